Context: an optimization exercise on an open-source flow, tuned for small area. The choices shown serve that exercise and are no tape-out recipe. Where RTL was checked, it was by simulation tests only, not by an equivalence proof against the original. The runs stand in the order in which they began. Some may have run side by side, so a run need not build on the results above it, and the first need not be the original design. Some runs may be left out. An edit can pass the tests and still lose a function that they never use. Only the layout flow was run in run 4; the RTL was not checked for function there. In runs 6 to 13 the design's own scripts or RTL, not TritonCTS, make the clock network. The clock input has no modelled driver; a real chip could not lean on it and would need a root buffer or a full tree. Power figures rest on the tool's default switching activity, not on a simulated workload.

===== flow/run.sh =====
#!/bin/bash
# synth_recipe.tcl (not shown) runs the flow's synth.tcl, then flattens the netlist and writes it again
# the make line also repeats each setting of config.mk as NAME=value (left out here)
make -C /OpenROAD-flow-scripts/flow DESIGN_CONFIG=/design/flow/config.mk WORK_HOME=/design/flow/orfs CLKGATE_MAP_FILE= SYNTH_SCRIPT=/design/flow/synth_recipe.tcl finish

===== flow/config.mk =====
export PLATFORM = sky130hd
export DESIGN_NAME = dcf77_clock_top
export DESIGN_NICKNAME = dcf77_clock_top
export VERILOG_FILES = /design/flow/design.v
export SDC_FILE = /design/flow/constraint.sdc
export NUM_CORES = 4
export LEC_CHECK = 0
export CAP_MARGIN = 20
export CORE_MARGIN = 2
export CORE_UTILIZATION = 40
export SLEW_MARGIN = 20

===== flow/constraint.sdc =====
create_clock -name core_clock -period 10.0 [get_ports {clk}]
set_input_delay 2.0000 -clock core_clock [delete_from_list [all_inputs] [get_ports {clk}]]
set_output_delay 2.0000 -clock core_clock [all_outputs]
set_load 0.01 [all_outputs]

===== flow/design.v =====
module sync_reset(input        clk,     
		  input        key,     
		  output logic reset);  
   logic [1:2] reset_s;  
   always_ff @(posedge clk or negedge key)
     if(!key)
       {reset_s,reset}<='1;
     else
       {reset_s,reset}<={1'b0,reset_s};
endmodule
module clk_en #(parameter integer DIV=24)    
  (input        reset,    
   input        clk,      
   output logic clk_en);  
   logic [$clog2(DIV)-1:0] count_10ms;  
   always_ff @(posedge clk)
     if(reset)
       count_10ms<='0;
     else if(clk_en)
       count_10ms<='0;
     else
       count_10ms<=count_10ms+1'b1;
   always_comb
     clk_en=(count_10ms==DIV-1);
endmodule
module dcf77(input               reset,        
	     input               clk,          
	     input               clk_en,       
	     input               rx,           
	     output logic [58:0] data_hold,    
	     output logic        error,        
	     output logic        sync,         
	     output logic [7:0]  minute,       
	     output logic [7:0]  hour,         
	     output logic [7:0]  day,          
	     output logic [2:0]  day_of_week,  
	     output logic [7:0]  month,        
	     output logic [7:0]  year);        
   logic [58:0] data_shift;            
   logic        valid,data_valid;      
   always_comb
     begin:intrface
	minute     ={1'b0,data_hold[27:21]};
	hour       ={2'b0,data_hold[34:29]};
	day        ={2'b0,data_hold[41:36]};
	day_of_week=      data_hold[44:42];
	month      ={3'b0,data_hold[49:45]};
	year       =      data_hold[57:50];
     end:intrface
   logic [0:3]  rx_s;                 
   logic [0:1]  rx_d;                 
   logic [4:0]  counter_pulse;        
   logic        d;                    
   logic        shift_en;             
   logic [7:0]  counter_start1;       
   logic [7:0]  counter_start2;
   logic        start;                
   always_ff @(posedge clk)
     begin:main
	if(reset)
	  begin
	     rx_s            <='0;
	     rx_d            <='0;
	     counter_pulse   <='0;
	     d               <='0;
	     shift_en        <='0;
	     counter_start1  <='0;
	     counter_start2  <='0;
	     start           <='0;
	     data_shift      <='0;
	     data_hold       <='0;
	     error           <='1;
	     data_valid      <='0;
	  end
	else if(clk_en)
	  begin
	     rx_s<={rx,rx_s[0:2]};
	     rx_d[0]<=(rx_s[1] && rx_s[2]) || (rx_s[2] && rx_s[3]) || (rx_s[1] && rx_s[3]);
	     rx_d[1]<=rx_d[0];
	     shift_en<=1'b0;
	     if(rx_d==2'b11)  
	       counter_pulse<=counter_pulse+5'd1;
	     else if(rx_d==2'b01)  
	       begin
		  d<=(counter_pulse<5'd15)?1'b0:1'b1;  
		  shift_en<=1'b1;
		  counter_pulse<=5'd0;
	       end
	     counter_start1<=counter_start1+8'd1;
	     start<=1'b0;
	     if(rx_d==2'b10)  
	       begin
		  start<=(counter_start1-counter_start2)>8'd150;  
		  counter_start2<=counter_start1;
	       end
	     if(shift_en)
	       data_shift<={d,data_shift[58:1]};
	     data_valid<=1'b0;
	     if(start)
	       begin
		  data_hold<=data_shift;
		  error<=!valid;
		  data_valid<=valid;
	       end
	  end
     end:main
   always_comb sync=data_valid & clk_en;
   logic p1,p2,p3;                    
   logic start_of_minute,             
	 start_of_encoding_times,
	 minutes,hours,day_of_month,
	 day_of_week_ok,month_ok,year_ok;
   always_comb
     begin:validy_check
	p1=~^data_shift[28:21];  
	p2=~^data_shift[35:29];  
	p3=~^data_shift[58:36];  
	start_of_minute=!data_shift[0];
	start_of_encoding_times=data_shift[20];
	minutes       =(data_shift[27:25]<6 && data_shift[24:21]<10);
	hours         =(data_shift[34:33]<3 && data_shift[32:29]<10 && !(data_shift[34:33]==2 && data_shift[32:29]>3));
	day_of_month  =(data_shift[39:36]<10 && !(data_shift[41:40]==3 && data_shift[39:36]>1));
	day_of_week_ok=(data_shift[44:42]>0 && {1'b0,data_shift[44:42]}<8);
	month_ok      =(data_shift[48:45]<10 && !(data_shift[49]==1 && data_shift[48:45]>2));
	year_ok       =(data_shift[57:54]<10 && data_shift[53:50]<10);
	valid=(p1 && p2 && p3 &&
	       start_of_minute && start_of_encoding_times &&
	       minutes && hours &&
	       day_of_month && day_of_week_ok &&
	       month_ok && year_ok);
     end:validy_check
endmodule
module clock(input        reset,       
	     input        clk,         
	     input        clk_en,      
	     input        dcf77_sync,  
	     input  [1:0][3:0]  dcf77_year,
	     input  [1:0][3:0]  dcf77_month,
	     input  [1:0][3:0]  dcf77_day,
	     input  [2:0]       dcf77_day_of_week,
	     input  [1:0][3:0]  dcf77_hour,
	     input  [1:0][3:0]  dcf77_minute,
	     output logic [1:0][3:0] year,
	     output logic [1:0][3:0] month,
	     output logic [1:0][3:0] day,
	     output logic [1:0][3:0] hour,
	     output logic [1:0][3:0] minute,
	     output logic [1:0][3:0] second,
	     output logic [2:0]      day_of_week);
   logic [6:0] counter;
   logic january,february,march,april,may,june,july,august,september,october,november,december,
	leap_year,month_has_28_days,month_has_29_days,month_has_30_days,month_has_31_days,
	last_tick,last_second,last_minute,last_hour,last_day,last_month,last_year;
   always_comb
     begin:flags
		  january  =month[1]==4'd0 && month[0]==4'd1;
		  february =month[1]==4'd0 && month[0]==4'd2;
		  march    =month[1]==4'd0 && month[0]==4'd3;
		  april    =month[1]==4'd0 && month[0]==4'd4;
		  may      =month[1]==4'd0 && month[0]==4'd5;
		  june     =month[1]==4'd0 && month[0]==4'd6;
		  july     =month[1]==4'd0 && month[0]==4'd7;
		  august   =month[1]==4'd0 && month[0]==4'd8;
		  september=month[1]==4'd0 && month[0]==4'd9;
		  october  =month[1]==4'd1 && month[0]==4'd0;
		  november =month[1]==4'd1 && month[0]==4'd1;
		  december =month[1]==4'd1 && month[0]==4'd2;
		  leap_year=(year[1]==4'd0 && year[0]==4'd4) ||
			    (year[1]==4'd0 && year[0]==4'd8) ||
			    (year[1]==4'd1 && year[0]==4'd2) ||
			    (year[1]==4'd1 && year[0]==4'd6) ||
			    (year[1]==4'd2 && year[0]==4'd0) ||
			    (year[1]==4'd2 && year[0]==4'd4) ||
			    (year[1]==4'd2 && year[0]==4'd8) ||
			    (year[1]==4'd3 && year[0]==4'd2) ||
			    (year[1]==4'd3 && year[0]==4'd6) ||
			    (year[1]==4'd4 && year[0]==4'd0) ||
			    (year[1]==4'd4 && year[0]==4'd4) ||
			    (year[1]==4'd4 && year[0]==4'd8) ||
			    (year[1]==4'd5 && year[0]==4'd2) ||
			    (year[1]==4'd5 && year[0]==4'd6) ||
			    (year[1]==4'd6 && year[0]==4'd0) ||
			    (year[1]==4'd6 && year[0]==4'd4) ||
			    (year[1]==4'd6 && year[0]==4'd8) ||
			    (year[1]==4'd7 && year[0]==4'd2) ||
			    (year[1]==4'd7 && year[0]==4'd6) ||
			    (year[1]==4'd8 && year[0]==4'd0) ||
			    (year[1]==4'd8 && year[0]==4'd4) ||
			    (year[1]==4'd8 && year[0]==4'd8) ||
			    (year[1]==4'd9 && year[0]==4'd2) ||
			    (year[1]==4'd9 && year[0]==4'd6);
		  month_has_28_days=february && !leap_year;
		  month_has_29_days=february && leap_year;
		  month_has_30_days=april || june || september || november;
		  month_has_31_days=january || march || may || july || august || october || december;
		  last_tick  =counter==7'd99;
		  last_second=second[1]==4'd5 && second[0]==4'd9;
		  last_minute=minute[1]==4'd5 && minute[0]==4'd9;
		  last_hour  =  hour[1]==4'd2 && hour[0]==4'd3;
		  last_day   =(month_has_28_days && day[1]==4'd2 && day[0]==4'd8) ||
			      (month_has_29_days && day[1]==4'd2 && day[0]==4'd9) ||
			      (month_has_30_days && day[1]==4'd3 && day[0]==4'd0) ||
			      (month_has_31_days && day[1]==4'd3 && day[0]==4'd1);
		  last_month = month[1]==4'd1 && month[0]==4'd2;
		  last_year  =  year[1]==4'd9 &&  year[0]==4'd9;
     end:flags
   always_ff @(posedge clk)
     begin:main
	if(reset)
	  begin
	     counter    <='0;
	     year       <='0;
	     month      <={4'd0,4'd1};
	     day        <={4'd0,4'd1};
	     day_of_week<=3'd1;
	     hour       <='0;
	     minute     <='0;
	     second     <='0;
	  end
	else if(clk_en)
	  begin
	     if(dcf77_sync)
	       begin
		  counter    <=7'd7;  
		  year       <=dcf77_year;
		  month      <=dcf77_month;
		  day        <=dcf77_day;
		  day_of_week<=dcf77_day_of_week;
		  hour       <=dcf77_hour;
		  minute     <=dcf77_minute;
		  second     <='0;
	       end
	     else
	       begin
		  if(last_tick)
		    counter<=7'd0;
		  else
		    counter<=counter+7'd1;
		  if(last_tick)
		    begin:count_seconds
		       second[0]<=second[0]+4'd1;
		       if(second[0]==4'd9)
			 begin
			    second[0]<=4'd0;
			    second[1]<=second[1]+4'd1;
			 end
		       if(last_second)
			 second[1]<=4'd0;
		       if(last_second)
			 begin:count_minutes
			    minute[0]<=minute[0]+4'd1;
			    if(minute[0]==4'd9)
			      begin
				 minute[0]<=4'd0;
				 minute[1]<=minute[1]+4'd1;
			      end
			    if(last_minute)
			      minute[1]<=4'd0;
			 end:count_minutes
		       if(last_minute && last_second)
			 begin:count_hours
			    hour[0]<=hour[0]+4'd1;
			    if(hour[0]==4'd9)
			      begin
				 hour[0]<=4'd0;
				 hour[1]<=hour[1]+4'd1;
			      end
			    if(last_hour)
			      begin
				 hour[0]<=4'd0;
				 hour[1]<=4'd0;
			      end
			 end:count_hours
		       if(last_hour && last_minute && last_second)
			 begin:count_days
			    day_of_week<=day_of_week+3'd1;
			    day[0]<=day[0]+4'd1;
			    if(day_of_week==3'd7)
			      day_of_week<=3'd1;
			    if(day[0]==4'd9)
			      begin
				 day[0]<=4'd0;
				 day[1]<=day[1]+4'd1;
			      end
			    if(last_day)
			      begin
				 day[0]<=4'd1;
				 day[1]<=4'd0;
			      end
			 end:count_days
		       if(last_day && last_hour && last_minute && last_second)
			 begin:count_months
			    month[0]<=month[0]+4'd1;
			    if(month[0]==4'd9)
			      begin
				 month[0]<=4'd0;
				 month[1]<=month[1]+4'd1;
			      end
			    if(last_month)
			      begin
				 month[0]<=4'd1;
				 month[1]<=4'd0;
			      end
			 end:count_months
		       if(last_month && last_day && last_hour && last_minute && last_second)
			 begin:count_years
			    year[0]<=year[0]+4'd1;
			    if(year[0]==4'd9)
			      begin
				 year[0]<=4'd0;
				 year[1]<=year[1]+4'd1;
			      end
			    if(last_year)
			      year[1]<=4'd0;
			 end:count_years
		    end:count_seconds
	       end
	  end
     end:main
endmodule
module display_decoder(input        [2:0]       SW,           
		       input        [1:0][3:0]  year,
		       input        [1:0][3:0]  month,
		       input        [1:0][3:0]  day,
		       input        [1:0][3:0]  hour,
		       input        [1:0][3:0]  minute,
		       input        [1:0][3:0]  second,
		       input        [2:0]       day_of_week,
		       output logic [6:0]  HEX0,   
		       output logic [6:0]  HEX1,   
		       output logic [6:0]  HEX2,   
		       output logic [6:0]  HEX3);  
   always_comb
     if(SW[0])
       begin
	  HEX3=~7'b0;
	  HEX2=~7'b0;
	  HEX1=bcd_digit(second[1]);
	  HEX0=bcd_digit(second[0]);
       end
     else if(SW[1])
       begin
	  {HEX3,HEX2}=week_day_chars(day_of_week);
	  HEX1=bcd_digit(day[1]);
	  HEX0=bcd_digit(day[0]);
       end
     else if(SW[2])
       begin
	  HEX3=bcd_digit(year[1]);
	  HEX2=bcd_digit(year[0]);
	  HEX1=bcd_digit(month[1]);
	  HEX0=bcd_digit(month[0]);
       end
     else
       begin
	  HEX3=bcd_digit(hour[1]);
	  HEX2=bcd_digit(hour[0]);
	  HEX1=bcd_digit(minute[1]);
	  HEX0=bcd_digit(minute[0]);
       end
   function [6:0] bcd_digit(input [3:0] i);
      case(i)               
	4'h0:    bcd_digit=~7'b0111111;   
	4'h1:    bcd_digit=~7'b0000110;   
	4'h2:    bcd_digit=~7'b1011011;   
	4'h3:    bcd_digit=~7'b1001111;   
	4'h4:    bcd_digit=~7'b1100110;   
	4'h5:    bcd_digit=~7'b1101101;   
	4'h6:    bcd_digit=~7'b1111101;   
	4'h7:    bcd_digit=~7'b0000111;   
	4'h8:    bcd_digit=~7'b1111111;   
	4'h9:    bcd_digit=~7'b1101111;   
	4'ha:    bcd_digit=~7'b1110111;   
	4'hb:    bcd_digit=~7'b1111100;   
	4'hc:    bcd_digit=~7'b0111001;   
	4'hd:    bcd_digit=~7'b1011110;   
	4'he:    bcd_digit=~7'b1111001;   
	default: bcd_digit=~7'b1110001;   
      endcase
   endfunction
   function [13:0] week_day_chars(input [2:0] i);
      case(i)               
	3'd0:    week_day_chars=~14'b1000000_1000000;   
	3'd1:    week_day_chars=~14'b0110111_1011100;   
	3'd2:    week_day_chars=~14'b1111000_0011100;   
	3'd3:    week_day_chars=~14'b0111110_1111001;   
	3'd4:    week_day_chars=~14'b1111000_1110100;   
	3'd5:    week_day_chars=~14'b1110001_1010000;   
	3'd6:    week_day_chars=~14'b1101101_1110111;   
	default: week_day_chars=~14'b1101101_1011100;   
      endcase
   endfunction
endmodule
module dcf77_clock_top(input        clk,       
		       input        key_n,     
		       input        rx,        
		       input  [2:0] sw_disp,   
		       input        sw_fast,   
		       input        sw_sync,   
		       output [6:0] hex0,      
		       output [6:0] hex1,      
		       output [6:0] hex2,      
		       output [6:0] hex3,      
		       output       led_error, 
		       output       led_rx);   
   wire reset;
   wire clk_en_10ms;
   wire dcf77_error;
   wire dcf77_sync;
   logic clock_clk_en;
   logic clock_dcf77_sync;
   wire [1:0][3:0] dcf77_year,dcf77_month,dcf77_day,dcf77_hour,dcf77_minute;
   wire [2:0]      dcf77_day_of_week;
   wire [1:0][3:0] clock_year,clock_month,clock_day,clock_hour,clock_minute,clock_second;
   wire [2:0]      clock_day_of_week;
   assign led_error=dcf77_error;
   assign led_rx   =rx;
   sync_reset sync_reset(.clk(clk),.key(key_n),.reset(reset));
   clk_en clk_en(.reset(reset),.clk(clk),.clk_en(clk_en_10ms));
   dcf77 dcf77(.reset(reset),.clk(clk),.clk_en(clk_en_10ms),
	       .rx(rx),
	       .data_hold( ),
	       .error(dcf77_error),.sync(dcf77_sync),
	       .minute(dcf77_minute),.hour(dcf77_hour),.day(dcf77_day),
	       .day_of_week(dcf77_day_of_week),.month(dcf77_month),.year(dcf77_year));
   clock clock(.reset(reset),.clk(clk),.clk_en(clock_clk_en),
	       .dcf77_sync(clock_dcf77_sync),
	       .dcf77_year(dcf77_year),.dcf77_month(dcf77_month),.dcf77_day(dcf77_day),
	       .dcf77_day_of_week(dcf77_day_of_week),.dcf77_hour(dcf77_hour),.dcf77_minute(dcf77_minute),
	       .year(clock_year),.month(clock_month),.day(clock_day),.hour(clock_hour),
	       .minute(clock_minute),.second(clock_second),.day_of_week(clock_day_of_week));
   display_decoder display_decoder(.SW(sw_disp),
				   .year(clock_year),.month(clock_month),.day(clock_day),
				   .hour(clock_hour),.minute(clock_minute),.second(clock_second),
				   .day_of_week(clock_day_of_week),
				   .HEX0(hex0),.HEX1(hex1),.HEX2(hex2),.HEX3(hex3));
   always_comb
     begin
	clock_clk_en     = clk_en_10ms | sw_fast;
	clock_dcf77_sync = dcf77_sync  & sw_sync;
     end
endmodule

==> results.sh, run 1 <==
export IMPL_outcome="complete, no violations"
export IMPL_io_pins=38
export IMPL_synthTopCellsByArea="dfxtp_1, ha_1, nand2_1"
export IMPL_antenna_found_initial=0
export IMPL_fin_setup_tns_ns=0
export IMPL_wl_mm=35.1
export IMPL_initial_core_util=0.403
export IMPL_cp_required_ns=8.00
export IMPL_fmax_mhz=162
export IMPL_cts_root_buf="clkbuf_16"
export IMPL_setup_violations=0
export IMPL_die_w_um=198
export IMPL_wl_met3_mm=1.17
export IMPL_reg2reg_from="clock.counter[5]"
export IMPL_endpoint_kind="output pin"
export IMPL_slowest_delay_ns=0.66
export IMPL_hp_class="register to register"
export IMPL_cts_reportedPaths_clkPinSlew_ns=0.06
export IMPL_grt_pass1_vias=11500
export IMPL_period_needed_ns=6.17
export IMPL_grt_max_degree=79
export IMPL_layout_drive_gt1_share=0.0668
export IMPL_ys_ff_latch=276
export IMPL_synth_top_cell_area_share=0.363
export IMPL_routedWlPerCell_um=15.0
export IMPL_dp_hpwl_mm=24.5
export IMPL_dr_wl_met2_mm=16.4
export IMPL_yosys_warnings=6
export IMPL_max_cap_violations=0
export IMPL_rrSetupSlack_ns=4.98
export IMPL_die_h_um=198
export IMPL_min_to="sync_reset.reset"
export IMPL_tightest_slew_ns=1.09
export IMPL_grt_pass1_wl_mm=57.9
export IMPL_gr_usage_all_layers=0.178
export IMPL_ys_async_sr_fraction=0.0109
export IMPL_port_buffers=37
export IMPL_highest_signal_layer="met4"
export IMPL_ir_worst_vdd_mv=0.0925
export IMPL_met1_length_mm=16.9
export IMPL_fin_skew_ns=0.0161
export IMPL_cts_tree="done"
export IMPL_drc=0
export IMPL_synth_cells=1816
export IMPL_ant_nets=0
export IMPL_rr_worst_depth=11
export IMPL_rsz0062_at_grt="false"
export IMPL_num_vias=12300
export IMPL_antenna_cells=0
export IMPL_rows=71
export IMPL_post_cts_buffers=0
export IMPL_dpl_cell_area_um2=15800
export IMPL_finalHoldViolCount=0
export IMPL_area_growth_pct=12.3
export IMPL_synth_seq_area_share=0.368
export IMPL_fin_area_um2=16900
export IMPL_synth_edff_count=0
export IMPL_synth_most_common_cell="nand2_1"
export IMPL_critPathMaxFanout=50
export IMPL_core_area_um2=37400
export IMPL_power_density_nw_per_um2=140
export IMPL_hold_depth=0
export IMPL_drt_initial_drc_count=769
export IMPL_cts_resized=0
export IMPL_gr_total_overflow=0
export IMPL_avgViaCountPerCell=5.24
export IMPL_final_max_slew_viol_count=0
export IMPL_path_cells="buf_2 > o21ai_0 > nor4b_1 > o21bai_1 > clkdlybuf4s50_1"
export IMPL_yosys_area_top_type="dfxtp_1"
export IMPL_cts_sinks=276
export IMPL_synth_ff_type="dfxtp_1"
export IMPL_finalCritPeriodShare=0.617
export IMPL_maxSlewHeadroom=0.277
export IMPL_clk_latency_ns=0.57
export IMPL_place_gp_congestion=0.864
export IMPL_cp_start_kind="primary input"
export IMPL_clockBufferDepth=3
export IMPL_dp_cells=2283
export IMPL_synth_cell_area_um2=15100
export IMPL_ys_types=96
export IMPL_cts_buffers_inserted=31
export IMPL_leakagePower_nw=6.42
export IMPL_hold_buffers=0
export IMPL_first_pass_iters=5
export IMPL_crit_buf_inv=2
export IMPL_criticalPathCategory="primary input to output pin"
export IMPL_hold_start="sync_reset.reset_s[2]"
export IMPL_fin_cells=2338
export IMPL_synthesis_nets=1948
export IMPL_cp_arrival_ns=4.17
export IMPL_finalNetCount=1938
export IMPL_cts_max_level=1
export IMPL_synth_commonest_cells="nand2_1, dfxtp_1, a21oi_1, nor2_1, ha_1"
export IMPL_dieArea_um2=39200
export IMPL_syn_area_per_cell_um2=8.30
export IMPL_critPathTopFamily="buffers and inverters"
export IMPL_slowest_stage="buf_2"
## layout make-up
class | count | area (um2)
Fill cell | 3659 | 20500
Multi-Input combinational cell | 1345 | 8780
Sequential cell | 276 | 5550
Clock buffer | 44 | 915
Tap cell | 511 | 639
Timing Repair Buffer | 54 | 495
Inverter | 98 | 369
Clock inverter | 10 | 169
## worst max-delay path by stage
| stage | start | to | slack, ns | cells past startpoint |
|---|---|---|---|---|
| after CTS | sw_disp[1] | hex3[1] | 3.83 | 5 |
| after global routing | sw_disp[1] | hex3[4] | 3.64 | 5 |
| after global placement | sw_sync | register | 3.66 | 13 |
| after detailed placement | sw_sync | register | 3.54 | 13 |
| final | sw_disp[1] | hex3[1] | 3.83 | 5 |
| after floorplan | sw_disp[2] | hex1[6] | 4.63 | 6 |
## metrics by stage
step	hold WS (ns)	utilization	setup slack [ns]	power (W)
3_5_place_dp	0.348	0.423	3.54	0.00120
2_1_floorplan	0.345	-	4.63	0.00117
3_3_place_gp	0.347	0.423	3.66	0.00120
6_report	0.356	0.452	3.83	0.00237
4_1_cts	0.357	0.452	3.83	0.00240
5_1_grt	0.365	0.452	3.64	0.00244
## power by group
group	internal, W	switching (W)	total (W)
registers	0.00111	0.00000397	0.00111
logic	0.0000256	0.0000411	0.0000667
clock network	0.000735	0.000454	0.00119
## logic make-up after synthesis
kind of cell    synth area share
compound gates             0.185
xor+xnor                  0.0390
fa+ha+maj                  0.103
buf+inv                   0.0502
flops                      0.368
mux                       0.0588
other cells             0.000249
simple gates               0.196
## cells in the final DEF (no fill, tap or decap), types with 9 or more instances in the layout
cell	count
nor2b_1	12
or3_1	16
xor2_1	26
nor3_1	32
clkbuf_8	9
nand4_1	11
nor3b_1	12
clkbuf_16	31
mux2i_1	62
and2_1	15
inv_1	95
nand2_1	303
a211oi_1	32
nand3_1	33
xnor2_1	41
buf_4	16
nor2_1	126
ha_1	123
dfxtp_1	273
mux2_2	12
a21o_1	13
a31oi_1	9
o22ai_1	24
a21oi_1	168
o31ai_1	13
clkdlybuf4s50_1	35
o211ai_1	11
o21ai_0	71
a22oi_1	13
nand2b_1	19
## layer usage
layer | up-vias | global-route usage
li1 | 6286 | -
met1 | 5741 | 0.239
met2 | 183 | 0.306
met3 | 41 | 0.0186
met4 | 0 | 0.0462
met5 | - | 0
==> inputs of run 2 (changes only) <==
==> flow/design.v (replaced) <==
module sync_reset(input        clk,     
		  input        key,     
		  output logic reset);  
   logic [1:2] reset_s;  
   always_ff @(posedge clk or negedge key)
     if(!key)
       {reset_s,reset}<='1;
     else
       {reset_s,reset}<={1'b0,reset_s};
endmodule
module clk_en
  (input        reset,    
   input        clk,      
   output logic clk_en);  
   logic [4:0] lfsr_10ms;  
   always_ff @(posedge clk)
     if(reset || clk_en)
       lfsr_10ms<='0;
     else
       lfsr_10ms<={lfsr_10ms[3:0],~(lfsr_10ms[4]^lfsr_10ms[2])};
   always_comb
     clk_en=(lfsr_10ms==5'b11010);
endmodule
module dcf77(input               reset,        
	     input               clk,          
	     input               clk_en,       
	     input               rx,           
	     output logic [58:0] data_shift,   
	     output logic        error,        
	     output logic        sync);        
   logic [0:3]  rx_s;            
   logic [0:2]  rx_d;            
   logic [4:0]  counter_pulse;   
   logic [7:0]  counter_start;   
   logic        data_valid;      
   logic        valid;
   logic        rise,fall,start,d;
   always_comb
     begin
	rise =rx_d[1] && !rx_d[2];   
	fall =!rx_d[1] && rx_d[2];   
	start=rise && (counter_start>8'd151 || counter_start==8'd0);
	d    =counter_pulse>=5'd15;  
     end
   always_ff @(posedge clk)
     if(reset)
       begin
	  rx_s              <='0;
	  rx_d              <='0;
	  counter_start     <='0;
	  data_shift[58:20] <='0;
	  error             <='1;
	  data_valid        <='0;
       end
     else if(clk_en)
       begin
	  rx_s<={rx,rx_s[0:2]};
	  rx_d[0]<=(rx_s[1] && rx_s[2]) || (rx_s[2] && rx_s[3]) || (rx_s[1] && rx_s[3]);
	  rx_d[1:2]<=rx_d[0:1];
	  if(rise)
	    counter_start<=8'd2;
	  else
	    counter_start<=counter_start+8'd1;
	  if(fall)
	    data_shift[58:20]<={d,data_shift[58:21]};
	  data_valid<=start && valid;
	  if(start)
	    error<=!valid;
       end
   always_ff @(posedge clk)
     if(clk_en)
       begin
	  if(rx_d[0:1]==2'b10)  
	    counter_pulse<=5'd0;
	  else if(rx_d[0:1]==2'b11)  
	    counter_pulse<=counter_pulse+5'd1;
	  if(fall)
	    data_shift[19:0]<=data_shift[20:1];
       end
   always_comb sync=data_valid & clk_en;
   logic p1,p2,p3;                    
   logic start_of_minute,             
	 start_of_encoding_times,
	 minutes,hours,day_of_month,
	 day_of_week_ok,month_ok,year_ok;
   always_comb
     begin:validy_check
	p1=~^data_shift[28:21];  
	p2=~^data_shift[35:29];  
	p3=~^data_shift[58:36];  
	start_of_minute=!data_shift[0];
	start_of_encoding_times=data_shift[20];
	minutes       =(data_shift[27:25]<6 && data_shift[24:21]<10);
	hours         =(data_shift[34:33]<3 && data_shift[32:29]<10 && !(data_shift[34:33]==2 && data_shift[32:29]>3));
	day_of_month  =(data_shift[39:36]<10 && !(data_shift[41:40]==3 && data_shift[39:36]>1));
	day_of_week_ok=(data_shift[44:42]>0);
	month_ok      =(data_shift[48:45]<10 && !(data_shift[49]==1 && data_shift[48:45]>2));
	year_ok       =(data_shift[57:54]<10 && data_shift[53:50]<10);
	valid=(p1 && p2 && p3 &&
	       start_of_minute && start_of_encoding_times &&
	       minutes && hours &&
	       day_of_month && day_of_week_ok &&
	       month_ok && year_ok);
     end:validy_check
endmodule
module clock(input        reset,       
	     input        clk,         
	     input        clk_en,      
	     input        dcf77_sync,  
	     input  [58:0] dcf77_data,  
	     output logic [3:0] year1,year0,
	     output logic       month1,
	     output logic [3:0] month0,
	     output logic [3:0] day1,day0,
	     output logic [1:0] hour1,
	     output logic [3:0] hour0,
	     output logic [2:0] minute1,
	     output logic [3:0] minute0,
	     output logic [2:0] second1,
	     output logic [3:0] second0,
	     output logic [2:0] day_of_week);
   logic [6:0] counter;
   logic leap_year,february,month_has_30_days,month_has_31_days,
	 last_tick,last_second,last_minute,last_hour,last_day,last_month,last_year,
	 s0_9,m0_9,h0_9,d0_9,mo0_9,y0_9;
   function automatic [3:0] bcd_inc(input [3:0] q);
      bcd_inc={q[3] ? !q[0] : q[2]&q[1]&q[0],
	       q[2]^(q[1]&q[0]),
	       !q[3]&(q[1]^q[0]),
	       !q[0]};
   endfunction
   always_comb
     begin:flags
	s0_9 =second0[3]&second0[0];
	m0_9 =minute0[3]&minute0[0];
	h0_9 =hour0[3]&hour0[0];
	d0_9 =day0[3]&day0[0];
	mo0_9=month0[3]&month0[0];
	y0_9 =year0[3]&year0[0];
	february         =!month1 && month0==4'd2;
	month_has_30_days=(!month1 && (month0==4'd4 || month0==4'd6 || month0==4'd9)) ||
			  (month1 && month0[0]);
	month_has_31_days=(!month1 && (month0==4'd1 || month0==4'd3 || month0==4'd5 ||
				       month0==4'd7 || month0==4'd8)) ||
			  (month1 && !month0[0]);
	leap_year=!year0[0] && (year0[1]==year1[0]) && (year0!=4'd0 || year1!=4'd0);
	last_tick  =counter==7'b1001011;
	last_second=second1[2]&second1[0]&s0_9;
	last_minute=minute1[2]&minute1[0]&m0_9;
	last_hour  =hour1[1]&hour0[1]&hour0[0];
	last_day   =(february && !leap_year && day1==4'd2 && day0[3] && !day0[0]) ||
		    (february && leap_year && day1==4'd2 && d0_9) ||
		    (month_has_30_days && day1==4'd3 && day0==4'd0) ||
		    (month_has_31_days && day1==4'd3 && day0==4'd1);
	last_month =month1 && month0[1];
	last_year  =year1[3]&year1[0]&y0_9;
     end:flags
   always_ff @(posedge clk)
     begin:main
	if(reset)
	  begin
	     counter    <='0;
	     year1      <='0;
	     year0      <='0;
	     month1     <='0;
	     month0     <=4'd1;
	     day1       <='0;
	     day0       <=4'd1;
	     day_of_week<=3'd1;
	     hour1      <='0;
	     hour0      <='0;
	     minute1    <='0;
	     minute0    <='0;
	     second1    <='0;
	     second0    <='0;
	  end
	else if(clk_en)
	  begin
	     if(dcf77_sync)
	       begin
		  counter    <=7'b1111110;  
		  year1      <=dcf77_data[57:54];
		  year0      <=dcf77_data[53:50];
		  month1     <=dcf77_data[49];
		  month0     <=dcf77_data[48:45];
		  day_of_week<=dcf77_data[44:42];
		  day1       <={2'b0,dcf77_data[41:40]};
		  day0       <=dcf77_data[39:36];
		  hour1      <=dcf77_data[34:33];
		  hour0      <=dcf77_data[32:29];
		  minute1    <=dcf77_data[27:25];
		  minute0    <=dcf77_data[24:21];
		  second1    <='0;
		  second0    <='0;
	       end
	     else
	       begin
		  if(last_tick)
		    counter<=7'd0;
		  else
		    counter<={counter[5:0],~(counter[6]^counter[5])};
		  if(last_tick)
		    begin:count_seconds
		       second0<=bcd_inc(second0);
		       if(s0_9)
			 second1<=last_second ? 3'd0 : second1+3'd1;
		       if(last_second)
			 begin:count_minutes
			    minute0<=bcd_inc(minute0);
			    if(m0_9)
			      minute1<=last_minute ? 3'd0 : minute1+3'd1;
			 end:count_minutes
		       if(last_minute && last_second)
			 begin:count_hours
			    if(last_hour)
			      begin
				 hour0<=4'd0;
				 hour1<=2'd0;
			      end
			    else
			      begin
				 hour0<=bcd_inc(hour0);
				 if(h0_9)
				   hour1<=hour1+2'd1;
			      end
			 end:count_hours
		       if(last_hour && last_minute && last_second)
			 begin:count_days
			    day_of_week<=(day_of_week==3'd7) ? 3'd1 : day_of_week+3'd1;
			    if(last_day)
			      begin
				 day0<=4'd1;
				 day1<=4'd0;
			      end
			    else
			      begin
				 day0<=bcd_inc(day0);
				 if(d0_9)
				   day1<=day1+4'd1;
			      end
			 end:count_days
		       if(last_day && last_hour && last_minute && last_second)
			 begin:count_months
			    if(last_month)
			      begin
				 month0<=4'd1;
				 month1<=1'b0;
			      end
			    else
			      begin
				 month0<=bcd_inc(month0);
				 if(mo0_9)
				   month1<=1'b1;
			      end
			 end:count_months
		       if(last_month && last_day && last_hour && last_minute && last_second)
			 begin:count_years
			    year0<=bcd_inc(year0);
			    if(y0_9)
			      year1<=last_year ? 4'd0 : year1+4'd1;
			 end:count_years
		    end:count_seconds
	       end
	  end
     end:main
endmodule
module display_decoder(input        [2:0] SW,           
		       input        [3:0] year1,year0,
		       input              month1,
		       input        [3:0] month0,
		       input        [3:0] day1,day0,
		       input        [1:0] hour1,
		       input        [3:0] hour0,
		       input        [2:0] minute1,
		       input        [3:0] minute0,
		       input        [2:0] second1,
		       input        [3:0] second0,
		       input        [2:0] day_of_week,
		       output logic [6:0] HEX0,   
		       output logic [6:0] HEX1,   
		       output logic [6:0] HEX2,   
		       output logic [6:0] HEX3);  
   logic [3:0] digit0,digit1,digit2,digit3;
   always_comb
     begin
	if(SW[0])
	  begin
	     digit0=second0;
	     digit1={1'b0,second1};
	  end
	else if(SW[1])
	  begin
	     digit0=day0;
	     digit1=day1;
	  end
	else if(SW[2])
	  begin
	     digit0=month0;
	     digit1={3'b0,month1};
	  end
	else
	  begin
	     digit0=minute0;
	     digit1={1'b0,minute1};
	  end
	digit2=SW[2] ? year0 : hour0;
	digit3=SW[2] ? year1 : {2'b0,hour1};
	HEX0=dec_digit(digit0);
	HEX1=hex_digit(digit1);
	if(SW[0])
	  begin
	     HEX3=~7'b0;
	     HEX2=~7'b0;
	  end
	else if(SW[1])
	  {HEX3,HEX2}=week_day_chars(day_of_week);
	else
	  begin
	     HEX3=dec_digit(digit3);
	     HEX2=dec_digit(digit2);
	  end
     end
   function [6:0] hex_digit(input [3:0] i);
      case(i)               
	4'h0:    hex_digit=~7'b0111111;   
	4'h1:    hex_digit=~7'b0000110;   
	4'h2:    hex_digit=~7'b1011011;   
	4'h3:    hex_digit=~7'b1001111;   
	4'h4:    hex_digit=~7'b1100110;   
	4'h5:    hex_digit=~7'b1101101;   
	4'h6:    hex_digit=~7'b1111101;   
	4'h7:    hex_digit=~7'b0000111;   
	4'h8:    hex_digit=~7'b1111111;   
	4'h9:    hex_digit=~7'b1101111;   
	4'ha:    hex_digit=~7'b1110111;   
	4'hb:    hex_digit=~7'b1111100;   
	4'hc:    hex_digit=~7'b0111001;   
	4'hd:    hex_digit=~7'b1011110;   
	4'he:    hex_digit=~7'b1111001;   
	default: hex_digit=~7'b1110001;   
      endcase
   endfunction
   function [6:0] dec_digit(input [3:0] i);
      dec_digit=hex_digit(i);
   endfunction
   function [13:0] week_day_chars(input [2:0] i);
      case(i)               
	3'd1:    week_day_chars=~14'b0110111_1011100;   
	3'd2:    week_day_chars=~14'b1111000_0011100;   
	3'd3:    week_day_chars=~14'b0111110_1111001;   
	3'd4:    week_day_chars=~14'b1111000_1110100;   
	3'd5:    week_day_chars=~14'b1110001_1010000;   
	3'd6:    week_day_chars=~14'b1101101_1110111;   
	default: week_day_chars=~14'b1101101_1011100;   
      endcase
   endfunction
endmodule
module dcf77_clock_top(input        clk,       
		       input        key_n,     
		       input        rx,        
		       input  [2:0] sw_disp,   
		       input        sw_fast,   
		       input        sw_sync,   
		       output [6:0] hex0,      
		       output [6:0] hex1,      
		       output [6:0] hex2,      
		       output [6:0] hex3,      
		       output       led_error, 
		       output       led_rx);   
   wire reset;
   wire clk_en_10ms;
   wire dcf77_error;
   wire dcf77_sync;
   logic clock_clk_en;
   logic clock_dcf77_sync;
   wire [58:0] dcf77_data;
   wire [3:0]  year1,year0,month0,day1,day0,hour0,minute0,second0;
   wire        month1;
   wire [1:0]  hour1;
   wire [2:0]  minute1,second1,day_of_week;
   assign led_error=dcf77_error;
   assign led_rx   =rx;
   sync_reset sync_reset(.clk(clk),.key(key_n),.reset(reset));
   clk_en clk_en(.reset(reset),.clk(clk),.clk_en(clk_en_10ms));
   dcf77 dcf77(.reset(reset),.clk(clk),.clk_en(clk_en_10ms),
	       .rx(rx),
	       .data_shift(dcf77_data),
	       .error(dcf77_error),.sync(dcf77_sync));
   clock clock(.reset(reset),.clk(clk),.clk_en(clock_clk_en),
	       .dcf77_sync(clock_dcf77_sync),.dcf77_data(dcf77_data),
	       .year1(year1),.year0(year0),.month1(month1),.month0(month0),
	       .day1(day1),.day0(day0),.hour1(hour1),.hour0(hour0),
	       .minute1(minute1),.minute0(minute0),.second1(second1),.second0(second0),
	       .day_of_week(day_of_week));
   display_decoder display_decoder(.SW(sw_disp),
				   .year1(year1),.year0(year0),.month1(month1),.month0(month0),
				   .day1(day1),.day0(day0),.hour1(hour1),.hour0(hour0),
				   .minute1(minute1),.minute0(minute0),.second1(second1),.second0(second0),
				   .day_of_week(day_of_week),
				   .HEX0(hex0),.HEX1(hex1),.HEX2(hex2),.HEX3(hex3));
   always_comb
     begin
	clock_clk_en     = clk_en_10ms | sw_fast;
	clock_dcf77_sync = dcf77_sync  & sw_sync;
     end
endmodule
--- a/flow/config.mk
+++ b/flow/config.mk
@@ -5,6 +5,7 @@
 export SDC_FILE = /design/flow/constraint.sdc
 export NUM_CORES = 4
 export LEC_CHECK = 0
+export ABC_AREA = 1
 export CAP_MARGIN = 20
 export CORE_MARGIN = 2
 export CORE_UTILIZATION = 40
==> run 2 against run 1 <==
Sequential cell count is 136 lower. Non-clock buffer count is 14 lower. Sequential power is 48% lower. Sequential share of layout area is 0.13 points lower. Clock skew is 0.0073 ns lower. Register-to-register slack better by 2.2 ns. Still clean. Highest routed layer unchanged. Critical path type unchanged.
==> results.sh, run 2 <==
export IMPL_reg2reg_from="clk_en.lfsr_10ms[0]"
export IMPL_max_cap_violations=0
export IMPL_cp_arrival_ns=5.21
export IMPL_avgViaCountPerCell=5.05
export IMPL_postLayoutCoreUtil=0.463
export IMPL_cts_root_buf="clkbuf_16"
export IMPL_hold_buffers=0
export IMPL_slowest_delay_ns=0.86
export IMPL_ys_types=54
export IMPL_hold_depth=0
export IMPL_hold_start="sync_reset.reset_s[1]"
export IMPL_die_h_um=148
export IMPL_outcome="complete, no violations"
export IMPL_crit_top_cell="o21ai_0"
export IMPL_post_cts_buffers=0
export IMPL_dieArea_um2=21900
export IMPL_drt_initial_drc_count=485
export IMPL_cts_resized=0
export IMPL_synth_edff_count=25
export IMPL_cp_required_ns=8.00
export IMPL_slowest_stage="clkdlybuf4s50_1"
export IMPL_fin_setup_tns_ns=0
export IMPL_grt_max_degree=85
export IMPL_gr_usage_all_layers=0.183
export IMPL_grt_pass1_vias=6554
export IMPL_r2r_end="clock.year1[3]"
export IMPL_cts_max_level=4
export IMPL_top_register="dcf77.data_shift"
export IMPL_setup_violations=0
export IMPL_synthTopCellsByArea="dfxtp_1, ha_1, o21ai_0"
export IMPL_yosys_warnings=6
export IMPL_synth_cell_area_um2=8280
export IMPL_ant_nets=0
export IMPL_rrSetupSlack_ns=7.22
export IMPL_dp_hpwl_mm=13.6
export IMPL_gr_total_overflow=0
export IMPL_cts_buffers_inserted=17
export IMPL_path_cells="clkdlybuf4s50_1 > inv_2 > o21ai_0 > o21ai_0 > or2_2 > o21ai_1 > inv_1 > nand2_1 > o21ai_0 > a21boi_0 > clkdlybuf4s50_1"
export IMPL_yosys_area_top_type="dfxtp_1"
export IMPL_place_gp_congestion=0.819
export IMPL_rr_worst_depth=10
export IMPL_final_max_slew_viol_count=0
export IMPL_pre_cts_ws_ns=2.79
export IMPL_leakagePower_nw=3.95
export IMPL_power_density_nw_per_um2=135
export IMPL_die_w_um=148
export IMPL_io_pins=38
export IMPL_grt_pass1_wl_mm=32.7
export IMPL_initial_core_util=0.408
export IMPL_maxSlewHeadroom=0.461
export IMPL_endpoint_kind="output pin"
export IMPL_fmax_mhz=139
export IMPL_hp_class="register to register"
export IMPL_mostFrequentLayoutCell="nand2_1"
export IMPL_port_buffers=37
export IMPL_largest_registers="dcf77.data_shift (59), dcf77.counter_start (8), clock.counter (7)"
export IMPL_dp_cells=1383
export IMPL_setup_slack_ns=2.79
export IMPL_synth_top_cell_area_share=0.271
export IMPL_final_cell_mix="nand2_1, o21ai_0, inv_1, dfxtp_1, a21oi_1"
export IMPL_synth_ff_type="dfxtp_1"
export IMPL_criticalPathCategory="primary input to output pin"
export IMPL_synth_commonest_cells="nand2_1, o21ai_0, inv_1, dfxtp_1, a21oi_1"
export IMPL_whs_ns=0.357
export IMPL_num_vias=7148
export IMPL_cts_tree="done"
export IMPL_synth_seq_area_share=0.371
export IMPL_wl_mm=19.4
export IMPL_ys_async_sr_fraction=0.0214
export IMPL_syn_area_per_cell_um2=7.46
export IMPL_synth_cells=1110
export IMPL_rsz0062_at_grt="false"
export IMPL_fin_cells=1415
export IMPL_clockBufferDepth=2
export IMPL_ir_worst_vdd_mv=0.123
export IMPL_largest_register_ffs=59
export IMPL_routedWlPerCell_um=13.7
export IMPL_finalNetCount=1209
export IMPL_antenna_cells=0
export IMPL_synth_most_common_cell="nand2_1"
export IMPL_antenna_found_initial=0
export IMPL_drc=0
export IMPL_critPathMaxFanout=24
export IMPL_finalCritPeriodShare=0.721
export IMPL_ys_ff_latch=140
export IMPL_clk_latency_ns=0.43
export IMPL_cp_start_kind="primary input"
export IMPL_area_growth_pct=13.6
export IMPL_min_to="sync_reset.reset_s[2]"
export IMPL_cts_reportedPaths_clkPinSlew_ns=0.06
export IMPL_layout_drive_gt1_share=0.0576
export IMPL_tightest_slew_ns=0.803
export IMPL_cts_sinks=140
export IMPL_finalHoldViolCount=0
export IMPL_rows=52
export IMPL_period_needed_ns=7.21
export IMPL_first_pass_iters=5
export IMPL_fin_skew_ns=0.00876
export IMPL_synthesis_nets=1187
export IMPL_core_area_um2=20300
==> run 2: worst max-delay path by stage <==
stage	cells past startpoint	to	from	slack, ns
global placement	11	hex1[1]	sw_disp[1]	2.80
detailed placement	11	hex1[1]	sw_disp[1]	2.79
floorplan	10	hex0[1]	sw_disp[1]	4.46
global route	11	hex1[1]	sw_disp[1]	2.47
CTS	11	hex1[1]	sw_disp[1]	2.78
finish	11	hex1[1]	sw_disp[1]	2.79
==> run 2: where the power goes <==
part,internal [W],switching (W)
combinational,0.0000336,0.0000452
sequential,0.000576,0.00000325
clock,0.000334,0.000274
total,0.000943,0.000322
==> run 2: area by class of cell <==
| type | count | area, um2 |
|---|---|---|
| clock inverters | 14 | 123 |
| fillers | 2084 | 10900 |
| repair buffers | 40 | 393 |
| well taps | 270 | 338 |
| inverters | 145 | 546 |
| multi-input cells | 788 | 4490 |
| flip-flops and latches | 140 | 3070 |
| clock buffers | 18 | 439 |
==> run 2: logic make-up (layout without fill, tap and decap cells) <==
kind of cell               Yosys count  in the layout  share of synthesized area
xor gates and xnor gates            32             32                     0.0339
other                                1              1                   0.000453
AOI/OAI and AO/OA                  313            313                      0.208
adders and majority gates           69             69                      0.104
buffers and inverters              182            217                     0.0860
and+or+nand+nor                    373            373                      0.196
DFF                                140            140                      0.371
==> run 2: worst max-delay path, delay by kind of cell <==
family                 cells  cell delay (ns)
buffers and inverters      4             1.89
and+or+nand+nor            2             0.40
AOI/OAI and AO/OA          5             0.90
==> run 2: layer usage <==
layer,global-route usage,part of all wire,vias up
met1,0.258,0.51,3247
met5,0,0,-
met2,0.289,0.44,132
met4,0.0457,0.013,0
li1,-,-,3745
met3,0.0346,0.037,24
==> run 2: through the flow <==
| step | power, W | instance area [um2] |
|---|---|---|
| final | 0.00126 | 9400 |
| after global placement | 0.000670 | 8840 |
| after detailed placement | 0.000670 | 8840 |
| after CTS | 0.00128 | 9400 |
| after global routing | 0.00131 | 9400 |
| after floorplan | 0.000639 | 8280 |
==> inputs of run 3 (changes only) <==
--- a/flow/config.mk
+++ b/flow/config.mk
@@ -9,4 +9,5 @@
 export CAP_MARGIN = 20
 export CORE_MARGIN = 2
 export CORE_UTILIZATION = 40
+export CTS_BUF_LIST = sky130_fd_sc_hd__clkbuf_8
 export SLEW_MARGIN = 20
==> run 3 against run 2 <==
Die area stayed put. First-iteration DRC count is 1.4% lower. Routed wire length is 0.72% lower. Sequential power hardly changed. Combinational power hardly changed. Via count is 0.39% lower. Area after synthesis stayed put. Register-to-register slack hardly changed. Sequential cell count stayed put. Clock skew is 0.0065 ns higher. Hold slack better by 0.0035 ns. Synthesized cell count stayed put.
==> results.sh, run 3 <==
export IMPL_synth_top_cell_area_share=0.271
export IMPL_synthTopCellsByArea="dfxtp_1, ha_1, o21ai_0"
export IMPL_fin_setup_tns_ns=0
export IMPL_r2r_end="clock.year1[3]"
export IMPL_slowest_delay_ns=0.87
export IMPL_seq_area_um2=3070
export IMPL_synth_cell_area_um2=8280
export IMPL_path_cells="clkdlybuf4s50_1 > inv_2 > o21ai_0 > o21ai_0 > or2_2 > o21ai_1 > inv_1 > nand2_1 > o21ai_0 > a21boi_0 > clkdlybuf4s50_1"
export IMPL_dp_hpwl_mm=13.6
export IMPL_syn_area_per_cell_um2=7.46
export IMPL_core_area_um2=20300
export IMPL_largest_register_ffs=59
export IMPL_clk_latency_ns=0.46
export IMPL_period_needed_ns=7.21
export IMPL_die_w_um=148
export IMPL_crit_top_cell="o21ai_0"
export IMPL_cp_required_ns=8.00
export IMPL_top_usage_layer="met2"
export IMPL_rr_worst_depth=9
export IMPL_power_density_nw_per_um2=119
export IMPL_synth_ff_type="dfxtp_1"
export IMPL_finalHoldViolCount=0
export IMPL_hp_class="register to register"
export IMPL_finalCritPeriodShare=0.721
export IMPL_drt_initial_drc_count=478
export IMPL_rows=52
export IMPL_maxSlewHeadroom=0.446
export IMPL_area_growth_pct=11.3
export IMPL_fill_cells=2104
export IMPL_use_met2=0.287
export IMPL_hold_start="sync_reset.reset_s[1]"
export IMPL_place_gp_congestion=0.819
export IMPL_cts_max_level=4
export IMPL_synth_edff_count=25
export IMPL_fin_skew_ns=0.0152
export IMPL_outcome="complete, no violations"
export IMPL_ys_async_sr_fraction=0.0214
export IMPL_io_pins=38
export IMPL_hold_depth=0
export IMPL_cts_resized=0
export IMPL_post_cts_buffers=0
export IMPL_max_cap_violations=0
export IMPL_antenna_cells=0
export IMPL_cp_arrival_ns=5.21
export IMPL_first_pass_iters=5
export IMPL_ir_worst_vdd_mv=0.0900
export IMPL_largest_registers="dcf77.data_shift (59), dcf77.counter_start (8), clock.counter (7)"
export IMPL_synth_seq_area_share=0.371
export IMPL_gr_usage_all_layers=0.182
export IMPL_grt_pass1_wl_mm=32.5
export IMPL_synth_commonest_cells="nand2_1, o21ai_0, inv_1, dfxtp_1, a21oi_1"
export IMPL_tightest_slew_ns=0.830
export IMPL_top_register="dcf77.data_shift"
export IMPL_routedWlPerCell_um=13.6
export IMPL_antenna_found_initial=0
export IMPL_criticalPathCategory="primary input to output pin"
export IMPL_grt_pass1_vias=6555
export IMPL_final_cell_mix="nand2_1, o21ai_0, inv_1, dfxtp_1, a21oi_1"
export IMPL_leakagePower_nw=3.86
export IMPL_finalNetCount=1209
export IMPL_critPathTopFamily="buffers and inverters"
export IMPL_wl_mm=19.2
export IMPL_crit_buf_inv=4
export IMPL_ant_nets=0
export IMPL_synthesis_nets=1187
export IMPL_cts_sinks=140
export IMPL_mostFrequentLayoutCell="nand2_1"
export IMPL_cts_buffers_inserted=17
export IMPL_fmax_mhz=139
export IMPL_cp_start_kind="primary input"
export IMPL_cts_tree="done"
export IMPL_initial_core_util=0.408
export IMPL_gr_usage_met1=0.258
export IMPL_num_vias=7120
export IMPL_layout_drive_gt1_share=0.0576
export IMPL_yosys_area_top_type="dfxtp_1"
export IMPL_min_to="sync_reset.reset_s[2]"
export IMPL_multi_input_area_um2=4490
export IMPL_rrSetupSlack_ns=7.22
export IMPL_critPathMaxFanout=24
export IMPL_ys_types=54
export IMPL_synth_cells=1110
export IMPL_avgViaCountPerCell=5.03
export IMPL_hold_buffers=0
export IMPL_yosys_warnings=6
export IMPL_port_buffers=37
export IMPL_ys_ff_latch=140
export IMPL_dieArea_um2=21900
export IMPL_cts_root_buf="clkbuf_8"
export IMPL_synth_most_common_cell="nand2_1"
export IMPL_reg2reg_from="clk_en.lfsr_10ms[1]"
export IMPL_clockBufferDepth=2
export IMPL_grt_use_met3=0.0336
export IMPL_final_max_slew_viol_count=0
export IMPL_slowest_stage="clkdlybuf4s50_1"
export IMPL_drc=0
export IMPL_setup_violations=0
export IMPL_rsz0062_at_grt="false"
export IMPL_grt_max_degree=85
export IMPL_gr_total_overflow=0
export IMPL_endpoint_kind="output pin"
export IMPL_finalPower_w=0.00110
export IMPL_cts_reportedPaths_clkPinSlew_ns=0.09
export IMPL_die_h_um=148
## run 3: changes by cell type in the layout (fill, tap and decap cells not counted)
cell	change
clkbuf_16	-17
clkbuf_8	+17
## run 3: cell families after synthesis
kind of cell | count (synthesis) | share of synthesized area
and+or+nand+nor | 373 | 0.196
AOI/OAI and AO/OA | 313 | 0.208
buffers and inverters | 182 | 0.0860
DFF | 140 | 0.371
adders and majority gates | 69 | 0.104
xor gates and xnor gates | 32 | 0.0339
other | 1 | 0.000453
## run 3: per-stage QoR
step	util	hold slack [ns]	setup WS, ns	std cells	instance area (um2)
finish	0.454	0.360	2.79	1415	9210
global route	0.454	0.366	2.47	1415	9210
CTS	0.454	0.362	2.78	1415	9210
detailed placement	0.436	0.348	2.79	1383	8840
global placement	0.436	0.346	2.80	1383	8840
floorplan	-	0.345	4.46	1110	8280
## run 3: routing by layer
metal	routed length, um	share of wire	vias to the layer above
met3	723	0.038	19
met4	248	0.013	0
li1	-	-	3744
met1	9790	0.51	3219
met5	0	0	-
met2	8460	0.44	138
## run 3: where the power goes
part / internal [W] / switching [W] / total, W
logic: 0.0000336 / 0.0000454 / 0.0000791
clock network: 0.000188 / 0.000255 / 0.000443
registers: 0.000575 / 0.00000322 / 0.000578
## run 3: final cells by class
type | count | area share
Tap cell | 270 | 0.0367
Inverter | 145 | 0.0592
Clock inverter | 14 | 0.0133
Multi-Input combinational cell | 788 | 0.488
Timing Repair Buffer | 40 | 0.0426
Sequential cell | 140 | 0.333
Clock buffer | 18 | 0.0269
## run 3: worst register-to-register path, cell delays in order, from the launching register on
cell and delay, ns:
dfxtp_1 0.37, nand3_2 0.14, nor2_8 0.26, nand2_4 0.35
nand2_2 0.19, nand2_4 0.11, o21ai_2 0.58, nand4_2 0.41
nor2_1 0.21, nor2_1 0.06
## run 3: worst max-delay path by stage
stage | from | endpoint | slack (ns) | cells past startpoint
global placement | sw_disp[1] | hex1[1] | 2.80 | 11
floorplan | sw_disp[1] | hex0[1] | 4.46 | 10
CTS | sw_disp[1] | hex1[1] | 2.78 | 11
global route | sw_disp[1] | hex1[1] | 2.47 | 11
finish | sw_disp[1] | hex1[1] | 2.79 | 11
detailed placement | sw_disp[1] | hex1[1] | 2.79 | 11
==> inputs of run 4 (changes only) <==
--- a/flow/design.v
+++ b/flow/design.v
@@ -1,12 +1,13 @@
 module sync_reset(input        clk,     
 		  input        key,     
 		  output logic reset);  
-   logic [1:2] reset_s;  
+   logic [1:0] reset_s;  
    always_ff @(posedge clk or negedge key)
      if(!key)
-       {reset_s,reset}<='1;
+       reset_s<=2'b11;
      else
-       {reset_s,reset}<={1'b0,reset_s};
+       reset_s<={reset_s[1]&reset_s[0],!reset_s[1]};
+   always_comb reset=reset_s[1] | !reset_s[0];
 endmodule
 module clk_en
   (input        reset,    
@@ -35,6 +36,7 @@
    logic        data_valid;      
    logic        valid;
    logic        rise,fall,start,d;
+   logic        par1,par2,par3;  
    always_comb
      begin
 	rise =rx_d[1] && !rx_d[2];   
@@ -49,6 +51,7 @@
 	  rx_d              <='0;
 	  counter_start     <='0;
 	  data_shift[58:20] <='0;
+	  {par1,par2,par3}  <='0;
 	  error             <='1;
 	  data_valid        <='0;
        end
@@ -62,7 +65,12 @@
 	  else
 	    counter_start<=counter_start+8'd1;
 	  if(fall)
-	    data_shift[58:20]<={d,data_shift[58:21]};
+	    begin
+	       data_shift[58:20]<={d,data_shift[58:21]};
+	       par1<=par1^data_shift[29]^data_shift[21];
+	       par2<=par2^data_shift[36]^data_shift[29];
+	       par3<=par3^d^data_shift[36];
+	    end
 	  data_valid<=start && valid;
 	  if(start)
 	    error<=!valid;
@@ -85,9 +93,9 @@
 	 day_of_week_ok,month_ok,year_ok;
    always_comb
      begin:validy_check
-	p1=~^data_shift[28:21];  
-	p2=~^data_shift[35:29];  
-	p3=~^data_shift[58:36];  
+	p1=!par1;  
+	p2=!par2;  
+	p3=!par3;  
 	start_of_minute=!data_shift[0];
 	start_of_encoding_times=data_shift[20];
 	minutes       =(data_shift[27:25]<6 && data_shift[24:21]<10);
@@ -283,75 +291,105 @@
    logic [3:0] digit0,digit1,digit2,digit3;
    always_comb
      begin
-	if(SW[0])
-	  begin
-	     digit0=second0;
-	     digit1={1'b0,second1};
-	  end
-	else if(SW[1])
-	  begin
-	     digit0=day0;
-	     digit1=day1;
-	  end
-	else if(SW[2])
-	  begin
-	     digit0=month0;
-	     digit1={3'b0,month1};
-	  end
-	else
-	  begin
-	     digit0=minute0;
-	     digit1={1'b0,minute1};
-	  end
-	digit2=SW[2] ? year0 : hour0;
-	digit3=SW[2] ? year1 : {2'b0,hour1};
+	if(SW[0]) begin digit0=second0; digit1={1'b0,second1}; end
+	else if(SW[1]) begin digit0=day0; digit1=day1; end
+	else if(SW[2]) begin digit0=month0; digit1={3'b0,month1}; end
+	else begin digit0=minute0; digit1={1'b0,minute1}; end
+	digit2=SW[1] ? code2(day_of_week) : SW[2] ? year0 : hour0;
+	digit3=SW[1] ? code3(day_of_week) : SW[2] ? year1 : {2'b0,hour1};
 	HEX0=dec_digit(digit0);
 	HEX1=hex_digit(digit1);
-	if(SW[0])
-	  begin
-	     HEX3=~7'b0;
-	     HEX2=~7'b0;
-	  end
-	else if(SW[1])
-	  {HEX3,HEX2}=week_day_chars(day_of_week);
-	else
-	  begin
-	     HEX3=dec_digit(digit3);
-	     HEX2=dec_digit(digit2);
-	  end
+	HEX2=SW[0] ? ~7'b0 : seg2(digit2);
+	HEX3=SW[0] ? ~7'b0 : seg3(digit3);
      end
    function [6:0] hex_digit(input [3:0] i);
-      case(i)               
-	4'h0:    hex_digit=~7'b0111111;   
-	4'h1:    hex_digit=~7'b0000110;   
-	4'h2:    hex_digit=~7'b1011011;   
-	4'h3:    hex_digit=~7'b1001111;   
-	4'h4:    hex_digit=~7'b1100110;   
-	4'h5:    hex_digit=~7'b1101101;   
-	4'h6:    hex_digit=~7'b1111101;   
-	4'h7:    hex_digit=~7'b0000111;   
-	4'h8:    hex_digit=~7'b1111111;   
-	4'h9:    hex_digit=~7'b1101111;   
-	4'ha:    hex_digit=~7'b1110111;   
-	4'hb:    hex_digit=~7'b1111100;   
-	4'hc:    hex_digit=~7'b0111001;   
-	4'hd:    hex_digit=~7'b1011110;   
-	4'he:    hex_digit=~7'b1111001;   
-	default: hex_digit=~7'b1110001;   
+      case(i)
+	4'h0: hex_digit=~7'b0111111;
+	4'h1: hex_digit=~7'b0000110;
+	4'h2: hex_digit=~7'b1011011;
+	4'h3: hex_digit=~7'b1001111;
+	4'h4: hex_digit=~7'b1100110;
+	4'h5: hex_digit=~7'b1101101;
+	4'h6: hex_digit=~7'b1111101;
+	4'h7: hex_digit=~7'b0000111;
+	4'h8: hex_digit=~7'b1111111;
+	4'h9: hex_digit=~7'b1101111;
+	4'ha: hex_digit=~7'b1110111;
+	4'hb: hex_digit=~7'b1111100;
+	4'hc: hex_digit=~7'b0111001;
+	4'hd: hex_digit=~7'b1011110;
+	4'he: hex_digit=~7'b1111001;
+	4'hf: hex_digit=~7'b1110001;
+	default: hex_digit='0;
       endcase
    endfunction
    function [6:0] dec_digit(input [3:0] i);
-      dec_digit=hex_digit(i);
+      dec_digit=hex_digit(i[3] ? {3'b100,i[0]} : i);
+   endfunction
+   function [6:0] seg2(input [3:0] i);
+      case(i)
+	4'h0: seg2=~7'b0111111;
+	4'h1: seg2=~7'b0000110;
+	4'h2: seg2=~7'b1011011;
+	4'h3: seg2=~7'b1001111;
+	4'h4: seg2=~7'b1100110;
+	4'h5: seg2=~7'b1101101;
+	4'h6: seg2=~7'b1111101;
+	4'h7: seg2=~7'b0000111;
+	4'h8: seg2=~7'b1111111;
+	4'h9: seg2=~7'b1101111;
+	4'ha: seg2=~7'b1011100;
+	4'hb: seg2=~7'b1110100;
+	4'hc: seg2=~7'b1111001;
+	4'hd: seg2=~7'b1010000;
+	4'he: seg2=~7'b1110111;
+	4'hf: seg2=~7'b0011100;
+	default: seg2='0;
+      endcase
+   endfunction
+   function [6:0] seg3(input [3:0] i);
+      case(i)
+	4'h0: seg3=~7'b0111111;
+	4'h1: seg3=~7'b0000110;
+	4'h2: seg3=~7'b1011011;
+	4'h3: seg3=~7'b1001111;
+	4'h4: seg3=~7'b1100110;
+	4'h5: seg3=~7'b1101101;
+	4'h6: seg3=~7'b1111101;
+	4'h7: seg3=~7'b0000111;
+	4'h8: seg3=~7'b1111111;
+	4'h9: seg3=~7'b1101111;
+	4'ha: seg3=~7'b1111000;
+	4'hb: seg3=~7'b1110001;
+	4'hc: seg3=~7'b0110111;
+	4'hd: seg3=~7'b1011110;
+	4'he: seg3=~7'b0111110;
+	4'hf: seg3=~7'b1110001;
+	default: seg3='0;
+      endcase
+   endfunction
+   function [3:0] code2(input [2:0] i);
+      case(i)
+	3'd1: code2=4'd10;
+	3'd2: code2=4'd15;
+	3'd3: code2=4'd12;
+	3'd4: code2=4'd11;
+	3'd5: code2=4'd13;
+	3'd6: code2=4'd14;
+	3'd7: code2=4'd10;
+	default: code2=4'd10;
+      endcase
    endfunction
-   function [13:0] week_day_chars(input [2:0] i);
-      case(i)               
-	3'd1:    week_day_chars=~14'b0110111_1011100;   
-	3'd2:    week_day_chars=~14'b1111000_0011100;   
-	3'd3:    week_day_chars=~14'b0111110_1111001;   
-	3'd4:    week_day_chars=~14'b1111000_1110100;   
-	3'd5:    week_day_chars=~14'b1110001_1010000;   
-	3'd6:    week_day_chars=~14'b1101101_1110111;   
-	default: week_day_chars=~14'b1101101_1011100;   
+   function [3:0] code3(input [2:0] i);
+      case(i)
+	3'd1: code3=4'd12;
+	3'd2: code3=4'd10;
+	3'd3: code3=4'd14;
+	3'd4: code3=4'd10;
+	3'd5: code3=4'd11;
+	3'd6: code3=4'd5;
+	3'd7: code3=4'd5;
+	default: code3=4'd12;
       endcase
    endfunction
 endmodule
==> flow/flow/run.sh (new file) <==
#!/bin/bash
# Layout flow: the standard synthesis, then its combinational logic
# re-mapped for area by ABC (the registers, their names and cells are kept as
# the standard synthesis made them), then the standard layout steps with
# buf_1 port buffers and clkbuf_8 clock buffers without dummy loads.
# Each tool's output goes to its own log file in the work folder.
set -euo pipefail
R=orfs/results/sky130hd/dcf77_clock_top/base

bash standard.sh synth > 1_standard_synth.log 2>&1
cp "$R/1_2_yosys.v" standard_synth.v

# re-map, and use the result only if it is proven equivalent
if yosys -c flow/resyn.tcl > 2_resyn.log 2>&1 &&
   yosys -c flow/equiv.tcl > 3_equiv.log 2>&1; then
  # the re-mapped netlist replaces the synthesis result; make rebuilds from it
  cp resyn.v "$R/1_2_yosys.v"
else
  echo "re-mapping not used" > 3_equiv_failed.txt
fi

bash standard.sh finish \
  BUFFER_PORTS_ARGS="-buffer_cell sky130_fd_sc_hd__buf_1" \
  CTS_ARGS="-sink_clustering_enable -repair_clock_nets -buf_list sky130_fd_sc_hd__clkbuf_8 -dont_use_dummy_load" \
  > 4_standard_layout.log 2>&1
==> flow/flow/conb.v (new file) <==
module sky130_fd_sc_hd__conb_1(output HI, output LO);
  assign HI = 1'b1;
  assign LO = 1'b0;
endmodule
==> flow/flow/equiv.tcl (new file) <==
# Prove that the re-mapped netlist (resyn.v) computes what the standard
# synthesis netlist (standard_synth.v) computes: the register cells are cut
# into inputs (their outputs) and outputs (their inputs), matched by instance
# name, and a SAT miter checks every output and register input.
yosys -import
set lib $::env(FLOW_HOME)/platforms/sky130hd/lib/sky130_fd_sc_hd__tt_025C_1v80.lib
read_liberty -ignore_miss_func $lib
set fh [open $lib]
set text [read $fh]
close $fh
foreach {all cell} [regexp -all -inline {cell\s*\(\s*"?(sky130_fd_sc_hd__\w+)"?\s*\)} $text] {
  if { [regexp {__(df|edf|sdf|sedf|dl[rx]|dlclkp|sdlclkp)} $cell] } {
    blackbox $cell
  }
}
read_verilog -overwrite flow/conb.v
read_verilog standard_synth.v
yosys rename $::env(FLOW_TOP) gold
read_verilog resyn.v
yosys rename $::env(FLOW_TOP) gate
hierarchy -check
yosys cd gate
check -assert
yosys cd
flatten gold gate
opt_clean
yosys cd gold
yosys rename -hide w:* x:* %d
yosys cd gate
yosys rename -hide w:* x:* %d
yosys cd
expose -evert gold gate
opt_clean
miter -equiv -flatten -make_outputs -ignore_gold_x gold gate miter
hierarchy -top miter
sat -verify -prove trigger 0 miter
==> flow/flow/resyn.abc (new file) <==
strash
&get -n
&deepsyn -T 20
&put
dch -f
amap
==> flow/flow/resyn.tcl (new file) <==
# Re-map the combinational logic of the standard synthesis netlist for area.
# Sequential cells are read as black boxes, so every register instance keeps
# its name, its cell and its connections; everything else is flattened into
# logic and mapped again by ABC with flow/resyn.abc.
yosys -import
set lib $::env(FLOW_HOME)/platforms/sky130hd/lib/sky130_fd_sc_hd__tt_025C_1v80.lib

read_liberty -ignore_miss_func $lib
set fh [open $lib]
set text [read $fh]
close $fh
foreach {all cell} [regexp -all -inline {cell\s*\(\s*"?(sky130_fd_sc_hd__\w+)"?\s*\)} $text] {
  if { [regexp {__(df|edf|sdf|sedf|dl[rx]|dlclkp|sdlclkp)} $cell] } {
    blackbox $cell
  }
}

# the tie cell has no logic function in the library
read_verilog -overwrite flow/conb.v
read_verilog standard_synth.v
hierarchy -top $::env(FLOW_TOP)
tee -o resyn_before.txt stat -liberty $lib
flatten
opt_clean
synth -run fine:
abc -liberty $lib -dont_use *lpflow* -dont_use *probe* -script [pwd]/flow/resyn.abc
opt_clean -purge
setundef -zero
hilomap -singleton -hicell sky130_fd_sc_hd__conb_1 HI -locell sky130_fd_sc_hd__conb_1 LO
insbuf -buf sky130_fd_sc_hd__buf_1 A X
splitnets
opt_clean -purge
# (check runs in flow/equiv.tcl on the written netlist)
tee -o resyn_after.txt stat -liberty $lib
write_verilog -noattr -nohex -nodec resyn.v
==> flow/standard.sh (new file) <==
#!/bin/bash
# synth_recipe.tcl (not shown) runs the flow's synth.tcl, then flattens the netlist and writes it again
# the make line also repeats each setting of config.mk as NAME=value (left out here)
make -C /OpenROAD-flow-scripts/flow DESIGN_CONFIG=/design/flow/config.mk WORK_HOME=/design/flow/orfs CLKGATE_MAP_FILE= SYNTH_SCRIPT=/design/flow/synth_recipe.tcl "${@:-finish}"
--- a/flow/config.mk
+++ b/flow/config.mk
@@ -9,5 +9,4 @@
 export CAP_MARGIN = 20
 export CORE_MARGIN = 2
 export CORE_UTILIZATION = 40
-export CTS_BUF_LIST = sky130_fd_sc_hd__clkbuf_8
 export SLEW_MARGIN = 20
removed: flow/run.sh
==> run 4 against run 3 <==
Still clean on timing, DRC and antenna. Global-route usage up 1.1 points. Sequential power up 3%. Die area down 25%. Clock skew up 0.015 ns. Design area down 27%. Hold slack better by 0.048 ns. Final cell count down 30%. Critical path depth up 1. Largest cell class is now flip-flops and latches.
==> results.sh, run 4 <==
export IMPL_period_needed_ns=6.63
export IMPL_die_w_um=128
export IMPL_critical_path_endpoint="hex2[4]"
export IMPL_cts_sinks=142
export IMPL_fill_cells=1482
export IMPL_synth_cells=746
export IMPL_drc=0
export IMPL_cp_required_ns=8.00
export IMPL_num_vias=5488
export IMPL_routedWlPerCell_um=15.1
export IMPL_switchingPower_w=0.000220
export IMPL_max_cap_violations=0
export IMPL_fin_setup_tns_ns=0
export IMPL_finalCritPeriodShare=0.663
export IMPL_top_register="dcf77.data_shift"
export IMPL_pwr_share_clk=0.332
export IMPL_endpoint_kind="output pin"
export IMPL_critPathMaxFanout=13
export IMPL_tightest_slew_ns=0.987
export IMPL_switching_share=0.225
export IMPL_rows=45
export IMPL_reg2reg_from="clk_en.lfsr_10ms[4]"
export IMPL_fin_skew_ns=0.0299
export IMPL_hp_class="register to register"
export IMPL_cp_start_kind="primary input"
export IMPL_cts_resized=0
export IMPL_cts_max_level=4
export IMPL_port_buffers=37
export IMPL_p_seq_frac=0.609
export IMPL_syn_area_per_cell_um2=8.23
export IMPL_gr_usage_all_layers=0.193
export IMPL_cts_root_buf="clkbuf_8"
export IMPL_clk_latency_ns=0.44
export IMPL_r2r_end="clock.year1[2]"
export IMPL_largest_registers="dcf77.data_shift (59), dcf77.counter_start (8), clock.counter (7)"
export IMPL_io_pins=38
export IMPL_ir_worst_vdd_mv=0.0774
export IMPL_rsz0062_at_grt="false"
export IMPL_cts_buffers_inserted=17
export IMPL_mostFrequentLayoutCell="clkinv_1"
export IMPL_cts_tree="done"
export IMPL_core_area_um2=15100
export IMPL_place_gp_congestion=0.959
export IMPL_grt_pass1_wl_mm=25.0
export IMPL_first_pass_iters=5
export IMPL_area_growth_pct=10.3
export IMPL_rr_worst_depth=26
export IMPL_synth_cell_area_um2=6140
export IMPL_synthesis_nets=754
export IMPL_finalNetCount=813
export IMPL_fmax_mhz=151
export IMPL_drt_initial_drc_count=355
export IMPL_outcome="complete, no violations"
export IMPL_pwr_share_comb=0.059
export IMPL_antenna_found_initial=0
export IMPL_initial_core_util=0.407
export IMPL_largest_register_ffs=59
export IMPL_hold_buffers=0
export IMPL_pre_cts_ws_ns=3.40
export IMPL_setup_violations=0
export IMPL_startpoint="sw_disp[1]"
export IMPL_grt_max_degree=40
export IMPL_setup_slack_ns=3.37
export IMPL_gr_total_overflow=0
export IMPL_post_cts_buffers=0
export IMPL_clockBufferDepth=2
export IMPL_yosys_warnings=6
export IMPL_antenna_cells=0
export IMPL_dp_hpwl_mm=11.2
export IMPL_cts_reportedPaths_clkPinSlew_ns=0.06
export IMPL_ant_nets=0
export IMPL_finalHoldViolCount=0
export IMPL_avgViaCountPerCell=5.54
export IMPL_criticalPathCategory="primary input to output pin"
export IMPL_p_int_w=0.000758
export IMPL_power_density_nw_per_um2=145
export IMPL_wl_mm=15.0
export IMPL_rrSetupSlack_ns=4.84
export IMPL_final_max_slew_viol_count=0
export IMPL_die_h_um=128
export IMPL_maxSlewHeadroom=0.342
export IMPL_grt_pass1_vias=5106
export IMPL_final_cell_mix="clkinv_1, nor2_1, dfxtp_1, o22ai_1, o21ai_0"
export IMPL_leakagePower_nw=2.13
export IMPL_layout_drive_gt1_share=0.0286
export IMPL_cp_arrival_ns=4.63
export IMPL_dieArea_um2=16300
## run 4: cell types whose count changed in the layout (fill, tap and decap cells not counted), moves of 55 or more
cell,change
o22ai_1,+55
clkinv_1,+132
o21ai_0,-109
inv_1,-134
ha_1,-69
a21oi_1,-57
nand2_1,-141
## run 4: worst min path at each step
stage,cells after the start,end,slack [ns],start
2_1_floorplan,0,dcf77.data_shift[0],0.40,dcf77.data_shift[1]
3_3_place_gp,0,dcf77.data_shift[1],0.40,dcf77.data_shift[2]
3_5_place_dp,0,dcf77.data_shift[12],0.40,dcf77.data_shift[13]
4_1_cts,0,dcf77.data_shift[6],0.42,dcf77.data_shift[7]
5_1_grt,0,dcf77.data_shift[17],0.43,dcf77.data_shift[18]
6_report,0,dcf77.data_shift[6],0.41,dcf77.data_shift[7]
## run 4: layout make-up
type | count | area (um2) | share of cell area
Clock buffer | 17 | 234 | 0.0346
Sequential cell | 142 | 3110 | 0.459
Multi-Input combinational cell | 468 | 2520 | 0.372
Inverter | 135 | 507 | 0.0748
Tap cell | 188 | 235 | 0.0347
Timing Repair Buffer | 41 | 169 | 0.0249
## run 4: critical path: stages
cell and delay [ns]:
buf_1 0.44, clkinv_1 0.26, nor2_1 0.19, o21ai_0 0.17, nor2_1 0.18, o22ai_1 0.10
a21oi_1 0.29, clkinv_1 0.24, nor2_1 0.22, nor3_1 0.07, or3_1 0.34, buf_1 0.13
## run 4: power groups by stage
stage	combinational, W	sequential [W]	clock (W)
after floorplan	0.0000416	0.000606	0
after global placement	0.0000547	0.000608	0
final	0.0000580	0.000596	0.000325
after global routing	0.0000666	0.000597	0.000359
after detailed placement	0.0000574	0.000609	0
after CTS	0.0000578	0.000596	0.000339
## run 4: stage by stage
stage          hold slack, ns  total power, W  instance area (um2)   util  std cells
6_report                0.408        0.000978                 6770  0.449        991
5_1_grt                 0.427         0.00102                 6770  0.449        991
4_1_cts                 0.417        0.000993                 6770  0.449        991
3_5_place_dp            0.405        0.000666                 6540  0.433        974
3_3_place_gp            0.405        0.000663                 6540  0.433        974
2_1_floorplan           0.400        0.000647                 6140      -        746
## run 4: metal layers
layer / vias to the layer above / share of wire / track usage
met5: - / 0 / 0
met4: 0 / 0.029 / 0.0937
met3: 33 / 0.047 / 0.0422
met2: 163 / 0.45 / 0.303
met1: 2516 / 0.47 / 0.252
li1: 2776 / - / -
==> inputs of run 5 (changes only) <==
--- a/flow/design.v
+++ b/flow/design.v
@@ -291,105 +291,75 @@
    logic [3:0] digit0,digit1,digit2,digit3;
    always_comb
      begin
-	if(SW[0]) begin digit0=second0; digit1={1'b0,second1}; end
-	else if(SW[1]) begin digit0=day0; digit1=day1; end
-	else if(SW[2]) begin digit0=month0; digit1={3'b0,month1}; end
-	else begin digit0=minute0; digit1={1'b0,minute1}; end
-	digit2=SW[1] ? code2(day_of_week) : SW[2] ? year0 : hour0;
-	digit3=SW[1] ? code3(day_of_week) : SW[2] ? year1 : {2'b0,hour1};
+	if(SW[0])
+	  begin
+	     digit0=second0;
+	     digit1={1'b0,second1};
+	  end
+	else if(SW[1])
+	  begin
+	     digit0=day0;
+	     digit1=day1;
+	  end
+	else if(SW[2])
+	  begin
+	     digit0=month0;
+	     digit1={3'b0,month1};
+	  end
+	else
+	  begin
+	     digit0=minute0;
+	     digit1={1'b0,minute1};
+	  end
+	digit2=SW[2] ? year0 : hour0;
+	digit3=SW[2] ? year1 : {2'b0,hour1};
 	HEX0=dec_digit(digit0);
 	HEX1=hex_digit(digit1);
-	HEX2=SW[0] ? ~7'b0 : seg2(digit2);
-	HEX3=SW[0] ? ~7'b0 : seg3(digit3);
+	if(SW[0])
+	  begin
+	     HEX3=~7'b0;
+	     HEX2=~7'b0;
+	  end
+	else if(SW[1])
+	  {HEX3,HEX2}=week_day_chars(day_of_week);
+	else
+	  begin
+	     HEX3=dec_digit(digit3);
+	     HEX2=dec_digit(digit2);
+	  end
      end
    function [6:0] hex_digit(input [3:0] i);
-      case(i)
-	4'h0: hex_digit=~7'b0111111;
-	4'h1: hex_digit=~7'b0000110;
-	4'h2: hex_digit=~7'b1011011;
-	4'h3: hex_digit=~7'b1001111;
-	4'h4: hex_digit=~7'b1100110;
-	4'h5: hex_digit=~7'b1101101;
-	4'h6: hex_digit=~7'b1111101;
-	4'h7: hex_digit=~7'b0000111;
-	4'h8: hex_digit=~7'b1111111;
-	4'h9: hex_digit=~7'b1101111;
-	4'ha: hex_digit=~7'b1110111;
-	4'hb: hex_digit=~7'b1111100;
-	4'hc: hex_digit=~7'b0111001;
-	4'hd: hex_digit=~7'b1011110;
-	4'he: hex_digit=~7'b1111001;
-	4'hf: hex_digit=~7'b1110001;
-	default: hex_digit='0;
+      case(i)               
+	4'h0:    hex_digit=~7'b0111111;   
+	4'h1:    hex_digit=~7'b0000110;   
+	4'h2:    hex_digit=~7'b1011011;   
+	4'h3:    hex_digit=~7'b1001111;   
+	4'h4:    hex_digit=~7'b1100110;   
+	4'h5:    hex_digit=~7'b1101101;   
+	4'h6:    hex_digit=~7'b1111101;   
+	4'h7:    hex_digit=~7'b0000111;   
+	4'h8:    hex_digit=~7'b1111111;   
+	4'h9:    hex_digit=~7'b1101111;   
+	4'ha:    hex_digit=~7'b1110111;   
+	4'hb:    hex_digit=~7'b1111100;   
+	4'hc:    hex_digit=~7'b0111001;   
+	4'hd:    hex_digit=~7'b1011110;   
+	4'he:    hex_digit=~7'b1111001;   
+	default: hex_digit=~7'b1110001;   
       endcase
    endfunction
    function [6:0] dec_digit(input [3:0] i);
       dec_digit=hex_digit(i[3] ? {3'b100,i[0]} : i);
    endfunction
-   function [6:0] seg2(input [3:0] i);
-      case(i)
-	4'h0: seg2=~7'b0111111;
-	4'h1: seg2=~7'b0000110;
-	4'h2: seg2=~7'b1011011;
-	4'h3: seg2=~7'b1001111;
-	4'h4: seg2=~7'b1100110;
-	4'h5: seg2=~7'b1101101;
-	4'h6: seg2=~7'b1111101;
-	4'h7: seg2=~7'b0000111;
-	4'h8: seg2=~7'b1111111;
-	4'h9: seg2=~7'b1101111;
-	4'ha: seg2=~7'b1011100;
-	4'hb: seg2=~7'b1110100;
-	4'hc: seg2=~7'b1111001;
-	4'hd: seg2=~7'b1010000;
-	4'he: seg2=~7'b1110111;
-	4'hf: seg2=~7'b0011100;
-	default: seg2='0;
-      endcase
-   endfunction
-   function [6:0] seg3(input [3:0] i);
-      case(i)
-	4'h0: seg3=~7'b0111111;
-	4'h1: seg3=~7'b0000110;
-	4'h2: seg3=~7'b1011011;
-	4'h3: seg3=~7'b1001111;
-	4'h4: seg3=~7'b1100110;
-	4'h5: seg3=~7'b1101101;
-	4'h6: seg3=~7'b1111101;
-	4'h7: seg3=~7'b0000111;
-	4'h8: seg3=~7'b1111111;
-	4'h9: seg3=~7'b1101111;
-	4'ha: seg3=~7'b1111000;
-	4'hb: seg3=~7'b1110001;
-	4'hc: seg3=~7'b0110111;
-	4'hd: seg3=~7'b1011110;
-	4'he: seg3=~7'b0111110;
-	4'hf: seg3=~7'b1110001;
-	default: seg3='0;
-      endcase
-   endfunction
-   function [3:0] code2(input [2:0] i);
-      case(i)
-	3'd1: code2=4'd10;
-	3'd2: code2=4'd15;
-	3'd3: code2=4'd12;
-	3'd4: code2=4'd11;
-	3'd5: code2=4'd13;
-	3'd6: code2=4'd14;
-	3'd7: code2=4'd10;
-	default: code2=4'd10;
-      endcase
-   endfunction
-   function [3:0] code3(input [2:0] i);
-      case(i)
-	3'd1: code3=4'd12;
-	3'd2: code3=4'd10;
-	3'd3: code3=4'd14;
-	3'd4: code3=4'd10;
-	3'd5: code3=4'd11;
-	3'd6: code3=4'd5;
-	3'd7: code3=4'd5;
-	default: code3=4'd12;
+   function [13:0] week_day_chars(input [2:0] i);
+      case(i)               
+	3'd1:    week_day_chars=~14'b0110111_1011100;   
+	3'd2:    week_day_chars=~14'b1111000_0011100;   
+	3'd3:    week_day_chars=~14'b0111110_1111001;   
+	3'd4:    week_day_chars=~14'b1111000_1110100;   
+	3'd5:    week_day_chars=~14'b1110001_1010000;   
+	3'd6:    week_day_chars=~14'b1101101_1110111;   
+	default: week_day_chars=~14'b1101101_1011100;   
       endcase
    endfunction
 endmodule
==> run 5 against run 4 <==
Still clean on timing, DRC and antenna. Worst setup slack worse by 0.075 ns. Combinational power is 35% lower. Design area fell by 1.6%. Sequential power decreased by 0.8%. Via count is 2.8% lower. Area after synthesis down 1.8%. Critical path type unchanged.
==> results.sh, run 5 <==
export IMPL_maxSlewHeadroom=0.469
export IMPL_antenna_cells=0
export IMPL_die_h_um=127
export IMPL_synth_cell_area_um2=6030
export IMPL_power_density_nw_per_um2=143
export IMPL_area_growth_pct=10.6
export IMPL_synthesis_nets=731
export IMPL_avgViaCountPerCell=5.53
export IMPL_pre_cts_ws_ns=3.37
export IMPL_cp_arrival_ns=4.71
export IMPL_fmax_mhz=149
export IMPL_core_area_um2=14600
export IMPL_die_w_um=127
export IMPL_cts_root_buf="clkbuf_8"
export IMPL_cts_max_level=4
export IMPL_syn_area_per_cell_um2=8.33
export IMPL_drc=0
export IMPL_cts_resized=0
export IMPL_wl_mm=14.5
export IMPL_hold_buffers=0
export IMPL_cts_reportedPaths_clkPinSlew_ns=0.08
export IMPL_largest_registers="dcf77.data_shift (59), dcf77.counter_start (8), clock.counter (7)"
export IMPL_initial_core_util=0.411
export IMPL_largest_register_ffs=59
export IMPL_whs_ns=0.411
export IMPL_ant_nets=0
export IMPL_outcome="complete, no violations"
export IMPL_fin_setup_tns_ns=0
export IMPL_setup_violations=0
export IMPL_finalHoldViolCount=0
export IMPL_cp_start_kind="primary input"
export IMPL_dp_hpwl_mm=10.8
export IMPL_tightest_slew_ns=0.792
export IMPL_ir_worst_vdd_mv=0.0791
export IMPL_place_gp_congestion=0.852
export IMPL_clockBufferDepth=2
export IMPL_mostFrequentLayoutCell="clkinv_1"
export IMPL_grt_pass1_wl_mm=24.3
export IMPL_synth_cells=723
export IMPL_first_pass_iters=5
export IMPL_setup_slack_ns=3.29
export IMPL_criticalPathCategory="primary input to output pin"
export IMPL_clk_latency_ns=0.44
export IMPL_grt_pass1_vias=4900
export IMPL_critPathMaxFanout=9
export IMPL_cts_tree="done"
export IMPL_finalNetCount=791
export IMPL_endpoint_kind="output pin"
export IMPL_num_vias=5337
export IMPL_grt_max_degree=40
export IMPL_antenna_found_initial=0
export IMPL_port_buffers=37
export IMPL_post_cts_buffers=0
export IMPL_final_max_slew_viol_count=0
export IMPL_gr_usage_all_layers=0.188
export IMPL_period_needed_ns=6.71
export IMPL_cp_required_ns=8.00
export IMPL_io_pins=38
export IMPL_cts_sinks=142
export IMPL_gr_total_overflow=0
export IMPL_routedWlPerCell_um=15.0
export IMPL_leakagePower_nw=2.12
export IMPL_top_register="dcf77.data_shift"
export IMPL_rows=44
export IMPL_cts_buffers_inserted=17
export IMPL_drt_initial_drc_count=329
export IMPL_finalCritPeriodShare=0.671
export IMPL_max_cap_violations=0
export IMPL_dieArea_um2=16100
export IMPL_fin_skew_ns=0.0204
export IMPL_hp_class="register to register"
export IMPL_yosys_warnings=6
export IMPL_final_cell_mix="clkinv_1, nor2_1, dfxtp_1, o22ai_1, o21ai_0"
export IMPL_rrSetupSlack_ns=5.07
export IMPL_rsz0062_at_grt="false"
export IMPL_layout_drive_gt1_share=0.0307
-- run 5: final timing paths --
kind | start | endpoint | cells past startpoint
hold / removal | dcf77.data_shift[12] | dcf77.data_shift[11] | 0
setup / recovery | sw_disp[1] | hex0[2] | 14
hold reg to reg | dcf77.data_shift[12] | dcf77.data_shift[11] | 0
max in group asynchronous | key_n | sync_reset.reset_s[1] | 1
setup reg to reg | clk_en.lfsr_10ms[1] | clock.year1[2] | 23
min in group asynchronous | key_n | sync_reset.reset_s[0] | 1
-- run 5: per-stage QoR --
stage | std cells | total power [W] | utilization | cell area, um2
after floorplan | 723 | 0.000628 | - | 6030
after CTS | 965 | 0.000964 | 0.455 | 6660
after global placement | 948 | 0.000638 | 0.439 | 6430
after detailed placement | 948 | 0.000640 | 0.439 | 6430
final | 965 | 0.000954 | 0.455 | 6660
after global routing | 965 | 0.000992 | 0.455 | 6660
-- run 5: routing by layer --
| layer | track usage | wire (um) | vias up |
|---|---|---|---|
| li1 | - | - | 2691 |
| met3 | 0.0405 | 709 | 18 |
| met2 | 0.310 | 6760 | 151 |
| met4 | 0.0653 | 201 | 0 |
| met1 | 0.246 | 6850 | 2477 |
| met5 | 0 | 0 | - |
-- run 5: critical path, stage by stage --
cell and delay (ns):
buf_1 0.23, clkinv_1 0.30, nor2_1 0.41, clkinv_1 0.16, o22a_1 0.19, o221ai_1 0.11
clkinv_1 0.16, o21ai_0 0.35, nor2_1 0.11, nor2_1 0.09, o21ai_0 0.14, o21ai_0 0.25
nor3_1 0.07, buf_1 0.14
-- run 5: cell type report --
| cell class | count | area [um2] |
|---|---|---|
| fill | 1440 | 7980 |
| sequential | 142 | 3110 |
| multi-input combinational | 448 | 2420 |
| inverter | 132 | 495 |
| clock buffer | 17 | 234 |
| tap | 184 | 230 |
| timing repair buffer | 42 | 176 |
-- run 5: power breakdown --
| group | internal (W) | total, W | switching [W] |
|---|---|---|---|
| combinational | 0.0000129 | 0.0000375 | 0.0000245 |
| sequential | 0.000586 | 0.000591 | 0.00000416 |
| clock | 0.000149 | 0.000326 | 0.000176 |
| total | 0.000749 | 0.000954 | 0.000205 |
==> inputs of run 6 (changes only) <==
--- a/flow/flow/run.sh
+++ b/flow/flow/run.sh
@@ -2,7 +2,7 @@
 # Layout flow: the standard synthesis, then its combinational logic
 # re-mapped for area by ABC (the registers, their names and cells are kept as
 # the standard synthesis made them), then the standard layout steps with
-# buf_1 port buffers and clkbuf_8 clock buffers without dummy loads.
+# buf_1 port buffers and a clock tree made by flow/manual_cts.tcl.
 # Each tool's output goes to its own log file in the work folder.
 set -euo pipefail
 R=orfs/results/sky130hd/dcf77_clock_top/base
@@ -21,5 +21,5 @@
 
 bash standard.sh finish \
   BUFFER_PORTS_ARGS="-buffer_cell sky130_fd_sc_hd__buf_1" \
-  CTS_ARGS="-sink_clustering_enable -repair_clock_nets -buf_list sky130_fd_sc_hd__clkbuf_8 -dont_use_dummy_load" \
+  PRE_CTS_TCL="$PWD/flow/manual_cts.tcl" \
   > 4_standard_layout.log 2>&1
==> flow/flow/manual_cts.tcl (new file) <==
# Clock tree made by hand, sourced before ORFS's CTS step (PRE_CTS_TCL).
# The clock port drives one root buffer; the root drives NLEAF leaf buffers;
# the flip-flops are split into NLEAF groups of nearby cells (columns by x,
# then rows by y within each column), each driven by a leaf buffer placed at
# the group's centroid. All leaves are the same cell with about the same load,
# so every register's clock arrives at about the same time. ORFS's
# clock_tree_synthesis is then skipped; the rest of its CTS step (detailed
# placement, timing repair) runs as usual.
proc manual_cts { clk_port nbuf bufcell rootcell } {
  set block [ord::get_db_block]
  set db [ord::get_db]
  set master [$db findMaster $bufcell]
  set clknet [[$block findBTerm $clk_port] getNet]
  set sinks {}
  foreach it [$clknet getITerms] {
    set loc [[$it getInst] getLocation]
    lappend sinks [list $it [lindex $loc 0] [lindex $loc 1]]
  }
  set n [llength $sinks]
  set ncol [expr {int(ceil(sqrt($nbuf)))}]
  while { $nbuf % $ncol != 0 } { incr ncol -1 }
  set nrow [expr {$nbuf / $ncol}]
  set sorted [lsort -integer -index 1 $sinks]
  set groups {}
  set per_col [expr {double($n) / $ncol}]
  for {set c 0} {$c < $ncol} {incr c} {
    set lo [expr {int(round($c * $per_col))}]
    set hi [expr {int(round(($c + 1) * $per_col)) - 1}]
    set col [lsort -integer -index 2 [lrange $sorted $lo $hi]]
    set m [llength $col]
    set per_row [expr {double($m) / $nrow}]
    for {set r 0} {$r < $nrow} {incr r} {
      set lo2 [expr {int(round($r * $per_row))}]
      set hi2 [expr {int(round(($r + 1) * $per_row)) - 1}]
      lappend groups [lrange $col $lo2 $hi2]
    }
  }
  # root buffer at the centroid of all sinks
  set rnet [odb::dbNet_create $block "clknet_root_$clk_port"]
  $rnet setSigType CLOCK
  set root [odb::dbInst_create $block [$db findMaster $rootcell] "clkbuf_root_$clk_port"]
  [$root findITerm A] connect $clknet
  [$root findITerm X] connect $rnet
  set sx 0; set sy 0
  foreach s $sinks { incr sx [lindex $s 1]; incr sy [lindex $s 2] }
  $root setLocation [expr {$sx / $n}] [expr {$sy / $n}]
  $root setPlacementStatus PLACED
  set i 0
  foreach g $groups {
    set net [odb::dbNet_create $block "clknet_leaf_${i}_$clk_port"]
    $net setSigType CLOCK
    set buf [odb::dbInst_create $block $master "clkbuf_leaf_${i}_$clk_port"]
    [$buf findITerm A] connect $rnet
    [$buf findITerm X] connect $net
    set sx 0; set sy 0
    foreach s $g {
      set it [lindex $s 0]
      $it disconnect
      $it connect $net
      incr sx [lindex $s 1]; incr sy [lindex $s 2]
    }
    set k [llength $g]
    $buf setLocation [expr {$sx / $k}] [expr {$sy / $k}]
    $buf setPlacementStatus PLACED
    incr i
  }
  puts "manual_cts: $n sinks, root $rootcell, $nbuf leaves $bufcell"
}

set clk_port [get_full_name [lindex [get_property [lindex [all_clocks] 0] sources] 0]]
manual_cts $clk_port 8 sky130_fd_sc_hd__clkbuf_8 sky130_fd_sc_hd__clkbuf_16
set_propagated_clock [all_clocks]
proc clock_tree_synthesis { args } {
  puts "clock_tree_synthesis skipped: the clock tree was made by flow/manual_cts.tcl"
}
==> run 6 against run 5 <==
Global-route usage down 1.2 points. Register-to-register slack about the same. Area after synthesis unchanged. Design area down 1.5%. Critical endpoint unchanged. Clock skew down 0.0023 ns. Synthesized cell count unchanged. Core utilization down 0.68 points. Total power down 7.6%. First-iteration DRC count down 15%. Via count down 1.9%. Combinational power about the same.
==> results.sh, run 6 <==
export IMPL_outcome="complete, no violations"
export IMPL_dieArea_um2=16100
export IMPL_tightest_slew_ns=0.763
export IMPL_cts_resized=0
export IMPL_clk_latency_ns=0.36
export IMPL_critPathTopFamily="compound AO/OA/AOI/OAI gates"
export IMPL_dr_wl_met2_mm=6.55
export IMPL_fin_setup_tns_ns=0
export IMPL_crit_buf_inv=5
export IMPL_die_w_um=127
export IMPL_synthesis_nets=731
export IMPL_hp_class="register to register"
export IMPL_cp_start_kind="primary input"
export IMPL_hold_start="clk_en.lfsr_10ms[1]"
export IMPL_finalHoldViolCount=0
export IMPL_ir_worst_vdd_mv=0.0790
export IMPL_fill_cells=1461
export IMPL_reg2reg_from="clk_en.lfsr_10ms[1]"
export IMPL_antenna_cells=0
export IMPL_avgViaCountPerCell=5.47
export IMPL_antenna_found_initial=0
export IMPL_final_max_slew_viol_count=0
export IMPL_first_pass_iters=6
export IMPL_met1_length_mm=6.96
export IMPL_core_area_um2=14600
export IMPL_finalNetCount=783
export IMPL_slowest_delay_ns=0.40
export IMPL_criticalPathCategory="primary input to output pin"
export IMPL_area_growth_pct=8.93
export IMPL_critPathMaxFanout=9
export IMPL_fin_cells=957
export IMPL_largest_registers="dcf77.data_shift (59), dcf77.counter_start (8), clock.counter (7)"
export IMPL_num_vias=5235
export IMPL_place_gp_congestion=0.852
export IMPL_dp_hpwl_mm=10.8
export IMPL_rows=44
export IMPL_wl_mm=14.3
export IMPL_endpoint_kind="output pin"
export IMPL_post_cts_buffers=0
export IMPL_finalCritPeriodShare=0.670
export IMPL_grt_pass1_vias=4808
export IMPL_layout_drive_gt1_share=0.0207
export IMPL_final_cell_mix="clkinv_1, nor2_1, dfxtp_1, o22ai_1, o21ai_0"
export IMPL_fmax_mhz=149
export IMPL_die_h_um=127
export IMPL_io_pins=38
export IMPL_maxSlewHeadroom=0.488
export IMPL_gr_usage_all_layers=0.176
export IMPL_synth_cell_area_um2=6030
export IMPL_cp_required_ns=8.00
export IMPL_path_cells="buf_1 > clkinv_1 > nor2_1 > clkinv_1 > o22a_1 > o221ai_1 > clkinv_1 > o21ai_0 > nor2_1 > nor2_1 > o21ai_0 > o21ai_0 > nor3_1 > buf_1"
export IMPL_port_buffers=37
export IMPL_grt_pass1_wl_mm=24.0
export IMPL_max_cap_violations=0
export IMPL_leakagePower_nw=2.07
export IMPL_drc=0
export IMPL_wl_met3_um=538
export IMPL_initial_core_util=0.411
export IMPL_top_register="dcf77.data_shift"
export IMPL_synth_cells=723
export IMPL_dpl_cell_area_um2=6430
export IMPL_setup_violations=0
export IMPL_fin_area_um2=6560
export IMPL_syn_area_per_cell_um2=8.33
export IMPL_fin_skew_ns=0.0181
export IMPL_ant_nets=0
export IMPL_rsz0062_at_grt="false"
export IMPL_hold_buffers=0
export IMPL_cp_arrival_ns=4.70
export IMPL_routedWlPerCell_um=15.0
export IMPL_drt_initial_drc_count=279
export IMPL_startpoint="sw_disp[1]"
export IMPL_slowest_stage="nor2_1"
export IMPL_dp_cells=948
export IMPL_mostFrequentLayoutCell="clkinv_1"
export IMPL_largest_register_ffs=59
export IMPL_cts_reportedPaths_clkPinSlew_ns=0.10
export IMPL_gr_total_overflow=0
export IMPL_yosys_warnings=6
export IMPL_period_needed_ns=6.70
export IMPL_highest_signal_layer="met4"
export IMPL_grt_max_degree=40
export IMPL_power_density_nw_per_um2=134
-- run 6: changes by cell type in the layout (fill, tap and decap cells not counted), sizes merged --
cell | previous run | this run
clkbuf | 17 | 9
-- run 6: report_power, final --
part / switching [W] / total, W / internal, W / leakage (nW)
sequential: 0.00000419 / 0.000590 / 0.000586 / 1.10
clock: 0.000162 / 0.000254 / 0.0000913 / 0.0698
combinational: 0.0000245 / 0.0000374 / 0.0000129 / 0.900
total: 0.000191 / 0.000881 / 0.000690 / 2.07
-- run 6: worst paths after layout --
check | depth (start not counted) | slack (ns) | endpoint
min | 2 | 0.42 | clk_en.lfsr_10ms[2]
min reg2reg | 2 | 0.42 | clk_en.lfsr_10ms[2]
max | 14 | 3.30 | hex0[2]
max reg2reg | 23 | 5.07 | clock.year1[2]
min in group asynchronous | 1 | 1.60 | sync_reset.reset_s[0]
max in group asynchronous | 1 | 8.38 | sync_reset.reset_s[1]
-- run 6: metrics by stage --
step	utilization	setup WS, ns	total power (W)	hold WS, ns
2_1_floorplan	-	3.95	0.000628	0.400
3_3_place_gp	0.439	3.58	0.000638	0.406
3_5_place_dp	0.439	3.37	0.000640	0.405
4_1_cts	0.448	3.37	0.000892	0.426
5_1_grt	0.448	2.93	0.000916	0.436
6_report	0.448	3.30	0.000881	0.425
-- run 6: cell type report --
class                           instances  area (um2)  area share
Buffer                                  9         135      0.0206
Inverter                              132         495      0.0755
Sequential cell                       142        3110       0.473
Multi-Input combinational cell        448        2420       0.369
Tap cell                              184         230      0.0351
Timing Repair Buffer                   42         176      0.0269
-- run 6: worst register-to-register path, cell delays in order (launching register included) --
cell and delay (ns):
dfxtp_1 0.33, clkinv_1 0.07, nor3_1 0.21, nand3_1 0.28, clkinv_1 0.24, o21ai_0 0.27
nor2_1 0.23, nand3_1 0.15, clkinv_1 0.08, nand3_1 0.12, nor2_1 0.21, nand2_1 0.11
nor2_1 0.29, nand3_1 0.20, nor2_1 0.36, nand2_1 0.13, nor3_1 0.47, nand2_1 0.19
nor2_1 0.19, nand2_1 0.11, clkinv_1 0.09, nor2_1 0.07, o21ai_0 0.26, o221ai_1 0.16
-- run 6: layer usage --
layer | track usage | vias up
li1 | - | 2675
met3 | 0.00970 | 20
met4 | 0.0246 | 0
met2 | 0.306 | 121
met1 | 0.250 | 2419
met5 | 0 | -
==> inputs of run 7 (changes only) <==
--- a/flow/config.mk
+++ b/flow/config.mk
@@ -8,5 +8,5 @@
 export ABC_AREA = 1
 export CAP_MARGIN = 20
 export CORE_MARGIN = 2
-export CORE_UTILIZATION = 40
+export CORE_UTILIZATION = 75
 export SLEW_MARGIN = 20
==> run 7 against run 6 <==
Area after synthesis unchanged. Largest cell class unchanged. Via count up 9.6%. Global-route usage up 18 points. Design area down 1.8%. Still clean on timing, DRC and antenna. Total power up 0.55%. Critical path type unchanged. Critical path depth down 1. Register-to-register slack worse by 0.18 ns.
==> results.sh, run 7 <==
export IMPL_endpoint_kind="output pin"
export IMPL_yosys_warnings=6
export IMPL_rsz0062_at_grt="false"
export IMPL_synth_cell_area_um2=6030
export IMPL_port_buffers=37
export IMPL_dieArea_um2=8770
export IMPL_cp_start_kind="primary input"
export IMPL_place_gp_congestion=0.905
export IMPL_power_density_nw_per_um2=137
export IMPL_antenna_found_initial=0
export IMPL_cp_required_ns=8.00
export IMPL_area_growth_pct=6.94
export IMPL_tightest_slew_ns=0.793
export IMPL_syn_area_per_cell_um2=8.33
export IMPL_post_cts_buffers=0
export IMPL_gr_usage_all_layers=0.355
export IMPL_cp_arrival_ns=4.70
export IMPL_grt_pass1_vias=5440
export IMPL_final_max_slew_viol_count=0
export IMPL_routedWlPerCell_um=18.0
export IMPL_grt_pass1_wl_mm=25.1
export IMPL_finalHoldViolCount=0
export IMPL_first_pass_iters=7
export IMPL_dp_hpwl_mm=11.4
export IMPL_wl_mm=15.7
export IMPL_cts_resized=0
export IMPL_path_cells="buf_1 > clkinv_1 > nand2_1 > nor2_1 > a222oi_1 > clkinv_1 > nor2_1 > nand2_1 > nand2_1 > clkinv_1 > nor3_1 > a221o_1 > buf_1"
export IMPL_leakagePower_nw=2.05
export IMPL_hp_class="register to register"
export IMPL_synthesis_nets=731
export IMPL_core_area_um2=7770
export IMPL_max_cap_violations=0
export IMPL_initial_core_util=0.776
export IMPL_slowest_stage="a222oi_1"
export IMPL_fin_skew_ns=0.0127
export IMPL_period_needed_ns=6.70
export IMPL_layout_drive_gt1_share=0.0195
export IMPL_top_register="dcf77.data_shift"
export IMPL_rows=32
export IMPL_synth_cells=723
export IMPL_die_w_um=93.6
export IMPL_finalCritPeriodShare=0.670
export IMPL_antenna_cells=0
export IMPL_num_vias=5740
export IMPL_hold_buffers=0
export IMPL_ir_worst_vdd_mv=0.174
export IMPL_final_cell_mix="clkinv_1, nor2_1, dfxtp_1, o22ai_1, o21ai_0"
export IMPL_whs_ns=0.435
export IMPL_fmax_mhz=149
export IMPL_avgViaCountPerCell=6.58
export IMPL_clk_latency_ns=0.35
export IMPL_fill_cells=497
export IMPL_drt_initial_drc_count=503
export IMPL_die_h_um=93.6
export IMPL_maxSlewHeadroom=0.468
export IMPL_mostFrequentLayoutCell="clkinv_1"
export IMPL_largest_register_ffs=59
export IMPL_outcome="complete, no violations"
export IMPL_io_pins=38
export IMPL_drc=0
export IMPL_grt_max_degree=41
export IMPL_gr_total_overflow=0
export IMPL_ant_nets=0
export IMPL_largest_registers="dcf77.data_shift (59), dcf77.counter_start (8), clock.counter (7)"
export IMPL_criticalPathCategory="primary input to output pin"
export IMPL_setup_violations=0
export IMPL_cts_reportedPaths_clkPinSlew_ns=0.10
export IMPL_slowest_delay_ns=0.54
export IMPL_fin_setup_tns_ns=0
export IMPL_critPathMaxFanout=8
export IMPL_finalNetCount=780
-- run 7: critical path, delay by kind of cell --
| kind | cells | cell delay [ns] |
|---|---|---|
| AND/OR/NAND/NOR | 6 | 0.98 |
| AO/OA/AOI/OAI | 2 | 0.73 |
| buffers and inverters | 5 | 0.99 |
-- run 7: layout make-up --
cell class	instances	area, um2	area share
buffer	9	135	0.0210
sequential	142	3110	0.482
inverter	132	495	0.0769
multi-input combinational	448	2430	0.377
tap	102	128	0.0198
timing repair buffer	39	154	0.0239
-- run 7: metrics by stage --
stage                     instances  power [W]  instance area, um2  utilization  worst slack, ns
final                           872   0.000886                6440        0.830             3.30
after global routing            872   0.000907                6440        0.830             3.04
after CTS                       872   0.000883                6440        0.829             3.38
after detailed placement        863   0.000641                6310        0.812             3.40
after global placement          863   0.000637                6300        0.812             3.59
after floorplan                 723   0.000628                6030            -             3.95
-- run 7: per-layer routing --
layer	global-route usage	vias to the layer above	share of wire	routed length, um
li1	-	2671	-	-
met1	0.438	2635	0.39	6080
met2	0.634	360	0.49	7670
met3	0.0338	74	0.077	1210
met4	0.157	0	0.046	719
met5	0	-	0	0
-- run 7: power breakdown --
part	internal (W)	total, W	switching [W]
registers	0.000586	0.000591	0.00000472
clock network	0.0000914	0.000255	0.000164
logic	0.0000129	0.0000397	0.0000268
total	0.000690	0.000886	0.000196
-- run 7: worst paths after layout --
path	startpoint	cells after the start	endpoint	slack [ns]
max	sw_disp[2]	13	hex1[6]	3.30
min	dcf77.data_shift[6]	0	dcf77.data_shift[5]	0.43
max reg2reg	clock.counter[6]	23	clock.year1[2]	4.89
min reg2reg	dcf77.data_shift[6]	0	dcf77.data_shift[5]	0.43
max in group asynchronous	key_n	1	sync_reset.reset_s[0]	8.36
min in group asynchronous	key_n	1	sync_reset.reset_s[1]	1.62
==> inputs of run 8 (changes only) <==
--- a/flow/config.mk
+++ b/flow/config.mk
@@ -8,5 +8,5 @@
 export ABC_AREA = 1
 export CAP_MARGIN = 20
 export CORE_MARGIN = 2
-export CORE_UTILIZATION = 75
+export CORE_UTILIZATION = 60
 export SLEW_MARGIN = 20
==> run 8 against run 7 <==
Still clean on timing, DRC and antenna. Total power fell by 1.1%. First-iteration DRC count fell by 30%. Register-to-register slack improved by 0.09 ns. Die area rose by 24%. Critical path depth did not move. Largest cell class unchanged.
==> results.sh, run 8 <==
export IMPL_rows=36
export IMPL_criticalPathCategory="primary input to output pin"
export IMPL_top_usage_layer="met2"
export IMPL_finalCritPeriodShare=0.664
export IMPL_synthesis_nets=731
export IMPL_port_buffers=37
export IMPL_layout_drive_gt1_share=0.0195
export IMPL_final_max_slew_viol_count=0
export IMPL_grt_use_met3=0.0188
export IMPL_syn_area_per_cell_um2=8.33
export IMPL_first_pass_iters=5
export IMPL_cp_start_kind="primary input"
export IMPL_largest_register_ffs=59
export IMPL_endpoint_kind="output pin"
export IMPL_die_w_um=104
export IMPL_top_register="dcf77.data_shift"
export IMPL_fin_setup_tns_ns=0
export IMPL_power_density_nw_per_um2=135
export IMPL_p_int_w=0.000690
export IMPL_routedWlPerCell_um=15.3
export IMPL_finalHoldViolCount=0
export IMPL_cts_reportedPaths_clkPinSlew_ns=0.09
export IMPL_dp_hpwl_mm=10.4
export IMPL_gr_usage_all_layers=0.252
export IMPL_final_cell_mix="clkinv_1, nor2_1, dfxtp_1, o22ai_1, o21ai_0"
export IMPL_ir_worst_vdd_mv=0.112
export IMPL_cp_required_ns=8.00
export IMPL_gr_usage_met1=0.340
export IMPL_pwr_share_comb=0.043
export IMPL_gr_total_overflow=0
export IMPL_cp_arrival_ns=4.64
export IMPL_antenna_cells=0
export IMPL_grt_pass1_wl_mm=23.1
export IMPL_outcome="complete, no violations"
export IMPL_io_pins=38
export IMPL_place_gp_congestion=0.923
export IMPL_period_needed_ns=6.64
export IMPL_hold_buffers=0
export IMPL_cts_resized=0
export IMPL_use_met2=0.435
export IMPL_largest_registers="dcf77.data_shift (59), dcf77.counter_start (8), clock.counter (7)"
export IMPL_max_cap_violations=0
export IMPL_clk_latency_ns=0.34
export IMPL_drt_initial_drc_count=350
export IMPL_grt_pass1_vias=4882
export IMPL_fin_skew_ns=0.0121
export IMPL_leakagePower_nw=2.06
export IMPL_tightest_slew_ns=0.813
export IMPL_avgViaCountPerCell=5.80
export IMPL_synth_cell_area_um2=6030
export IMPL_wl_mm=13.9
export IMPL_hp_class="register to register"
export IMPL_area_growth_pct=7.66
export IMPL_finalNetCount=781
export IMPL_critPathMaxFanout=8
export IMPL_ant_nets=0
export IMPL_antenna_found_initial=0
export IMPL_initial_core_util=0.616
export IMPL_setup_violations=0
export IMPL_mostFrequentLayoutCell="clkinv_1"
export IMPL_fmax_mhz=151
export IMPL_pwr_share_clk=0.284
export IMPL_p_seq_frac=0.673
export IMPL_num_vias=5244
export IMPL_synth_cells=723
export IMPL_switchingPower_w=0.000186
export IMPL_drc=0
export IMPL_postLayoutCoreUtil=0.664
export IMPL_grt_max_degree=41
export IMPL_yosys_warnings=6
export IMPL_dieArea_um2=10900
export IMPL_switching_share=0.213
export IMPL_maxSlewHeadroom=0.455
export IMPL_die_h_um=104
export IMPL_rsz0062_at_grt="false"
export IMPL_core_area_um2=9770
export IMPL_post_cts_buffers=0
## run 8: final cells by class
type / count / area, um2
plain buffers: 9 / 135
fillers: 856 / 3290
inverters: 132 / 495
multi-input cells: 448 / 2420
flip-flops and latches: 142 / 3110
well taps: 133 / 166
repair buffers: 40 / 161
## run 8: per-layer routing
metal | wire, um | share of wire | up-vias
li1 | - | - | 2673
met1 | 6350 | 0.46 | 2381
met2 | 6310 | 0.46 | 153
met3 | 690 | 0.050 | 37
met4 | 508 | 0.037 | 0
met5 | 0 | 0 | -
## run 8: path summary, 6_finish.rpt
check / cells after the start / start / to / slack, ns
max in group asynchronous: 1 / key_n / sync_reset.reset_s[1] / 8.37
min in group asynchronous: 1 / key_n / sync_reset.reset_s[0] / 1.61
min reg2reg: 0 / dcf77.data_shift[4] / dcf77.data_shift[3] / 0.43
max: 13 / sw_disp[2] / hex1[6] / 3.36
min: 0 / dcf77.data_shift[4] / dcf77.data_shift[3] / 0.43
max reg2reg: 23 / clk_en.lfsr_10ms[1] / clock.year1[2] / 4.98
## run 8: metrics by stage
stage                     instance area (um2)  cells  total power, W  hold slack (ns)  setup WS [ns]
final                                    6490    904        0.000876            0.429           3.36
after detailed placement                 6350    895        0.000640            0.407           3.41
after CTS                                6490    904        0.000882            0.430           3.39
after global routing                     6490    904        0.000905            0.433           2.94
after floorplan                          6030    723        0.000628            0.400           3.95
after global placement                   6350    895        0.000638            0.405           3.59
## run 8: power by group through the flow
stage / sequential (W) / clock (W) / combinational (W)
finish: 0.000590 / 0.000249 / 0.0000373
global route: 0.000591 / 0.000271 / 0.0000424
CTS: 0.000590 / 0.000255 / 0.0000371
detailed placement: 0.000603 / 0 / 0.0000370
global placement: 0.000603 / 0 / 0.0000354
floorplan: 0.000602 / 0 / 0.0000258
## run 8: worst max-delay path: stages
cell	delay, ns
buf_1	0.27
clkinv_1	0.27
nand2_1	0.17
nor2_1	0.11
a222oi_1	0.51
clkinv_1	0.20
nor2_1	0.21
nand2_1	0.10
nand2_1	0.11
clkinv_1	0.09
nor3_1	0.27
a221o_1	0.20
buf_1	0.14
==> inputs of run 9 (changes only) <==
==> flow/flow/resyn.abc (replaced) <==
strash
&get -n
&deepsyn -T 120
&put
dch -f
amap
strash
dch -f
amap
==> run 9 against run 8 <==
Still clean. Area after synthesis is 1.7% lower. Final cell count is 2.9% lower. Die area is 1.6% lower.
==> results.sh, run 9 <==
export IMPL_io_pins=38
export IMPL_place_gp_congestion=0.917
export IMPL_final_cell_mix="clkinv_1, nor2_1, dfxtp_1, o22ai_1, o21ai_0"
export IMPL_fin_skew_ns=0.0119
export IMPL_cp_arrival_ns=4.80
export IMPL_fin_area_um2=6390
export IMPL_pre_cts_ws_ns=3.26
export IMPL_cp_start_kind="primary input"
export IMPL_syn_area_per_cell_um2=8.51
export IMPL_post_cts_buffers=0
export IMPL_rows=36
export IMPL_final_max_slew_viol_count=0
export IMPL_setup_slack_ns=3.20
export IMPL_yosys_warnings=6
export IMPL_rr_worst_depth=23
export IMPL_dpl_cell_area_um2=6260
export IMPL_critPathMaxFanout=12
export IMPL_dp_hpwl_mm=10.2
export IMPL_clk_latency_ns=0.34
export IMPL_max_cap_violations=0
export IMPL_initial_core_util=0.612
export IMPL_rsz0062_at_grt="false"
export IMPL_core_area_um2=9680
export IMPL_setup_violations=0
export IMPL_hold_start="dcf77.data_shift[8]"
export IMPL_ir_worst_vdd_mv=0.144
export IMPL_tightest_slew_ns=0.983
export IMPL_wl_mm=13.5
export IMPL_endpoint_kind="output pin"
export IMPL_hold_depth=0
export IMPL_drc=0
export IMPL_cts_resized=0
export IMPL_port_buffers=37
export IMPL_mostFrequentLayoutCell="clkinv_1"
export IMPL_die_h_um=103
export IMPL_criticalPathCategory="primary input to output pin"
export IMPL_crit_buf_inv=5
export IMPL_synth_cells=696
export IMPL_dieArea_um2=10700
export IMPL_finalNetCount=755
export IMPL_r2r_end="clock.year1[2]"
export IMPL_cts_reportedPaths_clkPinSlew_ns=0.09
export IMPL_leakagePower_nw=2.01
export IMPL_avgViaCountPerCell=5.89
export IMPL_gr_total_overflow=0
export IMPL_grt_max_degree=40
export IMPL_power_density_nw_per_um2=139
export IMPL_hp_class="register to register"
export IMPL_first_pass_iters=7
export IMPL_min_to="dcf77.data_shift[7]"
export IMPL_grt_pass1_vias=4508
export IMPL_gr_usage_all_layers=0.248
export IMPL_synth_cell_area_um2=5920
export IMPL_finalHoldViolCount=0
export IMPL_ant_nets=0
export IMPL_critPathTopFamily="buffers and inverters"
export IMPL_num_vias=5168
export IMPL_slowest_stage="a2111oi_0"
export IMPL_fmax_mhz=147
export IMPL_hold_buffers=0
export IMPL_antenna_found_initial=0
export IMPL_antenna_cells=0
export IMPL_rrSetupSlack_ns=5.01
export IMPL_crit_top_cell="clkinv_1"
export IMPL_maxSlewHeadroom=0.345
export IMPL_largest_registers="dcf77.data_shift (59), dcf77.counter_start (8), clock.counter (7)"
export IMPL_die_w_um=103
export IMPL_slowest_delay_ns=0.59
export IMPL_top_register="dcf77.data_shift"
export IMPL_grt_pass1_wl_mm=21.4
export IMPL_routedWlPerCell_um=15.4
export IMPL_reg2reg_from="clk_en.lfsr_10ms[1]"
export IMPL_largest_register_ffs=59
export IMPL_outcome="complete, no violations"
export IMPL_fin_setup_tns_ns=0
export IMPL_drt_initial_drc_count=256
export IMPL_cp_required_ns=8.00
export IMPL_area_growth_pct=7.88
export IMPL_finalCritPeriodShare=0.680
export IMPL_synthesis_nets=704
export IMPL_period_needed_ns=6.80
export IMPL_layout_drive_gt1_share=0.0201
export IMPL_path_cells="buf_1 > clkinv_1 > nand3_1 > nor2_1 > a2111oi_0 > nand2b_1 > nor3_1 > clkinv_1 > o31ai_1 > o21ai_0 > clkinv_1 > nor2_1 > buf_1"
[run 9: cell type report]
class                      count  area [um2]
fill                         847        3290
buffer                         9         135
sequential                   142        3110
inverter                     122         458
multi-input combinational    431        2360
tap                          133         166
timing repair buffer          41         169
[run 9: worst max-delay path by stage]
stage | slack (ns) | start | cells after the start | to
after floorplan | 4.02 | sw_disp[2] | 13 | hex0[1]
after global placement | 3.44 | sw_disp[1] | 15 | hex0[1]
after detailed placement | 3.26 | sw_disp[1] | 15 | hex0[1]
after CTS | 3.26 | sw_disp[1] | 15 | hex0[1]
after global routing | 2.84 | sw_disp[1] | 15 | hex0[1]
final | 3.20 | sw_disp[0] | 13 | hex0[1]
[run 9: power breakdown]
group / internal [W] / switching [W] / total, W
combinational: 0.0000159 / 0.0000306 / 0.0000465
clock: 0.0000912 / 0.000157 / 0.000248
sequential: 0.000586 / 0.00000448 / 0.000590
total: 0.000693 / 0.000192 / 0.000885
[run 9: per-layer routing]
| layer | GRT usage | vias up | routed length, um |
|---|---|---|---|
| li1 | - | 2618 | - |
| met1 | 0.353 | 2390 | 6220 |
| met2 | 0.424 | 135 | 6420 |
| met3 | 0.0108 | 25 | 545 |
| met4 | 0.0516 | 0 | 335 |
| met5 | 0 | - | 0 |
[run 9: metrics by stage]
step	total power, W	cells	hold slack, ns	util
finish	0.000885	878	0.426	0.660
global route	0.000916	878	0.432	0.660
CTS	0.000892	878	0.429	0.660
detailed placement	0.000649	869	0.405	0.646
global placement	0.000648	869	0.404	0.646
floorplan	0.000634	696	0.400	-
[run 9: worst register-to-register path, cell delays in order, from the launching register on]
cell and delay (ns):
dfxtp_1 0.34, clkinv_1 0.08, nor3_1 0.19, nand3_1 0.25, clkinv_1 0.20, o21ai_0 0.22
nor3_1 0.48, nand3_1 0.18, clkinv_1 0.11, nand2_1 0.10, clkinv_1 0.10, and3_1 0.17
nand2_1 0.11, nor2_1 0.26, nand2_1 0.12, nor2_1 0.31, clkinv_1 0.20, nor2_1 0.22
nand3_1 0.15, nor2_1 0.23, nand2_1 0.11, nor4_1 0.46, o21ai_0 0.17, o221ai_1 0.17
==> inputs of run 10 (changes only) <==
--- a/flow/flow/manual_cts.tcl
+++ b/flow/flow/manual_cts.tcl
@@ -68,7 +68,7 @@
 }
 
 set clk_port [get_full_name [lindex [get_property [lindex [all_clocks] 0] sources] 0]]
-manual_cts $clk_port 8 sky130_fd_sc_hd__clkbuf_8 sky130_fd_sc_hd__clkbuf_16
+manual_cts $clk_port 8 sky130_fd_sc_hd__clkbuf_8 sky130_fd_sc_hd__clkbuf_4
 set_propagated_clock [all_clocks]
 proc clock_tree_synthesis { args } {
   puts "clock_tree_synthesis skipped: the clock tree was made by flow/manual_cts.tcl"
==> run 10 against run 9 <==
Still clean on timing, DRC and antenna. Design area fell by 0.27%. First-iteration DRC count is 11% higher. Global-route usage about the same. Area after synthesis stayed put. Routed wire length down 0.69%. Via count about the same. Clock power decreased by 6%. Critical path depth did not move. Sequential power hardly changed. Total power fell by 1.8%. Hold slack barely moved. Sequential cell count unchanged. Largest power group unchanged. Highest routed layer unchanged.
==> results.sh, run 10 <==
export IMPL_outcome="complete, no violations"
export IMPL_slowest_delay_ns=0.66
export IMPL_initial_core_util=0.612
export IMPL_layout_drive_gt1_share=0.0201
export IMPL_finalHoldViolCount=0
export IMPL_num_vias=5163
export IMPL_synthesis_nets=704
export IMPL_synth_cells=696
export IMPL_leakagePower_nw=2.00
export IMPL_period_needed_ns=6.85
export IMPL_finalNetCount=755
export IMPL_antenna_found_initial=0
export IMPL_fmax_mhz=146
export IMPL_antenna_cells=0
export IMPL_synth_cell_area_um2=5920
export IMPL_path_cells="buf_1 > clkinv_1 > nand3_1 > nor2_1 > a2111oi_0 > nand2b_1 > nor3_1 > clkinv_1 > o31ai_1 > o21ai_0 > clkinv_1 > nor2_1 > buf_1"
export IMPL_first_pass_iters=6
export IMPL_yosys_warnings=6
export IMPL_syn_area_per_cell_um2=8.51
export IMPL_grt_pass1_vias=4512
export IMPL_rsz0062_at_grt="false"
export IMPL_final_max_slew_viol_count=0
export IMPL_dpl_cell_area_um2=6260
export IMPL_critPathTopFamily="buffers and inverters"
export IMPL_hp_class="register to register"
export IMPL_drt_initial_drc_count=285
export IMPL_ir_worst_vdd_mv=0.144
export IMPL_grt_pass1_wl_mm=21.4
export IMPL_final_cell_mix="clkinv_1, nor2_1, dfxtp_1, o22ai_1, o21ai_0"
export IMPL_fin_setup_tns_ns=0
export IMPL_maxSlewHeadroom=0.347
export IMPL_top_register="dcf77.data_shift"
export IMPL_slowest_stage="a2111oi_0"
export IMPL_finalCritPeriodShare=0.685
export IMPL_post_cts_buffers=0
export IMPL_port_buffers=37
export IMPL_gr_total_overflow=0
export IMPL_ant_nets=0
export IMPL_endpoint_kind="output pin"
export IMPL_drc=0
export IMPL_rows=36
export IMPL_largest_registers="dcf77.data_shift (59), dcf77.counter_start (8), clock.counter (7)"
export IMPL_place_gp_congestion=0.917
export IMPL_crit_buf_inv=5
export IMPL_grt_max_degree=40
export IMPL_dieArea_um2=10700
export IMPL_die_h_um=103
export IMPL_largest_register_ffs=59
export IMPL_hold_buffers=0
export IMPL_mostFrequentLayoutCell="clkinv_1"
export IMPL_power_density_nw_per_um2=136
export IMPL_routedWlPerCell_um=15.3
export IMPL_criticalPathCategory="primary input to output pin"
export IMPL_avgViaCountPerCell=5.88
export IMPL_cts_reportedPaths_clkPinSlew_ns=0.09
export IMPL_clk_latency_ns=0.48
export IMPL_postLayoutCoreUtil=0.658
export IMPL_fin_skew_ns=0.0113
export IMPL_fin_area_um2=6370
export IMPL_die_w_um=103
export IMPL_tightest_slew_ns=0.980
export IMPL_cp_required_ns=8.00
export IMPL_cp_start_kind="primary input"
export IMPL_wl_mm=13.4
export IMPL_core_area_um2=9680
export IMPL_max_cap_violations=0
export IMPL_gr_usage_all_layers=0.248
export IMPL_cts_resized=0
export IMPL_io_pins=38
export IMPL_crit_top_cell="clkinv_1"
export IMPL_setup_violations=0
export IMPL_critPathMaxFanout=12
export IMPL_cp_arrival_ns=4.85
export IMPL_dp_hpwl_mm=10.2
export IMPL_area_growth_pct=7.58
export IMPL_fill_cells=850
==> run 10: worst paths after layout <==
kind                                      from                     to  slack [ns]  cells after the start
setup / recovery                    sw_disp[0]                hex0[1]        3.15                     13
hold / removal             dcf77.data_shift[8]    dcf77.data_shift[7]        0.43                      0
setup reg to reg           clk_en.lfsr_10ms[1]         clock.year1[2]        5.01                     23
hold reg to reg            dcf77.data_shift[8]    dcf77.data_shift[7]        0.43                      0
max in group asynchronous                key_n  sync_reset.reset_s[1]        8.49                      1
min in group asynchronous                key_n  sync_reset.reset_s[0]        1.49                      1
==> run 10: worst register-to-register path, stage by stage, from the launching register on <==
cell and delay [ns]:
dfxtp_1 0.34, clkinv_1 0.08, nor3_1 0.19, nand3_1 0.25, clkinv_1 0.20, o21ai_0 0.22
nor3_1 0.48, nand3_1 0.18, clkinv_1 0.11, nand2_1 0.10, clkinv_1 0.10, and3_1 0.17
nand2_1 0.11, nor2_1 0.26, nand2_1 0.12, nor2_1 0.32, clkinv_1 0.20, nor2_1 0.22
nand3_1 0.15, nor2_1 0.23, nand2_1 0.11, nor4_1 0.46, o21ai_0 0.17, o221ai_1 0.17
==> run 10: layout make-up <==
cell class / count / area, um2 / area share
tap: 133 / 166 / 0.0261
multi-input combinational: 431 / 2360 / 0.370
sequential: 142 / 3110 / 0.487
buffer: 9 / 118 / 0.0185
timing repair buffer: 41 / 169 / 0.0265
inverter: 122 / 458 / 0.0718
==> run 10: power by group <==
part | internal [W] | switching (W) | total [W]
Combinational | 0.0000159 | 0.0000304 | 0.0000464
Clock | 0.0000762 | 0.000156 | 0.000233
Sequential | 0.000586 | 0.00000435 | 0.000590
Total | 0.000678 | 0.000191 | 0.000869
==> run 10: per-layer routing <==
metal  part of all wire  vias up  track usage
li1                   -     2618            -
met1               0.46     2362        0.352
met2               0.47      154        0.424
met3              0.045       29       0.0128
met4              0.026        0       0.0506
met5                  0        -            0
==> run 10: stage by stage <==
stage / cells / worst slack (ns) / total power (W) / hold WS (ns)
3_5_place_dp: 869 / 3.26 / 0.000649 / 0.405
6_report: 878 / 3.15 / 0.000869 / 0.427
5_1_grt: 878 / 2.84 / 0.000901 / 0.432
3_3_place_gp: 869 / 3.44 / 0.000648 / 0.404
4_1_cts: 878 / 3.26 / 0.000876 / 0.430
2_1_floorplan: 696 / 4.02 / 0.000634 / 0.400
==> inputs of run 11 (changes only) <==
--- a/flow/design.v
+++ b/flow/design.v
@@ -50,7 +50,8 @@
 	  rx_s              <='0;
 	  rx_d              <='0;
 	  counter_start     <='0;
-	  data_shift[58:20] <='0;
+	  counter_pulse     <='0;
+	  data_shift        <='0;
 	  {par1,par2,par3}  <='0;
 	  error             <='1;
 	  data_valid        <='0;
@@ -64,9 +65,13 @@
 	    counter_start<=8'd2;
 	  else
 	    counter_start<=counter_start+8'd1;
+	  if(rx_d[0:1]==2'b10)  
+	    counter_pulse<=5'd0;
+	  else if(rx_d[0:1]==2'b11)  
+	    counter_pulse<=counter_pulse+5'd1;
 	  if(fall)
 	    begin
-	       data_shift[58:20]<={d,data_shift[58:21]};
+	       data_shift<={d,data_shift[58:1]};
 	       par1<=par1^data_shift[29]^data_shift[21];
 	       par2<=par2^data_shift[36]^data_shift[29];
 	       par3<=par3^d^data_shift[36];
@@ -75,16 +80,6 @@
 	  if(start)
 	    error<=!valid;
        end
-   always_ff @(posedge clk)
-     if(clk_en)
-       begin
-	  if(rx_d[0:1]==2'b10)  
-	    counter_pulse<=5'd0;
-	  else if(rx_d[0:1]==2'b11)  
-	    counter_pulse<=counter_pulse+5'd1;
-	  if(fall)
-	    data_shift[19:0]<=data_shift[20:1];
-       end
    always_comb sync=data_valid & clk_en;
    logic p1,p2,p3;                    
    logic start_of_minute,             
==> run 11 against run 10 <==
Largest cell class unchanged. Still clean. Die area hardly changed. Sequential share of layout area is 3.8 points lower. Register-to-register slack worse by 1.4 ns.
==> results.sh, run 11 <==
export IMPL_hold_depth=2
export IMPL_wl_mm=13.8
export IMPL_synth_cell_area_um2=5930
export IMPL_finalHoldViolCount=0
export IMPL_place_gp_congestion=0.925
export IMPL_leakagePower_nw=2.07
export IMPL_dieArea_um2=10700
export IMPL_endpoint_kind="output pin"
export IMPL_synth_cells=753
export IMPL_cts_resized=0
export IMPL_ir_worst_vdd_mv=0.136
export IMPL_routedWlPerCell_um=14.8
export IMPL_layout_drive_gt1_share=0.0163
export IMPL_largest_registers="dcf77.data_shift (59), dcf77.counter_start (8), clock.counter (7)"
export IMPL_avgViaCountPerCell=5.86
export IMPL_rr_worst_depth=28
export IMPL_dpl_cell_area_um2=6240
export IMPL_post_cts_buffers=0
export IMPL_setup_violations=0
export IMPL_antenna_cells=0
export IMPL_grt_pass1_vias=4820
export IMPL_fin_cells=933
export IMPL_core_area_um2=9680
export IMPL_r2r_end="clock.year1[3]"
export IMPL_finalCritPeriodShare=0.699
export IMPL_drc=0
export IMPL_dp_hpwl_mm=10.5
export IMPL_min_to="clk_en.lfsr_10ms[4]"
export IMPL_critPathMaxFanout=10
export IMPL_rrSetupSlack_ns=3.61
export IMPL_top_register="dcf77.data_shift"
export IMPL_fin_skew_ns=0.0157
export IMPL_power_density_nw_per_um2=137
export IMPL_drt_initial_drc_count=307
export IMPL_first_pass_iters=5
export IMPL_period_needed_ns=6.99
export IMPL_initial_core_util=0.612
export IMPL_ant_nets=0
export IMPL_largest_register_ffs=59
export IMPL_cp_arrival_ns=4.99
export IMPL_syn_area_per_cell_um2=7.87
export IMPL_port_buffers=37
export IMPL_num_vias=5465
export IMPL_final_cell_mix="clkinv_1, dfxtp_1, nor2_1, o22ai_1, o21ai_0"
export IMPL_die_w_um=103
export IMPL_hp_class="register to register"
export IMPL_cp_start_kind="primary input"
export IMPL_fin_setup_tns_ns=0
export IMPL_mostFrequentLayoutCell="clkinv_1"
export IMPL_antenna_found_initial=0
export IMPL_synthesis_nets=761
export IMPL_cts_reportedPaths_clkPinSlew_ns=0.10
export IMPL_gr_usage_all_layers=0.255
export IMPL_area_growth_pct=7.32
export IMPL_yosys_warnings=6
export IMPL_criticalPathCategory="primary input to output pin"
export IMPL_whs_ns=0.434
export IMPL_rsz0062_at_grt="false"
export IMPL_fill_cells=851
export IMPL_grt_pass1_wl_mm=22.3
export IMPL_outcome="complete, no violations"
export IMPL_gr_total_overflow=0
export IMPL_max_cap_violations=0
export IMPL_die_h_um=103
export IMPL_cp_required_ns=8.00
export IMPL_final_max_slew_viol_count=0
export IMPL_rows=36
export IMPL_grt_max_degree=60
export IMPL_tightest_slew_ns=0.868
export IMPL_fin_area_um2=6360
export IMPL_maxSlewHeadroom=0.419
export IMPL_hold_start="clk_en.lfsr_10ms[3]"
export IMPL_finalNetCount=810
export IMPL_reg2reg_from="clock.counter[6]"
export IMPL_hold_buffers=0
export IMPL_io_pins=38
export IMPL_dp_cells=924
export IMPL_fmax_mhz=143
export IMPL_clk_latency_ns=0.48
run 11: layer usage:
| metal | track usage | vias up | part of all wire |
|---|---|---|---|
| met5 | 0 | - | 0 |
| met4 | 0.0628 | 0 | 0.024 |
| met3 | 0.0128 | 32 | 0.048 |
| met2 | 0.428 | 141 | 0.46 |
| met1 | 0.364 | 2517 | 0.46 |
| li1 | - | 2775 | - |
run 11: area by class of cell:
class | instances | area, um2 | area share
Sequential cell | 142 | 2860 | 0.449
Timing Repair Buffer | 39 | 154 | 0.0242
Inverter | 150 | 563 | 0.0885
Multi-Input combinational cell | 460 | 2510 | 0.394
Tap cell | 133 | 166 | 0.0262
Buffer | 9 | 118 | 0.0185
run 11: worst max-delay path by stage:
stage                from              to  cells past startpoint
6_report       sw_disp[0]         hex1[2]                     12
5_1_grt           sw_fast  clock.year1[3]                     26
4_1_cts        sw_disp[0]         hex1[2]                     12
3_5_place_dp      sw_fast  clock.year1[3]                     26
2_1_floorplan     sw_fast  clock.year1[3]                     25
3_3_place_gp      sw_fast  clock.year1[3]                     26
run 11: power by group:
part	internal (W)	switching, W	total, W
clock	0.0000763	0.000159	0.000235
sequential	0.000575	0.00000384	0.000579
combinational	0.0000196	0.0000370	0.0000566
run 11: through the flow:
step / total power (W) / util / setup WS (ns)
after global placement: 0.000645 / 0.645 / 3.20
after global routing: 0.000901 / 0.657 / 2.62
after floorplan: 0.000630 / - / 3.92
after detailed placement: 0.000648 / 0.645 / 2.81
final: 0.000871 / 0.657 / 3.01
after CTS: 0.000875 / 0.657 / 3.10
run 11: worst max-delay path, stage by stage:
cell and delay [ns]:
buf_1 0.36, clkinv_1 0.41, nand3_1 0.31, nor2_1 0.07, a221oi_1 0.47, clkinv_1 0.23
nor2_1 0.22, clkinv_1 0.14, o21ai_0 0.12, nor2_1 0.09, a2111oi_0 0.37, buf_1 0.19
==> inputs of run 12 (changes only) <==
--- a/flow/design.v
+++ b/flow/design.v
@@ -31,8 +31,8 @@
 	     output logic        sync);        
    logic [0:3]  rx_s;            
    logic [0:2]  rx_d;            
-   logic [4:0]  counter_pulse;   
    logic [7:0]  counter_start;   
+   logic [4:0]  counter_pulse;   
    logic        data_valid;      
    logic        valid;
    logic        rise,fall,start,d;
@@ -42,6 +42,7 @@
 	rise =rx_d[1] && !rx_d[2];   
 	fall =!rx_d[1] && rx_d[2];   
 	start=rise && (counter_start>8'd151 || counter_start==8'd0);
+	counter_pulse=counter_start[4:0]-5'd2;
 	d    =counter_pulse>=5'd15;  
      end
    always_ff @(posedge clk)
@@ -50,8 +51,7 @@
 	  rx_s              <='0;
 	  rx_d              <='0;
 	  counter_start     <='0;
-	  counter_pulse     <='0;
-	  data_shift        <='0;
+	  data_shift[58:20] <='0;
 	  {par1,par2,par3}  <='0;
 	  error             <='1;
 	  data_valid        <='0;
@@ -65,13 +65,9 @@
 	    counter_start<=8'd2;
 	  else
 	    counter_start<=counter_start+8'd1;
-	  if(rx_d[0:1]==2'b10)  
-	    counter_pulse<=5'd0;
-	  else if(rx_d[0:1]==2'b11)  
-	    counter_pulse<=counter_pulse+5'd1;
 	  if(fall)
 	    begin
-	       data_shift<={d,data_shift[58:1]};
+	       data_shift[58:20]<={d,data_shift[58:21]};
 	       par1<=par1^data_shift[29]^data_shift[21];
 	       par2<=par2^data_shift[36]^data_shift[29];
 	       par3<=par3^d^data_shift[36];
@@ -80,6 +76,12 @@
 	  if(start)
 	    error<=!valid;
        end
+   always_ff @(posedge clk)
+     if(clk_en)
+       begin
+	  if(fall)
+	    data_shift[19:0]<=data_shift[20:1];
+       end
    always_comb sync=data_valid & clk_en;
    logic p1,p2,p3;                    
    logic start_of_minute,             
==> run 12 against run 11 <==
Global-route usage down 0.68 points. Final cell count down 6.1%. Sequential share of layout area up 2.6 points. Via count down 6.1%. First-iteration DRC count down 17%. Critical endpoint is now hex0[4]. Design area down 2.2%. Largest power group unchanged. Hold slack worse by 0.0078 ns. Worst setup slack better by 0.47 ns.
==> results.sh, run 12 <==
export IMPL_outcome="complete, no violations"
export IMPL_dp_hpwl_mm=9.84
export IMPL_synth_cell_area_um2=5770
export IMPL_avgViaCountPerCell=5.86
export IMPL_final_max_slew_viol_count=0
export IMPL_max_cap_violations=0
export IMPL_power_density_nw_per_um2=138
export IMPL_port_buffers=37
export IMPL_cp_required_ns=8.00
export IMPL_synth_cells=697
export IMPL_p_int_w=0.000664
export IMPL_pre_cts_ws_ns=3.58
export IMPL_yosys_warnings=6
export IMPL_mostFrequentLayoutCell="clkinv_1"
export IMPL_fin_skew_ns=0.0127
export IMPL_p_seq_frac=0.673
export IMPL_maxSlewHeadroom=0.460
export IMPL_criticalPathCategory="primary input to output pin"
export IMPL_critPathMaxFanout=9
export IMPL_multi_input_area_um2=2340
export IMPL_tightest_slew_ns=0.789
export IMPL_final_cell_mix="clkinv_1, dfxtp_1, nor2_1, o22ai_1, o21ai_0"
export IMPL_synthesis_nets=705
export IMPL_grt_max_degree=41
export IMPL_cts_reportedPaths_clkPinSlew_ns=0.09
export IMPL_core_area_um2=9280
export IMPL_largest_register_ffs=59
export IMPL_die_w_um=102
export IMPL_switchingPower_w=0.000194
export IMPL_hp_class="register to register"
export IMPL_period_needed_ns=6.52
export IMPL_fill_cells=808
export IMPL_grt_pass1_vias=4529
export IMPL_gr_total_overflow=0
export IMPL_drt_initial_drc_count=254
export IMPL_cts_resized=0
export IMPL_ant_nets=0
export IMPL_io_pins=38
export IMPL_leakagePower_nw=1.95
export IMPL_endpoint_kind="output pin"
export IMPL_clk_latency_ns=0.46
export IMPL_postLayoutCoreUtil=0.670
export IMPL_pwr_share_comb=0.060
export IMPL_gr_usage_all_layers=0.248
export IMPL_setup_slack_ns=3.48
export IMPL_finalPower_w=0.000858
export IMPL_finalNetCount=757
export IMPL_rows=35
export IMPL_layout_drive_gt1_share=0.0241
export IMPL_largest_registers="dcf77.data_shift (59), dcf77.counter_start (8), clock.counter (7)"
export IMPL_num_vias=5131
export IMPL_ir_worst_vdd_mv=0.123
export IMPL_top_register="dcf77.data_shift"
export IMPL_drc=0
export IMPL_area_growth_pct=7.96
export IMPL_finalHoldViolCount=0
export IMPL_initial_core_util=0.621
export IMPL_die_h_um=102
export IMPL_first_pass_iters=5
export IMPL_pwr_share_clk=0.267
export IMPL_cp_start_kind="primary input"
export IMPL_fmax_mhz=153
export IMPL_syn_area_per_cell_um2=8.27
export IMPL_dieArea_um2=10400
export IMPL_routedWlPerCell_um=14.8
export IMPL_setup_violations=0
export IMPL_finalCritPeriodShare=0.652
export IMPL_fin_setup_tns_ns=0
export IMPL_hold_buffers=0
export IMPL_antenna_found_initial=0
export IMPL_switching_share=0.226
export IMPL_post_cts_buffers=0
export IMPL_antenna_cells=0
export IMPL_place_gp_congestion=0.966
export IMPL_rrSetupSlack_ns=5.48
export IMPL_seq_area_um2=2960
export IMPL_cp_arrival_ns=4.52
export IMPL_wl_mm=13.0
export IMPL_rsz0062_at_grt="false"
export IMPL_grt_pass1_wl_mm=21.1
## run 12: critical path, stage by stage
cell      delay [ns]
buf_1           0.34
clkinv_1        0.37
nand3_1         0.29
nor2_1          0.08
a21oi_1         0.12
o221ai_1        0.21
o21ai_0         0.36
nor2b_1         0.11
nor3_1          0.23
nand2b_1        0.15
or2_0           0.10
buf_1           0.15
## run 12: area by class of cell
type                       instances  area share
buffer                             9      0.0189
inverter                         125      0.0754
multi-input combinational        434       0.377
sequential                       137       0.475
tap                              129      0.0259
timing repair buffer              42      0.0283
## run 12: metal layers
| layer | wire, um | vias to the layer above | track usage |
|---|---|---|---|
| li1 | - | 2582 | - |
| met1 | 6010 | 2392 | 0.352 |
| met2 | 6210 | 143 | 0.428 |
| met3 | 572 | 14 | 0.0144 |
| met4 | 170 | 0 | 0.0462 |
| met5 | 0 | - | 0 |
## run 12: path summary, 6_finish.rpt
check	from	endpoint	depth (start not counted)
min	dcf77.data_shift[2]	dcf77.data_shift[1]	0
min reg2reg	dcf77.data_shift[2]	dcf77.data_shift[1]	0
min in group asynchronous	key_n	sync_reset.reset_s[1]	1
max reg2reg	clk_en.lfsr_10ms[3]	clock.year0[1]	22
max in group asynchronous	key_n	sync_reset.reset_s[0]	1
max	sw_disp[0]	hex0[4]	12
## run 12: power by group through the flow
stage	Combinational, W	Clock, W	Sequential, W
global route	0.0000580	0.000251	0.000580
floorplan	0.0000365	0	0.000587
detailed placement	0.0000509	0	0.000590
CTS	0.0000511	0.000236	0.000578
global placement	0.0000486	0	0.000590
finish	0.0000513	0.000229	0.000578
## run 12: metrics by stage
step,cells,hold WS [ns],cell area [um2]
2_1_floorplan,697,0.400,5770
6_report,876,0.427,6220
5_1_grt,876,0.432,6220
3_3_place_gp,867,0.406,6100
4_1_cts,876,0.429,6220
3_5_place_dp,867,0.405,6100
==> inputs of run 13 (changes only) <==
--- a/flow/design.v
+++ b/flow/design.v
@@ -51,7 +51,7 @@
 	  rx_s              <='0;
 	  rx_d              <='0;
 	  counter_start     <='0;
-	  data_shift[58:20] <='0;
+	  data_shift        <='0;
 	  {par1,par2,par3}  <='0;
 	  error             <='1;
 	  data_valid        <='0;
@@ -67,7 +67,7 @@
 	    counter_start<=counter_start+8'd1;
 	  if(fall)
 	    begin
-	       data_shift[58:20]<={d,data_shift[58:21]};
+	       data_shift<={d,data_shift[58:1]};
 	       par1<=par1^data_shift[29]^data_shift[21];
 	       par2<=par2^data_shift[36]^data_shift[29];
 	       par3<=par3^d^data_shift[36];
@@ -76,12 +76,6 @@
 	  if(start)
 	    error<=!valid;
        end
-   always_ff @(posedge clk)
-     if(clk_en)
-       begin
-	  if(fall)
-	    data_shift[19:0]<=data_shift[20:1];
-       end
    always_comb sync=data_valid & clk_en;
    logic p1,p2,p3;                    
    logic start_of_minute,             
==> run 13 against run 12 <==
Design area is 1.3% lower. Area after synthesis down 1.3%. Sequential power down 3%. Highest routed layer unchanged. Largest power group unchanged. Critical path type unchanged. Worst setup slack worse by 0.026 ns. Synthesized cell count rose by 4.3%. Sequential share of layout area is 2.6 points lower. Fmax decreased by 0.39%. Final cell count is 3.2% higher. Total power is 1.7% lower. Global-route usage rose by 0.17 points. Routed wire length rose by 0.82%. Critical path depth is 1 higher. Still clean on timing, DRC and antenna.
==> results.sh, run 13 <==
export IMPL_outcome="complete, no violations"
export IMPL_seq_area_um2=2760
export IMPL_dp_cells=894
export IMPL_hold_depth=2
export IMPL_yosys_warnings=6
export IMPL_finalHoldViolCount=0
export IMPL_wl_met3_um=513
export IMPL_ir_worst_vdd_mv=0.133
export IMPL_critPathMaxFanout=13
export IMPL_drc=0
export IMPL_switchingPower_w=0.000194
export IMPL_hold_buffers=0
export IMPL_mostFrequentLayoutCell="clkinv_1"
export IMPL_num_vias=5256
export IMPL_fin_setup_tns_ns=0
export IMPL_antenna_found_initial=0
export IMPL_switching_share=0.230
export IMPL_cp_start_kind="primary input"
export IMPL_grt_pass1_wl_mm=21.4
export IMPL_largest_register_ffs=59
export IMPL_ant_nets=0
export IMPL_top_register="dcf77.data_shift"
export IMPL_pwr_share_clk=0.273
export IMPL_leakagePower_nw=2.03
export IMPL_drt_initial_drc_count=234
export IMPL_wl_mm=13.1
export IMPL_cp_required_ns=8.00
export IMPL_synthesis_nets=735
export IMPL_synth_cell_area_um2=5690
export IMPL_die_h_um=101
export IMPL_period_needed_ns=6.55
export IMPL_power_density_nw_per_um2=137
export IMPL_rrSetupSlack_ns=4.82
export IMPL_final_max_slew_viol_count=0
export IMPL_dr_wl_met2_mm=6.14
export IMPL_min_to="clk_en.lfsr_10ms[4]"
export IMPL_highest_signal_layer="met4"
export IMPL_pwr_share_comb=0.061
export IMPL_fin_cells=904
export IMPL_hold_start="clk_en.lfsr_10ms[3]"
export IMPL_whs_ns=0.433
export IMPL_multi_input_area_um2=2420
export IMPL_routedWlPerCell_um=14.5
export IMPL_avgViaCountPerCell=5.81
export IMPL_initial_core_util=0.616
export IMPL_layout_drive_gt1_share=0.0194
export IMPL_fill_cells=847
export IMPL_endpoint_kind="output pin"
export IMPL_rr_worst_depth=24
export IMPL_maxSlewHeadroom=0.346
export IMPL_hp_class="register to register"
export IMPL_place_gp_congestion=0.861
export IMPL_p_seq_frac=0.666
export IMPL_fin_area_um2=6140
export IMPL_largest_registers="dcf77.data_shift (59), dcf77.counter_start (8), clock.counter (7)"
export IMPL_synth_cells=727
export IMPL_grt_pass1_vias=4711
export IMPL_tightest_slew_ns=0.971
export IMPL_gr_total_overflow=0
export IMPL_post_cts_buffers=0
export IMPL_r2r_end="clock.year1[2]"
export IMPL_gr_usage_all_layers=0.250
export IMPL_p_int_w=0.000650
export IMPL_cp_arrival_ns=4.55
export IMPL_antenna_cells=0
export IMPL_dieArea_um2=10300
export IMPL_grt_max_degree=60
export IMPL_rows=35
export IMPL_port_buffers=37
export IMPL_area_growth_pct=7.94
export IMPL_io_pins=38
export IMPL_cts_reportedPaths_clkPinSlew_ns=0.10
export IMPL_first_pass_iters=5
export IMPL_max_cap_violations=0
export IMPL_fin_skew_ns=0.0100
export IMPL_rsz0062_at_grt="false"
export IMPL_fmax_mhz=153
export IMPL_core_area_um2=9240
export IMPL_cts_resized=0
export IMPL_final_cell_mix="clkinv_1, dfxtp_1, nor2_1, o22ai_1, nand2_1"
export IMPL_syn_area_per_cell_um2=7.83
export IMPL_criticalPathCategory="primary input to output pin"
export IMPL_met1_length_mm=6.01
export IMPL_finalCritPeriodShare=0.655
export IMPL_dp_hpwl_mm=9.96
export IMPL_reg2reg_from="clk_en.lfsr_10ms[1]"
export IMPL_clk_latency_ns=0.47
export IMPL_setup_violations=0
export IMPL_die_w_um=101
export IMPL_finalNetCount=785
export IMPL_dpl_cell_area_um2=6010
[run 13: layout make-up]
cell class,count,share of cell area
plain buffers,9,0.0191
inverters,136,0.0831
multi-input cells,453,0.395
flip-flops and latches,137,0.448
repair buffers,40,0.0283
well taps,129,0.0263
[run 13: power by group through the flow]
stage,logic [W],clock network [W],registers [W]
global route,0.0000581,0.000253,0.000563
detailed placement,0.0000516,0,0.000574
CTS,0.0000516,0.000235,0.000562
global placement,0.0000497,0,0.000574
finish,0.0000514,0.000230,0.000562
floorplan,0.0000357,0,0.000572
[run 13: metrics by stage]
stage | setup slack (ns) | util | power (W)
6_report | 3.45 | 0.665 | 0.000844
5_1_grt | 3.14 | 0.665 | 0.000874
3_3_place_gp | 3.63 | 0.650 | 0.000624
4_1_cts | 3.48 | 0.663 | 0.000849
3_5_place_dp | 3.50 | 0.650 | 0.000626
2_1_floorplan | 4.24 | - | 0.000608
[run 13: worst max path at each step]
stage,endpoint,depth (start not counted),startpoint
2_1_floorplan,hex0[4],11,sw_disp[2]
6_report,hex1[6],13,sw_disp[0]
3_3_place_gp,hex1[6],13,sw_disp[0]
3_5_place_dp,hex1[6],11,sw_disp[0]
5_1_grt,hex1[6],13,sw_disp[0]
4_1_cts,hex1[6],11,sw_disp[0]
[run 13: worst max-delay path, cell delays in order]
cell and delay, ns:
buf_1 0.42, clkinv_1 0.39, nand2_1 0.17, nor2_1 0.05, a221oi_1 0.35, clkinv_1 0.23
nor2_1 0.18, nor2_1 0.09, nand2_1 0.11, nand2_1 0.07, o21bai_1 0.17, o22ai_1 0.14
buf_1 0.17
[run 13: metal layers]
metal	GRT usage	vias to the layer above
li1	-	2662
met2	0.429	129
met3	0.0138	32
met1	0.342	2433
met4	0.0748	0
met5	0	-

-- what the ideal ports hide --
In the flow no input, the clock included, has a driving cell. The finished layouts below were timed again as built, in two steps.
Step 1: set_driving_cell puts a clkbuf_16 on clk and a buf_2 on each other input, an assumption about the parent block.
Step 2 adds t to the input delays and takes it off the output delays; t is the mean of the earliest and latest rising clock arrival at the registers after step 1. Input paths then give back, and output paths get back, about the clock's delay inside the block.
Three values: ideal ports, drivers, drivers and shift; two values: the first two.
| run | t (ns) | slack for setup (ns) | hold slack, ns | latest minus earliest clock arrival (ns) | cell pins on the clock port's net |
|---|---|---|---|---|---|
| run 1 | 0.612 | 3.830 / 3.806 / 3.511 | 0.356 / 0.356 / 0.356 | 0.016 / 0.016 | 1 |
| run 2 | 0.467 | 2.791 / 2.764 / 2.764 | 0.357 / 0.357 / 0.357 | 0.011 / 0.011 | 1 |
| run 3 | 0.486 | 2.788 / 2.761 / 2.761 | 0.360 / 0.360 / 0.360 | 0.015 / 0.015 | 1 |
| run 4 | 0.459 | 3.370 / 3.346 / 3.346 | 0.408 / 0.408 / 0.408 | 0.030 / 0.031 | 1 |
| run 5 | 0.467 | 3.295 / 3.269 / 3.269 | 0.411 / 0.411 / 0.411 | 0.024 / 0.023 | 1 |
| run 6 | 0.383 | 3.302 / 3.276 / 3.276 | 0.425 / 0.425 / 0.425 | 0.019 / 0.019 | 1 |
| run 7 | 0.377 | 3.299 / 3.276 / 3.276 | 0.435 / 0.435 / 0.435 | 0.013 / 0.013 | 1 |
| run 8 | 0.373 | 3.356 / 3.316 / 3.316 | 0.429 / 0.429 / 0.429 | 0.013 / 0.012 | 1 |
| run 9 | 0.370 | 3.200 / 3.173 / 3.173 | 0.426 / 0.426 / 0.426 | 0.013 / 0.013 | 1 |
| run 10 | 0.502 | 3.152 / 3.125 / 3.125 | 0.427 / 0.427 / 0.427 | 0.012 / 0.011 | 1 |
| run 11 | 0.505 | 3.012 / 2.985 / 2.756 | 0.434 / 0.434 / 0.434 | 0.016 / 0.016 | 1 |
| run 12 | 0.485 | 3.481 / 3.457 / 3.457 | 0.427 / 0.427 / 0.427 | 0.015 / 0.015 | 1 |
| run 13 | 0.494 | 3.455 / 3.431 / 3.431 | 0.433 / 0.433 / 0.433 | 0.010 / 0.011 | 1 |
After both steps setup and hold are still met in every run listed. For run 1, which loses most, drivers alone change the setup slack by -0.024 ns; drivers and shift together by -0.319 ns.
